Context: an optimization exercise on an open-source flow, tuned for small area. The choices shown serve that exercise and are no tape-out recipe.
Where RTL was checked, it was by simulation tests only, not by an equivalence proof against the original.
Runs are listed by start time; runs that overlapped did not see each other's results, and the first one shown may already differ from the original design.
Not every run is shown, and edits may drop behaviour that the tests do not exercise.
No functional check of the RTL was part of runs 2, 16, 17 and 25.
Power is estimated from default activity; no workload was simulated.

==> design.v <==
module unum_adder(
	input clk,
	input[31:0] unum1,
	input[31:0] unum2,
	output[31:0] unum_o
);
reg[1:0] isZero_1;    
reg[1:0] isInf_1;	  
reg[31:0] temp1,temp2;   
reg[4:0] unum1_shift,unum2_shift;  
wire[4:0] n1,n2; 
wire[30:0] unum1_2s,unum2_2s;
assign unum1_2s=~unum1[30:0]+31'b1;
assign unum2_2s=~unum2[30:0]+31'b1;
always@(posedge clk)begin   
	if(unum1[30:0]==31'b0)begin isZero_1[1]<=unum1[31]; isInf_1[1]<=unum1[31]; end
	else begin isZero_1[1]<=1'b1; isInf_1[1]<=1'b0;end 
	if(unum2[30:0]==31'b0)begin isZero_1[0]<=unum2[31]; isInf_1[0]<=unum2[31]; end
	else begin isZero_1[0]<=1'b1; isInf_1[0]<=1'b0; end
	if(unum1[31])begin temp1<=unum1_2s; end   
	else begin temp1<=unum1[31:0]; end
	if(unum2[31])begin temp2<=unum2_2s; end
	else begin temp2<=unum2[31:0]; end
	unum1_shift<=n1;
	unum2_shift<=n2;
	temp1[31]<=unum1[31];
	temp2[31]<=unum2[31];
end
LZC lzc1(.x1(unum1[31]?unum1_2s:unum1[31:0]),.n(n1));
LZC lzc2(.x1(unum2[31]?unum2_2s:unum2[31:0]),.n(n2));
reg isInf_2;   
reg[8:0] expo_num1, expo_num2;  
reg[31:0] temp1_2,temp2_2;   
reg[1:0] isZero_2;    
reg compare_abs_2;              
always@(posedge clk)begin         
	temp1_2[30:0]<=temp1[30:0]<<unum1_shift;
	temp2_2[30:0]<=temp2[30:0]<<unum2_shift;
	temp1_2[31]<=temp1[31];
	temp2_2[31]<=temp2[31];
	if(temp1[30]) begin  expo_num1[7:3]<=unum1_shift; end
	else begin  expo_num1[7:3]<=~unum1_shift; end
	expo_num1[8]<=~temp1[30];
	if(temp2[30]) begin expo_num2[7:3]<=unum2_shift; end
	else begin expo_num2[7:3]<=~unum2_shift; end
	expo_num2[8]<=~temp2[30];
	isInf_2<=isInf_1[1]|isInf_1[0];
	compare_abs_2<=(temp1[30:0]>temp2[30:0]);
	isZero_2<=isZero_1;
end
reg[55:27] frac_num1_3,frac_num2_3;  
reg[8:0] expo_numo_3;
reg compare_abs_3;
reg[8:0] diff_expo; 
reg isInf_3;
always@(posedge clk)begin          
	frac_num1_3[55]<=temp1_2[31];
	frac_num2_3[55]<=temp2_2[31];
	frac_num1_3[53]<=isZero_2[1];
	frac_num2_3[53]<=isZero_2[0];
	frac_num1_3[52:27]<=temp1_2[25:0];
	frac_num2_3[52:27]<=temp2_2[25:0];
	compare_abs_3<=compare_abs_2;
	if(compare_abs_2)begin expo_numo_3<={expo_num1[8:3],temp1_2[28:26]}; diff_expo<={expo_num1[8:3],temp1_2[28:26]}-{expo_num2[8:3],temp2_2[28:26]}; end
	else begin expo_numo_3<={expo_num2[8:3],temp2_2[28:26]};	diff_expo<={expo_num2[8:3],temp2_2[28:26]}-{expo_num1[8:3],temp1_2[28:26]};end
	compare_abs_3<=compare_abs_2;
	isInf_3<=isInf_2;
end
reg[55:0] frac_num1_4,frac_num2_4;
reg[8:0] expo_numo_4;
reg isInf_4;
reg compare_abs_4;
always@(posedge clk)begin			 
	if(compare_abs_3)begin
		frac_num2_4[53:0]<={frac_num2_3[53:27],27'b0}>>diff_expo;
		frac_num1_4[53:0]<={frac_num1_3[53:27],27'b0};
	end
	else begin
		frac_num1_4[53:0]<={frac_num1_3[53:27],27'b0}>>diff_expo;
		frac_num2_4[53:0]<={frac_num2_3[53:27],27'b0};
	end
	expo_numo_4<=expo_numo_3;
	isInf_4<=isInf_3;
	frac_num2_4[55:54]<={frac_num2_3[55],1'b0};
	frac_num1_4[55:54]<={frac_num1_3[55],1'b0};
	compare_abs_4<=compare_abs_3;
end
reg[55:0] frac_numo_5;   
reg[8:0] expo_numo_5;
reg isInf_5;
wire[54:0] frac_add;
reg[4:0] frac_shift_5;
wire[4:0] frac_shift;
always@(posedge clk)begin   
	if(frac_num1_4[55]==frac_num2_4[55]) begin frac_numo_5[55]<=frac_num1_4[55]; frac_numo_5[54:25]<=frac_num1_4[53:25]+frac_num2_4[53:25]; end
	else if(compare_abs_4) begin frac_numo_5[55]<=frac_num1_4[55]; frac_numo_5[54:25]<=frac_num1_4[53:25]-frac_num2_4[53:25]; end
	else begin frac_numo_5[55]<=frac_num2_4[55]; frac_numo_5[54:25]<=frac_num2_4[53:25]-frac_num1_4[53:25]; end
	isInf_5<=isInf_4;
	expo_numo_5<=expo_numo_4;
	frac_shift_5<=frac_shift;
end
LZA_fraction lza_fraction1(.num1({frac_num1_4[55],(frac_num1_4[55]?~frac_num1_4[54:25]:frac_num1_4[54:25])}),.num2({frac_num2_4[55],(frac_num2_4[55]?~frac_num2_4[54:25]:frac_num2_4[54:25])}),.n(frac_shift));
reg[55:0] frac_numo_6;
reg[8:0] expo_numo_6;
reg isZero_6;
reg isInf_6;
wire[29:0] shift_result;
assign shift_result=frac_numo_5[54:25]<<frac_shift_5;
always@(posedge clk)begin     
	if(shift_result[29])begin frac_numo_6[53:25]<=shift_result[29:1]; end
	else begin frac_numo_6[53:25]<=shift_result[28:0];  end 
	expo_numo_6<=expo_numo_5+9'd1-{4'b0,frac_shift_5}-{4'b0,~shift_result[29]};
	isZero_6<=(frac_shift_5!=5'd30);
	isInf_6<=isInf_5;
	frac_numo_6[55]<=frac_numo_5[55];	
end
reg[31:0] runum_o_7;
wire signed[31:0] shift;
assign shift={~expo_numo_6[8]&isZero_6,expo_numo_6[8]&isZero_6,expo_numo_6[2:0]&{isZero_6,isZero_6,isZero_6},frac_numo_6[52:26]};
reg round;   
reg isInf_7;
always@(posedge clk)begin 
		{runum_o_7[30:0],round}<=shift>>>(expo_numo_6[8]?(~expo_numo_6[7:3]):expo_numo_6[7:3]);
		runum_o_7[31]<=frac_numo_6[55]&isZero_6;
		isInf_7<=isInf_6;	
end
reg[31:0] runum_o_8;
always@(posedge clk)begin 
	if(isInf_7) begin runum_o_8[31:0]<=32'h8000_0000; end
	else if(runum_o_7[31])begin runum_o_8[30:0]<=~runum_o_7[30:0]+32'd1+{31'd0,round}; runum_o_8[31]<=runum_o_7[31]; end
	else begin runum_o_8[30:0]<=runum_o_7[30:0]+{31'd0,round};	runum_o_8[31]<=runum_o_7[31];end
end
assign unum_o=runum_o_8;
endmodule
module LZC(
			input[30:0] x1,
			output[4:0] n
			);
wire[7:0] a;
wire[15:0] z;
reg[31:0] x;
reg [1:0] n1;
wire[2:0] y;
assign n[1:0]=n1[1:0];
assign n[4:2]=y;
always@(*)begin
	if(x1[30]) begin x[31:2]=~x1[29:0]; end			 
	else begin x[31:2]=x1[29:0]; end
	x[1:0]=2'b10;
	case(y)
	3'b000: n1[1:0]=z[1:0];
	3'b001: n1[1:0]=z[3:2];
	3'b010: n1[1:0]=z[5:4];
	3'b011: n1[1:0]=z[7:6];
	3'b100: n1[1:0]=z[9:8];
	3'b101: n1[1:0]=z[11:10];
	3'b110: n1[1:0]=z[13:12];
	3'b111: n1[1:0]=z[15:14];
	endcase
end
BNE BNE1(.a(a), .y(y));			
NLC NLC7(.x(x[3:0]),		.a(a[7]), 	.z(z[15:14]) );
NLC NLC6(.x(x[7:4]),		.a(a[6]), 	.z(z[13:12]) );
NLC NLC5(.x(x[11:8]),	.a(a[5]),	.z(z[11:10]) );
NLC NLC4(.x(x[15:12]),	.a(a[4]), 	.z(z[9:8])  );
NLC NLC3(.x(x[19:16]),	.a(a[3]), 	.z(z[7:6])  );
NLC NLC2(.x(x[23:20]),	.a(a[2]), 	.z(z[5:4])  );
NLC NLC1(.x(x[27:24]),	.a(a[1]), 	.z(z[3:2])  );
NLC NLC0(.x(x[31:28]),	.a(a[0]), 	.z(z[1:0])  );
endmodule
module LZA_fraction(
			input[30:0] num1,
			input[30:0] num2,
			output[4:0] n
			);
wire[7:0] a;
wire[15:0] z;
wire[31:0] x;
reg [1:0] n1;
wire[2:0] y;
wire [30:0] LOP_T, LOP_G, LOP_Z; 
wire[30:0] LOP;
assign n[1:0]=n1[1:0];
assign n[4:2]=y;
assign LOP_T[30:0] = num1[30:0] ^ num2[30:0]; 
assign LOP_G[30:0] = num1[30:0] & num2[30:0]; 
assign LOP_Z[30:0] = ~(num1[30:0] | num2[30:0]);
assign LOP[30:0] = {(LOP_T[30:2] & LOP_G[29:1] & ~LOP_Z[28:0] ) |
					(~LOP_T[30:2] & LOP_Z[29:1] & ~LOP_Z[28:0] ) |
					(LOP_T[30:2] & LOP_Z[29:1] & ~LOP_G[28:0] ) |
					(~LOP_T[30:2] & LOP_G[29:1] & ~LOP_G[28:0] ), ~LOP_T[0], 1'b1};
assign x={LOP,1'b0};
always@(*)begin
	case(y)
	3'b000: n1[1:0]=z[1:0];
	3'b001: n1[1:0]=z[3:2];
	3'b010: n1[1:0]=z[5:4];
	3'b011: n1[1:0]=z[7:6];
	3'b100: n1[1:0]=z[9:8];
	3'b101: n1[1:0]=z[11:10];
	3'b110: n1[1:0]=z[13:12];
	3'b111: n1[1:0]=z[15:14];
	endcase
end
BNE BNE1(.a(a), .y(y));			
NLC NLC7(.x(x[3:0]),		.a(a[7]), 	.z(z[15:14]) );
NLC NLC6(.x(x[7:4]),		.a(a[6]), 	.z(z[13:12]) );
NLC NLC5(.x(x[11:8]),	.a(a[5]),	.z(z[11:10]) );
NLC NLC4(.x(x[15:12]),	.a(a[4]), 	.z(z[9:8])  );
NLC NLC3(.x(x[19:16]),	.a(a[3]), 	.z(z[7:6])  );
NLC NLC2(.x(x[23:20]),	.a(a[2]), 	.z(z[5:4])  );
NLC NLC1(.x(x[27:24]),	.a(a[1]), 	.z(z[3:2])  );
NLC NLC0(.x(x[31:28]),	.a(a[0]), 	.z(z[1:0])  );
endmodule
module LZC_fraction(
			input[31:0] x,
			output[4:0] n
			);
wire[7:0] a;
wire[15:0] z;
reg [1:0] n1;
wire[2:0] y;
assign n[1:0]=n1[1:0];
assign n[4:2]=y;
always@(*)begin
	case(y)
	3'b000: n1[1:0]=z[1:0];
	3'b001: n1[1:0]=z[3:2];
	3'b010: n1[1:0]=z[5:4];
	3'b011: n1[1:0]=z[7:6];
	3'b100: n1[1:0]=z[9:8];
	3'b101: n1[1:0]=z[11:10];
	3'b110: n1[1:0]=z[13:12];
	3'b111: n1[1:0]=z[15:14];
	endcase
end
BNE BNE1(.a(a), .y(y));			
NLC NLC7(.x(x[3:0]),		.a(a[7]), 	.z(z[15:14]) );
NLC NLC6(.x(x[7:4]),		.a(a[6]), 	.z(z[13:12]) );
NLC NLC5(.x(x[11:8]),	.a(a[5]),	.z(z[11:10]) );
NLC NLC4(.x(x[15:12]),	.a(a[4]), 	.z(z[9:8])  );
NLC NLC3(.x(x[19:16]),	.a(a[3]), 	.z(z[7:6])  );
NLC NLC2(.x(x[23:20]),	.a(a[2]), 	.z(z[5:4])  );
NLC NLC1(.x(x[27:24]),	.a(a[1]), 	.z(z[3:2])  );
NLC NLC0(.x(x[31:28]),	.a(a[0]), 	.z(z[1:0])  );
endmodule
module BNE(
			input[7:0] a,
			output[2:0] y 
			);
assign y[2]=a[0]&a[1]&a[2]&a[3];
assign y[1]=a[0]&a[1]&(~a[2]|~a[3]|(a[4]&a[5]));
assign y[0]=a[0]&(~a[1]|(a[2]&~a[3]))|(a[0]&a[2]&a[4]&(~a[5]|a[6]));
endmodule
module NLC(
			input[3:0] x,
			output a,
			output[1:0] z
			);
assign z[1]=~(x[3]|x[2]);
assign z[0]=~(((~x[2])&x[1])|x[3]);
assign a=~(x[0]|x[1]|x[2]|x[3]);
endmodule 
==> run.sh <==
#!/bin/bash
# synth_recipe.tcl (not shown) runs the flow's synth.tcl, then flattens the netlist and writes it again
# the make line also repeats each setting of config.mk as NAME=value (left out here)
make -C /OpenROAD-flow-scripts/flow DESIGN_CONFIG=/design/flow/config.mk WORK_HOME=/design/flow/orfs CLKGATE_MAP_FILE= SYNTH_SCRIPT=/design/flow/synth_recipe.tcl finish
==> config.mk <==
export PLATFORM = sky130hd
export DESIGN_NAME = unum_adder
export DESIGN_NICKNAME = unum_adder
export VERILOG_FILES = /design/flow/design.v
export SDC_FILE = /design/flow/constraint.sdc
export NUM_CORES = 4
export LEC_CHECK = 0
export CAP_MARGIN = 20
export CORE_MARGIN = 2
export CORE_UTILIZATION = 40
export SLEW_MARGIN = 20
==> constraint.sdc <==
create_clock -name core_clock -period 4.5 [get_ports {clk}]
set_input_delay 0.9000 -clock core_clock [delete_from_list [all_inputs] [get_ports {clk}]]
set_output_delay 0.9000 -clock core_clock [all_outputs]
set_load 0.01 [all_outputs]
==> results of run 1 <==
through the flow:
step / TNS (ns) / setup slack (ns) / power [mW] / std cells / cell area [um^2]
3_3_place_gp: -1.01 / -0.358 / 22.8 / 5043 / 34800
3_5_place_dp: -1.32 / -0.414 / 22.9 / 5043 / 34800
5_1_grt: 0 / 0.0171 / 29.3 / 5131 / 36500
2_1_floorplan: 0 / 0.0900 / 18.5 / 3959 / 32000
4_1_cts: 0 / 0.208 / 27.1 / 5131 / 36400
6_report: 0 / 0.251 / 27.1 / 5132 / 36500
routing by layer:
metal / part of all wire / vias to the layer above
li1: - / 14200
met5: 0 / -
met2: 0.48 / 763
met3: 0.040 / 184
met4: 0.040 / 0
met1: 0.44 / 13200
synthesized netlist by cell type, types with 53 or more instances:
cell type,number,share of area
sky130_fd_sc_hd__dfxtp_1,452,0.28
sky130_fd_sc_hd__a21oi_1,294,0.046
sky130_fd_sc_hd__nand3_1,102,0.016
sky130_fd_sc_hd__nor3_1,78,0.012
sky130_fd_sc_hd__xnor2_1,110,0.030
sky130_fd_sc_hd__inv_1,317,0.037
sky130_fd_sc_hd__clkbuf_1,191,0.022
sky130_fd_sc_hd__ha_1,211,0.083
sky130_fd_sc_hd__xor2_1,97,0.027
sky130_fd_sc_hd__o21ai_0,272,0.043
sky130_fd_sc_hd__nand2_1,349,0.041
sky130_fd_sc_hd__buf_1,53,0.0062
sky130_fd_sc_hd__a211oi_1,55,0.013
sky130_fd_sc_hd__o22ai_1,69,0.013
sky130_fd_sc_hd__mux4_2,70,0.049
sky130_fd_sc_hd__mux2i_1,243,0.076
sky130_fd_sc_hd__nor2_1,308,0.036
power breakdown:
group / switching, mW / total [mW] / internal [mW]
Sequential: 1.73 / 7.25 / 5.52
Clock: 1.69 / 4.06 / 2.36
Combinational: 9.06 / 15.8 / 6.72
path summary, 6_finish.rpt:
check	start	endpoint	cells past startpoint
max	unum2[14]	unum2_shift[1]	12
min	expo_numo_4[3]	expo_numo_5[3]	0
max reg2reg	frac_shift_5[0]	expo_numo_6[7]	16
min reg2reg	expo_numo_4[3]	expo_numo_5[3]	0
state kept, by name, indices dropped and copies added (netlist names), 30 cells and up:
register	flops
temp2_2	30
temp1_2	30
temp1	32
runum_o_7	32
frac_num2_4	30
runum_o_8	32
frac_num1_4	30
temp2	32
frac_numo_5	31
cell families (layout without fill, tap and decap cells):
| family | Yosys count | count (layout) | share of synthesized area |
|---|---|---|---|
| AOI/OAI and AO/OA | 1028 | 1028 | 0.201 |
| xor gates and xnor gates | 209 | 209 | 0.0577 |
| adders and majority gates | 218 | 218 | 0.0869 |
| buffers and inverters | 579 | 701 | 0.0683 |
| DFF | 452 | 452 | 0.283 |
| muxes | 350 | 350 | 0.138 |
| other | 0 | 1 | 0 |
| and+or+nand+nor | 1123 | 1123 | 0.165 |
layout make-up:
class | count | area, um^2
Fill cell | 7948 | 42700
Multi-Input combinational cell | 2928 | 20800
Sequential cell | 452 | 9070
Timing Repair Buffer | 288 | 2420
Clock buffer | 59 | 1330
Tap cell | 1050 | 1310
Inverter | 325 | 1220
Clock inverter | 29 | 312
Antenna cell | 1 | 2.50
what timing repair did:
action / 4_1_cts / 5_1_grt
hold buffers: 0 / 0
endpoints found under the setup margin: 0 / 4
resized for setup: 0 / 3
==> PnR_summary.wiki, run 1 <==
{| class="wikitable"
! Metric !! Value
|-
| Outcome || finished clean
|-
| Final clock skew || 0.0227 ns
|-
| Setup-failing EPs final || 0
|-
| Top cell family by delay on the critical path || simple AND/OR/NAND/NOR gates
|-
| Crit-path slowest cell || sky130_fd_sc_hd__or4_1
|-
| Grt ovf || 0
|-
| I/O Buffers || 96
|-
| Busiest metal layer after global routing || met2
|-
| Wire length of the first global-routing pass || 142 mm
|-
| Met2 Use GR || 0.365
|-
| Mean routed wirelength per cell || 17.3 um
|-
| Net count of the finished layout || 4326
|-
| Time the final worst path needs with I/O delays and setup || 4.25 ns
|-
| Bufs on Longest Clock Path || 3
|-
| Slowest cell delay on critical path || 0.55 ns
|-
| Path type of the worst setup path || input port to register
|-
| Static power due to leakage || 15.5 nW
|-
| Sequential share of the synthesized area || 0.283
|-
| Nature of the critical path startpoint || input port
|-
| Placed wire-length estimate || 70.3 mm
|-
| Critical Path, Cell by Cell || clkdlybuf4s50_1 -> or4_1 -> or3_1 -> o41ai_4 -> xor2_2 -> inv_2 -> or4_4 -> o22a_1 -> or2_2 -> a2111oi_0 -> a31oi_1 -> a21oi_1
|-
| Final period utilization || 0.944
|-
| Core Footprint || 0.0791 mm^2
|-
| Commonest register cell after synthesis || sky130_fd_sc_hd__dfxtp_1
|-
| Area added between synthesis and finish || 14.0%
|-
| Setup repair after global routing missed its margin || no
|-
| Most used cells in the layout excluding fill and tap cells || sky130_fd_sc_hd__dfxtp_1 (439), sky130_fd_sc_hd__nand2_1 (349), sky130_fd_sc_hd__inv_1 (317)
|-
| Number of vias per cell || 5.52
|-
| Actual slew at the worst max-slew pin || 1.00 ns
|-
| Count of buffer and inverter cells on the critical path || 2
|-
| Sinks on Clock Net || 452
|-
| Routability-driven placement congestion ratio || 0.936
|-
| Total number of H-tree levels || 2
|-
| Share of final-layout standard cells stronger than drive strength 1 || 0.110
|-
| Util after Layout || 0.461
|-
| Largest fanout on the critical path || 9
|-
| Fraction of met3 tracks used by global routing || 0.0187
|-
| Number of top-level pins || 97
|-
| Fmax || 235 MHz
|-
| Most common cell after layout, fill and taps aside || sky130_fd_sc_hd__dfxtp_1
|-
| Postcts setup bufs || 0
|-
| Initial antenna violation count || 0
|-
| Remaining antenna violation count after routing || 0
|-
| Register-to-register path setup slack || 0.37 ns
|-
| Worst-case vdd ir drop || 0.433 mV
|-
| Iter 0 DRT Violations || 1847
|-
| Vias || 28400
|-
| Die height || 287 um
|-
| Critical Path End Type || register
|-
| Clock transition at path regs || 0.06 ns
|-
| Number of hold violations in the final report || 0
|-
| Horizontal die dimension || 287 um
|-
| Worst path required time || 5.02 ns
|-
| Worst min path class || register to register
|-
| TritonRoute pass-1 iters || 5
|-
| Worst hold slack across all endpoints || 0.311 ns
|-
| Number of warnings printed during yosys synthesis || 5
|-
| Number of enable-type register cells in the synthesized netlist || 0
|-
| TritonCTS Buffers || 48
|-
| Overall global routing resource usage || 0.211
|-
| Net count after synthesis || 4242
|-
| Power density relative to cell area || 743 mW/mm^2
|-
| Synthesized area per cell || 8.08 um^2
|-
| Number of global-route vias before repair || 26900
|-
| Die ar. || 0.0822 mm^2
|-
| DRT Wirelength || 88.9 mm
|-
| Total standard cell area after synthesis || 0.0320 mm^2
|-
| Source-to-sink clock delay at the later pin of the worst-skew pair || 0.59 ns
|-
| Share of async-settable or async-resettable flops after synthesis || 0
|-
| Number of storage elements in the synthesis netlist || 452
|-
| Number of pins with negative max-slew slack in the final report || 0
|-
| Residual DRC count || 0
|-
| Number of maximum-capacitance constraint violations || 0
|-
| Post-Synthesis Cells || 3959
|-
| Count of cell types in the netlist || 87
|-
| Slew HR || 0.332
|-
| Largest net degree at the start of global routing || 59
|-
| Met1 capacity usage during global routing || 0.272
|-
| TritonCTS clock tree || done
|-
| Root Buffer Master || sky130_fd_sc_hd__clkbuf_16
|-
| Initial core utilization || 0.404
|-
| Endpoint arrival time on the critical path || 4.77 ns
|-
| Number of placement rows || 103
|}
==> run 2, diff against run 1 <==
==> design.v (replaced) <==
module unum_adder(
	input clk,
	input[31:0] unum1,
	input[31:0] unum2,
	output[31:0] unum_o
);
wire [30:0] m1, m2;
neg31 ng1(.x(unum1[30:0]), .s(unum1[31]), .m(m1));
neg31 ng2(.x(unum2[30:0]), .s(unum2[31]), .m(m2));
wire cmp;
gt31 gt(.a(m1), .b(m2), .gt(cmp));
reg sL_1, sS_1;
reg [30:0] mL_1, mS_1;
always @(posedge clk) begin
	sL_1 <= cmp ? unum1[31] : unum2[31];
	sS_1 <= cmp ? unum2[31] : unum1[31];
	mL_1 <= cmp ? m1 : m2;
	mS_1 <= cmp ? m2 : m1;
end
wire rL = mL_1[30], rS = mS_1[30];
wire [4:0] nL, nS;
lzc32 lzL(.v({mL_1[29:0] ^ {30{rL}}, 2'b10}), .n(nL));
lzc32 lzS(.v({mS_1[29:0] ^ {30{rS}}, 2'b10}), .n(nS));
wire [28:0] tL, tS;
shl29 shL(.d(mL_1[28:0]), .n(nL), .q(tL));
shl29 shS(.d(mS_1[28:0]), .n(nS), .q(tS));
wire [8:0] scL = {~rL, rL ? nL : ~nL, tL[28:26]};
wire [8:0] scS = {~rS, rS ? nS : ~nS, tS[28:26]};
wire zL = ~rL & (nL == 5'd30);   
wire zS = ~rS & (nS == 5'd30);
wire [8:0] diff = scL - scS;
reg sL_2, sS_2, inf_2;
reg [8:0] sc_2;
reg [4:0] d_2;
reg [25:0] fL_2;
reg [26:0] fS_2;
always @(posedge clk) begin
	sL_2 <= sL_1;
	sS_2 <= sS_1;
	inf_2 <= (sL_1 & zL) | (sS_1 & zS);
	sc_2 <= zL ? 9'd232 : scL;
	d_2 <= (diff[8:5] != 4'd0) ? 5'd31 : diff[4:0];
	fL_2 <= tL[25:0];
	fS_2 <= {~zS | sS_1, tS[25:0]};
end
wire [28:0] A = {1'b1, fL_2, 2'b00};
wire [28:0] B;
shr29 shB(.d({fS_2, 2'b00}), .n(d_2), .q(B));
wire sub = sL_2 ^ sS_2;
wire [29:0] sum;
addsub29 as(.a(A), .b(B), .sub(sub), .y(sum));
reg sg_3, inf_3;
reg [8:0] sc_3;
reg [29:0] sum_3;
always @(posedge clk) begin
	sg_3 <= sL_2;
	inf_3 <= inf_2;
	sc_3 <= sc_2;
	sum_3 <= sum;
end
wire [4:0] lz;
lzc32 lzN(.v({sum_3, 2'b01}), .n(lz));      
wire nz = ~&lz;
wire [28:0] sh;
shl29 shN(.d(sum_3[28:0]), .n(lz), .q(sh));    
wire [8:0] e6 = sc_3 + 9'd1 - {4'd0, lz};
wire [31:0] shv = {~e6[8] & nz, e6[8] & nz, e6[2:0] & {3{nz}}, sh[28:2]};
wire [4:0] amt = e6[8] ? ~e6[7:3] : e6[7:3];
wire [31:0] pk;
sra32 shP(.d(shv), .n(amt), .q(pk));
reg sg_4, rnd_4;
reg [30:0] r_4;
always @(posedge clk) begin
	sg_4 <= (sg_3 & nz) | inf_3;
	r_4 <= inf_3 ? 31'd0 : pk[31:1];
	rnd_4 <= ~inf_3 & pk[0];
end
wire [30:0] o;
rnd31 rn(.r(r_4), .sg(sg_4), .rnd(rnd_4), .y(o));
reg [31:0] o_5, o_6, o_7, o_8;
always @(posedge clk) begin
	o_5 <= {sg_4, o};
	o_6 <= o_5;
	o_7 <= o_6;
	o_8 <= o_7;
end
assign unum_o = o_8;
endmodule
module neg31(input [30:0] x, input s, output [30:0] m);
wire [7:0] go;   
wire [7:0] gp;   
genvar i;
generate for (i = 0; i < 8; i = i + 1) begin: g
	if (i < 7) assign go[i] = |x[4*i+3:4*i];
	else assign go[i] = |x[30:28];
	if (i == 0) assign gp[i] = 1'b0;
	else assign gp[i] = gp[i-1] | go[i-1];
end endgenerate
wire [30:0] p;
generate for (i = 0; i < 31; i = i + 1) begin: b
	if (i % 4 == 0) assign p[i] = gp[i/4];
	else assign p[i] = p[i-1] | x[i-1];
end endgenerate
assign m = x ^ (p & {31{s}});
endmodule
module gt31(input [30:0] a, input [30:0] b, output gt);
wire [7:0] g, e;
genvar i;
generate for (i = 0; i < 8; i = i + 1) begin: grp
	wire [3:0] aa = (i < 7) ? a[4*i+3:4*i] : {1'b0, a[30:28]};
	wire [3:0] bb = (i < 7) ? b[4*i+3:4*i] : {1'b0, b[30:28]};
	assign g[i] = aa > bb;
	assign e[i] = aa == bb;
end endgenerate
wire [8:0] c;
assign c[0] = 1'b0;
generate for (i = 0; i < 8; i = i + 1) begin: rip
	assign c[i+1] = g[i] | (e[i] & c[i]);
end endgenerate
assign gt = c[8];
endmodule
module lzc32(input [31:0] v, output [4:0] n);
wire [15:0] z1, c1;
genvar i;
generate for (i = 0; i < 16; i = i + 1) begin: l1
	assign z1[i] = ~(v[2*i+1] | v[2*i]);
	assign c1[i] = ~v[2*i+1];
end endgenerate
wire [7:0] z2; wire [15:0] c2;
generate for (i = 0; i < 8; i = i + 1) begin: l2
	assign z2[i] = z1[2*i+1] & z1[2*i];
	assign c2[2*i+1:2*i] = z1[2*i+1] ? {1'b1, c1[2*i]} : {1'b0, c1[2*i+1]};
end endgenerate
wire [3:0] z3; wire [11:0] c3;
generate for (i = 0; i < 4; i = i + 1) begin: l3
	assign z3[i] = z2[2*i+1] & z2[2*i];
	assign c3[3*i+2:3*i] = z2[2*i+1] ? {1'b1, c2[4*i+1:4*i]} : {1'b0, c2[4*i+3:4*i+2]};
end endgenerate
wire [1:0] z4; wire [7:0] c4;
generate for (i = 0; i < 2; i = i + 1) begin: l4
	assign z4[i] = z3[2*i+1] & z3[2*i];
	assign c4[4*i+3:4*i] = z3[2*i+1] ? {1'b1, c3[6*i+2:6*i]} : {1'b0, c3[6*i+5:6*i+3]};
end endgenerate
assign n = z4[1] ? {1'b1, c4[3:0]} : {1'b0, c4[7:4]};
endmodule
module shl29(input [28:0] d, input [4:0] n, output [28:0] q);
wire [28:0] l1 = n[0] ? {d[27:0], 1'b0} : d;
wire [28:0] l2 = n[1] ? {l1[26:0], 2'b0} : l1;
wire [28:0] l3 = n[2] ? {l2[24:0], 4'b0} : l2;
wire [28:0] l4 = n[3] ? {l3[20:0], 8'b0} : l3;
assign q = n[4] ? {l4[12:0], 16'b0} : l4;
endmodule
module shr29(input [28:0] d, input [4:0] n, output [28:0] q);
wire [28:0] l1 = n[4] ? {16'b0, d[28:16]} : d;
wire [28:0] l2 = n[3] ? {8'b0, l1[28:8]} : l1;
wire [28:0] l3 = n[2] ? {4'b0, l2[28:4]} : l2;
wire [28:0] l4 = n[1] ? {2'b0, l3[28:2]} : l3;
assign q = n[0] ? {1'b0, l4[28:1]} : l4;
endmodule
module sra32(input [31:0] d, input [4:0] n, output [31:0] q);
wire s = d[31];
wire [31:0] l1 = n[4] ? {{16{s}}, d[31:16]} : d;
wire [31:0] l2 = n[3] ? {{8{s}}, l1[31:8]} : l1;
wire [31:0] l3 = n[2] ? {{4{s}}, l2[31:4]} : l2;
wire [31:0] l4 = n[1] ? {{2{s}}, l3[31:2]} : l3;
assign q = n[0] ? {s, l4[31:1]} : l4;
endmodule
module addsub29(input [28:0] a, input [28:0] b, input sub, output [29:0] y);
wire [28:0] bb = b ^ {29{sub}};
wire [28:0] g0 = a & bb;
wire [28:0] p0 = a ^ bb;
wire [29:0] G, P;    
wire [28:0] gi = {g0[28:1], g0[0] | (p0[0] & sub)};
wire [28:0] pi = p0;
wire [28:0] G1, P1;
genvar i;
generate for (i = 0; i < 29; i = i + 1) begin: s1
	if (i % 2 == 1) begin
		assign G1[i] = gi[i] | (pi[i] & gi[i-1]);
		assign P1[i] = pi[i] & pi[i-1];
	end else begin
		assign G1[i] = gi[i];
		assign P1[i] = pi[i];
	end
end endgenerate
wire [28:0] G2, P2;
generate for (i = 0; i < 29; i = i + 1) begin: s2
	if (i % 4 == 3) begin
		assign G2[i] = G1[i] | (P1[i] & G1[i-2]);
		assign P2[i] = P1[i] & P1[i-2];
	end else begin
		assign G2[i] = G1[i];
		assign P2[i] = P1[i];
	end
end endgenerate
wire [28:0] G3, P3;
generate for (i = 0; i < 29; i = i + 1) begin: s3
	if (i % 8 == 7) begin
		assign G3[i] = G2[i] | (P2[i] & G2[i-4]);
		assign P3[i] = P2[i] & P2[i-4];
	end else begin
		assign G3[i] = G2[i];
		assign P3[i] = P2[i];
	end
end endgenerate
wire [28:0] G4, P4;
generate for (i = 0; i < 29; i = i + 1) begin: s4
	if (i % 16 == 15) begin
		assign G4[i] = G3[i] | (P3[i] & G3[i-8]);
		assign P4[i] = P3[i] & P3[i-8];
	end else begin
		assign G4[i] = G3[i];
		assign P4[i] = P3[i];
	end
end endgenerate
wire [28:0] C;
assign C[15] = G4[15];
assign C[7] = G4[7];
assign C[23] = G4[23] | (P4[23] & C[15]);
assign C[3] = G4[3];
assign C[11] = G4[11] | (P4[11] & C[7]);
assign C[19] = G4[19] | (P4[19] & C[15]);
assign C[27] = G4[27] | (P4[27] & C[23]);
generate for (i = 0; i < 29; i = i + 1) begin: dn
	if (i % 4 == 1 && i > 1) assign C[i] = G4[i] | (P4[i] & C[i-2]);
	else if (i == 1) assign C[i] = G4[1];
	else if (i % 2 == 0 && i > 0) assign C[i] = gi[i] | (pi[i] & C[i-1]);
	else if (i == 0) assign C[i] = gi[0];
end endgenerate
assign y[0] = p0[0] ^ sub;
assign y[28:1] = p0[28:1] ^ C[27:0];
assign y[29] = C[28] ^ sub;
endmodule
module rnd31(input [30:0] r, input sg, input rnd, output [30:0] y);
wire [30:0] v = r ^ {31{sg}};
wire a0 = sg ^ rnd;
wire c1 = (v[0] & a0) | (sg & rnd);
wire [29:0] w = v[30:1];
wire [5:0] ga;   
wire [5:0] gc;   
genvar i;
generate for (i = 0; i < 6; i = i + 1) begin: g
	assign ga[i] = &w[5*i+4:5*i];
	if (i == 0) assign gc[i] = c1;
	else assign gc[i] = gc[i-1] & ga[i-1];
end endgenerate
wire [29:0] c;
generate for (i = 0; i < 30; i = i + 1) begin: b
	if (i % 5 == 0) assign c[i] = gc[i/5];
	else assign c[i] = c[i-1] & w[i-1];
end endgenerate
assign y = {w ^ c, v[0] ^ a0};
endmodule
--- a/config.mk
+++ b/config.mk
@@ -5,6 +5,7 @@
 export SDC_FILE = /design/flow/constraint.sdc
 export NUM_CORES = 4
 export LEC_CHECK = 0
+export ABC_AREA = 1
 export CAP_MARGIN = 20
 export CORE_MARGIN = 2
 export CORE_UTILIZATION = 40
==> PnR_summary.wiki, run 2 <==
{| class="wikitable"
! Metric !! Value
|-
| Outcome || failed layout checks
|-
| Violated layout checks || negative setup slack
|-
| Number of global-route vias before repair || 21900
|-
| Endpoint arrival time on the critical path || 5.14 ns
|-
| Sinks on Clock Net || 336
|-
| Grt ovf || 0
|-
| Synth cell count leaders || sky130_fd_sc_hd__nand2_1 (879), sky130_fd_sc_hd__nand3_1 (591), sky130_fd_sc_hd__dfxtp_1 (336)
|-
| Reg2reg start || mS_1[30]
|-
| TritonCTS Buffers || 38
|-
| Most used cells in the layout excluding fill and tap cells || sky130_fd_sc_hd__nand2_1 (740), sky130_fd_sc_hd__nand3_1 (535), sky130_fd_sc_hd__buf_4 (490)
|-
| Number of top-level pins || 97
|-
| Number of warnings printed during yosys synthesis || 1
|-
| Final period utilization || 1.05
|-
| Bufs on Longest Clock Path || 3
|-
| Mean routed wirelength per cell || 17.0 um
|-
| Cell taking the most area after synthesis || sky130_fd_sc_hd__dfxtp_1
|-
| Number of storage elements in the synthesis netlist || 336
|-
| Net count after synthesis || 3374
|-
| Number of vias per cell || 5.24
|-
| Number of enable-type register cells in the synthesized netlist || 0
|-
| Root Buffer Master || sky130_fd_sc_hd__clkbuf_16
|-
| Share of final-layout standard cells stronger than drive strength 1 || 0.290
|-
| Setup-failing EPs final || 6
|-
| Leading cell types by total area after synthesis || sky130_fd_sc_hd__dfxtp_1 (31%), sky130_fd_sc_hd__nand2_1 (15%), sky130_fd_sc_hd__nand3_1 (14%), sky130_fd_sc_hd__xor2_1 (6.1%), sky130_fd_sc_hd__ha_1 (5.9%)
|-
| Largest net degree at the start of global routing || 37
|-
| Critical Path End Type || register
|-
| Net count of the finished layout || 3924
|-
| Smallest setup slack after layout || -0.204 ns
|-
| Number of placement rows || 85
|-
| FF/Latch Area || 0.00674 mm^2
|-
| Nature of the critical path startpoint || register
|-
| Origin of the worst setup path || mS_1[30]
|-
| Die height || 238 um
|-
| Source-to-sink clock delay at the later pin of the worst-skew pair || 0.57 ns
|-
| Clock transition at path regs || 0.06 ns
|-
| Initial antenna violation count || 2
|-
| Fmax || 213 MHz
|-
| Crit-path slowest cell || sky130_fd_sc_hd__dfxtp_4
|-
| Top cell family by delay on the critical path || compound AO/OA/AOI/OAI gates
|-
| Number of hold violations in the final report || 0
|-
| Wire length of the first global-routing pass || 115 mm
|-
| Slowest cell delay on critical path || 0.37 ns
|-
| I/O Buffers || 96
|-
| Worst min path class || register to register
|-
| Final setup TNS || -1.08 ns
|-
| Largest fanout on the critical path || 8
|-
| Most used cell, CP || sky130_fd_sc_hd__buf_4
|-
| Worst path required time || 4.94 ns
|-
| Vias || 23400
|-
| Number of pins with negative max-slew slack in the final report || 0
|-
| Core Footprint || 0.0539 mm^2
|-
| Fill count || 4873
|-
| Post-Synthesis Cells || 3191
|-
| Time the final worst path needs with I/O delays and setup || 4.70 ns
|-
| Total number of H-tree levels || 2
|-
| Share of async-settable or async-resettable flops after synthesis || 0
|-
| Synthesized area per cell || 6.85 um^2
|-
| Sequential share of the synthesized area || 0.308
|-
| Count of hold-fix buffers inserted at cts || 0
|-
| Most repeated cell in the gate-level netlist after synthesis || sky130_fd_sc_hd__nand2_1
|-
| Initial core utilization || 0.405
|-
| Most common cell after layout, fill and taps aside || sky130_fd_sc_hd__nand2_1
|-
| Count of cell types in the netlist || 70
|-
| Overall global routing resource usage || 0.250
|-
| Setup repair after global routing missed its margin || yes
|-
| Slew HR || 0.499
|-
| Routability-driven placement congestion ratio || 0.948
|-
| Residual DRC count || 0
|-
| Count of buffer and inverter cells on the critical path || 9
|-
| Area added between synthesis and finish || 42.0%
|-
| Min-delay src || o_6[16]
|-
| Iter 0 DRT Violations || 1826
|-
| Number of maximum-capacitance constraint violations || 0
|-
| Register-to-register path setup slack || -0.20 ns
|-
| Actual slew at the worst max-slew pin || 0.746 ns
|-
| DRT Wirelength || 76.0 mm
|-
| Die ar. || 0.0565 mm^2
|-
| Remaining antenna violation count after routing || 0
|-
| TritonRoute pass-1 iters || 5
|-
| Placed wire-length estimate || 54.6 mm
|-
| Commonest register cell after synthesis || sky130_fd_sc_hd__dfxtp_1
|-
| TritonCTS clock tree || done
|-
| Final clock skew || 0.0314 ns
|-
| Total standard cell area after synthesis || 0.0218 mm^2
|-
| Top-area cell type share of the netlist area || 0.308
|-
| Path type of the worst setup path || register to register
|-
| Horizontal die dimension || 238 um
|-
| Multi-input gate area || 0.0150 mm^2
|}
-- run 2: final timing paths --
path	cells past startpoint	endpoint
min	0	o_7[16]
max reg2reg	31	d_2[3]
max	31	d_2[3]
min reg2reg	0	o_7[16]
-- run 2: worst register-to-register path, delay by kind of cell, from the launching register on --
kind,cells,cell delay (ns)
AOI/OAI and AO/OA,9,1.47
buffers and inverters,9,1.16
and+or+nand+nor,11,1.07
adders and majority gates,2,0.53
DFF,1,0.37
-- run 2: layout make-up --
cell class                      count  area share
Inverter                          264      0.0335
Antenna cell                        1   0.0000806
Clock buffer                       47      0.0337
Tap cell                          696      0.0281
Timing Repair Buffer              667       0.197
Multi-Input combinational cell   2434       0.482
Clock inverter                     22     0.00907
Sequential cell                   336       0.217
-- run 2: per-stage QoR --
| step | instance area [um^2] | util | std cells | setup slack (ns) | hold WS (ns) |
|---|---|---|---|---|---|
| 2_1_floorplan | 21900 | - | 3191 | 0.127 | 0.310 |
| 3_3_place_gp | 26000 | 0.483 | 4228 | -0.637 | 0.310 |
| 3_5_place_dp | 26000 | 0.483 | 4228 | -0.855 | 0.312 |
| 4_1_cts | 29000 | 0.537 | 4395 | -0.278 | 0.309 |
| 5_1_grt | 31000 | 0.576 | 4466 | -0.450 | 0.328 |
| 6_report | 31000 | 0.576 | 4467 | -0.204 | 0.314 |
-- run 2: what timing repair did --
item | CTS | global route
pin swaps | 95 | 143
resized for setup | 184 | 417
buffers inserted | 88 | 53
setup endpoints to repair | 69 | 116
cloned | 10 | 21
-- run 2: cell families (layout without fill, tap and decap cells) --
logic type	after synthesis	in the layout	share of synthesized area
mux	11	11	0.00510
other cells	0	1	0
buf+inv	421	1000	0.0839
fa+ha+maj	118	118	0.0727
compound gates	406	406	0.107
flops	336	336	0.308
xor+xnor	193	193	0.0784
simple gates	1706	1706	0.345
-- run 2: layer usage --
metal / routed length, um / vias to the layer above / track usage
met5: 0 / - / 0
met4: 2900 / 0 / 0.0719
met3: 3670 / 161 / 0.0304
met2: 34900 / 685 / 0.413
met1: 34500 / 10900 / 0.341
li1: - / 11600 / -
Power of run 2 is left out: the tool's default activity adds up to more than one toggle a clock period on the data nets, which glitch-free logic cannot reach.
==> run 3, diff against run 2 <==
--- a/design.v
+++ b/design.v
@@ -9,99 +9,120 @@
 neg31 ng2(.x(unum2[30:0]), .s(unum2[31]), .m(m2));
 wire cmp;
 gt31 gt(.a(m1), .b(m2), .gt(cmp));
-reg sL_1, sS_1;
-reg [30:0] mL_1, mS_1;
-always @(posedge clk) begin
-	sL_1 <= cmp ? unum1[31] : unum2[31];
-	sS_1 <= cmp ? unum2[31] : unum1[31];
-	mL_1 <= cmp ? m1 : m2;
-	mS_1 <= cmp ? m2 : m1;
-end
-wire rL = mL_1[30], rS = mS_1[30];
-wire [4:0] nL, nS;
-lzc32 lzL(.v({mL_1[29:0] ^ {30{rL}}, 2'b10}), .n(nL));
-lzc32 lzS(.v({mS_1[29:0] ^ {30{rS}}, 2'b10}), .n(nS));
-wire [28:0] tL, tS;
-shl29 shL(.d(mL_1[28:0]), .n(nL), .q(tL));
-shl29 shS(.d(mS_1[28:0]), .n(nS), .q(tS));
-wire [8:0] scL = {~rL, rL ? nL : ~nL, tL[28:26]};
-wire [8:0] scS = {~rS, rS ? nS : ~nS, tS[28:26]};
-wire zL = ~rL & (nL == 5'd30);   
-wire zS = ~rS & (nS == 5'd30);
-wire [8:0] diff = scL - scS;
+reg s1_1, s2_1, cmp_1;
+reg [30:0] m1_1, m2_1;
+always @(posedge clk) begin
+	s1_1 <= unum1[31];
+	s2_1 <= unum2[31];
+	m1_1 <= m1;
+	m2_1 <= m2;
+	cmp_1 <= cmp;
+end
+wire r1 = m1_1[30], r2 = m2_1[30];
+wire [4:0] n1, n2;
+lzc32 lz1(.v({m1_1[29:0] ^ {30{r1}}, 2'b10}), .n(n1));
+lzc32 lz2(.v({m2_1[29:0] ^ {30{r2}}, 2'b10}), .n(n2));
+wire [28:0] t1, t2;
+shl29 sh1(.d(m1_1[28:0]), .n(n1), .q(t1));
+shl29 sh2(.d(m2_1[28:0]), .n(n2), .q(t2));
+wire z1 = ~r1 & (n1 == 5'd30);   
+wire z2 = ~r2 & (n2 == 5'd30);
+wire [8:0] sc1 = {~r1, r1 ? n1 : ~n1, t1[28:26]};
+wire [8:0] sc2 = {~r2, r2 ? n2 : ~n2, t2[28:26]};
+wire sL = cmp_1 ? s1_1 : s2_1;
+wire sS = cmp_1 ? s2_1 : s1_1;
+wire zL = cmp_1 ? z1 : z2;
+wire zS = cmp_1 ? z2 : z1;
 reg sL_2, sS_2, inf_2;
-reg [8:0] sc_2;
-reg [4:0] d_2;
+reg [8:0] scL_2, scS_2;
 reg [25:0] fL_2;
 reg [26:0] fS_2;
 always @(posedge clk) begin
-	sL_2 <= sL_1;
-	sS_2 <= sS_1;
-	inf_2 <= (sL_1 & zL) | (sS_1 & zS);
-	sc_2 <= zL ? 9'd232 : scL;
-	d_2 <= (diff[8:5] != 4'd0) ? 5'd31 : diff[4:0];
-	fL_2 <= tL[25:0];
-	fS_2 <= {~zS | sS_1, tS[25:0]};
-end
-wire [28:0] A = {1'b1, fL_2, 2'b00};
+	sL_2 <= sL;
+	sS_2 <= sS;
+	inf_2 <= (s1_1 & z1) | (s2_1 & z2);
+	scL_2 <= zL ? 9'd232 : (cmp_1 ? sc1 : sc2);
+	scS_2 <= cmp_1 ? sc2 : sc1;
+	fL_2 <= cmp_1 ? t1[25:0] : t2[25:0];
+	fS_2 <= {~zS | sS, cmp_1 ? t2[25:0] : t1[25:0]};
+end
+wire [8:0] diff = scL_2 - scS_2;
+wire [4:0] d = (diff[8:5] != 4'd0) ? 5'd31 : diff[4:0];
 wire [28:0] B;
-shr29 shB(.d({fS_2, 2'b00}), .n(d_2), .q(B));
-wire sub = sL_2 ^ sS_2;
+shr29 shB(.d({fS_2, 2'b00}), .n(d), .q(B));
+reg sg_3, sub_3, inf_3;
+reg [8:0] sc_3;
+reg [25:0] fL_3;
+reg [28:0] B_3;
+always @(posedge clk) begin
+	sg_3 <= sL_2;
+	sub_3 <= sL_2 ^ sS_2;
+	inf_3 <= inf_2;
+	sc_3 <= scL_2;
+	fL_3 <= fL_2;
+	B_3 <= B;
+end
 wire [29:0] sum;
-addsub29 as(.a(A), .b(B), .sub(sub), .y(sum));
-reg sg_3, inf_3;
-reg [8:0] sc_3;
-reg [29:0] sum_3;
-always @(posedge clk) begin
-	sg_3 <= sL_2;
-	inf_3 <= inf_2;
-	sc_3 <= sc_2;
-	sum_3 <= sum;
+addsub29 as(.a({1'b1, fL_3, 2'b00}), .b(B_3), .sub(sub_3), .y(sum));
+reg sg_4, inf_4;
+reg [8:0] sc_4;
+reg [29:0] sum_4;
+always @(posedge clk) begin
+	sg_4 <= sg_3;
+	inf_4 <= inf_3;
+	sc_4 <= sc_3;
+	sum_4 <= sum;
 end
 wire [4:0] lz;
-lzc32 lzN(.v({sum_3, 2'b01}), .n(lz));      
+lzc32 lzN(.v({sum_4, 2'b01}), .n(lz));      
 wire nz = ~&lz;
 wire [28:0] sh;
-shl29 shN(.d(sum_3[28:0]), .n(lz), .q(sh));    
-wire [8:0] e6 = sc_3 + 9'd1 - {4'd0, lz};
-wire [31:0] shv = {~e6[8] & nz, e6[8] & nz, e6[2:0] & {3{nz}}, sh[28:2]};
-wire [4:0] amt = e6[8] ? ~e6[7:3] : e6[7:3];
+shl29 shN(.d(sum_4[28:0]), .n(lz), .q(sh));    
+reg sg_5, inf_5, nz_5;
+reg [8:0] e_5;
+reg [26:0] f_5;
+always @(posedge clk) begin
+	sg_5 <= sg_4;
+	inf_5 <= inf_4;
+	nz_5 <= nz;
+	e_5 <= sc_4 + 9'd1 - {4'd0, lz};
+	f_5 <= sh[28:2];
+end
+wire [31:0] shv = {~e_5[8] & nz_5, e_5[8] & nz_5, e_5[2:0] & {3{nz_5}}, f_5};
+wire [4:0] amt = e_5[8] ? ~e_5[7:3] : e_5[7:3];
 wire [31:0] pk;
 sra32 shP(.d(shv), .n(amt), .q(pk));
-reg sg_4, rnd_4;
-reg [30:0] r_4;
-always @(posedge clk) begin
-	sg_4 <= (sg_3 & nz) | inf_3;
-	r_4 <= inf_3 ? 31'd0 : pk[31:1];
-	rnd_4 <= ~inf_3 & pk[0];
-end
+wire sg = (sg_5 & nz_5) | inf_5;
 wire [30:0] o;
-rnd31 rn(.r(r_4), .sg(sg_4), .rnd(rnd_4), .y(o));
-reg [31:0] o_5, o_6, o_7, o_8;
-always @(posedge clk) begin
-	o_5 <= {sg_4, o};
-	o_6 <= o_5;
+rnd31 rn(.r(inf_5 ? 31'd0 : pk[31:1]), .sg(sg), .rnd(~inf_5 & pk[0]), .y(o));
+reg [31:0] o_6, o_7, o_8;
+always @(posedge clk) begin
+	o_6 <= {sg, o};
 	o_7 <= o_6;
 	o_8 <= o_7;
 end
 assign unum_o = o_8;
 endmodule
 module neg31(input [30:0] x, input s, output [30:0] m);
-wire [7:0] go;   
-wire [7:0] gp;   
-genvar i;
-generate for (i = 0; i < 8; i = i + 1) begin: g
-	if (i < 7) assign go[i] = |x[4*i+3:4*i];
-	else assign go[i] = |x[30:28];
-	if (i == 0) assign gp[i] = 1'b0;
-	else assign gp[i] = gp[i-1] | go[i-1];
-end endgenerate
-wire [30:0] p;
-generate for (i = 0; i < 31; i = i + 1) begin: b
-	if (i % 4 == 0) assign p[i] = gp[i/4];
-	else assign p[i] = p[i-1] | x[i-1];
-end endgenerate
-assign m = x ^ (p & {31{s}});
+wire [31:0] o0 = {x, 1'b0};
+wire [31:0] o1, o2, o3, o4, o5;
+genvar i;
+generate for (i = 0; i < 32; i = i + 1) begin: pf
+	assign o1[i] = (i % 2 >= 1) ? (o0[i] | o0[i - i % 2 + 0]) : o0[i];
+end endgenerate
+generate for (i = 0; i < 32; i = i + 1) begin: pf2
+	assign o2[i] = (i % 4 >= 2) ? (o1[i] | o1[i - i % 4 + 1]) : o1[i];
+end endgenerate
+generate for (i = 0; i < 32; i = i + 1) begin: pf3
+	assign o3[i] = (i % 8 >= 4) ? (o2[i] | o2[i - i % 8 + 3]) : o2[i];
+end endgenerate
+generate for (i = 0; i < 32; i = i + 1) begin: pf4
+	assign o4[i] = (i % 16 >= 8) ? (o3[i] | o3[i - i % 16 + 7]) : o3[i];
+end endgenerate
+generate for (i = 0; i < 32; i = i + 1) begin: pf5
+	assign o5[i] = (i >= 16) ? (o4[i] | o4[15]) : o4[i];
+end endgenerate
+assign m = x ^ (o5[30:0] & {31{s}});
 endmodule
 module gt31(input [30:0] a, input [30:0] b, output gt);
 wire [7:0] g, e;
@@ -112,12 +133,17 @@
 	assign g[i] = aa > bb;
 	assign e[i] = aa == bb;
 end endgenerate
-wire [8:0] c;
-assign c[0] = 1'b0;
-generate for (i = 0; i < 8; i = i + 1) begin: rip
-	assign c[i+1] = g[i] | (e[i] & c[i]);
-end endgenerate
-assign gt = c[8];
+wire [3:0] g2, e2;
+generate for (i = 0; i < 4; i = i + 1) begin: t1
+	assign g2[i] = g[2*i+1] | (e[2*i+1] & g[2*i]);
+	assign e2[i] = e[2*i+1] & e[2*i];
+end endgenerate
+wire [1:0] g3, e3;
+generate for (i = 0; i < 2; i = i + 1) begin: t2
+	assign g3[i] = g2[2*i+1] | (e2[2*i+1] & g2[2*i]);
+	assign e3[i] = e2[2*i+1] & e2[2*i];
+end endgenerate
+assign gt = g3[1] | (e3[1] & g3[0]);
 endmodule
 module lzc32(input [31:0] v, output [4:0] n);
 wire [15:0] z1, c1;
==> PnR_summary.wiki, run 3 <==
{| class="wikitable"
! Metric !! Value
|-
| Fmax || 259 MHz
|-
| Routability-driven placement congestion ratio || 0.914
|-
| DRT Wirelength || 68.0 mm
|-
| Setup-failing EPs final || 0
|-
| Count of hold-fix buffers inserted at cts || 0
|-
| Synthesized-area fraction occupied by xor and xnor cells || 0.0583
|-
| Remaining antenna violation count after routing || 0
|-
| Critical Path End Type || register
|-
| Net count of the finished layout || 3724
|-
| Share of final-layout standard cells stronger than drive strength 1 || 0.0616
|-
| Min-delay src || fL_2[24]
|-
| Final clock skew || 0.0272 ns
|-
| Bufs on Longest Clock Path || 3
|-
| TritonCTS clock tree || done
|-
| Post-synthesis share of cell area spent on and, or, nand and nor gates || 0.381
|-
| Multiplexer share of the synthesized area || 0.00169
|-
| Synth cell count leaders || sky130_fd_sc_hd__nand2_1 (953), sky130_fd_sc_hd__nand3_1 (791), sky130_fd_sc_hd__dfxtp_1 (382)
|-
| Initial core utilization || 0.404
|-
| Vias || 22500
|-
| Slew HR || 0.393
|-
| Final period utilization || 0.859
|-
| Post-synthesis compound-gate area fraction || 0.0761
|-
| Iter 0 DRT Violations || 1807
|-
| Postcts setup bufs || 0
|-
| Sinks on Clock Net || 382
|-
| Number of global-route vias before repair || 20800
|-
| Combinational family with the most area after synthesis || simple AND/OR/NAND/NOR gates
|-
| Number of maximum-capacitance constraint violations || 0
|-
| Largest net degree at the start of global routing || 77
|-
| Worst path required time || 5.01 ns
|-
| Most common cell after layout, fill and taps aside || sky130_fd_sc_hd__nand2_1
|-
| Number of placement rows || 89
|-
| Most used cells in the layout excluding fill and tap cells || sky130_fd_sc_hd__nand2_1 (953), sky130_fd_sc_hd__nand3_1 (791), sky130_fd_sc_hd__dfxtp_1 (379)
|-
| Pre-CTS setup slack || 0.0580 ns
|-
| Count of cell types in the netlist || 54
|-
| Grt ovf || 0
|-
| Total standard cell area after synthesis || 0.0237 mm^2
|-
| Actual slew at the worst max-slew pin || 0.910 ns
|-
| Biggest regs || o_6 x32, o_7 x32, o_8 x32
|-
| Leading cell types by total area after synthesis || sky130_fd_sc_hd__dfxtp_1 (32%), sky130_fd_sc_hd__nand3_1 (17%), sky130_fd_sc_hd__nand2_1 (15%), sky130_fd_sc_hd__ha_1 (5.4%), sky130_fd_sc_hd__inv_1 (5.0%)
|-
| Area added between synthesis and finish || 12.0%
|-
| Cell count of the worst reg-to-reg path || 16
|-
| Endpoint arrival time on the critical path || 4.38 ns
|-
| Wire length of the first global-routing pass || 109 mm
|-
| Number of storage elements in the synthesis netlist || 382
|-
| Core Footprint || 0.0588 mm^2
|-
| Number of warnings printed during yosys synthesis || 1
|-
| Horizontal die dimension || 248 um
|-
| Cell taking the most area after synthesis || sky130_fd_sc_hd__dfxtp_1
|-
| Initial antenna violation count || 0
|-
| Source-to-sink clock delay at the later pin of the worst-skew pair || 0.58 ns
|-
| Nature of the critical path startpoint || input port
|-
| Number of top-level pins || 97
|-
| Share of async-settable or async-resettable flops after synthesis || 0
|-
| Residual DRC count || 0
|-
| Instance count along the most critical hold path || 0
|-
| Worst min path class || register to register
|-
| Fill count || 6161
|-
| Setup repair after global routing missed its margin || no
|-
| Final setup TNS || 0 ns
|-
| Smallest setup slack after layout || 0.633 ns
|-
| Mean routed wirelength per cell || 15.6 um
|-
| Sequential share of the synthesized area || 0.322
|-
| Number of hold violations in the final report || 0
|-
| Die ar. || 0.0613 mm^2
|-
| Multi-input gate area || 0.0139 mm^2
|-
| Synthesized area per cell || 6.76 um^2
|-
| Largest fanout on the critical path || 4
|-
| TritonRoute pass-1 iters || 7
|-
| Root Buffer Master || sky130_fd_sc_hd__clkbuf_16
|-
| Clock transition at path regs || 0.06 ns
|-
| FF/Latch Area || 0.00765 mm^2
|-
| Outcome || finished clean
|-
| Overall global routing resource usage || 0.222
|-
| Top-area cell type share of the netlist area || 0.322
|-
| Time the final worst path needs with I/O delays and setup || 3.87 ns
|-
| Number of enable-type register cells in the synthesized netlist || 0
|-
| Quantity of gates resized following cts || 0
|-
| TritonCTS Buffers || 41
|-
| Origin of the worst setup path || unum2[1]
|-
| Path type of the worst setup path || input port to register
|-
| Most repeated cell in the gate-level netlist after synthesis || sky130_fd_sc_hd__nand2_1
|-
| Antenna diodes || 0
|-
| Number of vias per cell || 5.18
|-
| Post-Synthesis Cells || 3510
|-
| I/O Buffers || 96
|-
| Number of pins with negative max-slew slack in the final report || 0
|-
| Reg2reg start || scL_2[0]
|-
| Commonest register cell after synthesis || sky130_fd_sc_hd__dfxtp_1
|-
| Adder-Cell Fraction of Synth Area || 0.0670
|-
| Placed wire-length estimate || 53.1 mm
|-
| Net count after synthesis || 3693
|-
| Total number of H-tree levels || 2
|-
| Die height || 248 um
|}
## run 3: final timing paths
kind / endpoint / slack, ns
worst max-delay path: cmp_1 / 0.63
worst min-delay path: fL_3[24] / 0.32
worst max register to register: B_3[14] / 0.70
worst min register to register: fL_3[24] / 0.32
## run 3: metrics by stage
step	std cells	cell area, um^2	utilization	hold slack (ns)
final	4347	26600	0.452	0.318
after global routing	4347	26600	0.452	0.311
after CTS	4347	26600	0.452	0.308
after detailed placement	4271	25200	0.429	0.312
after global placement	4271	25200	0.429	0.311
after floorplan	3510	23700	-	0.310
## run 3: kinds of logic after synthesis
| family | after synthesis |
|---|---|
| simple gates | 2012 |
| buf+inv | 512 |
| flops | 382 |
| compound gates | 324 |
| xor+xnor | 158 |
| fa+ha+maj | 118 |
| mux | 4 |
## run 3: worst max-delay path, stage by stage
cell and delay [ns]:
sky130_fd_sc_hd__clkdlybuf4s50_1 0.46, sky130_fd_sc_hd__nor3_2 0.23, sky130_fd_sc_hd__nand2_1 0.11, sky130_fd_sc_hd__nor2_1 0.14, sky130_fd_sc_hd__nand2_1 0.09, sky130_fd_sc_hd__or2_1 0.24, sky130_fd_sc_hd__nor2_1 0.09, sky130_fd_sc_hd__nand2_1 0.08
sky130_fd_sc_hd__nor2_2 0.16, sky130_fd_sc_hd__nand4_1 0.13, sky130_fd_sc_hd__nor2_1 0.11, sky130_fd_sc_hd__inv_1 0.05, sky130_fd_sc_hd__o21ai_0 0.25, sky130_fd_sc_hd__xor2_1 0.12, sky130_fd_sc_hd__ha_1 0.30, sky130_fd_sc_hd__nand3_1 0.08
sky130_fd_sc_hd__inv_1 0.06, sky130_fd_sc_hd__nand2_1 0.06, sky130_fd_sc_hd__inv_1 0.07, sky130_fd_sc_hd__nand4_1 0.10, sky130_fd_sc_hd__o31ai_1 0.36, sky130_fd_sc_hd__nand3b_1 0.12, sky130_fd_sc_hd__nand2_1 0.07
## run 3: routing by layer
metal | global-route usage | vias to the layer above | wire, um
li1 | - | 11700 | -
met1 | 0.288 | 10200 | 30400
met2 | 0.384 | 523 | 32800
met3 | 0.0229 | 113 | 2610
met4 | 0.0775 | 0 | 2120
met5 | 0 | - | 0
## run 3: area by class of cell
type                    count  share of cell area
flip-flops and latches    382               0.288
clock inverters            23             0.00809
multi-input cells        2616               0.523
clock buffers              53              0.0425
well taps                 773              0.0364
repair buffers            163              0.0551
inverters                 337              0.0477
Power of run 3 is not shown: the default activity estimate is doubtful for this run.
==> run 4, diff against run 3 <==
==> flow/run.sh (new file) <==
#!/bin/bash
# Own layout flow: the standard synthesis, then the combinational logic between the
# standard synthesis's registers is mapped again with an area-oriented ABC script
# (the registers, their names and cells are kept), then the standard layout steps.
# Ports are buffered with the smallest buffer.
set -euo pipefail
W=$(pwd)
R=$W/orfs/results/$FLOW_PLATFORM/unum_adder/base
LIB=$FLOW_HOME/platforms/$FLOW_PLATFORM/lib/sky130_fd_sc_hd__tt_025C_1v80.lib
YOSYS=$(dirname $(command -v yosys 2>/dev/null || echo /OpenROAD-flow-scripts/tools/install/yosys/bin/yosys))/yosys
[ -x "$YOSYS" ] || YOSYS=/OpenROAD-flow-scripts/tools/install/yosys/bin/yosys

bash standard.sh synth > $W/log_synth.txt 2>&1

python3 $W/flow/genmodels.py $LIB > $W/cell_models.v 2> $W/log_genmodels.txt
cp $R/1_2_yosys.v $W/standard_synth.v
ABC_SCRIPT=${ABC_SCRIPT:-"strash;dch;amap -m"}
echo "$ABC_SCRIPT" | tr ';' '\n' > $W/remap.abc
DU=""
for c in $(grep -o "sky130_fd_sc_hd__probe\S*\|sky130_fd_sc_hd__lpflow\S*" $FLOW_HOME/platforms/$FLOW_PLATFORM/config.mk | sort -u); do DU="$DU -dont_use $c"; done
cat > $W/remap.ys <<EOT
read_verilog $W/cell_models.v
read_verilog $W/standard_synth.v
hierarchy -top $FLOW_TOP
flatten
opt_clean -purge
simplemap
opt -fast
abc -liberty $LIB $DU -script $W/remap.abc
opt_clean -purge
setundef -zero
splitnets
opt_clean -purge
hilomap -singleton -hicell sky130_fd_sc_hd__conb_1 HI -locell sky130_fd_sc_hd__conb_1 LO
opt_clean -purge
tee -o $W/remap_stat.txt stat -liberty $LIB
write_verilog -noattr -noexpr -nohex -nodec $R/1_2_yosys.v
EOT
$YOSYS -q -l $W/log_remap.txt -s $W/remap.ys > /dev/null 2>&1
rm -f $R/1_synth.odb
export BUFFER_PORTS_ARGS="-buffer_cell sky130_fd_sc_hd__buf_1"
bash standard.sh finish > $W/log_finish.txt 2>&1
==> flow/genmodels.py (new file) <==
# Generate Verilog models of the sky130hd combinational cells (from liberty functions)
# and blackbox stubs of the sequential ones.
import re, sys
lib = open(sys.argv[1]).read()
out = []
# split into cell blocks
idx = [m.start() for m in re.finditer(r'\n\s*cell\s*\(', lib)]
idx.append(len(lib))
def conv(f):
    f = f.strip().strip('"')
    # liberty: ! prefix not, ' postfix not, & * and, | + or, ^ xor, space = and
    f = re.sub(r"(\w+)'", r"(!\1)", f)
    f = re.sub(r"\(([^()]*)\)'", r"(!(\1))", f)
    f = f.replace('*', '&').replace('+', '|')
    # implicit AND (space between operands)
    f = re.sub(r'(?<=[\w)])\s+(?=[\w(!])', ' & ', f)
    f = f.replace('!', '~')
    return f
for a, b in zip(idx, idx[1:]):
    blk = lib[a:b]
    name = re.search(r'cell\s*\(\s*"?(\w+)"?\s*\)', blk).group(1)
    pins = re.findall(r'\n\s*pin\s*\(\s*"?(\w+)"?\s*\)\s*\{(.*?)\n\s{8}\}', blk, re.S)
    if not pins:
        pins = re.findall(r'pin\s*\(\s*"?(\w+)"?\s*\)\s*\{((?:[^{}]|\{[^{}]*\})*)\}', blk, re.S)
    seq = re.search(r'\b(ff|latch|statetable)\s*\(', blk) is not None
    ins, outs = [], []
    for pn, body in pins:
        d = re.search(r'direction\s*:\s*"?(\w+)"?', body)
        if not d: continue
        if d.group(1) == 'input': ins.append(pn)
        elif d.group(1) == 'output':
            fn = re.search(r'\bfunction\s*:\s*"([^"]*)"', body)
            outs.append((pn, fn.group(1) if fn else None))
    if not outs and not ins: continue
    ins = list(dict.fromkeys(ins)); outs = [o for o in dict((o[0], o) for o in outs).values() if o[0] not in ins]
    ports = ins + [o for o, _ in outs]
    if seq or any(f is None for _, f in outs):
        out.append('(* blackbox *)\nmodule %s(%s);\n%s\nendmodule\n' % (name, ', '.join(ports),
            '\n'.join(['input %s;' % i for i in ins] + ['output %s;' % o for o, _ in outs])))
    else:
        body = ['input %s;' % i for i in ins] + ['output %s;' % o for o, _ in outs]
        body += ['assign %s = %s;' % (o, conv(f)) for o, f in outs]
        out.append('module %s(%s);\n%s\nendmodule\n' % (name, ', '.join(ports), '\n'.join(body)))
print('\n'.join(out))
==> standard.sh (new file) <==
#!/bin/bash
# synth_recipe.tcl (not shown) runs the flow's synth.tcl, then flattens the netlist and writes it again
# the make line also repeats each setting of config.mk as NAME=value (left out here)
make -C /OpenROAD-flow-scripts/flow DESIGN_CONFIG=/design/flow/config.mk WORK_HOME=/design/flow/orfs CLKGATE_MAP_FILE= SYNTH_SCRIPT=/design/flow/synth_recipe.tcl "${@:-finish}"
removed: run.sh
==> PnR_summary.wiki, run 4 <==
{| class="wikitable"
! Metric !! Value
|-
| Worst min path class || register to register
|-
| Remaining antenna violation count after routing || 0
|-
| Number of maximum-capacitance constraint violations || 0
|-
| Outcome || failed layout checks
|-
| Setup repair after global routing missed its margin || yes
|-
| Worst path required time || 4.98 ns
|-
| Grt ovf || 0
|-
| Number of vias per cell || 5.70
|-
| Crit-path slowest cell || sky130_fd_sc_hd__dfxtp_2
|-
| Residual DRC count || 0
|-
| Sinks on Clock Net || 382
|-
| Most used cells in the layout excluding fill and tap cells || sky130_fd_sc_hd__nor2_1 (425), sky130_fd_sc_hd__o22ai_1 (388), sky130_fd_sc_hd__dfxtp_1 (376)
|-
| I/O Buffers || 96
|-
| Worst-case vdd ir drop || 0.503 mV
|-
| Mean routed wirelength per cell || 18.1 um
|-
| Number of warnings printed during yosys synthesis || 1
|-
| TritonCTS Buffers || 41
|-
| Initial antenna violation count || 1
|-
| Power density relative to cell area || 893 mW/mm^2
|-
| Slew HR || 0.373
|-
| Die height || 220 um
|-
| Iter 0 DRT Violations || 1748
|-
| PnR Total Power || 22.3 mW
|-
| Static power due to leakage || 9.53 nW
|-
| Root Buffer Master || sky130_fd_sc_hd__clkbuf_16
|-
| Core Footprint || 0.0464 mm^2
|-
| Cell count of the worst reg-to-reg path || 39
|-
| Endpoint arrival time on the critical path || 5.85 ns
|-
| Routability-driven placement congestion ratio || 0.937
|-
| Reg2reg start || e_5[8]
|-
| Synthesized area per cell || 7.47 um^2
|-
| DRT Wirelength || 65.7 mm
|-
| Slowest cell delay on critical path || 0.33 ns
|-
| TritonRoute pass-1 iters || 6
|-
| Count of hold-fix buffers inserted at cts || 0
|-
| Placed wire-length estimate || 51.1 mm
|-
| Share of final-layout standard cells stronger than drive strength 1 || 0.203
|-
| R2r endpoint || o_6[30]
|-
| Reported net switching power || 9.90 mW
|-
| Area added between synthesis and finish || 33.9%
|-
| Antenna diodes || 0
|-
| Worst hold slack across all endpoints || 0.317 ns
|-
| TritonCTS clock tree || done
|-
| Number of global-route vias before repair || 18800
|-
| Actual slew at the worst max-slew pin || 0.930 ns
|-
| Violated layout checks || negative setup slack
|-
| Combinational share of power || 0.601
|-
| Path type of the worst setup path || register to register
|-
| Die ar. || 0.0484 mm^2
|-
| Number of top-level pins || 97
|-
| Smallest setup slack after layout || -0.879 ns
|-
| Sequential share of power || 0.243
|-
| Largest net degree at the start of global routing || 63
|-
| Net count of the finished layout || 3070
|-
| Clock transition at path regs || 0.06 ns
|-
| Most common cell after layout, fill and taps aside || sky130_fd_sc_hd__nor2_1
|-
| Number of pins with negative max-slew slack in the final report || 0
|-
| Nature of the critical path startpoint || register
|-
| Net count after synthesis || 2565
|-
| Number of hold violations in the final report || 0
|-
| Min-delay src || sg_3
|-
| Most used cell, CP || sky130_fd_sc_hd__nor2_4
|-
| Largest fanout on the critical path || 6
|-
| Final clock skew || 0.0175 ns
|-
| Time the final worst path needs with I/O delays and setup || 5.38 ns
|-
| Switching power share of the total || 0.444
|-
| Biggest regs || o_6 x32, o_7 x32, o_8 x32
|-
| Number of placement rows || 79
|-
| Internal portion of total power || 12.4 mW
|-
| Final period utilization || 1.20
|-
| Fmax || 186 MHz
|-
| Portion of total power attributed to the clock network || 0.156
|-
| Total standard cell area after synthesis || 0.0187 mm^2
|-
| Initial core utilization || 0.403
|-
| Instance count along the most critical hold path || 0
|-
| End point of the most critical hold path || sg_4
|-
| Setup-failing EPs final || 9
|-
| Post-Synthesis Cells || 2500
|-
| Horizontal die dimension || 220 um
|-
| Register-to-register path setup slack || -0.88 ns
|-
| Bufs on Longest Clock Path || 3
|-
| Source-to-sink clock delay at the later pin of the worst-skew pair || 0.56 ns
|-
| Total number of H-tree levels || 2
|-
| Overall global routing resource usage || 0.265
|-
| Vias || 20800
|-
| Critical Path End Type || register
|-
| Wire length of the first global-routing pass || 101 mm
|}
==> run 4: cell count changes in the layout (fill, tap and decap cells not counted), sizes merged, moves of 60 or more <==
cell,before,now
nand3,802,17
nand2,966,182
o22ai,1,409
buf,67,461
inv,338,12
nor2,133,456
clkinv,18,248
a21oi,69,223
ha,103,0
xor2,98,0
clkdlybuf4s50,96,0
nand4,66,2
xnor2,60,0
==> run 4: power by group through the flow <==
stage,Clock (mW),Sequential (mW),Combinational (mW)
after global placement,0,5.47,12.1
final,3.48,5.43,13.4
after global routing,3.70,5.57,14.6
after floorplan,0,5.32,7.24
after CTS,3.56,5.42,12.5
after detailed placement,0,5.48,12.1
==> run 4: layout make-up <==
cell class | count | area (um^2)
fillers | 4357 | 21400
repair buffers | 462 | 3160
well taps | 607 | 759
multi-input cells | 1870 | 11100
flip-flops and latches | 382 | 7660
repair inverters | 1 | 8.76
inverters | 247 | 985
clock inverters | 19 | 273
clock buffers | 51 | 1110
==> run 4: worst max path at each step <==
| stage | startpoint | end | cells after the start |
|---|---|---|---|
| 2_1_floorplan | e_5[8] | o_6[30] | 35 |
| 6_report | e_5[8] | o_6[30] | 39 |
| 4_1_cts | e_5[8] | o_6[30] | 35 |
| 3_3_place_gp | e_5[8] | o_6[30] | 40 |
| 3_5_place_dp | e_5[8] | o_6[30] | 40 |
| 5_1_grt | e_5[8] | o_6[30] | 38 |
==> run 4: routing by layer <==
layer,wire (um),global-route usage
met1,29800,0.354
met2,30300,0.440
met3,3450,0.0338
met4,2180,0.0893
met5,0,0
==> run 4: repair_timing <==
action | CTS | global route
pin swaps | 13 | 62
resized for setup | 31 | 149
endpoints found under the setup margin | 17 | 90
cloned | 1 | 0
buffers inserted | 24 | 18
==> run 4: through the flow <==
step / TNS [ns] / utilization / area [um^2] / setup slack, ns / instances
after floorplan: -8.23 / - / 19000 / -1.32 / 2500
after global placement: -7.94 / 0.488 / 22600 / -1.17 / 3531
after detailed placement: -8.89 / 0.488 / 22600 / -1.23 / 3531
after CTS: -6.82 / 0.525 / 24300 / -0.946 / 3626
after global routing: -9.19 / 0.539 / 25000 / -1.19 / 3639
final: -6.10 / 0.539 / 25000 / -0.879 / 3639
==> run 4: worst max-delay path: cells and delay by family, from the launching register on <==
family,cells,cell delay (ns)
AO/OA/AOI/OAI,7,1.23
AND/OR/NAND/NOR,24,3.08
buffers and inverters,8,0.72
flip-flops,1,0.33
==> run 5, diff against run 4 <==
--- a/flow/run.sh
+++ b/flow/run.sh
@@ -14,7 +14,7 @@
 
 python3 $W/flow/genmodels.py $LIB > $W/cell_models.v 2> $W/log_genmodels.txt
 cp $R/1_2_yosys.v $W/standard_synth.v
-ABC_SCRIPT=${ABC_SCRIPT:-"strash;dch;amap -m"}
+ABC_SCRIPT=${ABC_SCRIPT:-"strash;dch;map -D 2000;topo;stime -c;buffer -c;upsize -c;dnsize -c"}
 echo "$ABC_SCRIPT" | tr ';' '\n' > $W/remap.abc
 DU=""
 for c in $(grep -o "sky130_fd_sc_hd__probe\S*\|sky130_fd_sc_hd__lpflow\S*" $FLOW_HOME/platforms/$FLOW_PLATFORM/config.mk | sort -u); do DU="$DU -dont_use $c"; done
==> PnR_summary.wiki, run 5 <==
{| class="wikitable"
! Metric !! Value
|-
| Number of global-route vias before repair || 19200
|-
| Largest net degree at the start of global routing || 65
|-
| Die height || 238 um
|-
| Routability-driven placement congestion ratio || 0.982
|-
| Area added between synthesis and finish || 12.7%
|-
| Worst min path class || register to register
|-
| Horizontal die dimension || 238 um
|-
| Mean routed wirelength per cell || 15.7 um
|-
| Number of hold violations in the final report || 0
|-
| Outcome || finished clean
|-
| Endpoint arrival time on the critical path || 4.67 ns
|-
| Time the final worst path needs with I/O delays and setup || 4.16 ns
|-
| Residual DRC count || 0
|-
| TritonCTS Buffers || 43
|-
| Most common cell after layout, fill and taps aside || sky130_fd_sc_hd__nand2_1
|-
| Share of final-layout standard cells stronger than drive strength 1 || 0.0741
|-
| Slew HR || 0.359
|-
| Post-Synthesis Cells || 3225
|-
| Path type of the worst setup path || register to register
|-
| Number of pins with negative max-slew slack in the final report || 0
|-
| Core Footprint || 0.0540 mm^2
|-
| Number of vias per cell || 5.21
|-
| Number of warnings printed during yosys synthesis || 1
|-
| Largest fanout on the critical path || 17
|-
| Number of maximum-capacitance constraint violations || 0
|-
| Critical Path End Type || register
|-
| Fmax || 240 MHz
|-
| Setup-failing EPs final || 0
|-
| Number of placement rows || 85
|-
| Total standard cell area after synthesis || 0.0219 mm^2
|-
| Overall global routing resource usage || 0.222
|-
| Instance count along the most critical hold path || 0
|-
| Min-delay src || fL_2[14]
|-
| TritonCTS clock tree || done
|-
| Wire length of the first global-routing pass || 101 mm
|-
| Synthesized area per cell || 6.80 um^2
|-
| Remaining antenna violation count after routing || 0
|-
| Bufs on Longest Clock Path || 3
|-
| Initial core utilization || 0.406
|-
| Die ar. || 0.0568 mm^2
|-
| Actual slew at the worst max-slew pin || 0.961 ns
|-
| Net count of the finished layout || 3381
|-
| Antenna diodes || 0
|-
| Source-to-sink clock delay at the later pin of the worst-skew pair || 0.58 ns
|-
| Worst path required time || 5.01 ns
|-
| Final setup TNS || 0 ns
|-
| Number of top-level pins || 97
|-
| Cell count of the worst reg-to-reg path || 18
|-
| Net count after synthesis || 3290
|-
| DRT Wirelength || 63.4 mm
|-
| Clock transition at path regs || 0.06 ns
|-
| Reg2reg start || m1_1[30]
|-
| Origin of the worst setup path || m1_1[30]
|-
| Post-route insts no fill || 4044
|-
| Biggest regs || o_6 x32, o_7 x32, o_8 x32
|-
| Worst hold slack across all endpoints || 0.324 ns
|-
| Final clock skew || 0.0211 ns
|-
| Count of placed standard cells including taps || 3967
|-
| Util after Layout || 0.458
|-
| I/O Buffers || 96
|-
| TritonRoute pass-1 iters || 6
|-
| Setup repair after global routing missed its margin || no
|-
| Root Buffer Master || sky130_fd_sc_hd__clkbuf_16
|-
| Most used cells in the layout excluding fill and tap cells || sky130_fd_sc_hd__nand2_1 (775), sky130_fd_sc_hd__dfxtp_1 (379), sky130_fd_sc_hd__o21ai_0 (324)
|-
| Vias || 21100
|-
| Nature of the critical path startpoint || register
|-
| Sinks on Clock Net || 382
|-
| Initial antenna violation count || 1
|-
| Placed wire-length estimate || 50.4 mm
|-
| Grt ovf || 0
|-
| Total number of H-tree levels || 2
|-
| Final period utilization || 0.925
|-
| Iter 0 DRT Violations || 1723
|}
## run 5: final cells by class
type	count	area (um^2)
Fill cell	5624	29300
Multi-Input combinational cell	2411	12600
Clock buffer	52	1140
Clock inverter	25	404
Tap cell	696	871
Inverter	310	1180
Sequential cell	382	7650
Timing Repair Buffer	168	921
## run 5: timing repair
| action | CTS | global route |
|---|---|---|
| gates resized for setup | 0 | 4 |
| setup endpoints to repair | 0 | 25 |
| setup buffers | 0 | 0 |
| hold buffers | 0 | 0 |
## run 5: worst paths after layout
check        slack (ns)  endpoint
max                0.34   fL_2[7]
min                0.32  fL_3[14]
max reg2reg        0.34   fL_2[7]
min reg2reg        0.32  fL_3[14]
## run 5: worst max-delay path, stage by stage, from the launching register on
cell,delay (ns)
sky130_fd_sc_hd__dfxtp_1,0.67
sky130_fd_sc_hd__buf_4,0.33
sky130_fd_sc_hd__nand2_1,0.09
sky130_fd_sc_hd__nand2_1,0.06
sky130_fd_sc_hd__o21ai_0,0.10
sky130_fd_sc_hd__nor2_1,0.14
sky130_fd_sc_hd__inv_1,0.09
sky130_fd_sc_hd__nor2_1,0.17
sky130_fd_sc_hd__nand3_1,0.10
sky130_fd_sc_hd__and3_1,0.20
sky130_fd_sc_hd__nor2_2,0.44
sky130_fd_sc_hd__mux2i_1,0.22
sky130_fd_sc_hd__nand2_1,0.09
sky130_fd_sc_hd__o21ai_0,0.19
sky130_fd_sc_hd__nand2_1,0.10
sky130_fd_sc_hd__o21ai_0,0.19
sky130_fd_sc_hd__or2_2,0.37
sky130_fd_sc_hd__o21ai_0,0.36
sky130_fd_sc_hd__buf_4,0.19
## run 5: routing by layer
| layer | up-vias | wire [um] | track usage |
|---|---|---|---|
| met1 | 9465 | 27900 | 0.278 |
| li1 | 10900 | - | - |
| met2 | 554 | 30700 | 0.391 |
| met5 | - | 0 | 0 |
| met3 | 118 | 3060 | 0.0289 |
| met4 | 0 | 1830 | 0.0737 |
## run 5: through the flow
stage               instance area, um^2  worst slack, ns
floorplan                         21900            0.865
global route                      24700          0.00244
detailed placement                23200            0.342
CTS                               24700            0.326
finish                            24700            0.338
global placement                  23200            0.353
Power of run 5 is not shown: the default activity estimate is doubtful for this run.
==> run 6, diff against run 5 <==
--- a/config.mk
+++ b/config.mk
@@ -8,5 +8,7 @@
 export ABC_AREA = 1
 export CAP_MARGIN = 20
 export CORE_MARGIN = 2
-export CORE_UTILIZATION = 40
+export CORE_UTILIZATION = 60
+export CTS_BUF_LIST = sky130_fd_sc_hd__clkbuf_4 sky130_fd_sc_hd__clkbuf_8
+export CTS_CLUSTER_SIZE = 30
 export SLEW_MARGIN = 20
==> PnR_summary.wiki, run 6 <==
{| class="wikitable"
! Metric !! Value
|-
| Outcome || finished clean
|-
| Bufs on Longest Clock Path || 3
|-
| Final period utilization || 0.903
|-
| Number of vias per cell || 5.76
|-
| Worst path required time || 5.01 ns
|-
| Biggest regs || o_6 x32, o_7 x32, o_8 x32
|-
| Iter 0 DRT Violations || 1795
|-
| Root Buffer Master || sky130_fd_sc_hd__clkbuf_8
|-
| Actual slew at the worst max-slew pin || 0.950 ns
|-
| Final setup TNS || 0 ns
|-
| Die height || 195 um
|-
| Largest fanout on the critical path || 21
|-
| Nature of the critical path startpoint || register
|-
| Endpoint arrival time on the critical path || 4.58 ns
|-
| Vias || 22100
|-
| Final clock skew || 0.0405 ns
|-
| Critical Path End Type || register
|-
| Post-route insts no fill || 3842
|-
| Total standard cell area after synthesis || 0.0219 mm^2
|-
| Worst min path class || register to register
|-
| Routability-driven placement congestion ratio || 1.06
|-
| Mean routed wirelength per cell || 17.4 um
|-
| Count of hold-fix buffers inserted at cts || 0
|-
| Synthesized area per cell || 6.80 um^2
|-
| Core Footprint || 0.0363 mm^2
|-
| Number of global-route vias before repair || 20900
|-
| Uppermost signal routing layer after detailed routing || met4
|-
| Total number of H-tree levels || 2
|-
| Net count after synthesis || 3290
|-
| Initial core utilization || 0.604
|-
| Grt ovf || 0
|-
| Horizontal die dimension || 195 um
|-
| Path type of the worst setup path || register to register
|-
| Postcts setup bufs || 0
|-
| Number of maximum-capacitance constraint violations || 0
|-
| Overall global routing resource usage || 0.348
|-
| Largest net degree at the start of global routing || 66
|-
| Wire length of the first global-routing pass || 105 mm
|-
| Count of placed standard cells including taps || 3742
|-
| TritonCTS clock tree || done
|-
| Wl on met1 || 24.9 mm
|-
| Net count of the finished layout || 3398
|-
| Number of placement rows || 70
|-
| Clock transition at path regs || 0.06 ns
|-
| Placed wire-length estimate || 53.0 mm
|-
| Source-to-sink clock delay at the later pin of the worst-skew pair || 0.69 ns
|-
| Slew HR || 0.366
|-
| TritonCTS Buffers || 57
|-
| Area added between synthesis and finish || 10.3%
|-
| Number of pins with negative max-slew slack in the final report || 0
|-
| TritonRoute pass-1 iters || 7
|-
| Time the final worst path needs with I/O delays and setup || 4.06 ns
|-
| Count of buffer and inverter cells on the critical path || 1
|-
| Post-Synthesis Cells || 3225
|-
| Initial antenna violation count || 3
|-
| Setup-failing EPs final || 0
|-
| Crit-path slowest cell || sky130_fd_sc_hd__dfxtp_1
|-
| Number of hold violations in the final report || 0
|-
| Most common cell after layout, fill and taps aside || sky130_fd_sc_hd__nand2_1
|-
| Critical Path, Cell by Cell || nand2_1 -> o21ai_0 -> nand2_1 -> nor2_1 -> o311ai_0 -> nand2_1 -> a21oi_1 -> nor2_2 -> buf_4 -> nand2_1 -> o21ai_0 -> nand2_1 -> o21ai_0 -> a21oi_1 -> o21ai_0 -> o21ai_0 -> nand2_1 -> o21ai_0
|-
| Share of final-layout standard cells stronger than drive strength 1 || 0.0824
|-
| Slowest cell delay on critical path || 0.70 ns
|-
| Die ar. || 0.0381 mm^2
|-
| Remaining antenna violation count after routing || 0
|-
| Number of top-level pins || 97
|-
| Setup repair after global routing missed its margin || no
|-
| Sinks on Clock Net || 382
|-
| Top cell family by delay on the critical path || compound AO/OA/AOI/OAI gates
|-
| Worst hold slack across all endpoints || 0.295 ns
|-
| Residual DRC count || 0
|-
| I/O Buffers || 96
|-
| Most used cells in the layout excluding fill and tap cells || sky130_fd_sc_hd__nand2_1 (775), sky130_fd_sc_hd__dfxtp_1 (379), sky130_fd_sc_hd__o21ai_0 (324)
|-
| Routed met2 length || 32.4 mm
|-
| Number of warnings printed during yosys synthesis || 1
|-
| Fmax || 246 MHz
|-
| DRT Wirelength || 66.8 mm
|-
| Routed wl met3 || 3.89 mm
|}
run 6: cell types whose count changed in the layout (fill, tap and decap cells not counted), moves of 2 or more:
cell                         delta
sky130_fd_sc_hd__buf_4          +3
sky130_fd_sc_hd__bufinv_16      -4
sky130_fd_sc_hd__clkbuf_1       -6
sky130_fd_sc_hd__clkbuf_16     -43
sky130_fd_sc_hd__clkbuf_4      +15
sky130_fd_sc_hd__clkbuf_8      +65
sky130_fd_sc_hd__clkinv_4       -2
sky130_fd_sc_hd__clkinvlp_4     +2
sky130_fd_sc_hd__inv_6          -5
sky130_fd_sc_hd__inv_8          -2
run 6: path summary, 6_finish.rpt:
check	cells after the start	startpoint	slack [ns]	to
worst max-delay path	18	m2_1[30]	0.44	fS_2[23]
worst min-delay path	0	fL_2[6]	0.30	fL_3[6]
worst max register to register	18	m2_1[30]	0.44	fS_2[23]
worst min register to register	0	fL_2[6]	0.30	fL_3[6]
run 6: area by class of cell:
cell class	instances	area (um^2)
well taps	468	586
fillers	3277	12100
inverters	310	1180
clock buffers	83	1050
clock inverters	16	233
repair buffers	171	936
diodes	1	2.50
flip-flops and latches	382	7650
multi-input cells	2411	12600
run 6: per-layer routing:
| layer | GRT usage | up-vias |
|---|---|---|
| met1 | 0.367 | 9966 |
| met3 | 0.0463 | 272 |
| met2 | 0.626 | 933 |
| li1 | - | 11000 |
| met4 | 0.273 | 0 |
| met5 | 0 | - |
run 6: what timing repair did:
item,CTS,global route
resized for setup,0,3
endpoints found under the hold margin,0,0
setup endpoints to repair,0,20
run 6: metrics by stage:
step,setup WS (ns),instance area (um^2),util
2_1_floorplan,0.865,21900,-
3_3_place_gp,0.373,22900,0.630
3_5_place_dp,0.262,22900,0.630
4_1_cts,0.221,24200,0.666
5_1_grt,0.00123,24200,0.666
6_report,0.436,24200,0.666
Power of run 6 is not shown: the default activity estimate is doubtful for this run.
==> run 7, diff against run 6 <==
--- a/design.v
+++ b/design.v
@@ -9,42 +9,35 @@
 neg31 ng2(.x(unum2[30:0]), .s(unum2[31]), .m(m2));
 wire cmp;
 gt31 gt(.a(m1), .b(m2), .gt(cmp));
-reg s1_1, s2_1, cmp_1;
-reg [30:0] m1_1, m2_1;
-always @(posedge clk) begin
-	s1_1 <= unum1[31];
-	s2_1 <= unum2[31];
-	m1_1 <= m1;
-	m2_1 <= m2;
-	cmp_1 <= cmp;
-end
-wire r1 = m1_1[30], r2 = m2_1[30];
-wire [4:0] n1, n2;
-lzc32 lz1(.v({m1_1[29:0] ^ {30{r1}}, 2'b10}), .n(n1));
-lzc32 lz2(.v({m2_1[29:0] ^ {30{r2}}, 2'b10}), .n(n2));
-wire [28:0] t1, t2;
-shl29 sh1(.d(m1_1[28:0]), .n(n1), .q(t1));
-shl29 sh2(.d(m2_1[28:0]), .n(n2), .q(t2));
-wire z1 = ~r1 & (n1 == 5'd30);   
-wire z2 = ~r2 & (n2 == 5'd30);
-wire [8:0] sc1 = {~r1, r1 ? n1 : ~n1, t1[28:26]};
-wire [8:0] sc2 = {~r2, r2 ? n2 : ~n2, t2[28:26]};
-wire sL = cmp_1 ? s1_1 : s2_1;
-wire sS = cmp_1 ? s2_1 : s1_1;
-wire zL = cmp_1 ? z1 : z2;
-wire zS = cmp_1 ? z2 : z1;
+reg sL_1, sS_1;
+reg [30:0] mL_1, mS_1;
+always @(posedge clk) begin
+	sL_1 <= cmp ? unum1[31] : unum2[31];
+	sS_1 <= cmp ? unum2[31] : unum1[31];
+	mL_1 <= cmp ? m1 : m2;
+	mS_1 <= cmp ? m2 : m1;
+end
+wire rL = mL_1[30], rS = mS_1[30];
+wire [4:0] nL, nS;
+lzc32 lzL(.v({mL_1[29:0] ^ {30{rL}}, 2'b10}), .n(nL));
+lzc32 lzS(.v({mS_1[29:0] ^ {30{rS}}, 2'b10}), .n(nS));
+wire [28:0] tL, tS;
+shl29 shL(.d(mL_1[28:0]), .n(nL), .q(tL));
+shl29 shS(.d(mS_1[28:0]), .n(nS), .q(tS));
+wire zL = ~rL & (nL == 5'd30);   
+wire zS = ~rS & (nS == 5'd30);
 reg sL_2, sS_2, inf_2;
 reg [8:0] scL_2, scS_2;
 reg [25:0] fL_2;
 reg [26:0] fS_2;
 always @(posedge clk) begin
-	sL_2 <= sL;
-	sS_2 <= sS;
-	inf_2 <= (s1_1 & z1) | (s2_1 & z2);
-	scL_2 <= zL ? 9'd232 : (cmp_1 ? sc1 : sc2);
-	scS_2 <= cmp_1 ? sc2 : sc1;
-	fL_2 <= cmp_1 ? t1[25:0] : t2[25:0];
-	fS_2 <= {~zS | sS, cmp_1 ? t2[25:0] : t1[25:0]};
+	sL_2 <= sL_1;
+	sS_2 <= sS_1;
+	inf_2 <= (sL_1 & zL) | (sS_1 & zS);
+	scL_2 <= zL ? 9'd232 : {~rL, rL ? nL : ~nL, tL[28:26]};
+	scS_2 <= {~rS, rS ? nS : ~nS, tS[28:26]};
+	fL_2 <= tL[25:0];
+	fS_2 <= {~zS | sS_1, tS[25:0]};
 end
 wire [8:0] diff = scL_2 - scS_2;
 wire [4:0] d = (diff[8:5] != 4'd0) ? 5'd31 : diff[4:0];
--- a/config.mk
+++ b/config.mk
@@ -8,7 +8,5 @@
 export ABC_AREA = 1
 export CAP_MARGIN = 20
 export CORE_MARGIN = 2
-export CORE_UTILIZATION = 60
-export CTS_BUF_LIST = sky130_fd_sc_hd__clkbuf_4 sky130_fd_sc_hd__clkbuf_8
-export CTS_CLUSTER_SIZE = 30
+export CORE_UTILIZATION = 40
 export SLEW_MARGIN = 20
==> PnR_summary.wiki, run 7 <==
{| class="wikitable"
! Metric !! Value
|-
| Count of hold-fix buffers inserted at cts || 0
|-
| Worst min path class || register to register
|-
| Largest fanout on the critical path || 29
|-
| Met2 Use GR || 0.364
|-
| Final setup TNS || 0 ns
|-
| Die ar. || 0.0563 mm^2
|-
| Actual slew at the worst max-slew pin || 0.885 ns
|-
| Most used cells in the layout excluding fill and tap cells || sky130_fd_sc_hd__nand2_1 (868), sky130_fd_sc_hd__o21ai_0 (389), sky130_fd_sc_hd__dfxtp_1 (379)
|-
| Remaining antenna violation count after routing || 0
|-
| Outcome || finished clean
|-
| Register-to-register path setup slack || 0.60 ns
|-
| Critical Path End Type || register
|-
| Number of vias per cell || 5.06
|-
| Fraction of met3 tracks used by global routing || 0.0210
|-
| Net count of the finished layout || 3438
|-
| Final period utilization || 0.868
|-
| Number of top-level pins || 97
|-
| TritonCTS clock tree || done
|-
| Total number of H-tree levels || 2
|-
| Final clock skew || 0.0413 ns
|-
| Util after Layout || 0.455
|-
| Time the final worst path needs with I/O delays and setup || 3.90 ns
|-
| Post-Synthesis Cells || 3295
|-
| Placed wire-length estimate || 46.3 mm
|-
| Net count after synthesis || 3360
|-
| Source-to-sink clock delay at the later pin of the worst-skew pair || 0.61 ns
|-
| Most common cell after layout, fill and taps aside || sky130_fd_sc_hd__nand2_1
|-
| Residual DRC count || 0
|-
| Initial antenna violation count || 0
|-
| Die height || 237 um
|-
| Busiest metal layer after global routing || met2
|-
| Worst path required time || 4.97 ns
|-
| Setup-failing EPs final || 0
|-
| Smallest setup slack after layout || 0.596 ns
|-
| Path type of the worst setup path || register to register
|-
| Number of placement rows || 85
|-
| I/O Buffers || 96
|-
| Total standard cell area after synthesis || 0.0218 mm^2
|-
| Number of pins with negative max-slew slack in the final report || 0
|-
| Core Footprint || 0.0538 mm^2
|-
| Count of placed standard cells including taps || 4025
|-
| Grt ovf || 0
|-
| TritonRoute pass-1 iters || 5
|-
| Share of final-layout standard cells stronger than drive strength 1 || 0.0663
|-
| Vias || 20700
|-
| Area added between synthesis and finish || 12.5%
|-
| Mean routed wirelength per cell || 14.3 um
|-
| Initial core utilization || 0.405
|-
| Bufs on Longest Clock Path || 3
|-
| Horizontal die dimension || 237 um
|-
| Pre-CTS setup slack || 0.262 ns
|-
| Met1 capacity usage during global routing || 0.255
|-
| Largest net degree at the start of global routing || 76
|-
| Synthesized area per cell || 6.61 um^2
|-
| TritonCTS Buffers || 42
|-
| Overall global routing resource usage || 0.206
|-
| Routability-driven placement congestion ratio || 0.919
|-
| Number of hold violations in the final report || 0
|-
| Biggest regs || o_6 x32, o_7 x32, o_8 x32
|-
| Number of maximum-capacitance constraint violations || 0
|-
| Number of global-route vias before repair || 18900
|-
| Fmax || 256 MHz
|-
| Slew HR || 0.408
|-
| Sinks on Clock Net || 381
|-
| Clock transition at path regs || 0.06 ns
|-
| Setup repair after global routing missed its margin || no
|-
| DRT Wirelength || 58.8 mm
|-
| Iter 0 DRT Violations || 1436
|-
| Nature of the critical path startpoint || register
|-
| Wire length of the first global-routing pass || 95.4 mm
|-
| Root Buffer Master || sky130_fd_sc_hd__clkbuf_16
|-
| Post-route insts no fill || 4104
|-
| Endpoint arrival time on the critical path || 4.37 ns
|-
| Number of warnings printed during yosys synthesis || 1
|}
run 7: cell types whose count changed in the layout (fill, tap and decap cells not counted), moves of 12 or more:
cell / change
sky130_fd_sc_hd__nand2_1: +93
sky130_fd_sc_hd__o21ai_0: +65
sky130_fd_sc_hd__clkbuf_8: -61
sky130_fd_sc_hd__o21ai_1: -56
sky130_fd_sc_hd__clkbuf_16: +42
sky130_fd_sc_hd__nor2_1: +42
sky130_fd_sc_hd__o211ai_1: -38
sky130_fd_sc_hd__nand4_1: +34
sky130_fd_sc_hd__o22ai_1: -21
sky130_fd_sc_hd__clkbuf_4: -15
sky130_fd_sc_hd__a21oi_1: -13
sky130_fd_sc_hd__nand3_1: -13
sky130_fd_sc_hd__nor3_1: +12
run 7: layout make-up:
type | instances | area [um^2]
timing repair buffer | 165 | 891
tap | 696 | 871
sequential | 381 | 7630
multi-input combinational | 2476 | 12400
fill | 5684 | 29300
antenna | 1 | 2.50
inverter | 307 | 1160
clock inverter | 28 | 348
clock buffer | 50 | 1150
run 7: layer usage:
layer	part of all wire	up-vias
li1	-	11000
met1	0.45	9187
met2	0.48	448
met3	0.035	112
met4	0.038	0
met5	0	-
run 7: critical path: stages, from the launching register on:
cell and delay, ns:
sky130_fd_sc_hd__dfxtp_1 0.54, sky130_fd_sc_hd__buf_4 0.29, sky130_fd_sc_hd__nand2_1 0.09, sky130_fd_sc_hd__nand2_1 0.06, sky130_fd_sc_hd__o21ai_0 0.09, sky130_fd_sc_hd__inv_1 0.10
sky130_fd_sc_hd__o211ai_1 0.09, sky130_fd_sc_hd__nor2_1 0.21, sky130_fd_sc_hd__inv_1 0.10, sky130_fd_sc_hd__nor2_1 0.13, sky130_fd_sc_hd__inv_1 0.24, sky130_fd_sc_hd__nor2_1 0.22
sky130_fd_sc_hd__nor2_2 0.07, sky130_fd_sc_hd__buf_4 0.23, sky130_fd_sc_hd__o21ai_0 0.27, sky130_fd_sc_hd__nand2_1 0.07, sky130_fd_sc_hd__o21ai_0 0.11, sky130_fd_sc_hd__buf_4 0.16
sky130_fd_sc_hd__nor2_1 0.03, sky130_fd_sc_hd__a31oi_1 0.29, sky130_fd_sc_hd__buf_4 0.17, sky130_fd_sc_hd__nor3_1 0.03, sky130_fd_sc_hd__buf_4 0.17
run 7: what timing repair did:
| item | CTS | global route |
|---|---|---|
| resized for setup | 0 | 2 |
| setup buffers | 0 | 0 |
| setup endpoints to repair | 0 | 2 |
run 7: path summary, 6_finish.rpt:
| check | start | end | cells after the start |
|---|---|---|---|
| hold reg to reg | fL_2[5] | fL_3[5] | 0 |
| setup reg to reg | mL_1[30] | fL_2[4] | 22 |
| setup / recovery | mL_1[30] | fL_2[4] | 22 |
| hold / removal | fL_2[5] | fL_3[5] | 0 |
run 7: stage by stage:
step	instance area [um^2]	hold slack (ns)
finish	24500	0.310
global route	24500	0.327
CTS	24500	0.312
detailed placement	23000	0.312
global placement	23000	0.310
floorplan	21800	0.310
Power of run 7 is not shown: the default activity estimate is doubtful for this run.
==> run 8, diff against run 7 <==
--- a/config.mk
+++ b/config.mk
@@ -8,5 +8,7 @@
 export ABC_AREA = 1
 export CAP_MARGIN = 20
 export CORE_MARGIN = 2
-export CORE_UTILIZATION = 40
+export CORE_UTILIZATION = 60
+export CTS_BUF_LIST = sky130_fd_sc_hd__clkbuf_4 sky130_fd_sc_hd__clkbuf_8
+export CTS_CLUSTER_SIZE = 30
 export SLEW_MARGIN = 20
==> PnR_summary.wiki, run 8 <==
{| class="wikitable"
! Metric !! Value
|-
| Outcome || finished clean
|-
| Largest fanout on the critical path || 24
|-
| Post-Synthesis Cells || 3295
|-
| Most used cell, CP || sky130_fd_sc_hd__nand2_1
|-
| Time the final worst path needs with I/O delays and setup || 4.09 ns
|-
| Setup-failing EPs final || 0
|-
| Grt ovf || 0
|-
| I/O Buffers || 96
|-
| Net count after synthesis || 3360
|-
| Number of pins with negative max-slew slack in the final report || 0
|-
| Initial core utilization || 0.611
|-
| Worst path required time || 5.06 ns
|-
| Fill count || 3225
|-
| DRT Wirelength || 59.5 mm
|-
| Cell count of the worst reg-to-reg path || 18
|-
| Top cell family by delay on the critical path || simple AND/OR/NAND/NOR gates
|-
| Min-delay src || fL_2[20]
|-
| Multi-input gate area || 0.0125 mm^2
|-
| Final clock skew || 0.0349 ns
|-
| Source-to-sink clock delay at the later pin of the worst-skew pair || 0.68 ns
|-
| R2r endpoint || o_6[29]
|-
| Synthesized area per cell || 6.61 um^2
|-
| Nature of the critical path startpoint || register
|-
| Number of global-route vias before repair || 19700
|-
| Reg2reg start || e_5[8]
|-
| Final setup TNS || 0 ns
|-
| Biggest regs || o_6 x32, o_7 x32, o_8 x32
|-
| Crit-path slowest cell || sky130_fd_sc_hd__xnor2_4
|-
| Remaining antenna violation count after routing || 0
|-
| Path type of the worst setup path || register to register
|-
| Uppermost signal routing layer after detailed routing || met4
|-
| Core Footprint || 0.0357 mm^2
|-
| Number of placement rows || 69
|-
| Antenna diodes || 0
|-
| Total standard cell area after synthesis || 0.0218 mm^2
|-
| Routability-driven placement congestion ratio || 0.969
|-
| Initial antenna violation count || 0
|-
| Critical Path, Cell by Cell || buf_4 -> xnor2_4 -> nor2_2 -> a21oi_1 -> o21ai_0 -> o21ai_0 -> o21ai_0 -> nand2_1 -> nand3_1 -> nand2_1 -> o21ai_0 -> nand3b_1 -> nor3_1 -> nand4_4 -> nor4_4 -> nand2_1 -> nand2_1 -> nand2_1
|-
| Number of maximum-capacitance constraint violations || 0
|-
| Routed met2 length || 29.6 mm
|-
| Number of top-level pins || 97
|-
| Total number of H-tree levels || 2
|-
| TritonCTS clock tree || done
|-
| Critical Path End Type || register
|-
| Clock transition at path regs || 0.06 ns
|-
| Placed wire-length estimate || 45.8 mm
|-
| Die ar. || 0.0378 mm^2
|-
| Number of warnings printed during yosys synthesis || 1
|-
| Actual slew at the worst max-slew pin || 0.787 ns
|-
| Bufs on Longest Clock Path || 3
|-
| Final period utilization || 0.908
|-
| TritonRoute pass-1 iters || 6
|-
| Vias || 21700
|-
| Worst hold slack across all endpoints || 0.296 ns
|-
| Worst min path class || register to register
|-
| Number of vias per cell || 5.58
|-
| Net count of the finished layout || 3441
|-
| Slowest cell delay on critical path || 0.50 ns
|-
| TritonCTS Buffers || 58
|-
| Most common cell after layout, fill and taps aside || sky130_fd_sc_hd__nand2_1
|-
| Sinks on Clock Net || 381
|-
| Overall global routing resource usage || 0.306
|-
| Count of buffer and inverter cells on the critical path || 1
|-
| Share of final-layout standard cells stronger than drive strength 1 || 0.0702
|-
| Die height || 194 um
|-
| Routed wl met3 || 3.18 mm
|-
| Setup repair after global routing missed its margin || no
|-
| Instance count along the most critical hold path || 0
|-
| Mean routed wirelength per cell || 15.3 um
|-
| Wl on met1 || 25.4 mm
|-
| Most used cells in the layout excluding fill and tap cells || sky130_fd_sc_hd__nand2_1 (868), sky130_fd_sc_hd__o21ai_0 (389), sky130_fd_sc_hd__dfxtp_1 (380)
|-
| Endpoint arrival time on the critical path || 4.65 ns
|-
| Register-to-register path setup slack || 0.41 ns
|-
| End point of the most critical hold path || fL_3[20]
|-
| Largest net degree at the start of global routing || 100
|-
| Fmax || 245 MHz
|-
| Wire length of the first global-routing pass || 95.7 mm
|-
| Root Buffer Master || sky130_fd_sc_hd__clkbuf_8
|-
| Number of hold violations in the final report || 0
|-
| FF/Latch Area || 0.00763 mm^2
|-
| Iter 0 DRT Violations || 1661
|-
| Slew HR || 0.475
|-
| Horizontal die dimension || 194 um
|-
| Count of hold-fix buffers inserted at cts || 0
|-
| Residual DRC count || 0
|-
| Area added between synthesis and finish || 10.3%
|}
-- run 8: layout make-up --
cell class / count / share of cell area
Multi-Input combinational cell: 2476 / 0.519
Sequential cell: 381 / 0.318
Inverter: 307 / 0.0482
Clock buffer: 81 / 0.0444
Timing Repair Buffer: 152 / 0.0336
Tap cell: 461 / 0.0240
Clock inverter: 24 / 0.0128
-- run 8: worst max-delay path by stage --
stage	start	end	depth (start not counted)
after floorplan	sub_3	sum_4[29]	14
after global placement	unum2[0]	mS_1[15]	22
after detailed placement	unum1[0]	mS_1[15]	18
after CTS	e_5[8]	o_6[29]	22
after global routing	e_5[8]	o_6[29]	18
final	e_5[8]	o_6[29]	18
-- run 8: per-layer routing --
layer  track usage  vias to the layer above
li1              -                    11000
met1         0.379                     9897
met2         0.545                      632
met3        0.0467                      119
met4        0.0980                        0
met5             0                        -
-- run 8: what timing repair did --
item / CTS / global route
setup endpoints to repair: 0 / 9
setup buffers: 0 / 0
gates resized for setup: 0 / 3
-- run 8: stage by stage --
step	util	instance area, um^2	instances	worst slack [ns]
2_1_floorplan	-	21800	3295	0.713
3_3_place_gp	0.634	22600	3777	0.364
3_5_place_dp	0.634	22600	3777	0.185
4_1_cts	0.673	24000	3882	0.347
5_1_grt	0.673	24000	3882	0.00926
6_report	0.673	24000	3882	0.414
Power of run 8 is not shown: the default activity estimate is doubtful for this run.
==> run 9, diff against run 8 <==
--- a/design.v
+++ b/design.v
@@ -85,13 +85,18 @@
 wire [4:0] amt = e_5[8] ? ~e_5[7:3] : e_5[7:3];
 wire [31:0] pk;
 sra32 shP(.d(shv), .n(amt), .q(pk));
-wire sg = (sg_5 & nz_5) | inf_5;
+reg sg_6, rnd_6;
+reg [30:0] r_6;
+always @(posedge clk) begin
+	sg_6 <= (sg_5 & nz_5) | inf_5;
+	r_6 <= inf_5 ? 31'd0 : pk[31:1];
+	rnd_6 <= ~inf_5 & pk[0];
+end
 wire [30:0] o;
-rnd31 rn(.r(inf_5 ? 31'd0 : pk[31:1]), .sg(sg), .rnd(~inf_5 & pk[0]), .y(o));
-reg [31:0] o_6, o_7, o_8;
-always @(posedge clk) begin
-	o_6 <= {sg, o};
-	o_7 <= o_6;
+rnd31 rn(.r(r_6), .sg(sg_6), .rnd(rnd_6), .y(o));
+reg [31:0] o_7, o_8;
+always @(posedge clk) begin
+	o_7 <= {sg_6, o};
 	o_8 <= o_7;
 end
 assign unum_o = o_8;
--- a/flow/run.sh
+++ b/flow/run.sh
@@ -1,7 +1,8 @@
 #!/bin/bash
 # Own layout flow: the standard synthesis, then the combinational logic between the
-# standard synthesis's registers is mapped again with an area-oriented ABC script
-# (the registers, their names and cells are kept), then the standard layout steps.
+# standard synthesis's registers is mapped again with ABC (the registers, their names
+# and cells are kept): the logic feeding the registers named in AREA_FLOPS with an
+# area-only mapper, the rest with a delay-bounded one. Then the standard layout steps.
 # Ports are buffered with the smallest buffer.
 set -euo pipefail
 W=$(pwd)
@@ -14,8 +15,14 @@
 
 python3 $W/flow/genmodels.py $LIB > $W/cell_models.v 2> $W/log_genmodels.txt
 cp $R/1_2_yosys.v $W/standard_synth.v
-ABC_SCRIPT=${ABC_SCRIPT:-"strash;dch;map -D 2000;topo;stime -c;buffer -c;upsize -c;dnsize -c"}
+FIX="topo;stime -c;buffer -c;upsize -c;dnsize -c"
+ABC_SCRIPT=${ABC_SCRIPT:-"strash;dch;map -D 2000;$FIX"}
+ABC_AREA_SCRIPT=${ABC_AREA_SCRIPT:-"strash;dch;amap -m;$FIX"}
+AREA_FLOPS=${AREA_FLOPS:-"sum_4* sg_4* inf_4* sc_4* e_5* f_5* nz_5* sg_5* inf_5* r_6* sg_6* rnd_6* o_7*"}
 echo "$ABC_SCRIPT" | tr ';' '\n' > $W/remap.abc
+echo "$ABC_AREA_SCRIPT" | tr ';' '\n' > $W/remap_area.abc
+SEL=""
+for p in $AREA_FLOPS; do if [ -z "$SEL" ]; then SEL="c:$p"; else SEL="$SEL c:$p %u"; fi; done
 DU=""
 for c in $(grep -o "sky130_fd_sc_hd__probe\S*\|sky130_fd_sc_hd__lpflow\S*" $FLOW_HOME/platforms/$FLOW_PLATFORM/config.mk | sort -u); do DU="$DU -dont_use $c"; done
 cat > $W/remap.ys <<EOT
@@ -26,7 +33,10 @@
 opt_clean -purge
 simplemap
 opt -fast
-abc -liberty $LIB $DU -script $W/remap.abc
+select -set late $SEL %ci*:-sky130_fd_sc_hd__dfxtp_1[Q,CLK] t:\$_* %i
+abc -liberty $LIB $DU -script $W/remap_area.abc @late
+select -clear
+abc -liberty $LIB $DU -script $W/remap.abc t:\$_*
 opt_clean -purge
 setundef -zero
 splitnets
==> PnR_summary.wiki, run 9 <==
{| class="wikitable"
! Metric !! Value
|-
| Area added between synthesis and finish || 10.8%
|-
| Dpl cell area || 0.0218 mm^2
|-
| Total standard cell area after synthesis || 0.0209 mm^2
|-
| Die ar. || 0.0363 mm^2
|-
| Fill count || 3123
|-
| Min-delay src || o_7[25]
|-
| Root Buffer Master || sky130_fd_sc_hd__clkbuf_8
|-
| Vias || 20700
|-
| Worst hold slack across all endpoints || 0.279 ns
|-
| Placed wire-length estimate || 44.3 mm
|-
| Most used cells in the layout excluding fill and tap cells || sky130_fd_sc_hd__nand2_1 (564), sky130_fd_sc_hd__dfxtp_1 (382), sky130_fd_sc_hd__nor2_1 (366)
|-
| TritonCTS clock tree || done
|-
| Largest net degree at the start of global routing || 45
|-
| Initial antenna violation count || 0
|-
| Post-Synthesis Cells || 3008
|-
| Net count of the finished layout || 3163
|-
| TritonCTS Buffers || 60
|-
| Critical Path End Type || register
|-
| Slew HR || 0.327
|-
| Grt ovf || 0
|-
| Wire length of the first global-routing pass || 92.7 mm
|-
| Number of top-level pins || 97
|-
| Most used cell, CP || sky130_fd_sc_hd__nand2_1
|-
| Number of hold violations in the final report || 0
|-
| Core Footprint || 0.0345 mm^2
|-
| Setup repair after global routing missed its margin || no
|-
| Sinks on Clock Net || 382
|-
| Remaining antenna violation count after routing || 0
|-
| I/O Buffers || 96
|-
| Bufs on Longest Clock Path || 3
|-
| Nature of the critical path startpoint || input port
|-
| Clock transition at path regs || 0.06 ns
|-
| Final clock skew || 0.0576 ns
|-
| Reg2reg start || scL_2[0]
|-
| Final period utilization || 0.897
|-
| Post-Layout Inst Area || 0.0231 mm^2
|-
| Final setup TNS || 0 ns
|-
| Net count after synthesis || 3073
|-
| Antenna diodes || 0
|-
| Util after Layout || 0.672
|-
| Horizontal die dimension || 191 um
|-
| Share of final-layout standard cells stronger than drive strength 1 || 0.0830
|-
| Largest fanout on the critical path || 20
|-
| Number of warnings printed during yosys synthesis || 1
|-
| Number of global-route vias before repair || 19000
|-
| Source-to-sink clock delay at the later pin of the worst-skew pair || 0.66 ns
|-
| Die height || 191 um
|-
| Number of placement rows || 68
|-
| Time the final worst path needs with I/O delays and setup || 4.04 ns
|-
| Postcts setup bufs || 0
|-
| Setup-failing EPs final || 0
|-
| Iter 0 DRT Violations || 1495
|-
| Overall global routing resource usage || 0.314
|-
| Slowest cell delay on critical path || 0.54 ns
|-
| Actual slew at the worst max-slew pin || 1.01 ns
|-
| DRT Wirelength || 57.4 mm
|-
| Routability-driven placement congestion ratio || 0.975
|-
| Total number of H-tree levels || 2
|-
| Initial core utilization || 0.607
|-
| Number of pins with negative max-slew slack in the final report || 0
|-
| Residual DRC count || 0
|-
| Multi-input gate area || 0.0118 mm^2
|-
| Critical Path, Cell by Cell || buf_1 -> nor3_4 -> nand4_1 -> nor2_2 -> nand3_2 -> nor4_4 -> nand3_2 -> nor2_2 -> nand4_1 -> o21ai_2 -> o21ai_1 -> inv_1 -> nand2_1 -> nand2_1 -> nor2_1 -> o311ai_0 -> o21ai_2 -> nand2_1 -> buf_12 -> o21ai_0
|-
| TritonRoute pass-1 iters || 6
|-
| Mean routed wirelength per cell || 15.9 um
|-
| Origin of the worst setup path || unum2[2]
|-
| Worst path required time || 4.99 ns
|-
| Crit-path slowest cell || sky130_fd_sc_hd__o311ai_0
|-
| Number of vias per cell || 5.76
|-
| Outcome || finished clean
|-
| Synthesized area per cell || 6.95 um^2
|-
| Number of maximum-capacitance constraint violations || 0
|-
| FF/Latch Area || 0.00765 mm^2
|-
| Fmax || 248 MHz
|-
| Worst min path class || register to register
|-
| Most common cell after layout, fill and taps aside || sky130_fd_sc_hd__nand2_1
|-
| Path type of the worst setup path || input port to register
|-
| Endpoint arrival time on the critical path || 4.52 ns
|-
| Biggest regs || o_7 x32, o_8 x32
|}
==> run 9: metal layers <==
| layer | GRT usage | vias up | wire [um] |
|---|---|---|---|
| li1 | - | 10600 | - |
| met1 | 0.397 | 9277 | 24700 |
| met2 | 0.531 | 728 | 26900 |
| met3 | 0.0366 | 159 | 3280 |
| met4 | 0.152 | 0 | 2560 |
| met5 | 0 | - | 0 |
==> run 9: layout make-up <==
type / count / share of cell area
multi-input cells: 2241 / 0.508
well taps: 455 / 0.0246
flip-flops and latches: 382 / 0.330
clock inverters: 20 / 0.0111
clock buffers: 87 / 0.0477
inverters: 256 / 0.0421
repair buffers: 157 / 0.0364
==> run 9: per-stage QoR <==
stage / cells / setup slack, ns
finish: 3598 / 0.461
CTS: 3598 / 0.444
floorplan: 3008 / 0.747
global route: 3598 / 0.00746
detailed placement: 3491 / -0.114
global placement: 3491 / 0.0786
==> run 9: worst max-delay path: cells and delay by family <==
family          cells  cell delay (ns)
compound gates      5             1.21
simple gates       12             2.02
buf+inv             3             0.38
==> run 9: worst paths after layout <==
kind | to | slack (ns) | cells after the start
min | o_8[25] | 0.28 | 0
max | mL_1[1] | 0.46 | 20
min reg2reg | o_8[25] | 0.28 | 0
max reg2reg | B_3[25] | 0.48 | 18
==> run 9: timing repair <==
action                     in CTS  in global routing
resized for setup               0                  2
setup endpoints to repair       0                  4
hold buffers                    0                  0
Power of run 9 is not shown: the default activity estimate is doubtful for this run.
==> run 10, diff against run 9 <==
--- a/flow/run.sh
+++ b/flow/run.sh
@@ -16,7 +16,7 @@
 python3 $W/flow/genmodels.py $LIB > $W/cell_models.v 2> $W/log_genmodels.txt
 cp $R/1_2_yosys.v $W/standard_synth.v
 FIX="topo;stime -c;buffer -c;upsize -c;dnsize -c"
-ABC_SCRIPT=${ABC_SCRIPT:-"strash;dch;map -D 2000;$FIX"}
+ABC_SCRIPT=${ABC_SCRIPT:-"strash;dch;map -D 2300;$FIX"}
 ABC_AREA_SCRIPT=${ABC_AREA_SCRIPT:-"strash;dch;amap -m;$FIX"}
 AREA_FLOPS=${AREA_FLOPS:-"sum_4* sg_4* inf_4* sc_4* e_5* f_5* nz_5* sg_5* inf_5* r_6* sg_6* rnd_6* o_7*"}
 echo "$ABC_SCRIPT" | tr ';' '\n' > $W/remap.abc
==> PnR_summary.wiki, run 10 <==
{| class="wikitable"
! Metric !! Value
|-
| Most used cell, CP || sky130_fd_sc_hd__o21ai_0
|-
| Top cell family by delay on the critical path || simple AND/OR/NAND/NOR gates
|-
| TritonCTS Buffers || 59
|-
| Worst hold slack across all endpoints || 0.311 ns
|-
| Wire length of the first global-routing pass || 90.8 mm
|-
| R2r endpoint || scL_2[1]
|-
| Path type of the worst setup path || register to register
|-
| Routability-driven placement congestion ratio || 0.955
|-
| Initial core utilization || 0.605
|-
| Antenna diodes || 0
|-
| Vias || 20300
|-
| Met2 Use GR || 0.543
|-
| Clock transition at path regs || 0.07 ns
|-
| TritonCTS clock tree || done
|-
| Iter 0 DRT Violations || 1684
|-
| Count of buffer and inverter cells on the critical path || 3
|-
| Die ar. || 0.0361 mm^2
|-
| Final period utilization || 0.907
|-
| Root Buffer Master || sky130_fd_sc_hd__clkbuf_8
|-
| Initial antenna violation count || 0
|-
| Cell count of the worst reg-to-reg path || 13
|-
| Core Footprint || 0.0343 mm^2
|-
| Final clock skew || 0.0261 ns
|-
| Met1 capacity usage during global routing || 0.384
|-
| Nature of the critical path startpoint || register
|-
| Number of maximum-capacitance constraint violations || 0
|-
| Overall global routing resource usage || 0.310
|-
| Number of warnings printed during yosys synthesis || 1
|-
| Bufs on Longest Clock Path || 3
|-
| Number of placement rows || 68
|-
| TritonRoute pass-1 iters || 6
|-
| Dpl cell area || 0.0216 mm^2
|-
| Net count after synthesis || 3020
|-
| Worst min path class || register to register
|-
| Source-to-sink clock delay at the later pin of the worst-skew pair || 0.66 ns
|-
| Origin of the worst setup path || mL_1[30]
|-
| Sinks on Clock Net || 382
|-
| Busiest metal layer after global routing || met2
|-
| Area added between synthesis and finish || 10.7%
|-
| Outcome || finished clean
|-
| Fraction of met3 tracks used by global routing || 0.0443
|-
| Register-to-register path setup slack || 0.42 ns
|-
| End point of the most critical hold path || fL_3[15]
|-
| Reg2reg start || mL_1[30]
|-
| Placed wire-length estimate || 44.5 mm
|-
| Critical Path, Cell by Cell || inv_1 -> o21ai_0 -> o21ai_0 -> nor2_1 -> inv_1 -> nor2_1 -> a2111oi_0 -> nor2_2 -> buf_4 -> mux2i_1 -> mux2i_1 -> o21ai_0 -> o21ai_0
|-
| Number of vias per cell || 5.73
|-
| Number of pins with negative max-slew slack in the final report || 0
|-
| Worst path required time || 5.01 ns
|-
| Total number of H-tree levels || 2
|-
| Number of hold violations in the final report || 0
|-
| Largest fanout on the critical path || 20
|-
| Residual DRC count || 0
|-
| Total standard cell area after synthesis || 0.0207 mm^2
|-
| Smallest setup slack after layout || 0.419 ns
|-
| Share of final-layout standard cells stronger than drive strength 1 || 0.0865
|-
| Number of top-level pins || 97
|-
| Post-Synthesis Cells || 2955
|-
| Time the final worst path needs with I/O delays and setup || 4.08 ns
|-
| Crit-path slowest cell || sky130_fd_sc_hd__nor2_2
|-
| Endpoint arrival time on the critical path || 4.60 ns
|-
| Most common cell after layout, fill and taps aside || sky130_fd_sc_hd__nand2_1
|-
| Synthesized area per cell || 7.02 um^2
|-
| Critical Path End Type || register
|-
| Instance count along the most critical hold path || 0
|-
| Post-Layout Inst Area || 0.0230 mm^2
|-
| Most used cells in the layout excluding fill and tap cells || sky130_fd_sc_hd__nand2_1 (492), sky130_fd_sc_hd__nor2_1 (399), sky130_fd_sc_hd__dfxtp_1 (381)
|-
| Largest net degree at the start of global routing || 69
|-
| Mean routed wirelength per cell || 16.2 um
|-
| I/O Buffers || 96
|-
| Setup repair after global routing missed its margin || no
|-
| Horizontal die dimension || 190 um
|-
| Pre-CTS setup slack || -0.00784 ns
|-
| Number of global-route vias before repair || 18700
|-
| Slew HR || 0.340
|-
| Net count of the finished layout || 3108
|-
| Biggest regs || o_7 x32, o_8 x32
|-
| Setup-failing EPs final || 0
|-
| Actual slew at the worst max-slew pin || 0.990 ns
|-
| Slowest cell delay on critical path || 0.64 ns
|-
| Remaining antenna violation count after routing || 0
|-
| Grt ovf || 0
|-
| DRT Wirelength || 57.2 mm
|-
| Fmax || 245 MHz
|-
| Min-delay src || fL_2[15]
|-
| Die height || 190 um
|-
| Final setup TNS || 0 ns
|}
run 10: what timing repair did:
item                                    CTS  global route
setup buffers                             0             0
hold buffers                              0             0
endpoints found under the setup margin    0            22
resized for setup                         0             1
run 10: final cells by class:
type                            instances  area [um^2]
Clock buffer                           91         1150
Clock inverter                         14          196
Fill cell                            2981        11300
Inverter                              298         1130
Multi-Input combinational cell       2149        11500
Sequential cell                       382         7650
Tap cell                              455          569
Timing Repair Buffer                  153          813
run 10: worst max-delay path by stage:
| stage | endpoint | cells after the start |
|---|---|---|
| 4_1_cts | scL_2[1] | 13 |
| 2_1_floorplan | mL_1[5] | 22 |
| 3_3_place_gp | mL_1[21] | 21 |
| 3_5_place_dp | mS_1[16] | 21 |
| 6_report | scL_2[1] | 13 |
| 5_1_grt | scL_2[1] | 16 |
run 10: worst reg2reg max path: cells and delay by family (launching register included):
family	cells	cell delay [ns]
flops	1	0.55
mux	2	0.52
simple gates	3	1.10
buf+inv	3	0.73
compound gates	5	1.05
run 10: metal layers:
layer  vias to the layer above  share of wire
met1                      9114           0.43
li1                      10300              -
met2                       687           0.48
met3                       140          0.056
met5                         -              0
met4                         0          0.034
run 10: stage by stage:
stage                     cells  utilization
after global routing       3542        0.670
after CTS                  3542        0.670
after global placement     3437        0.631
final                      3542        0.670
after detailed placement   3437        0.631
after floorplan            2955            -
Power of run 10 is not shown: the default activity estimate is doubtful for this run.
==> run 11, diff against run 10 <==
--- a/flow/run.sh
+++ b/flow/run.sh
@@ -16,7 +16,7 @@
 python3 $W/flow/genmodels.py $LIB > $W/cell_models.v 2> $W/log_genmodels.txt
 cp $R/1_2_yosys.v $W/standard_synth.v
 FIX="topo;stime -c;buffer -c;upsize -c;dnsize -c"
-ABC_SCRIPT=${ABC_SCRIPT:-"strash;dch;map -D 2300;$FIX"}
+ABC_SCRIPT=${ABC_SCRIPT:-"strash;dch;map -D 2000;$FIX"}
 ABC_AREA_SCRIPT=${ABC_AREA_SCRIPT:-"strash;dch;amap -m;$FIX"}
 AREA_FLOPS=${AREA_FLOPS:-"sum_4* sg_4* inf_4* sc_4* e_5* f_5* nz_5* sg_5* inf_5* r_6* sg_6* rnd_6* o_7*"}
 echo "$ABC_SCRIPT" | tr ';' '\n' > $W/remap.abc
--- a/config.mk
+++ b/config.mk
@@ -9,6 +9,7 @@
 export CAP_MARGIN = 20
 export CORE_MARGIN = 2
 export CORE_UTILIZATION = 60
-export CTS_BUF_LIST = sky130_fd_sc_hd__clkbuf_4 sky130_fd_sc_hd__clkbuf_8
+export CTS_BUF_LIST = sky130_fd_sc_hd__clkbuf_8 sky130_fd_sc_hd__clkbuf_16
+export CTS_CLUSTER_DIAMETER = 100
 export CTS_CLUSTER_SIZE = 30
 export SLEW_MARGIN = 20
==> PnR_summary.wiki, run 11 <==
{| class="wikitable"
! Metric !! Value
|-
| Slew HR || 0.317
|-
| Area added between synthesis and finish || 6.96%
|-
| Count of hold-fix buffers inserted at cts || 0
|-
| Iter 0 DRT Violations || 1599
|-
| Routed wl met3 || 3.00 mm
|-
| Synthesized area per cell || 6.95 um^2
|-
| Share of final-layout standard cells stronger than drive strength 1 || 0.0585
|-
| Routed met2 length || 26.8 mm
|-
| Number of hold violations in the final report || 0
|-
| Initial antenna violation count || 1
|-
| Postcts setup bufs || 0
|-
| Endpoint arrival time on the critical path || 4.53 ns
|-
| Sinks on Clock Net || 382
|-
| Outcome || finished clean
|-
| Worst path required time || 4.91 ns
|-
| Worst hold slack across all endpoints || 0.323 ns
|-
| Mean routed wirelength per cell || 16.1 um
|-
| Most common cell after layout, fill and taps aside || sky130_fd_sc_hd__nand2_1
|-
| Critical Path, Cell by Cell || buf_1 -> nor3_4 -> nand4_1 -> nor2_2 -> nand3_2 -> nor4_4 -> nand3_2 -> nor2_2 -> nand4_1 -> o21ai_2 -> xor2_2 -> xor2_1 -> nand4_1 -> nor3_2 -> nand4_2 -> nand2_1 -> buf_12 -> o21ai_0
|-
| Root Buffer Master || sky130_fd_sc_hd__clkbuf_16
|-
| Time the final worst path needs with I/O delays and setup || 4.12 ns
|-
| Grt ovf || 0
|-
| Quantity of gates resized following cts || 0
|-
| Wire length of the first global-routing pass || 91.1 mm
|-
| Post-route insts no fill || 3515
|-
| Wl on met1 || 24.7 mm
|-
| Horizontal die dimension || 191 um
|-
| Number of global-route vias before repair || 18400
|-
| Post-Layout Inst Area || 0.0224 mm^2
|-
| Most used cell, CP || sky130_fd_sc_hd__nand4_1
|-
| TritonCTS clock tree || done
|-
| Total number of H-tree levels || 1
|-
| Fmax || 243 MHz
|-
| Worst min path class || register to register
|-
| Dpl cell area || 0.0218 mm^2
|-
| Number of maximum-capacitance constraint violations || 0
|-
| Count of placed standard cells including taps || 3491
|-
| Number of pins with negative max-slew slack in the final report || 0
|-
| TritonRoute pass-1 iters || 6
|-
| Largest net degree at the start of global routing || 45
|-
| Number of top-level pins || 97
|-
| Nature of the critical path startpoint || input port
|-
| Final clock skew || 0.0256 ns
|-
| Bufs on Longest Clock Path || 3
|-
| Die height || 191 um
|-
| Source-to-sink clock delay at the later pin of the worst-skew pair || 0.54 ns
|-
| Routability-driven placement congestion ratio || 0.975
|-
| Pre-CTS setup slack || -0.114 ns
|-
| Path type of the worst setup path || input port to register
|-
| DRT Wirelength || 56.6 mm
|-
| TritonCTS Buffers || 18
|-
| Core Footprint || 0.0345 mm^2
|-
| Residual DRC count || 0
|-
| I/O Buffers || 96
|-
| Clock transition at path regs || 0.11 ns
|-
| Crit-path slowest cell || sky130_fd_sc_hd__nand2_1
|-
| Actual slew at the worst max-slew pin || 1.02 ns
|-
| Biggest regs || o_7 x32, o_8 x32
|-
| Final period utilization || 0.916
|-
| Slowest cell delay on critical path || 0.34 ns
|-
| Remaining antenna violation count after routing || 0
|-
| Uppermost signal routing layer after detailed routing || met4
|-
| Overall global routing resource usage || 0.306
|-
| Vias || 20300
|-
| Number of placement rows || 68
|-
| Die ar. || 0.0363 mm^2
|-
| Critical Path End Type || register
|-
| Initial core utilization || 0.607
|-
| Largest fanout on the critical path || 20
|-
| Total standard cell area after synthesis || 0.0209 mm^2
|-
| Antenna diodes || 0
|-
| Post-Synthesis Cells || 3008
|-
| Setup repair after global routing missed its margin || no
|-
| Number of vias per cell || 5.79
|-
| Smallest setup slack after layout || 0.377 ns
|-
| Number of warnings printed during yosys synthesis || 1
|-
| Setup-failing EPs final || 0
|-
| Most used cells in the layout excluding fill and tap cells || sky130_fd_sc_hd__nand2_1 (564), sky130_fd_sc_hd__dfxtp_1 (382), sky130_fd_sc_hd__nor2_1 (366)
|-
| Placed wire-length estimate || 44.3 mm
|-
| Net count of the finished layout || 3121
|-
| Net count after synthesis || 3073
|}
## run 11: cell type report
type                    instances  area (um^2)
repair buffers                157          843
well taps                     455          569
clock buffers                  19          475
fillers                      3212        12100
clock inverters                 5         81.3
inverters                     256          975
flip-flops and latches        382         7650
multi-input cells            2241        11800
## run 11: path summary, 6_finish.rpt
| check | endpoint | slack [ns] | cells after the start | startpoint |
|---|---|---|---|---|
| setup / recovery | mS_1[7] | 0.38 | 18 | unum2[2] |
| hold / removal | o_8[25] | 0.32 | 0 | o_7[25] |
| setup reg to reg | B_3[11] | 0.49 | 19 | scL_2[0] |
| hold reg to reg | o_8[25] | 0.32 | 0 | o_7[25] |
## run 11: critical path: cells and delay by family
kind	cells	cell delay (ns)
AO/OA/AOI/OAI	2	0.35
XOR/XNOR	2	0.48
buffers and inverters	2	0.32
AND/OR/NAND/NOR	12	2.47
## run 11: metal layers
layer,up-vias,GRT usage
met2,618,0.526
met4,0,0.117
met5,-,0
met1,9164,0.398
met3,126,0.0271
li1,10400,-
## run 11: per-stage QoR
stage | setup TNS [ns] | utilization
3_5_place_dp | -4.61 | 0.632
3_3_place_gp | 0 | 0.632
6_report | 0 | 0.649
4_1_cts | 0 | 0.648
2_1_floorplan | 0 | -
5_1_grt | 0 | 0.649
Power of run 11 is not shown: the default activity estimate is doubtful for this run.
==> run 12, diff against run 11 <==
--- a/flow/run.sh
+++ b/flow/run.sh
@@ -16,7 +16,7 @@
 python3 $W/flow/genmodels.py $LIB > $W/cell_models.v 2> $W/log_genmodels.txt
 cp $R/1_2_yosys.v $W/standard_synth.v
 FIX="topo;stime -c;buffer -c;upsize -c;dnsize -c"
-ABC_SCRIPT=${ABC_SCRIPT:-"strash;dch;map -D 2000;$FIX"}
+ABC_SCRIPT=${ABC_SCRIPT:-"strash;dch;map -D 2300;$FIX"}
 ABC_AREA_SCRIPT=${ABC_AREA_SCRIPT:-"strash;dch;amap -m;$FIX"}
 AREA_FLOPS=${AREA_FLOPS:-"sum_4* sg_4* inf_4* sc_4* e_5* f_5* nz_5* sg_5* inf_5* r_6* sg_6* rnd_6* o_7*"}
 echo "$ABC_SCRIPT" | tr ';' '\n' > $W/remap.abc
--- a/config.mk
+++ b/config.mk
@@ -8,7 +8,7 @@
 export ABC_AREA = 1
 export CAP_MARGIN = 20
 export CORE_MARGIN = 2
-export CORE_UTILIZATION = 60
+export CORE_UTILIZATION = 75
 export CTS_BUF_LIST = sky130_fd_sc_hd__clkbuf_8 sky130_fd_sc_hd__clkbuf_16
 export CTS_CLUSTER_DIAMETER = 100
 export CTS_CLUSTER_SIZE = 30
==> PnR_summary.wiki, run 12 <==
{| class="wikitable"
! Metric !! Value
|-
| End point of the most critical hold path || o_8[2]
|-
| Largest net degree at the start of global routing || 51
|-
| DRT Wirelength || 56.1 mm
|-
| Number of hold violations in the final report || 0
|-
| Setup repair after global routing missed its margin || no
|-
| Min-delay src || o_7[2]
|-
| Bufs on Longest Clock Path || 3
|-
| Die height || 170 um
|-
| Overall global routing resource usage || 0.376
|-
| Setup-failing EPs final || 0
|-
| Grt ovf || 0
|-
| Root Buffer Master || sky130_fd_sc_hd__clkbuf_16
|-
| Routability-driven placement congestion ratio || 1.01
|-
| Final setup TNS || 0 ns
|-
| Nature of the critical path startpoint || input port
|-
| Critical Path End Type || register
|-
| Outcome || finished clean
|-
| Remaining antenna violation count after routing || 0
|-
| Die ar. || 0.0290 mm^2
|-
| Endpoint arrival time on the critical path || 4.59 ns
|-
| Synthesized area per cell || 7.02 um^2
|-
| TritonRoute pass-1 iters || 7
|-
| Initial antenna violation count || 0
|-
| Number of maximum-capacitance constraint violations || 0
|-
| Area added between synthesis and finish || 5.95%
|-
| Number of pins with negative max-slew slack in the final report || 0
|-
| Path type of the worst setup path || input port to register
|-
| Source-to-sink clock delay at the later pin of the worst-skew pair || 0.53 ns
|-
| Final clock skew || 0.0258 ns
|-
| Reg2reg start || mL_1[30]
|-
| Largest fanout on the critical path || 33
|-
| Number of top-level pins || 97
|-
| Initial core utilization || 0.768
|-
| Time the final worst path needs with I/O delays and setup || 4.20 ns
|-
| Biggest regs || o_7 x32, o_8 x32
|-
| Vias || 21000
|-
| Instance count along the most critical hold path || 0
|-
| Total number of H-tree levels || 1
|-
| Slew HR || 0.317
|-
| Net count of the finished layout || 3066
|-
| Mean routed wirelength per cell || 16.8 um
|-
| Number of warnings printed during yosys synthesis || 1
|-
| Fill count || 1896
|-
| Count of hold-fix buffers inserted at cts || 0
|-
| Register-to-register path setup slack || 0.46 ns
|-
| Number of vias per cell || 6.29
|-
| Core Footprint || 0.0270 mm^2
|-
| Most used cells in the layout excluding fill and tap cells || sky130_fd_sc_hd__nand2_1 (492), sky130_fd_sc_hd__nor2_1 (399), sky130_fd_sc_hd__dfxtp_1 (381)
|-
| Actual slew at the worst max-slew pin || 1.02 ns
|-
| Net count after synthesis || 3020
|-
| Horizontal die dimension || 170 um
|-
| Worst path required time || 4.89 ns
|-
| Worst hold slack across all endpoints || 0.335 ns
|-
| Total standard cell area after synthesis || 0.0207 mm^2
|-
| Fmax || 238 MHz
|-
| Post-Synthesis Cells || 2955
|-
| R2r endpoint || fL_2[23]
|-
| Most common cell after layout, fill and taps aside || sky130_fd_sc_hd__nand2_1
|-
| Residual DRC count || 0
|-
| Cell count of the worst reg-to-reg path || 19
|-
| Placed wire-length estimate || 43.1 mm
|-
| TritonCTS Buffers || 17
|-
| Final period utilization || 0.934
|-
| Sinks on Clock Net || 382
|-
| Wire length of the first global-routing pass || 90.1 mm
|-
| I/O Buffers || 96
|-
| Iter 0 DRT Violations || 2409
|-
| Number of placement rows || 60
|-
| Antenna diodes || 0
|-
| Worst min path class || register to register
|-
| TritonCTS clock tree || done
|-
| Share of final-layout standard cells stronger than drive strength 1 || 0.0609
|-
| Number of global-route vias before repair || 19000
|-
| Clock transition at path regs || 0.11 ns
|}
run 12: cell type report:
type | instances | area, um^2 | share of cell area
inverters | 298 | 1140 | 0.0517
flip-flops and latches | 382 | 7650 | 0.348
well taps | 341 | 427 | 0.0194
clock buffers | 17 | 425 | 0.0194
repair buffers | 153 | 838 | 0.0381
clock inverters | 5 | 52.6 | 0.00239
multi-input cells | 2149 | 11500 | 0.521
run 12: layer usage:
metal | global-route usage | share of wire
met4 | 0.184 | 0.054
met2 | 0.648 | 0.48
met5 | 0 | 0
met3 | 0.0474 | 0.078
met1 | 0.467 | 0.39
run 12: how the worst max path moves through the flow:
stage	start	end	depth (start not counted)
after floorplan	unum1[0]	mL_1[5]	22
after global placement	unum1[0]	mL_1[28]	21
after detailed placement	unum1[0]	mL_1[22]	22
after CTS	unum1[0]	mL_1[25]	22
after global routing	scL_2[0]	B_3[19]	22
final	unum1[0]	mL_1[22]	22
run 12: critical path, cell delays in order:
cell                       delay, ns
sky130_fd_sc_hd__buf_1          0.11
sky130_fd_sc_hd__nor3_4         0.21
sky130_fd_sc_hd__nand4_1        0.16
sky130_fd_sc_hd__nor2_2         0.19
sky130_fd_sc_hd__nand2_1        0.12
sky130_fd_sc_hd__nor4_2         0.30
sky130_fd_sc_hd__nand2_1        0.20
sky130_fd_sc_hd__o31ai_4        0.25
sky130_fd_sc_hd__o21a_2         0.20
sky130_fd_sc_hd__o21ai_2        0.08
sky130_fd_sc_hd__a21oi_4        0.16
sky130_fd_sc_hd__o21ai_1        0.11
sky130_fd_sc_hd__xor2_1         0.24
sky130_fd_sc_hd__or2_1          0.17
sky130_fd_sc_hd__nand2_1        0.07
sky130_fd_sc_hd__a211oi_2       0.17
sky130_fd_sc_hd__nand4_1        0.15
sky130_fd_sc_hd__o211ai_2       0.13
sky130_fd_sc_hd__nand3_4        0.26
sky130_fd_sc_hd__buf_12         0.25
sky130_fd_sc_hd__nand2_1        0.06
sky130_fd_sc_hd__o21ai_0        0.09
run 12: per-stage QoR:
| stage | instance area, um^2 | instances | utilization | setup WS, ns |
|---|---|---|---|---|
| floorplan | 20700 | 2955 | - | 0.555 |
| global placement | 21500 | 3320 | 0.795 | 0.0727 |
| detailed placement | 21500 | 3320 | 0.795 | -0.151 |
| CTS | 22000 | 3342 | 0.812 | 0.376 |
| global route | 22000 | 3345 | 0.813 | 0.0103 |
| finish | 22000 | 3345 | 0.813 | 0.298 |
run 12: timing repair:
| action | in CTS | in global routing |
|---|---|---|
| resized for setup | 0 | 3 |
| buffers inserted | 0 | 3 |
| endpoints found under the setup margin | 0 | 10 |
Power of run 12 is not shown: the default activity estimate is doubtful for this run.
==> run 13, diff against run 12 <==
--- a/flow/run.sh
+++ b/flow/run.sh
@@ -15,7 +15,7 @@
 
 python3 $W/flow/genmodels.py $LIB > $W/cell_models.v 2> $W/log_genmodels.txt
 cp $R/1_2_yosys.v $W/standard_synth.v
-FIX="topo;stime -c;buffer -c;upsize -c;dnsize -c"
+FIX="topo;stime -c;buffer -c"
 ABC_SCRIPT=${ABC_SCRIPT:-"strash;dch;map -D 2300;$FIX"}
 ABC_AREA_SCRIPT=${ABC_AREA_SCRIPT:-"strash;dch;amap -m;$FIX"}
 AREA_FLOPS=${AREA_FLOPS:-"sum_4* sg_4* inf_4* sc_4* e_5* f_5* nz_5* sg_5* inf_5* r_6* sg_6* rnd_6* o_7*"}
--- a/config.mk
+++ b/config.mk
@@ -8,7 +8,7 @@
 export ABC_AREA = 1
 export CAP_MARGIN = 20
 export CORE_MARGIN = 2
-export CORE_UTILIZATION = 75
+export CORE_UTILIZATION = 60
 export CTS_BUF_LIST = sky130_fd_sc_hd__clkbuf_8 sky130_fd_sc_hd__clkbuf_16
 export CTS_CLUSTER_DIAMETER = 100
 export CTS_CLUSTER_SIZE = 30
==> PnR_summary.wiki, run 13 <==
{| class="wikitable"
! Metric !! Value
|-
| Outcome || finished clean
|-
| Number of warnings printed during yosys synthesis || 1
|-
| Number of maximum-capacitance constraint violations || 0
|-
| Initial antenna violation count || 0
|-
| Number of vias per cell || 5.71
|-
| Horizontal die dimension || 194 um
|-
| Antenna diodes || 0
|-
| Post-Synthesis Cells || 2955
|-
| Overall global routing resource usage || 0.286
|-
| Total standard cell area after synthesis || 0.0217 mm^2
|-
| Total number of H-tree levels || 1
|-
| Smallest setup slack after layout || 0.368 ns
|-
| Slowest cell delay on critical path || 0.54 ns
|-
| Instance count along the most critical hold path || 0
|-
| Net count after synthesis || 3020
|-
| Sinks on Clock Net || 382
|-
| Synthesized area per cell || 7.34 um^2
|-
| Bufs on Longest Clock Path || 3
|-
| Source-to-sink clock delay at the later pin of the worst-skew pair || 0.53 ns
|-
| Area added between synthesis and finish || 2.36%
|-
| Number of hold violations in the final report || 0
|-
| Final clock skew || 0.0162 ns
|-
| Crit-path slowest cell || sky130_fd_sc_hd__dfxtp_1
|-
| Most used cells in the layout excluding fill and tap cells || sky130_fd_sc_hd__nand2_1 (491), sky130_fd_sc_hd__nor2_1 (410), sky130_fd_sc_hd__dfxtp_1 (381), sky130_fd_sc_hd__o21ai_0 (381), sky130_fd_sc_hd__inv_1 (287)
|-
| Most used cell, CP || sky130_fd_sc_hd__o21ai_0
|-
| Number of pins with negative max-slew slack in the final report || 0
|-
| Fmax || 242 MHz
|-
| Residual DRC count || 0
|-
| Share of final-layout standard cells stronger than drive strength 1 || 0.0834
|-
| Grt ovf || 0
|-
| Most common cell after layout, fill and taps aside || sky130_fd_sc_hd__nand2_1
|-
| Largest net degree at the start of global routing || 65
|-
| Count of placed standard cells including taps || 3482
|-
| Reg2reg start || mL_1[30]
|-
| Root Buffer Master || sky130_fd_sc_hd__clkbuf_16
|-
| Mean routed wirelength per cell || 16.0 um
|-
| Nature of the critical path startpoint || register
|-
| TritonCTS Buffers || 17
|-
| Routability-driven placement congestion ratio || 0.929
|-
| Critical Path End Type || register
|-
| R2r endpoint || fL_2[25]
|-
| Register-to-register path setup slack || 0.37 ns
|-
| DRT Wirelength || 56.0 mm
|-
| TritonCTS clock tree || done
|-
| Number of placement rows || 69
|-
| Number of global-route vias before repair || 18300
|-
| Origin of the worst setup path || mL_1[30]
|-
| Biggest regs || o_7 x32, o_8 x32
|-
| Actual slew at the worst max-slew pin || 0.833 ns
|-
| Placed wire-length estimate || 44.4 mm
|-
| Number of top-level pins || 97
|-
| Pre-CTS setup slack || -0.268 ns
|-
| Final period utilization || 0.918
|-
| Capture point of the critical path || fL_2[25]
|-
| Wire length of the first global-routing pass || 90.2 mm
|-
| Post-route insts no fill || 3507
|-
| TritonRoute pass-1 iters || 6
|-
| Iter 0 DRT Violations || 1481
|-
| Net count of the finished layout || 3108
|-
| Endpoint arrival time on the critical path || 4.53 ns
|-
| Clock transition at path regs || 0.11 ns
|-
| Die height || 194 um
|-
| Die ar. || 0.0377 mm^2
|-
| Path type of the worst setup path || register to register
|-
| Worst hold slack across all endpoints || 0.325 ns
|-
| Initial core utilization || 0.610
|-
| Vias || 20000
|-
| Worst path required time || 4.89 ns
|-
| Critical Path, Cell by Cell || buf_4 -> nand2_1 -> nand2_1 -> o21ai_0 -> nor2_1 -> inv_1 -> nor2_1 -> inv_1 -> o311ai_1 -> nand3_1 -> buf_4 -> o21ai_0 -> or2_2 -> o21ai_0 -> o21ai_0 -> nor2_1 -> a31oi_1 -> o22ai_1
|-
| Largest fanout on the critical path || 49
|-
| Min-delay src || sg_3
|-
| Worst min path class || register to register
|-
| Time the final worst path needs with I/O delays and setup || 4.13 ns
|-
| Cell count of the worst reg-to-reg path || 18
|-
| I/O Buffers || 96
|-
| Setup-failing EPs final || 0
|-
| Remaining antenna violation count after routing || 0
|-
| Slew HR || 0.444
|-
| Core Footprint || 0.0356 mm^2
|}
-- run 13: per-layer routing --
metal / global-route usage / vias to the layer above / share of wire / wire (um)
li1: - / 10300 / - / -
met1: 0.364 / 9033 / 0.44 / 24500
met2: 0.510 / 568 / 0.48 / 27200
met3: 0.0217 / 127 / 0.043 / 2400
met4: 0.0979 / 0 / 0.035 / 1980
met5: 0 / - / 0 / 0
-- run 13: per-stage QoR --
step | utilization | instance area (um^2) | TNS [ns]
after floorplan | - | 21700 | 0
after global placement | 0.609 | 21700 | -4.78
after detailed placement | 0.609 | 21700 | -13.90
after CTS | 0.622 | 22100 | 0
after global routing | 0.624 | 22200 | -0.00435
final | 0.624 | 22200 | 0
-- run 13: final cells by class --
type | count | area, um^2
Clock inverter | 5 | 51.3
Sequential cell | 382 | 7650
Inverter | 298 | 1140
Timing Repair Buffer | 195 | 1120
Multi-Input combinational cell | 2149 | 11200
Clock buffer | 17 | 425
Fill cell | 3278 | 13400
Tap cell | 461 | 577
-- run 13: worst min path at each step --
stage               endpoint  slack [ns]
floorplan            fL_3[0]        0.31
global placement       inf_4        0.31
detailed placement     inf_5        0.31
CTS                     sg_4        0.33
global route            sg_4        0.34
finish                  sg_4        0.33
-- run 13: worst max-delay path: cells and delay by family, from the launching register on --
family                 cells  cell delay, ns
AO/OA/AOI/OAI              7            1.53
buffers and inverters      4            0.84
flip-flops                 1            0.54
AND/OR/NAND/NOR            7            1.07
-- run 13: what timing repair did --
action	CTS	global route
setup endpoints to repair	0	80
buffers inserted	0	3
gates resized for setup	0	15
hold buffers	0	0
Power of run 13 is not shown: the default activity estimate is doubtful for this run.
==> run 14, diff against run 13 <==
--- a/flow/run.sh
+++ b/flow/run.sh
@@ -15,7 +15,7 @@
 
 python3 $W/flow/genmodels.py $LIB > $W/cell_models.v 2> $W/log_genmodels.txt
 cp $R/1_2_yosys.v $W/standard_synth.v
-FIX="topo;stime -c;buffer -c"
+FIX="topo;stime -c;buffer -c;upsize -c;dnsize -c"
 ABC_SCRIPT=${ABC_SCRIPT:-"strash;dch;map -D 2300;$FIX"}
 ABC_AREA_SCRIPT=${ABC_AREA_SCRIPT:-"strash;dch;amap -m;$FIX"}
 AREA_FLOPS=${AREA_FLOPS:-"sum_4* sg_4* inf_4* sc_4* e_5* f_5* nz_5* sg_5* inf_5* r_6* sg_6* rnd_6* o_7*"}
--- a/config.mk
+++ b/config.mk
@@ -6,10 +6,10 @@
 export NUM_CORES = 4
 export LEC_CHECK = 0
 export ABC_AREA = 1
-export CAP_MARGIN = 20
+export CAP_MARGIN = 0
 export CORE_MARGIN = 2
 export CORE_UTILIZATION = 60
 export CTS_BUF_LIST = sky130_fd_sc_hd__clkbuf_8 sky130_fd_sc_hd__clkbuf_16
 export CTS_CLUSTER_DIAMETER = 100
 export CTS_CLUSTER_SIZE = 30
-export SLEW_MARGIN = 20
+export SLEW_MARGIN = 0
==> PnR_summary.wiki, run 14 <==
{| class="wikitable"
! Metric !! Value
|-
| Initial core utilization || 0.605
|-
| Reg2reg start || sub_3
|-
| Root Buffer Master || sky130_fd_sc_hd__clkbuf_16
|-
| Nature of the critical path startpoint || input port
|-
| Number of maximum-capacitance constraint violations || 0
|-
| Total standard cell area after synthesis || 0.0207 mm^2
|-
| Bufs on Longest Clock Path || 3
|-
| Post-Synthesis Cells || 2955
|-
| Critical Path End Type || register
|-
| Number of pins with negative max-slew slack in the final report || 0
|-
| Number of global-route vias before repair || 18200
|-
| Biggest regs || o_7 x32, o_8 x32
|-
| Largest net degree at the start of global routing || 69
|-
| Iter 0 DRT Violations || 1726
|-
| Residual DRC count || 0
|-
| Antenna diodes || 0
|-
| Share of final-layout standard cells stronger than drive strength 1 || 0.0612
|-
| Most common cell after layout, fill and taps aside || sky130_fd_sc_hd__nand2_1
|-
| Actual slew at the worst max-slew pin || 0.963 ns
|-
| Sinks on Clock Net || 382
|-
| Setup repair after global routing missed its margin || no
|-
| Worst min path class || register to register
|-
| Core Footprint || 0.0343 mm^2
|-
| Number of warnings printed during yosys synthesis || 1
|-
| Horizontal die dimension || 190 um
|-
| Worst hold slack across all endpoints || 0.325 ns
|-
| Clock transition at path regs || 0.11 ns
|-
| Area added between synthesis and finish || 6.59%
|-
| Overall global routing resource usage || 0.303
|-
| Largest fanout on the critical path || 68
|-
| Path type of the worst setup path || input port to register
|-
| Count of hold-fix buffers inserted at cts || 0
|-
| Count of placed standard cells including taps || 3437
|-
| Outcome || finished clean
|-
| Total number of H-tree levels || 1
|-
| Mean routed wirelength per cell || 16.3 um
|-
| Cell count of the worst reg-to-reg path || 19
|-
| TritonCTS Buffers || 17
|-
| TritonRoute pass-1 iters || 9
|-
| Fmax || 247 MHz
|-
| Min-delay src || sg_3
|-
| Remaining antenna violation count after routing || 0
|-
| Grt ovf || 0
|-
| Number of placement rows || 68
|-
| Setup-failing EPs final || 0
|-
| Wire length of the first global-routing pass || 89.6 mm
|-
| Initial antenna violation count || 0
|-
| Die height || 190 um
|-
| Most used cells in the layout excluding fill and tap cells || sky130_fd_sc_hd__nand2_1 (492), sky130_fd_sc_hd__nor2_1 (399), sky130_fd_sc_hd__dfxtp_1 (381)
|-
| Final clock skew || 0.0277 ns
|-
| Net count after synthesis || 3020
|-
| Die ar. || 0.0361 mm^2
|-
| Time the final worst path needs with I/O delays and setup || 4.05 ns
|-
| I/O Buffers || 96
|-
| DRT Wirelength || 56.6 mm
|-
| Synthesized area per cell || 7.02 um^2
|-
| Source-to-sink clock delay at the later pin of the worst-skew pair || 0.53 ns
|-
| Origin of the worst setup path || unum2[2]
|-
| Net count of the finished layout || 3066
|-
| Endpoint arrival time on the critical path || 4.46 ns
|-
| Post-route insts no fill || 3460
|-
| Number of hold violations in the final report || 0
|-
| Slew HR || 0.358
|-
| R2r endpoint || sum_4[27]
|-
| Register-to-register path setup slack || 0.47 ns
|-
| Final period utilization || 0.900
|-
| Routability-driven placement congestion ratio || 0.955
|-
| Number of vias per cell || 5.81
|-
| Worst path required time || 4.90 ns
|-
| Placed wire-length estimate || 44.5 mm
|-
| Vias || 20100
|-
| TritonCTS clock tree || done
|-
| Number of top-level pins || 97
|-
| Capture point of the critical path || mS_1[16]
|}
run 14: final cells by class:
type                            count  area (um^2)
Fill cell                        3073        12200
Multi-Input combinational cell   2149        11500
Sequential cell                   382         7650
Inverter                          298         1130
Timing Repair Buffer              153          817
Tap cell                          455          569
Clock buffer                       18          439
Clock inverter                      5         45.0
run 14: per-stage QoR:
step,instance area [um^2],setup TNS (ns),utilization,worst slack (ns)
after global routing,22100,0,0.645,0.0240
after CTS,22100,0,0.645,0.190
final,22100,0,0.645,0.448
after detailed placement,21600,-0.0216,0.631,-0.00784
after floorplan,20700,0,-,0.555
after global placement,21600,0,0.631,0.120
run 14: what timing repair did:
action	4_1_cts	5_1_grt
gates resized for setup	0	3
setup endpoints to repair	0	23
setup buffers	0	0
run 14: worst min-delay path by stage:
| stage | endpoint | slack, ns | cells after the start |
|---|---|---|---|
| floorplan | fL_3[0] | 0.31 | 0 |
| detailed placement | sc_4[6] | 0.31 | 0 |
| global route | sg_4 | 0.32 | 0 |
| global placement | fL_3[25] | 0.31 | 0 |
| CTS | sg_4 | 0.32 | 0 |
| finish | sg_4 | 0.32 | 0 |
run 14: per-layer routing:
layer / global-route usage / wire (um) / vias to the layer above
li1: - / - / 10200
met1: 0.384 / 23800 / 9083
met2: 0.541 / 27700 / 696
met3: 0.0277 / 3260 / 126
met4: 0.0993 / 1840 / 0
met5: 0 / 0 / -
run 14: worst max-delay path, cell delays in order:
cell and delay, ns:
sky130_fd_sc_hd__buf_1 0.12, sky130_fd_sc_hd__nor3_4 0.24, sky130_fd_sc_hd__nand2_1 0.14, sky130_fd_sc_hd__nor2_4 0.15
sky130_fd_sc_hd__nand4_2 0.14, sky130_fd_sc_hd__nor3_4 0.18, sky130_fd_sc_hd__nand3_2 0.21, sky130_fd_sc_hd__nor2_2 0.21
sky130_fd_sc_hd__inv_2 0.06, sky130_fd_sc_hd__o21ai_2 0.20, sky130_fd_sc_hd__o21ai_1 0.12, sky130_fd_sc_hd__xnor2_1 0.24
sky130_fd_sc_hd__nor2_1 0.06, sky130_fd_sc_hd__nor2_1 0.12, sky130_fd_sc_hd__nand3_1 0.09, sky130_fd_sc_hd__a211o_1 0.25
sky130_fd_sc_hd__and2b_1 0.27, sky130_fd_sc_hd__nand4_4 0.18, sky130_fd_sc_hd__nand3_4 0.15, sky130_fd_sc_hd__buf_12 0.26
sky130_fd_sc_hd__o21ai_0 0.12
Power of run 14 is not shown: the default activity estimate is doubtful for this run.
==> run 15, diff against run 14 <==
--- a/flow/run.sh
+++ b/flow/run.sh
@@ -18,7 +18,7 @@
 FIX="topo;stime -c;buffer -c;upsize -c;dnsize -c"
 ABC_SCRIPT=${ABC_SCRIPT:-"strash;dch;map -D 2300;$FIX"}
 ABC_AREA_SCRIPT=${ABC_AREA_SCRIPT:-"strash;dch;amap -m;$FIX"}
-AREA_FLOPS=${AREA_FLOPS:-"sum_4* sg_4* inf_4* sc_4* e_5* f_5* nz_5* sg_5* inf_5* r_6* sg_6* rnd_6* o_7*"}
+AREA_FLOPS=${AREA_FLOPS:-"sum_4* sg_4* inf_4* sc_4* e_5* f_5* nz_5* sg_5* inf_5* r_6* sg_6* rnd_6* o_7* fL_2* fS_2* scL_2* scS_2* sL_2* sS_2* inf_2* B_3* sg_3* sub_3* inf_3* sc_3* fL_3*"}
 echo "$ABC_SCRIPT" | tr ';' '\n' > $W/remap.abc
 echo "$ABC_AREA_SCRIPT" | tr ';' '\n' > $W/remap_area.abc
 SEL=""
==> PnR_summary.wiki, run 15 <==
{| class="wikitable"
! Metric !! Value
|-
| Area added between synthesis and finish || 6.75%
|-
| TritonCTS Buffers || 17
|-
| Net count of the finished layout || 2842
|-
| Multi-input gate area || 0.0110 mm^2
|-
| Share of final-layout standard cells stronger than drive strength 1 || 0.0651
|-
| Post-Synthesis Cells || 2736
|-
| Overall global routing resource usage || 0.306
|-
| Clock transition at path regs || 0.11 ns
|-
| Initial core utilization || 0.604
|-
| Uppermost signal routing layer after detailed routing || met5
|-
| Nature of the critical path startpoint || register
|-
| Worst hold slack across all endpoints || 0.331 ns
|-
| Slowest cell delay on critical path || 0.44 ns
|-
| Actual slew at the worst max-slew pin || 0.958 ns
|-
| Core Footprint || 0.0333 mm^2
|-
| Number of warnings printed during yosys synthesis || 1
|-
| Wire length of the first global-routing pass || 89.3 mm
|-
| Largest fanout on the critical path || 27
|-
| Mean routed wirelength per cell || 17.2 um
|-
| Endpoint arrival time on the critical path || 4.63 ns
|-
| Final period utilization || 0.940
|-
| Setup-failing EPs final || 0
|-
| Crit-path slowest cell || sky130_fd_sc_hd__clkinvlp_4
|-
| Bufs on Longest Clock Path || 3
|-
| Total number of H-tree levels || 1
|-
| Total standard cell area after synthesis || 0.0201 mm^2
|-
| Net count after synthesis || 2801
|-
| Die height || 187 um
|-
| Final clock skew || 0.0144 ns
|-
| Count of hold-fix buffers inserted at cts || 0
|-
| Root Buffer Master || sky130_fd_sc_hd__clkbuf_16
|-
| Remaining antenna violation count after routing || 0
|-
| Cell count of the worst reg-to-reg path || 18
|-
| Critical Path, Cell by Cell || inv_1 -> buf_4 -> nor2b_1 -> o22ai_1 -> nor2_1 -> inv_1 -> nor3_1 -> nor2_1 -> inv_2 -> nor3_1 -> nor4_4 -> clkinvlp_4 -> buf_4 -> nor2_1 -> nand2_1 -> o22ai_1 -> o22ai_1 -> o211ai_1
|-
| FF/Latch Area || 0.00765 mm^2
|-
| Antenna diodes || 0
|-
| TritonCTS clock tree || done
|-
| Vias || 19500
|-
| Largest net degree at the start of global routing || 64
|-
| Residual DRC count || 0
|-
| Sinks on Clock Net || 382
|-
| TritonRoute pass-1 iters || 6
|-
| Number of global-route vias before repair || 17800
|-
| Number of maximum-capacitance constraint violations || 0
|-
| Slew HR || 0.362
|-
| Fill count || 3044
|-
| Iter 0 DRT Violations || 1638
|-
| Routed wl met3 || 2.60 mm
|-
| Biggest regs || o_7 x32, o_8 x32
|-
| Placed wire-length estimate || 43.4 mm
|-
| I/O Buffers || 96
|-
| Fmax || 236 MHz
|-
| Path type of the worst setup path || register to register
|-
| Grt ovf || 0
|-
| Worst path required time || 4.90 ns
|-
| Instance count along the most critical hold path || 0
|-
| Outcome || finished clean
|-
| Number of pins with negative max-slew slack in the final report || 0
|-
| Number of vias per cell || 6.05
|-
| Most used cells in the layout excluding fill and tap cells || sky130_fd_sc_hd__nor2_1 (417), sky130_fd_sc_hd__dfxtp_1 (380), sky130_fd_sc_hd__o22ai_1 (333)
|-
| Synthesized area per cell || 7.35 um^2
|-
| Critical Path End Type || register
|-
| Initial antenna violation count || 1
|-
| Most common cell after layout, fill and taps aside || sky130_fd_sc_hd__nor2_1
|-
| Source-to-sink clock delay at the later pin of the worst-skew pair || 0.53 ns
|-
| Number of hold violations in the final report || 0
|-
| Wl on met1 || 24.2 mm
|-
| Time the final worst path needs with I/O delays and setup || 4.23 ns
|-
| Routability-driven placement congestion ratio || 0.984
|-
| Die ar. || 0.0350 mm^2
|-
| Routed met2 length || 26.5 mm
|-
| Number of placement rows || 67
|-
| DRT Wirelength || 55.5 mm
|-
| Horizontal die dimension || 187 um
|-
| Number of top-level pins || 97
|-
| Worst min path class || register to register
|}
## run 15: path summary, 6_finish.rpt
path            start  endpoint  slack [ns]
min           o_7[24]   o_8[24]        0.33
min reg2reg   o_7[24]   o_8[24]        0.33
max          mL_1[30]  scL_2[2]        0.27
max reg2reg  mL_1[30]  scL_2[2]        0.27
## run 15: worst max-delay path, delay by kind of cell (launching register included)
kind                   cells  cell delay, ns
and+or+nand+nor            8            1.53
buffers and inverters      6            1.27
AOI/OAI and AO/OA          4            0.89
DFF                        1            0.41
## run 15: through the flow
stage	setup WS [ns]	util	setup TNS, ns	instances	instance area [um^2]
after global routing	-0.0140	0.645	-0.0231	3228	21500
after detailed placement	-0.195	0.629	-6.93	3204	20900
after global placement	0.0212	0.629	0	3204	20900
after floorplan	0.428	-	0	2736	20100
final	0.271	0.645	0	3228	21500
after CTS	0.226	0.643	0	3226	21400
## run 15: cell type report
class	count	area share
well taps	448	0.0261
clock buffers	18	0.0205
inverters	230	0.0407
multi-input cells	1989	0.514
repair buffers	157	0.0407
flip-flops and latches	382	0.356
clock inverters	4	0.00210
## run 15: repair_timing
item,CTS,global route
buffers inserted,0,1
resized for setup,0,5
setup endpoints to repair,0,46
## run 15: metal layers
layer | vias to the layer above | global-route usage
met4 | 2 | 0.113
li1 | 9862 | -
met2 | 608 | 0.535
met5 | - | 0
met1 | 8929 | 0.393
met3 | 131 | 0.0287
Power of run 15 is not shown: the default activity estimate is doubtful for this run.
==> run 16, diff against run 15 <==
--- a/design.v
+++ b/design.v
@@ -175,19 +175,19 @@
 assign q = n[4] ? {l4[12:0], 16'b0} : l4;
 endmodule
 module shr29(input [28:0] d, input [4:0] n, output [28:0] q);
-wire [28:0] l1 = n[4] ? {16'b0, d[28:16]} : d;
-wire [28:0] l2 = n[3] ? {8'b0, l1[28:8]} : l1;
+wire [28:0] l1 = n[0] ? {1'b0, d[28:1]} : d;
+wire [28:0] l2 = n[1] ? {2'b0, l1[28:2]} : l1;
 wire [28:0] l3 = n[2] ? {4'b0, l2[28:4]} : l2;
-wire [28:0] l4 = n[1] ? {2'b0, l3[28:2]} : l3;
-assign q = n[0] ? {1'b0, l4[28:1]} : l4;
+wire [28:0] l4 = n[3] ? {8'b0, l3[28:8]} : l3;
+assign q = n[4] ? {16'b0, l4[28:16]} : l4;
 endmodule
 module sra32(input [31:0] d, input [4:0] n, output [31:0] q);
 wire s = d[31];
-wire [31:0] l1 = n[4] ? {{16{s}}, d[31:16]} : d;
-wire [31:0] l2 = n[3] ? {{8{s}}, l1[31:8]} : l1;
+wire [31:0] l1 = n[0] ? {s, d[31:1]} : d;
+wire [31:0] l2 = n[1] ? {{2{s}}, l1[31:2]} : l1;
 wire [31:0] l3 = n[2] ? {{4{s}}, l2[31:4]} : l2;
-wire [31:0] l4 = n[1] ? {{2{s}}, l3[31:2]} : l3;
-assign q = n[0] ? {s, l4[31:1]} : l4;
+wire [31:0] l4 = n[3] ? {{8{s}}, l3[31:8]} : l3;
+assign q = n[4] ? {{16{s}}, l4[31:16]} : l4;
 endmodule
 module addsub29(input [28:0] a, input [28:0] b, input sub, output [29:0] y);
 wire [28:0] bb = b ^ {29{sub}};
==> PnR_summary.wiki, run 16 <==
{| class="wikitable"
! Metric !! Value
|-
| Die ar. || 0.0346 mm^2
|-
| Post-route insts no fill || 3228
|-
| Total number of H-tree levels || 1
|-
| Util after Layout || 0.658
|-
| Number of global-route vias before repair || 17500
|-
| Horizontal die dimension || 186 um
|-
| Slew HR || 0.492
|-
| Area added between synthesis and finish || 7.94%
|-
| Overall global routing resource usage || 0.312
|-
| Die height || 186 um
|-
| Met2 Use GR || 0.531
|-
| Worst min path class || register to register
|-
| Placed wire-length estimate || 43.2 mm
|-
| Most used cells in the layout excluding fill and tap cells || sky130_fd_sc_hd__nor2_1 (413), sky130_fd_sc_hd__dfxtp_1 (380), sky130_fd_sc_hd__o22ai_1 (357)
|-
| Fraction of met3 tracks used by global routing || 0.0297
|-
| TritonCTS clock tree || done
|-
| Number of warnings printed during yosys synthesis || 1
|-
| Most used cell, CP || sky130_fd_sc_hd__nor2_4
|-
| Number of maximum-capacitance constraint violations || 0
|-
| Clock transition at path regs || 0.11 ns
|-
| Largest net degree at the start of global routing || 55
|-
| Grt ovf || 0
|-
| Core Footprint || 0.0326 mm^2
|-
| Vias || 19600
|-
| Final setup TNS || 0 ns
|-
| Number of vias per cell || 6.06
|-
| Path type of the worst setup path || register to register
|-
| Synthesized area per cell || 7.32 um^2
|-
| Number of placement rows || 66
|-
| Source-to-sink clock delay at the later pin of the worst-skew pair || 0.52 ns
|-
| Net count after synthesis || 2782
|-
| Setup-failing EPs final || 0
|-
| Share of final-layout standard cells stronger than drive strength 1 || 0.0897
|-
| Number of top-level pins || 97
|-
| Final period utilization || 0.981
|-
| TritonRoute pass-1 iters || 6
|-
| Fmax || 227 MHz
|-
| Fill count || 2897
|-
| Biggest regs || o_7 x32, o_8 x32
|-
| Outcome || finished clean
|-
| Met1 capacity usage during global routing || 0.401
|-
| Remaining antenna violation count after routing || 0
|-
| Mean routed wirelength per cell || 17.3 um
|-
| Nature of the critical path startpoint || register
|-
| Iter 0 DRT Violations || 1698
|-
| Dpl cell area || 0.0208 mm^2
|-
| Initial antenna violation count || 0
|-
| Net count of the finished layout || 2849
|-
| Residual DRC count || 0
|-
| Number of hold violations in the final report || 0
|-
| Root Buffer Master || sky130_fd_sc_hd__clkbuf_16
|-
| Wire length of the first global-routing pass || 87.3 mm
|-
| Number of pins with negative max-slew slack in the final report || 0
|-
| Crit-path slowest cell || sky130_fd_sc_hd__dfxtp_4
|-
| Antenna diodes || 0
|-
| Actual slew at the worst max-slew pin || 0.761 ns
|-
| Setup repair after global routing missed its margin || yes
|-
| Critical Path End Type || register
|-
| Sinks on Clock Net || 382
|-
| Initial core utilization || 0.610
|-
| DRT Wirelength || 55.8 mm
|-
| Time the final worst path needs with I/O delays and setup || 4.41 ns
|-
| Count of placed standard cells including taps || 3185
|-
| Routability-driven placement congestion ratio || 0.975
|-
| Post-Layout Inst Area || 0.0215 mm^2
|-
| Slowest cell delay on critical path || 0.50 ns
|-
| I/O Buffers || 96
|-
| Worst path required time || 4.95 ns
|-
| Total standard cell area after synthesis || 0.0199 mm^2
|-
| Most common cell after layout, fill and taps aside || sky130_fd_sc_hd__nor2_1
|-
| Post-Synthesis Cells || 2717
|-
| Final clock skew || 0.0206 ns
|-
| Busiest metal layer after global routing || met2
|-
| Bufs on Longest Clock Path || 3
|-
| Endpoint arrival time on the critical path || 4.86 ns
|-
| Largest fanout on the critical path || 6
|-
| TritonCTS Buffers || 17
|}
==> run 16: repair_timing <==
action,4_1_cts,5_1_grt
endpoints found under the hold margin,0,0
hold buffers,0,0
resized for setup,1,7
pin swaps,0,3
endpoints found under the setup margin,1,8
setup buffers,0,22
==> run 16: layout make-up <==
cell class	instances	area, um^2	share of cell area
clock buffers	17	425	0.0198
flip-flops and latches	382	7650	0.356
well taps	442	553	0.0258
clock inverters	4	51.3	0.00239
inverters	255	996	0.0464
multi-input cells	1948	10800	0.502
repair buffers	180	1020	0.0477
==> run 16: worst max-delay path, delay by kind of cell, from the launching register on <==
| family | cells | cell delay (ns) |
|---|---|---|
| buf+inv | 13 | 0.76 |
| compound gates | 1 | 0.19 |
| simple gates | 28 | 2.89 |
| flops | 1 | 0.50 |
==> run 16: per-layer routing <==
metal,part of all wire,wire length [um]
met1,0.43,24000
met2,0.47,26200
met3,0.053,2970
met4,0.046,2560
met5,0,0
==> run 16: final timing paths <==
path | start | to | slack, ns | cells after the start
setup / recovery | sg_6 | o_7[28] | 0.09 | 42
hold / removal | o_7[22] | o_8[22] | 0.32 | 0
setup reg to reg | sg_6 | o_7[28] | 0.09 | 42
hold reg to reg | o_7[22] | o_8[22] | 0.32 | 0
==> run 16: per-stage QoR <==
| stage | setup WS, ns | hold WS [ns] |
|---|---|---|
| floorplan | 0.129 | 0.310 |
| global placement | 0.0410 | 0.310 |
| detailed placement | -0.144 | 0.312 |
| CTS | 0.0722 | 0.330 |
| global route | -0.285 | 0.339 |
| finish | 0.0862 | 0.324 |
Power of run 16 is not shown: the default activity estimate is doubtful for this run.
==> run 17, diff against run 16 <==
--- a/flow/run.sh
+++ b/flow/run.sh
@@ -16,7 +16,7 @@
 python3 $W/flow/genmodels.py $LIB > $W/cell_models.v 2> $W/log_genmodels.txt
 cp $R/1_2_yosys.v $W/standard_synth.v
 FIX="topo;stime -c;buffer -c;upsize -c;dnsize -c"
-ABC_SCRIPT=${ABC_SCRIPT:-"strash;dch;map -D 2300;$FIX"}
+ABC_SCRIPT=${ABC_SCRIPT:-"strash;dch;map -D 2500;$FIX"}
 ABC_AREA_SCRIPT=${ABC_AREA_SCRIPT:-"strash;dch;amap -m;$FIX"}
 AREA_FLOPS=${AREA_FLOPS:-"sum_4* sg_4* inf_4* sc_4* e_5* f_5* nz_5* sg_5* inf_5* r_6* sg_6* rnd_6* o_7* fL_2* fS_2* scL_2* scS_2* sL_2* sS_2* inf_2* B_3* sg_3* sub_3* inf_3* sc_3* fL_3*"}
 echo "$ABC_SCRIPT" | tr ';' '\n' > $W/remap.abc
==> PnR_summary.wiki, run 17 <==
{| class="wikitable"
! Metric !! Value
|-
| Dpl cell area || 0.0210 mm^2
|-
| Die height || 186 um
|-
| Mean routed wirelength per cell || 17.3 um
|-
| Source-to-sink clock delay at the later pin of the worst-skew pair || 0.55 ns
|-
| Most used cells in the layout excluding fill and tap cells || sky130_fd_sc_hd__nor2_1 (424), sky130_fd_sc_hd__dfxtp_1 (379), sky130_fd_sc_hd__o22ai_1 (357)
|-
| Number of placement rows || 66
|-
| Initial antenna violation count || 1
|-
| Worst min path class || register to register
|-
| Largest fanout on the critical path || 4
|-
| Placed wire-length estimate || 43.2 mm
|-
| Final clock skew || 0.0476 ns
|-
| Overall global routing resource usage || 0.310
|-
| Smallest setup slack after layout || -0.0482 ns
|-
| Iter 0 DRT Violations || 1789
|-
| Count of buffer and inverter cells on the critical path || 14
|-
| Setup-failing EPs final || 2
|-
| Number of pins with negative max-slew slack in the final report || 0
|-
| Biggest regs || o_7 x32, o_8 x32
|-
| Fill count || 2805
|-
| Endpoint arrival time on the critical path || 5.04 ns
|-
| Number of warnings printed during yosys synthesis || 1
|-
| Post-Layout Inst Area || 0.0218 mm^2
|-
| Actual slew at the worst max-slew pin || 0.764 ns
|-
| Post-Synthesis Cells || 2712
|-
| Number of global-route vias before repair || 17600
|-
| Slew HR || 0.490
|-
| Final period utilization || 1.01
|-
| TritonCTS Buffers || 17
|-
| Register-to-register path setup slack || -0.05 ns
|-
| Core Footprint || 0.0326 mm^2
|-
| Wire length of the first global-routing pass || 86.9 mm
|-
| Initial core utilization || 0.611
|-
| Bufs on Longest Clock Path || 3
|-
| Root Buffer Master || sky130_fd_sc_hd__clkbuf_16
|-
| TritonRoute pass-1 iters || 6
|-
| Die ar. || 0.0347 mm^2
|-
| Net count of the finished layout || 2868
|-
| Total standard cell area after synthesis || 0.0199 mm^2
|-
| FF/Latch Area || 0.00765 mm^2
|-
| Reg2reg start || sg_6
|-
| Grt ovf || 0
|-
| Number of top-level pins || 97
|-
| Most used cell, CP || sky130_fd_sc_hd__nor2_4
|-
| Share of final-layout standard cells stronger than drive strength 1 || 0.102
|-
| Vias || 19800
|-
| Instance count along the most critical hold path || 0
|-
| I/O Buffers || 96
|-
| Origin of the worst setup path || sg_6
|-
| Time the final worst path needs with I/O delays and setup || 4.55 ns
|-
| Cell count of the worst reg-to-reg path || 43
|-
| Net count after synthesis || 2777
|-
| Total number of H-tree levels || 1
|-
| Horizontal die dimension || 186 um
|-
| Sinks on Clock Net || 382
|-
| DRT Wirelength || 56.4 mm
|-
| Min-delay src || o_7[7]
|-
| Routability-driven placement congestion ratio || 0.969
|-
| TritonCTS clock tree || done
|-
| Area added between synthesis and finish || 9.20%
|-
| Worst path required time || 4.99 ns
|-
| Clock transition at path regs || 0.12 ns
|-
| Path type of the worst setup path || register to register
|-
| Setup repair after global routing missed its margin || yes
|-
| Number of vias per cell || 6.11
|-
| Largest net degree at the start of global routing || 39
|-
| Top cell family by delay on the critical path || simple AND/OR/NAND/NOR gates
|-
| Outcome || failed layout checks
|-
| Synthesized area per cell || 7.35 um^2
|-
| Fmax || 220 MHz
|-
| Multi-input gate area || 0.0108 mm^2
|-
| End point of the most critical hold path || o_8[7]
|-
| Number of maximum-capacitance constraint violations || 0
|-
| Residual DRC count || 0
|-
| Most common cell after layout, fill and taps aside || sky130_fd_sc_hd__nor2_1
|-
| Crit-path slowest cell || sky130_fd_sc_hd__dfxtp_4
|-
| Violated layout checks || negative setup slack
|-
| R2r endpoint || o_7[28]
|-
| Critical Path End Type || register
|-
| Number of hold violations in the final report || 0
|-
| Remaining antenna violation count after routing || 0
|-
| Slowest cell delay on critical path || 0.39 ns
|-
| Nature of the critical path startpoint || register
|}
[run 17: worst max-delay path by stage]
stage | end | cells past startpoint
after floorplan | o_7[27] | 41
after detailed placement | o_7[28] | 42
after global routing | o_7[28] | 43
after global placement | mL_1[11] | 24
final | o_7[28] | 43
after CTS | o_7[28] | 42
[run 17: area by class of cell]
| cell class | count | area share |
|---|---|---|
| multi-input combinational | 1946 | 0.498 |
| sequential | 382 | 0.352 |
| timing repair buffer | 205 | 0.0582 |
| inverter | 251 | 0.0451 |
| tap | 442 | 0.0254 |
| clock buffer | 17 | 0.0195 |
| clock inverter | 6 | 0.00253 |
| antenna | 1 | 0.000115 |
[run 17: layer usage]
layer | global-route usage | wire length [um] | up-vias
met3 | 0.0263 | 3110 | 152
met4 | 0.140 | 2810 | 0
met5 | 0 | 0 | -
li1 | - | - | 9840
met2 | 0.532 | 26600 | 747
met1 | 0.398 | 23900 | 9108
[run 17: metrics by stage]
stage	worst slack (ns)	utilization	TNS, ns	cells	hold WS (ns)
floorplan	0.129	-	0	2712	0.310
global placement	0.185	0.643	0	3194	0.310
detailed placement	0.0246	0.643	0	3194	0.312
CTS	0.0128	0.657	0	3217	0.322
global route	-0.407	0.667	-0.927	3249	0.337
finish	-0.0482	0.667	-0.0517	3250	0.322
[run 17: timing repair]
action | CTS | global route
gates resized for setup | 1 | 17
endpoints found under the hold margin | 0 | 0
pin swaps | 0 | 2
hold buffers | 0 | 0
gates cloned | 0 | 1
endpoints found under the setup margin | 2 | 8
buffers inserted | 0 | 31
Power of run 17 is not shown: the default activity estimate is doubtful for this run.
==> run 18, diff against run 17 <==
--- a/design.v
+++ b/design.v
@@ -175,19 +175,19 @@
 assign q = n[4] ? {l4[12:0], 16'b0} : l4;
 endmodule
 module shr29(input [28:0] d, input [4:0] n, output [28:0] q);
-wire [28:0] l1 = n[0] ? {1'b0, d[28:1]} : d;
-wire [28:0] l2 = n[1] ? {2'b0, l1[28:2]} : l1;
+wire [28:0] l1 = n[4] ? {16'b0, d[28:16]} : d;
+wire [28:0] l2 = n[3] ? {8'b0, l1[28:8]} : l1;
 wire [28:0] l3 = n[2] ? {4'b0, l2[28:4]} : l2;
-wire [28:0] l4 = n[3] ? {8'b0, l3[28:8]} : l3;
-assign q = n[4] ? {16'b0, l4[28:16]} : l4;
+wire [28:0] l4 = n[1] ? {2'b0, l3[28:2]} : l3;
+assign q = n[0] ? {1'b0, l4[28:1]} : l4;
 endmodule
 module sra32(input [31:0] d, input [4:0] n, output [31:0] q);
 wire s = d[31];
-wire [31:0] l1 = n[0] ? {s, d[31:1]} : d;
-wire [31:0] l2 = n[1] ? {{2{s}}, l1[31:2]} : l1;
+wire [31:0] l1 = n[4] ? {{16{s}}, d[31:16]} : d;
+wire [31:0] l2 = n[3] ? {{8{s}}, l1[31:8]} : l1;
 wire [31:0] l3 = n[2] ? {{4{s}}, l2[31:4]} : l2;
-wire [31:0] l4 = n[3] ? {{8{s}}, l3[31:8]} : l3;
-assign q = n[4] ? {{16{s}}, l4[31:16]} : l4;
+wire [31:0] l4 = n[1] ? {{2{s}}, l3[31:2]} : l3;
+assign q = n[0] ? {s, l4[31:1]} : l4;
 endmodule
 module addsub29(input [28:0] a, input [28:0] b, input sub, output [29:0] y);
 wire [28:0] bb = b ^ {29{sub}};
--- a/flow/run.sh
+++ b/flow/run.sh
@@ -16,8 +16,8 @@
 python3 $W/flow/genmodels.py $LIB > $W/cell_models.v 2> $W/log_genmodels.txt
 cp $R/1_2_yosys.v $W/standard_synth.v
 FIX="topo;stime -c;buffer -c;upsize -c;dnsize -c"
-ABC_SCRIPT=${ABC_SCRIPT:-"strash;dch;map -D 2500;$FIX"}
-ABC_AREA_SCRIPT=${ABC_AREA_SCRIPT:-"strash;dch;amap -m;$FIX"}
+ABC_SCRIPT=${ABC_SCRIPT:-"strash;dch;map -D 2300;$FIX"}
+ABC_AREA_SCRIPT=${ABC_AREA_SCRIPT:-"strash;dch;amap -m"}
 AREA_FLOPS=${AREA_FLOPS:-"sum_4* sg_4* inf_4* sc_4* e_5* f_5* nz_5* sg_5* inf_5* r_6* sg_6* rnd_6* o_7* fL_2* fS_2* scL_2* scS_2* sL_2* sS_2* inf_2* B_3* sg_3* sub_3* inf_3* sc_3* fL_3*"}
 echo "$ABC_SCRIPT" | tr ';' '\n' > $W/remap.abc
 echo "$ABC_AREA_SCRIPT" | tr ';' '\n' > $W/remap_area.abc
==> PnR_summary.wiki, run 18 <==
{| class="wikitable"
! Metric !! Value
|-
| Instance count along the most critical hold path || 0
|-
| Synthesized area per cell || 7.43 um^2
|-
| Area added between synthesis and finish || 10.2%
|-
| Busiest metal layer after global routing || met2
|-
| Setup-failing EPs final || 0
|-
| Die ar. || 0.0339 mm^2
|-
| Iter 0 DRT Violations || 1755
|-
| Initial core utilization || 0.613
|-
| Number of top-level pins || 97
|-
| Number of placement rows || 65
|-
| DRT Wirelength || 54.4 mm
|-
| Sinks on Clock Net || 382
|-
| Number of global-route vias before repair || 17700
|-
| Number of vias per cell || 6.15
|-
| Largest net degree at the start of global routing || 47
|-
| Worst path required time || 4.91 ns
|-
| Clock transition at path regs || 0.11 ns
|-
| End point of the most critical hold path || fL_3[13]
|-
| Horizontal die dimension || 184 um
|-
| Initial antenna violation count || 0
|-
| Dpl cell area || 0.0208 mm^2
|-
| Residual DRC count || 0
|-
| Biggest regs || o_7 x32, o_8 x32
|-
| I/O Buffers || 96
|-
| Reg2reg start || mS_1[30]
|-
| Min-delay src || fL_2[13]
|-
| Count of hold-fix buffers inserted at cts || 0
|-
| Root Buffer Master || sky130_fd_sc_hd__clkbuf_16
|-
| Endpoint arrival time on the critical path || 4.54 ns
|-
| Die height || 184 um
|-
| Util after Layout || 0.676
|-
| Vias || 19600
|-
| Number of pins with negative max-slew slack in the final report || 0
|-
| TritonCTS clock tree || done
|-
| Core Footprint || 0.0317 mm^2
|-
| Placed wire-length estimate || 42.5 mm
|-
| Actual slew at the worst max-slew pin || 1.11 ns
|-
| Share of final-layout standard cells stronger than drive strength 1 || 0.0577
|-
| Register-to-register path setup slack || 0.37 ns
|-
| TritonRoute pass-1 iters || 6
|-
| Final period utilization || 0.917
|-
| Fmax || 242 MHz
|-
| Number of maximum-capacitance constraint violations || 0
|-
| Nature of the critical path startpoint || register
|-
| Slew HR || 0.255
|-
| Count of placed standard cells including taps || 3162
|-
| Bufs on Longest Clock Path || 3
|-
| Grt ovf || 0
|-
| Final clock skew || 0.00910 ns
|-
| Most used cells in the layout excluding fill and tap cells || sky130_fd_sc_hd__nor2_1 (419), sky130_fd_sc_hd__dfxtp_1 (379), sky130_fd_sc_hd__o22ai_1 (336)
|-
| Source-to-sink clock delay at the later pin of the worst-skew pair || 0.53 ns
|-
| Path type of the worst setup path || register to register
|-
| Outcome || finished clean
|-
| Fill count || 2758
|-
| Setup repair after global routing missed its margin || no
|-
| Post-route insts no fill || 3190
|-
| Most common cell after layout, fill and taps aside || sky130_fd_sc_hd__nor2_1
|-
| Fraction of met3 tracks used by global routing || 0.0244
|-
| Met1 capacity usage during global routing || 0.404
|-
| Remaining antenna violation count after routing || 0
|-
| Final setup TNS || 0 ns
|-
| Largest fanout on the critical path || 29
|-
| Cell count of the worst reg-to-reg path || 15
|-
| Net count of the finished layout || 2849
|-
| Total standard cell area after synthesis || 0.0194 mm^2
|-
| Critical Path End Type || register
|-
| Met2 Use GR || 0.555
|-
| Net count after synthesis || 2682
|-
| Total number of H-tree levels || 1
|-
| Antenna diodes || 0
|-
| Mean routed wirelength per cell || 17.0 um
|-
| Overall global routing resource usage || 0.315
|-
| Post-Layout Inst Area || 0.0214 mm^2
|-
| R2r endpoint || scS_2[1]
|-
| Routability-driven placement congestion ratio || 1.03
|-
| Time the final worst path needs with I/O delays and setup || 4.13 ns
|-
| Worst min path class || register to register
|-
| TritonCTS Buffers || 17
|-
| Wire length of the first global-routing pass || 87.7 mm
|-
| Number of warnings printed during yosys synthesis || 1
|-
| Number of hold violations in the final report || 0
|-
| Post-Synthesis Cells || 2617
|}
run 18: worst max path at each step:
stage / start / end / slack [ns] / cells after the start
global route: sg_6 / o_7[26] / 0.0001 / 23
global placement: unum1[9] / mL_1[20] / 0.11 / 21
CTS: sg_6 / o_7[26] / 0.12 / 23
finish: mS_1[30] / scS_2[1] / 0.37 / 15
detailed placement: unum2[1] / mL_1[5] / -0.09 / 21
floorplan: mL_1[30] / fL_2[20] / 0.02 / 17
run 18: stage by stage:
stage          worst slack, ns  hold slack, ns
2_1_floorplan           0.0244           0.310
3_3_place_gp             0.111           0.310
3_5_place_dp           -0.0855           0.312
4_1_cts                  0.119           0.334
5_1_grt               0.000122           0.341
6_report                 0.373           0.333
run 18: layer usage:
metal  routed length [um]  vias to the layer above
met4                 2050                        0
met2                26300                      685
met5                    0                        -
li1                     -                     9876
met1                23200                     8921
met3                 2800                      132
run 18: area by class of cell:
type	count	area, um^2	area share
multi-input cells	1989	11000	0.512
flip-flops and latches	382	7650	0.357
repair buffers	164	918	0.0429
inverters	230	903	0.0422
well taps	402	503	0.0235
clock buffers	17	425	0.0199
clock inverters	6	60.1	0.00280
run 18: critical path: stages, from the launching register on:
cell	delay, ns
sky130_fd_sc_hd__dfxtp_4	0.48
sky130_fd_sc_hd__clkinv_2	0.20
sky130_fd_sc_hd__nor2b_1	0.20
sky130_fd_sc_hd__o22ai_1	0.11
sky130_fd_sc_hd__or2_0	0.34
sky130_fd_sc_hd__or3_1	0.53
sky130_fd_sc_hd__a311oi_1	0.32
sky130_fd_sc_hd__nor3_2	0.10
sky130_fd_sc_hd__nor4_4	0.36
sky130_fd_sc_hd__clkinv_4	0.24
sky130_fd_sc_hd__o22ai_1	0.27
sky130_fd_sc_hd__nor2_1	0.07
sky130_fd_sc_hd__a21oi_1	0.19
sky130_fd_sc_hd__o21ai_0	0.16
sky130_fd_sc_hd__o22ai_1	0.28
sky130_fd_sc_hd__o22ai_1	0.13
run 18: timing repair:
item	4_1_cts	5_1_grt
setup endpoints to repair	0	42
buffers inserted	0	5
resized for setup	0	15
Power of run 18 is not shown: the default activity estimate is doubtful for this run.
==> run 19, diff against run 18 <==
--- a/flow/run.sh
+++ b/flow/run.sh
@@ -17,7 +17,7 @@
 cp $R/1_2_yosys.v $W/standard_synth.v
 FIX="topo;stime -c;buffer -c;upsize -c;dnsize -c"
 ABC_SCRIPT=${ABC_SCRIPT:-"strash;dch;map -D 2300;$FIX"}
-ABC_AREA_SCRIPT=${ABC_AREA_SCRIPT:-"strash;dch;amap -m"}
+ABC_AREA_SCRIPT=${ABC_AREA_SCRIPT:-"strash;dch;amap -m;topo;stime -c;buffer -c"}
 AREA_FLOPS=${AREA_FLOPS:-"sum_4* sg_4* inf_4* sc_4* e_5* f_5* nz_5* sg_5* inf_5* r_6* sg_6* rnd_6* o_7* fL_2* fS_2* scL_2* scS_2* sL_2* sS_2* inf_2* B_3* sg_3* sub_3* inf_3* sc_3* fL_3*"}
 echo "$ABC_SCRIPT" | tr ';' '\n' > $W/remap.abc
 echo "$ABC_AREA_SCRIPT" | tr ';' '\n' > $W/remap_area.abc
==> PnR_summary.wiki, run 19 <==
{| class="wikitable"
! Metric !! Value
|-
| Total number of H-tree levels || 1
|-
| Number of top-level pins || 97
|-
| Die ar. || 0.0371 mm^2
|-
| Number of global-route vias before repair || 17400
|-
| Fill count || 3295
|-
| Vias || 19500
|-
| Worst min path class || register to register
|-
| Sinks on Clock Net || 382
|-
| Actual slew at the worst max-slew pin || 1.21 ns
|-
| Wire length of the first global-routing pass || 87.3 mm
|-
| Horizontal die dimension || 192 um
|-
| Largest net degree at the start of global routing || 41
|-
| Residual DRC count || 0
|-
| Net count after synthesis || 2801
|-
| Number of maximum-capacitance constraint violations || 0
|-
| I/O Buffers || 96
|-
| Most used cells in the layout excluding fill and tap cells || sky130_fd_sc_hd__nor2_1 (421), sky130_fd_sc_hd__dfxtp_1 (379), sky130_fd_sc_hd__o22ai_1 (336)
|-
| Initial core utilization || 0.604
|-
| Total standard cell area after synthesis || 0.0213 mm^2
|-
| Post-Synthesis Cells || 2736
|-
| Setup-failing EPs final || 0
|-
| Number of vias per cell || 5.96
|-
| Placed wire-length estimate || 43.5 mm
|-
| Nature of the critical path startpoint || register
|-
| Overall global routing resource usage || 0.290
|-
| Worst path required time || 4.92 ns
|-
| Clock transition at path regs || 0.11 ns
|-
| Root Buffer Master || sky130_fd_sc_hd__clkbuf_16
|-
| Iter 0 DRT Violations || 1503
|-
| Number of pins with negative max-slew slack in the final report || 0
|-
| Final setup TNS || 0 ns
|-
| Grt ovf || 0
|-
| Outcome || finished clean
|-
| Time the final worst path needs with I/O delays and setup || 4.16 ns
|-
| Count of hold-fix buffers inserted at cts || 0
|-
| Area added between synthesis and finish || 1.93%
|-
| Most common cell after layout, fill and taps aside || sky130_fd_sc_hd__nor2_1
|-
| Setup repair after global routing missed its margin || no
|-
| Initial antenna violation count || 0
|-
| Number of warnings printed during yosys synthesis || 1
|-
| Worst hold slack across all endpoints || 0.335 ns
|-
| TritonCTS Buffers || 17
|-
| Number of placement rows || 69
|-
| Mean routed wirelength per cell || 17.0 um
|-
| Remaining antenna violation count after routing || 0
|-
| Bufs on Longest Clock Path || 3
|-
| Final period utilization || 0.925
|-
| Number of hold violations in the final report || 0
|-
| Fmax || 240 MHz
|-
| Synthesized area per cell || 7.79 um^2
|-
| Path type of the worst setup path || register to register
|-
| Source-to-sink clock delay at the later pin of the worst-skew pair || 0.53 ns
|-
| TritonCTS clock tree || done
|-
| Endpoint arrival time on the critical path || 4.58 ns
|-
| Share of final-layout standard cells stronger than drive strength 1 || 0.110
|-
| Net count of the finished layout || 2866
|-
| Core Footprint || 0.0353 mm^2
|-
| Die height || 192 um
|-
| Slew HR || 0.193
|-
| Util after Layout || 0.615
|-
| Largest fanout on the critical path || 14
|-
| Critical Path End Type || register
|-
| Biggest regs || o_7 x32, o_8 x32
|-
| Final clock skew || 0.0139 ns
|-
| TritonRoute pass-1 iters || 5
|-
| DRT Wirelength || 55.5 mm
|-
| Routability-driven placement congestion ratio || 0.963
|}
-- run 19: changes by cell type in the layout (fill, tap and decap cells not counted), sizes merged --
| cell | change |
|---|---|
| and2b | +20 |
| buf | +16 |
| bufinv | +1 |
| clkbuf | -1 |
| clkinv | -138 |
| clkinvlp | +1 |
| diode | +1 |
| inv | +137 |
| nand2b | -2 |
| nor2b | -20 |
| or2b | +2 |
-- run 19: routing by layer --
layer	GRT usage	vias up	share of wire
li1	-	9903	-
met1	0.373	8829	0.44
met2	0.500	609	0.47
met3	0.0280	120	0.048
met4	0.118	0	0.043
met5	0	-	0
-- run 19: cell type report --
class                   instances  area (um^2)  share of cell area
diodes                          1         2.50            0.000115
clock buffers                  17          425              0.0196
clock inverters                 5         56.3             0.00259
inverters                     230          892              0.0411
multi-input cells            1989        11100               0.511
flip-flops and latches        382         7650               0.352
well taps                     461          577              0.0265
repair buffers                179         1020              0.0468
repair inverters                2         15.0            0.000691
-- run 19: stage by stage --
step           instance area [um^2]  setup WS [ns]  std cells
2_1_floorplan                 21300         0.0673       2736
3_3_place_gp                  21200         0.0434       3237
6_report                      21700          0.335       3266
3_5_place_dp                  21200         -0.114       3237
5_1_grt                       21700         0.0176       3265
4_1_cts                       21600          0.236       3259
-- run 19: worst paths after layout --
| path | from | end | slack (ns) | cells after the start |
|---|---|---|---|---|
| worst max register to register | mS_1[30] | fS_2[25] | 0.34 | 16 |
| worst min-delay path | sc_3[1] | sc_4[1] | 0.34 | 0 |
| worst max-delay path | mS_1[30] | fS_2[25] | 0.34 | 16 |
| worst min register to register | sc_3[1] | sc_4[1] | 0.34 | 0 |
-- run 19: timing repair --
item / CTS / global route
buffers inserted: 0 / 4
gates resized for setup: 0 / 14
setup endpoints to repair: 0 / 29
-- run 19: worst max-delay path, stage by stage (launching register included) --
cell and delay, ns:
sky130_fd_sc_hd__dfxtp_2 0.39, sky130_fd_sc_hd__clkinv_1 0.14, sky130_fd_sc_hd__buf_4 0.20, sky130_fd_sc_hd__and2b_2 0.22, sky130_fd_sc_hd__o22ai_1 0.07, sky130_fd_sc_hd__or2_2 0.37, sky130_fd_sc_hd__or3_2 0.57, sky130_fd_sc_hd__a311oi_1 0.24
sky130_fd_sc_hd__nor3_1 0.14, sky130_fd_sc_hd__nor4_4 0.27, sky130_fd_sc_hd__buf_4 0.19, sky130_fd_sc_hd__clkinvlp_4 0.26, sky130_fd_sc_hd__o22ai_1 0.28, sky130_fd_sc_hd__o22ai_1 0.15, sky130_fd_sc_hd__a22o_2 0.29, sky130_fd_sc_hd__a31oi_1 0.17
sky130_fd_sc_hd__o21ai_0 0.10
Power of run 19 is not shown: the default activity estimate is doubtful for this run.
==> run 20, diff against run 19 <==
--- a/flow/run.sh
+++ b/flow/run.sh
@@ -17,7 +17,7 @@
 cp $R/1_2_yosys.v $W/standard_synth.v
 FIX="topo;stime -c;buffer -c;upsize -c;dnsize -c"
 ABC_SCRIPT=${ABC_SCRIPT:-"strash;dch;map -D 2300;$FIX"}
-ABC_AREA_SCRIPT=${ABC_AREA_SCRIPT:-"strash;dch;amap -m;topo;stime -c;buffer -c"}
+ABC_AREA_SCRIPT=${ABC_AREA_SCRIPT:-"strash;dch;amap -m;$FIX"}
 AREA_FLOPS=${AREA_FLOPS:-"sum_4* sg_4* inf_4* sc_4* e_5* f_5* nz_5* sg_5* inf_5* r_6* sg_6* rnd_6* o_7* fL_2* fS_2* scL_2* scS_2* sL_2* sS_2* inf_2* B_3* sg_3* sub_3* inf_3* sc_3* fL_3*"}
 echo "$ABC_SCRIPT" | tr ';' '\n' > $W/remap.abc
 echo "$ABC_AREA_SCRIPT" | tr ';' '\n' > $W/remap_area.abc
--- a/config.mk
+++ b/config.mk
@@ -12,4 +12,5 @@
 export CTS_BUF_LIST = sky130_fd_sc_hd__clkbuf_8 sky130_fd_sc_hd__clkbuf_16
 export CTS_CLUSTER_DIAMETER = 100
 export CTS_CLUSTER_SIZE = 30
+export GPL_TIMING_DRIVEN = 0
 export SLEW_MARGIN = 0
==> PnR_summary.wiki, run 20 <==
{| class="wikitable"
! Metric !! Value
|-
| Actual slew at the worst max-slew pin || 0.954 ns
|-
| Slew HR || 0.364
|-
| Clock transition at path regs || 0.11 ns
|-
| Mean routed wirelength per cell || 18.5 um
|-
| Remaining antenna violation count after routing || 0
|-
| Initial core utilization || 0.604
|-
| Number of maximum-capacitance constraint violations || 0
|-
| Util after Layout || 0.658
|-
| DRT Wirelength || 61.4 mm
|-
| Largest fanout on the critical path || 22
|-
| TritonCTS Buffers || 18
|-
| Horizontal die dimension || 187 um
|-
| Count of buffer and inverter cells on the critical path || 4
|-
| Slowest cell delay on critical path || 0.67 ns
|-
| Core Footprint || 0.0333 mm^2
|-
| Grt ovf || 0
|-
| Net count of the finished layout || 2928
|-
| Register-to-register path setup slack || 0.25 ns
|-
| Wire length of the first global-routing pass || 97.2 mm
|-
| Crit-path slowest cell || sky130_fd_sc_hd__clkdlybuf4s15_1
|-
| Most used cell, CP || sky130_fd_sc_hd__nand2_1
|-
| Die height || 187 um
|-
| Multi-input gate area || 0.0111 mm^2
|-
| Nature of the critical path startpoint || input port
|-
| Critical Path, Cell by Cell || clkdlybuf4s15_1 -> inv_1 -> clkbuf_1 -> nor2_1 -> xor2_1 -> nand2_1 -> o211ai_1 -> nand2_1 -> nor4_1 -> a21oi_1 -> nand4_1 -> a32oi_1 -> nand3b_4 -> clkbuf_2 -> nand2_1 -> o21ai_0
|-
| Final period utilization || 0.965
|-
| Path type of the worst setup path || input port to register
|-
| Number of pins with negative max-slew slack in the final report || 0
|-
| Number of top-level pins || 97
|-
| Source-to-sink clock delay at the later pin of the worst-skew pair || 0.54 ns
|-
| Number of vias per cell || 6.31
|-
| Fill count || 2882
|-
| Most used cells in the layout excluding fill and tap cells || sky130_fd_sc_hd__nor2_1 (416), sky130_fd_sc_hd__dfxtp_1 (378), sky130_fd_sc_hd__o22ai_1 (334)
|-
| Count of hold-fix buffers inserted at cts || 0
|-
| Share of final-layout standard cells stronger than drive strength 1 || 0.0715
|-
| Iter 0 DRT Violations || 2131
|-
| Biggest regs || o_7 x32, o_8 x32
|-
| Top cell family by delay on the critical path || buffers and inverters
|-
| Sinks on Clock Net || 382
|-
| Area added between synthesis and finish || 8.93%
|-
| Worst min path class || register to register
|-
| Total standard cell area after synthesis || 0.0201 mm^2
|-
| Final clock skew || 0.0259 ns
|-
| Number of hold violations in the final report || 0
|-
| I/O Buffers || 96
|-
| Die ar. || 0.0350 mm^2
|-
| Antenna diodes || 0
|-
| FF/Latch Area || 0.00766 mm^2
|-
| Net count after synthesis || 2801
|-
| Smallest setup slack after layout || 0.156 ns
|-
| Setup repair after global routing missed its margin || yes
|-
| Initial antenna violation count || 0
|-
| Post-Layout Inst Area || 0.0219 mm^2
|-
| Number of placement rows || 67
|-
| Time the final worst path needs with I/O delays and setup || 4.34 ns
|-
| Most common cell after layout, fill and taps aside || sky130_fd_sc_hd__nor2_1
|-
| Routability-driven placement congestion ratio || 0.991
|-
| Total number of H-tree levels || 1
|-
| Post-Synthesis Cells || 2736
|-
| Pre-CTS setup slack || -0.696 ns
|-
| Largest net degree at the start of global routing || 41
|-
| Dpl cell area || 0.0210 mm^2
|-
| Fmax || 230 MHz
|-
| Vias || 20900
|-
| Number of global-route vias before repair || 19300
|-
| Residual DRC count || 0
|-
| Number of warnings printed during yosys synthesis || 1
|-
| Worst path required time || 4.91 ns
|-
| TritonCTS clock tree || done
|-
| Root Buffer Master || sky130_fd_sc_hd__clkbuf_16
|-
| Synthesized area per cell || 7.35 um^2
|-
| Critical Path End Type || register
|-
| Placed wire-length estimate || 47.9 mm
|-
| Setup-failing EPs final || 0
|-
| Final setup TNS || 0 ns
|-
| Overall global routing resource usage || 0.334
|-
| TritonRoute pass-1 iters || 6
|-
| Bufs on Longest Clock Path || 3
|-
| Endpoint arrival time on the critical path || 4.75 ns
|-
| Outcome || finished clean
|}
==> run 20: worst register-to-register path: stages (launching register included) <==
cell and delay, ns:
sky130_fd_sc_hd__dfxtp_4 0.56, sky130_fd_sc_hd__inv_6 0.11, sky130_fd_sc_hd__nor2b_1 0.19, sky130_fd_sc_hd__o22ai_1 0.12, sky130_fd_sc_hd__or2_4 0.30, sky130_fd_sc_hd__or3_1 0.37, sky130_fd_sc_hd__clkbuf_1 0.22, sky130_fd_sc_hd__a311oi_2 0.30
sky130_fd_sc_hd__nor3_2 0.11, sky130_fd_sc_hd__nor4_4 0.42, sky130_fd_sc_hd__buf_2 0.29, sky130_fd_sc_hd__o22ai_1 0.12, sky130_fd_sc_hd__o22ai_1 0.27, sky130_fd_sc_hd__nand2_1 0.15, sky130_fd_sc_hd__nand2_1 0.08, sky130_fd_sc_hd__o21ai_0 0.14
sky130_fd_sc_hd__o22ai_1 0.38
==> run 20: worst paths after layout <==
path,from,to,depth (start not counted)
worst min-delay path,o_7[24],o_8[24],0
worst max register to register,mS_1[30],scS_2[0],16
worst min register to register,o_7[24],o_8[24],0
worst max-delay path,unum2[31],mS_1[24],16
==> run 20: what timing repair did <==
item | CTS | global route
hold endpoints to repair | 0 | 0
setup endpoints to repair | 60 | 102
pin swaps | 1 | 9
buffers inserted | 1 | 10
resized for setup | 12 | 94
==> run 20: stage by stage <==
stage / hold WS (ns) / std cells
floorplan: 0.310 / 2736
global placement: 0.310 / 3280
detailed placement: 0.312 / 3280
CTS: 0.314 / 3306
global route: 0.333 / 3316
finish: 0.317 / 3316
==> run 20: final cells by class <==
class,instances,share of cell area
multi-input cells,1989,0.508
flip-flops and latches,382,0.350
inverters,230,0.0397
plain buffers,135,0.0304
well taps,448,0.0256
clock buffers,19,0.0217
repair buffers,107,0.0208
clock inverters,6,0.00360
==> run 20: routing by layer <==
layer	vias up	global-route usage	part of all wire
li1	10000	-	-
met1	9700	0.417	0.41
met2	1011	0.586	0.48
met3	188	0.0311	0.067
met4	0	0.152	0.045
met5	-	0	0
Power of run 20 is not shown: the default activity estimate is doubtful for this run.
==> run 21, diff against run 20 <==
--- a/flow/run.sh
+++ b/flow/run.sh
@@ -17,7 +17,7 @@
 cp $R/1_2_yosys.v $W/standard_synth.v
 FIX="topo;stime -c;buffer -c;upsize -c;dnsize -c"
 ABC_SCRIPT=${ABC_SCRIPT:-"strash;dch;map -D 2300;$FIX"}
-ABC_AREA_SCRIPT=${ABC_AREA_SCRIPT:-"strash;dch;amap -m;$FIX"}
+ABC_AREA_SCRIPT=${ABC_AREA_SCRIPT:-"strash;dch;amap -m"}
 AREA_FLOPS=${AREA_FLOPS:-"sum_4* sg_4* inf_4* sc_4* e_5* f_5* nz_5* sg_5* inf_5* r_6* sg_6* rnd_6* o_7* fL_2* fS_2* scL_2* scS_2* sL_2* sS_2* inf_2* B_3* sg_3* sub_3* inf_3* sc_3* fL_3*"}
 echo "$ABC_SCRIPT" | tr ';' '\n' > $W/remap.abc
 echo "$ABC_AREA_SCRIPT" | tr ';' '\n' > $W/remap_area.abc
==> PnR_summary.wiki, run 21 <==
{| class="wikitable"
! Metric !! Value
|-
| Outcome || finished clean
|-
| I/O Buffers || 96
|-
| Net count after synthesis || 2682
|-
| Overall global routing resource usage || 0.321
|-
| Biggest regs || o_7 x32, o_8 x32
|-
| Actual slew at the worst max-slew pin || 1.19 ns
|-
| Endpoint arrival time on the critical path || 4.72 ns
|-
| TritonCTS clock tree || done
|-
| Mean routed wirelength per cell || 17.9 um
|-
| Worst min path class || register to register
|-
| Horizontal die dimension || 184 um
|-
| Final clock skew || 0.0226 ns
|-
| Source-to-sink clock delay at the later pin of the worst-skew pair || 0.53 ns
|-
| Die height || 184 um
|-
| Initial antenna violation count || 0
|-
| Nature of the critical path startpoint || input port
|-
| Wire length of the first global-routing pass || 89.5 mm
|-
| Time the final worst path needs with I/O delays and setup || 4.38 ns
|-
| Number of vias per cell || 6.29
|-
| Antenna diodes || 0
|-
| Path type of the worst setup path || input port to register
|-
| Vias || 20100
|-
| Worst hold slack across all endpoints || 0.333 ns
|-
| Total standard cell area after synthesis || 0.0194 mm^2
|-
| Synthesized area per cell || 7.43 um^2
|-
| Remaining antenna violation count after routing || 0
|-
| Slowest cell delay on critical path || 0.31 ns
|-
| Bufs on Longest Clock Path || 3
|-
| Instance count along the most critical hold path || 0
|-
| Number of pins with negative max-slew slack in the final report || 0
|-
| Area added between synthesis and finish || 12.8%
|-
| TritonRoute pass-1 iters || 6
|-
| Root Buffer Master || sky130_fd_sc_hd__clkbuf_16
|-
| Final period utilization || 0.974
|-
| DRT Wirelength || 57.2 mm
|-
| Largest net degree at the start of global routing || 41
|-
| Critical Path End Type || register
|-
| Sinks on Clock Net || 382
|-
| Setup repair after global routing missed its margin || yes
|-
| Residual DRC count || 0
|-
| Number of top-level pins || 97
|-
| Fill count || 2676
|-
| Grt ovf || 0
|-
| Largest fanout on the critical path || 10
|-
| Number of warnings printed during yosys synthesis || 1
|-
| Number of maximum-capacitance constraint violations || 0
|-
| Number of placement rows || 65
|-
| Fmax || 228 MHz
|-
| Slew HR || 0.207
|-
| Share of final-layout standard cells stronger than drive strength 1 || 0.0790
|-
| Post-Synthesis Cells || 2617
|-
| Net count of the finished layout || 2860
|-
| Die ar. || 0.0339 mm^2
|-
| Count of placed standard cells including taps || 3121
|-
| Multi-input gate area || 0.0113 mm^2
|-
| Number of hold violations in the final report || 0
|-
| Most used cells in the layout excluding fill and tap cells || sky130_fd_sc_hd__nor2_1 (409), sky130_fd_sc_hd__dfxtp_1 (378), sky130_fd_sc_hd__o22ai_1 (335)
|-
| Cell count of the worst reg-to-reg path || 14
|-
| Most common cell after layout, fill and taps aside || sky130_fd_sc_hd__nor2_1
|-
| FF/Latch Area || 0.00766 mm^2
|-
| Util after Layout || 0.691
|-
| Worst path required time || 4.84 ns
|-
| Setup-failing EPs final || 0
|-
| Count of hold-fix buffers inserted at cts || 0
|-
| Routability-driven placement congestion ratio || 0.968
|-
| Clock transition at path regs || 0.11 ns
|-
| Post-route insts no fill || 3200
|-
| Most used cell, CP || sky130_fd_sc_hd__nand2_1
|-
| Crit-path slowest cell || sky130_fd_sc_hd__nor4_4
|-
| Core Footprint || 0.0317 mm^2
|-
| Number of global-route vias before repair || 17800
|-
| Total number of H-tree levels || 1
|-
| Placed wire-length estimate || 41.4 mm
|-
| Critical Path, Cell by Cell || buf_1 -> nor3_4 -> nand2_2 -> nor2_4 -> nand3_2 -> nor4_4 -> nand3_2 -> nand3b_4 -> o31ai_4 -> o21ai_1 -> xor2_2 -> xnor2_1 -> nand3_1 -> a211o_1 -> nand2_1 -> nand2_1 -> o32ai_4 -> buf_12 -> nand3_4 -> buf_8 -> buf_8 -> nand2_1 -> o21ai_0
|-
| Initial core utilization || 0.613
|-
| TritonCTS Buffers || 17
|-
| Iter 0 DRT Violations || 2083
|}
-- run 21: cell types whose count changed in the layout (fill, tap and decap cells not counted), sizes merged, moves of 2 or more --
cell and change:
nor4 +2, clkbuf -95, nor2 +2, inv -144, buf +19, clkinv +140
a2111oi +2
-- run 21: critical path: cells and delay by family --
| kind | cells | cell delay [ns] |
|---|---|---|
| buffers and inverters | 4 | 0.61 |
| XOR/XNOR | 2 | 0.37 |
| AND/OR/NAND/NOR | 12 | 1.81 |
| AO/OA/AOI/OAI | 5 | 1.01 |
-- run 21: final timing paths --
check,endpoint,slack [ns],from
hold / removal,fL_3[6],0.33,fL_2[6]
setup reg to reg,fL_2[11],0.19,mL_1[30]
setup / recovery,mS_1[20],0.12,unum2[2]
hold reg to reg,fL_3[6],0.33,fL_2[6]
-- run 21: what timing repair did --
action	4_1_cts	5_1_grt
cloned	7	2
gates resized for setup	55	70
setup buffers	9	39
endpoints found under the setup margin	193	170
pin swaps	11	14
-- run 21: area by class of cell --
| type | instances | area share |
|---|---|---|
| Buffer | 16 | 0.00668 |
| Clock buffer | 18 | 0.0200 |
| Clock inverter | 4 | 0.00257 |
| Inverter | 230 | 0.0431 |
| Multi-Input combinational cell | 1998 | 0.517 |
| Sequential cell | 382 | 0.349 |
| Tap cell | 402 | 0.0229 |
| Timing Repair Buffer | 150 | 0.0382 |
-- run 21: metrics by stage --
stage | TNS, ns | setup WS, ns | cell area (um^2)
5_1_grt | -0.436 | -0.0690 | 21900
3_3_place_gp | -133.37 | -1.38 | 20500
3_5_place_dp | -146.97 | -1.44 | 20500
4_1_cts | -0.186 | -0.0516 | 21300
2_1_floorplan | 0 | 0.0244 | 19600
6_report | 0 | 0.118 | 21900
-- run 21: layer usage --
layer,vias to the layer above,GRT usage,part of all wire
met5,-,0,0
met4,0,0.0925,0.030
met3,154,0.0313,0.067
met2,899,0.566,0.48
met1,9122,0.419,0.42
li1,9940,-,-
Power of run 21 is not shown: the default activity estimate is doubtful for this run.
==> run 22, diff against run 21 <==
--- a/design.v
+++ b/design.v
@@ -9,21 +9,28 @@
 neg31 ng2(.x(unum2[30:0]), .s(unum2[31]), .m(m2));
 wire cmp;
 gt31 gt(.a(m1), .b(m2), .gt(cmp));
-reg sL_1, sS_1;
-reg [30:0] mL_1, mS_1;
-always @(posedge clk) begin
-	sL_1 <= cmp ? unum1[31] : unum2[31];
-	sS_1 <= cmp ? unum2[31] : unum1[31];
-	mL_1 <= cmp ? m1 : m2;
-	mS_1 <= cmp ? m2 : m1;
-end
-wire rL = mL_1[30], rS = mS_1[30];
-wire [4:0] nL, nS;
-lzc32 lzL(.v({mL_1[29:0] ^ {30{rL}}, 2'b10}), .n(nL));
-lzc32 lzS(.v({mS_1[29:0] ^ {30{rS}}, 2'b10}), .n(nS));
+reg s1_1, s2_1, cmp_1;
+reg [30:0] m1_1, m2_1;
+always @(posedge clk) begin
+	s1_1 <= unum1[31];
+	s2_1 <= unum2[31];
+	m1_1 <= m1;
+	m2_1 <= m2;
+	cmp_1 <= cmp;
+end
+wire [4:0] n1, n2;
+lzc32 lz1(.v({m1_1[29:0] ^ {30{m1_1[30]}}, 2'b10}), .n(n1));
+lzc32 lz2(.v({m2_1[29:0] ^ {30{m2_1[30]}}, 2'b10}), .n(n2));
+wire sL = cmp_1 ? s1_1 : s2_1;
+wire sS = cmp_1 ? s2_1 : s1_1;
+wire [30:0] mL = cmp_1 ? m1_1 : m2_1;
+wire [30:0] mS = cmp_1 ? m2_1 : m1_1;
+wire [4:0] nL = cmp_1 ? n1 : n2;
+wire [4:0] nS = cmp_1 ? n2 : n1;
+wire rL = mL[30], rS = mS[30];
 wire [28:0] tL, tS;
-shl29 shL(.d(mL_1[28:0]), .n(nL), .q(tL));
-shl29 shS(.d(mS_1[28:0]), .n(nS), .q(tS));
+shl29 shL(.d(mL[28:0]), .n(nL), .q(tL));
+shl29 shS(.d(mS[28:0]), .n(nS), .q(tS));
 wire zL = ~rL & (nL == 5'd30);   
 wire zS = ~rS & (nS == 5'd30);
 reg sL_2, sS_2, inf_2;
@@ -31,13 +38,13 @@
 reg [25:0] fL_2;
 reg [26:0] fS_2;
 always @(posedge clk) begin
-	sL_2 <= sL_1;
-	sS_2 <= sS_1;
-	inf_2 <= (sL_1 & zL) | (sS_1 & zS);
+	sL_2 <= sL;
+	sS_2 <= sS;
+	inf_2 <= (sL & zL) | (sS & zS);
 	scL_2 <= zL ? 9'd232 : {~rL, rL ? nL : ~nL, tL[28:26]};
 	scS_2 <= {~rS, rS ? nS : ~nS, tS[28:26]};
 	fL_2 <= tL[25:0];
-	fS_2 <= {~zS | sS_1, tS[25:0]};
+	fS_2 <= {~zS | sS, tS[25:0]};
 end
 wire [8:0] diff = scL_2 - scS_2;
 wire [4:0] d = (diff[8:5] != 4'd0) ? 5'd31 : diff[4:0];
@@ -175,19 +182,19 @@
 assign q = n[4] ? {l4[12:0], 16'b0} : l4;
 endmodule
 module shr29(input [28:0] d, input [4:0] n, output [28:0] q);
-wire [28:0] l1 = n[4] ? {16'b0, d[28:16]} : d;
-wire [28:0] l2 = n[3] ? {8'b0, l1[28:8]} : l1;
+wire [28:0] l1 = n[0] ? {1'b0, d[28:1]} : d;
+wire [28:0] l2 = n[1] ? {2'b0, l1[28:2]} : l1;
 wire [28:0] l3 = n[2] ? {4'b0, l2[28:4]} : l2;
-wire [28:0] l4 = n[1] ? {2'b0, l3[28:2]} : l3;
-assign q = n[0] ? {1'b0, l4[28:1]} : l4;
+wire [28:0] l4 = n[3] ? {8'b0, l3[28:8]} : l3;
+assign q = n[4] ? {16'b0, l4[28:16]} : l4;
 endmodule
 module sra32(input [31:0] d, input [4:0] n, output [31:0] q);
 wire s = d[31];
-wire [31:0] l1 = n[4] ? {{16{s}}, d[31:16]} : d;
-wire [31:0] l2 = n[3] ? {{8{s}}, l1[31:8]} : l1;
+wire [31:0] l1 = n[0] ? {s, d[31:1]} : d;
+wire [31:0] l2 = n[1] ? {{2{s}}, l1[31:2]} : l1;
 wire [31:0] l3 = n[2] ? {{4{s}}, l2[31:4]} : l2;
-wire [31:0] l4 = n[1] ? {{2{s}}, l3[31:2]} : l3;
-assign q = n[0] ? {s, l4[31:1]} : l4;
+wire [31:0] l4 = n[3] ? {{8{s}}, l3[31:8]} : l3;
+assign q = n[4] ? {{16{s}}, l4[31:16]} : l4;
 endmodule
 module addsub29(input [28:0] a, input [28:0] b, input sub, output [29:0] y);
 wire [28:0] bb = b ^ {29{sub}};
--- a/flow/run.sh
+++ b/flow/run.sh
@@ -17,7 +17,7 @@
 cp $R/1_2_yosys.v $W/standard_synth.v
 FIX="topo;stime -c;buffer -c;upsize -c;dnsize -c"
 ABC_SCRIPT=${ABC_SCRIPT:-"strash;dch;map -D 2300;$FIX"}
-ABC_AREA_SCRIPT=${ABC_AREA_SCRIPT:-"strash;dch;amap -m"}
+ABC_AREA_SCRIPT=${ABC_AREA_SCRIPT:-"strash;dch;amap -m;$FIX"}
 AREA_FLOPS=${AREA_FLOPS:-"sum_4* sg_4* inf_4* sc_4* e_5* f_5* nz_5* sg_5* inf_5* r_6* sg_6* rnd_6* o_7* fL_2* fS_2* scL_2* scS_2* sL_2* sS_2* inf_2* B_3* sg_3* sub_3* inf_3* sc_3* fL_3*"}
 echo "$ABC_SCRIPT" | tr ';' '\n' > $W/remap.abc
 echo "$ABC_AREA_SCRIPT" | tr ';' '\n' > $W/remap_area.abc
--- a/config.mk
+++ b/config.mk
@@ -12,5 +12,4 @@
 export CTS_BUF_LIST = sky130_fd_sc_hd__clkbuf_8 sky130_fd_sc_hd__clkbuf_16
 export CTS_CLUSTER_DIAMETER = 100
 export CTS_CLUSTER_SIZE = 30
-export GPL_TIMING_DRIVEN = 0
 export SLEW_MARGIN = 0
==> PnR_summary.wiki, run 22 <==
{| class="wikitable"
! Metric !! Value
|-
| Overall global routing resource usage || 0.305
|-
| TritonCTS Buffers || 17
|-
| Die ar. || 0.0345 mm^2
|-
| Final setup TNS || 0 ns
|-
| Final clock skew || 0.0234 ns
|-
| Critical Path End Type || register
|-
| Root Buffer Master || sky130_fd_sc_hd__clkbuf_16
|-
| DRT Wirelength || 55.0 mm
|-
| Wire length of the first global-routing pass || 84.4 mm
|-
| I/O Buffers || 96
|-
| Mean routed wirelength per cell || 17.8 um
|-
| Vias || 19100
|-
| Setup-failing EPs final || 0
|-
| Nature of the critical path startpoint || register
|-
| Largest net degree at the start of global routing || 73
|-
| Die height || 186 um
|-
| Total number of H-tree levels || 1
|-
| Slew HR || 0.453
|-
| Core Footprint || 0.0325 mm^2
|-
| Time the final worst path needs with I/O delays and setup || 4.21 ns
|-
| Multi-input gate area || 0.0108 mm^2
|-
| Total standard cell area after synthesis || 0.0198 mm^2
|-
| Path type of the worst setup path || register to register
|-
| TritonRoute pass-1 iters || 8
|-
| TritonCTS clock tree || done
|-
| Fmax || 238 MHz
|-
| Dpl cell area || 0.0206 mm^2
|-
| Source-to-sink clock delay at the later pin of the worst-skew pair || 0.53 ns
|-
| Most used cells in the layout excluding fill and tap cells || sky130_fd_sc_hd__nor2_1 (399), sky130_fd_sc_hd__dfxtp_1 (380), sky130_fd_sc_hd__o22ai_1 (346)
|-
| Worst path required time || 4.92 ns
|-
| Routability-driven placement congestion ratio || 1.01
|-
| Fill count || 2901
|-
| Number of hold violations in the final report || 0
|-
| Initial antenna violation count || 0
|-
| Net count after synthesis || 2672
|-
| Remaining antenna violation count after routing || 0
|-
| Clock transition at path regs || 0.11 ns
|-
| Number of warnings printed during yosys synthesis || 1
|-
| Iter 0 DRT Violations || 1864
|-
| Largest fanout on the critical path || 16
|-
| Setup repair after global routing missed its margin || yes
|-
| Util after Layout || 0.649
|-
| Sinks on Clock Net || 383
|-
| Endpoint arrival time on the critical path || 4.63 ns
|-
| Biggest regs || o_7 x32, o_8 x32
|-
| FF/Latch Area || 0.00767 mm^2
|-
| Worst min path class || register to register
|-
| Post-Layout Inst Area || 0.0211 mm^2
|-
| Synthesized area per cell || 7.60 um^2
|-
| Horizontal die dimension || 186 um
|-
| Number of top-level pins || 97
|-
| Number of placement rows || 66
|-
| Placed wire-length estimate || 42.6 mm
|-
| Outcome || finished clean
|-
| Most common cell after layout, fill and taps aside || sky130_fd_sc_hd__nor2_1
|-
| Net count of the finished layout || 2715
|-
| Actual slew at the worst max-slew pin || 0.821 ns
|-
| Initial core utilization || 0.609
|-
| Number of global-route vias before repair || 16700
|-
| Post-Synthesis Cells || 2607
|-
| Grt ovf || 0
|-
| Number of vias per cell || 6.18
|-
| Antenna diodes || 0
|-
| Final period utilization || 0.936
|-
| Area added between synthesis and finish || 6.61%
|-
| Share of final-layout standard cells stronger than drive strength 1 || 0.0746
|-
| Number of maximum-capacitance constraint violations || 0
|-
| Bufs on Longest Clock Path || 3
|-
| Residual DRC count || 0
|-
| Number of pins with negative max-slew slack in the final report || 0
|}
## run 22: metrics by stage
step           worst slack [ns]  std cells  hold WS [ns]
3_5_place_dp              0.232       3068         0.312
6_report                  0.290       3095         0.328
5_1_grt                -0.00400       3095         0.338
3_3_place_gp              0.378       3068         0.310
2_1_floorplan             0.679       2607         0.310
4_1_cts                   0.422       3090         0.325
## run 22: metal layers
metal / routed length [um] / global-route usage / part of all wire / vias up
met5: 0 / 0 / 0 / -
met4: 1270 / 0.0872 / 0.023 / 0
met3: 3470 / 0.0366 / 0.063 / 104
met2: 26700 / 0.531 / 0.49 / 710
met1: 23500 / 0.396 / 0.43 / 8766
li1: - / - / - / 9534
## run 22: final cells by class
class | instances | share of cell area
Clock inverter | 4 | 0.00201
Tap cell | 442 | 0.0262
Timing Repair inverter | 1 | 0.000237
Multi-Input combinational cell | 1884 | 0.513
Timing Repair Buffer | 148 | 0.0359
Sequential cell | 383 | 0.363
Inverter | 215 | 0.0390
Clock buffer | 18 | 0.0208
## run 22: path summary, 6_finish.rpt
check / from / to / slack (ns) / cells past startpoint
worst max-delay path: m1_1[30] / fS_2[20] / 0.29 / 19
worst max register to register: m1_1[30] / fS_2[20] / 0.29 / 19
worst min-delay path: sg_4 / sg_5 / 0.33 / 0
worst min register to register: sg_4 / sg_5 / 0.33 / 0
## run 22: repair_timing
item | 4_1_cts | 5_1_grt
setup endpoints to repair | 0 | 17
setup buffers | 0 | 4
hold buffers | 0 | 0
resized for setup | 0 | 8
## run 22: critical path: stages (launching register included)
cell	delay, ns
sky130_fd_sc_hd__dfxtp_1	0.46
sky130_fd_sc_hd__inv_6	0.12
sky130_fd_sc_hd__nor2b_1	0.18
sky130_fd_sc_hd__o22ai_1	0.14
sky130_fd_sc_hd__or2_2	0.36
sky130_fd_sc_hd__nor2_2	0.18
sky130_fd_sc_hd__inv_1	0.10
sky130_fd_sc_hd__nor4_2	0.19
sky130_fd_sc_hd__inv_1	0.16
sky130_fd_sc_hd__a32oi_1	0.19
sky130_fd_sc_hd__o31ai_1	0.15
sky130_fd_sc_hd__o22ai_2	0.32
sky130_fd_sc_hd__clkinvlp_4	0.25
sky130_fd_sc_hd__buf_4	0.18
sky130_fd_sc_hd__nand2_1	0.04
sky130_fd_sc_hd__o21ai_0	0.14
sky130_fd_sc_hd__o22ai_1	0.28
sky130_fd_sc_hd__o22ai_1	0.17
sky130_fd_sc_hd__a222oi_1	0.41
sky130_fd_sc_hd__inv_1	0.07
Power of run 22 is not shown: the default activity estimate is doubtful for this run.
==> run 23, diff against run 22 <==
--- a/config.mk
+++ b/config.mk
@@ -9,7 +9,7 @@
 export CAP_MARGIN = 0
 export CORE_MARGIN = 2
 export CORE_UTILIZATION = 60
-export CTS_BUF_LIST = sky130_fd_sc_hd__clkbuf_8 sky130_fd_sc_hd__clkbuf_16
-export CTS_CLUSTER_DIAMETER = 100
-export CTS_CLUSTER_SIZE = 30
+export CTS_BUF_LIST = sky130_fd_sc_hd__clkbuf_8
+export CTS_CLUSTER_DIAMETER = 80
+export CTS_CLUSTER_SIZE = 20
 export SLEW_MARGIN = 0
==> PnR_summary.wiki, run 23 <==
{| class="wikitable"
! Metric !! Value
|-
| Actual slew at the worst max-slew pin || 0.813 ns
|-
| Area added between synthesis and finish || 6.51%
|-
| Fmax || 239 MHz
|-
| Grt ovf || 0
|-
| Cell count of the worst reg-to-reg path || 19
|-
| Net count after synthesis || 2672
|-
| Die height || 186 um
|-
| Number of pins with negative max-slew slack in the final report || 0
|-
| Total standard cell area after synthesis || 0.0198 mm^2
|-
| Share of final-layout standard cells stronger than drive strength 1 || 0.0780
|-
| Time the final worst path needs with I/O delays and setup || 4.18 ns
|-
| Largest net degree at the start of global routing || 73
|-
| Met2 Use GR || 0.534
|-
| Critical Path, Cell by Cell || inv_6 -> nor2b_1 -> o22ai_1 -> or2_2 -> nor2_2 -> inv_1 -> nor4_2 -> inv_1 -> a32oi_1 -> o31ai_1 -> o22ai_2 -> clkinvlp_4 -> buf_4 -> nand2_1 -> o21ai_0 -> o22ai_1 -> o22ai_1 -> a222oi_1 -> inv_1
|-
| Synthesized area per cell || 7.60 um^2
|-
| Bufs on Longest Clock Path || 3
|-
| Largest fanout on the critical path || 16
|-
| Endpoint arrival time on the critical path || 4.67 ns
|-
| Wire length of the first global-routing pass || 84.8 mm
|-
| Nature of the critical path startpoint || register
|-
| Top cell family by delay on the critical path || compound AO/OA/AOI/OAI gates
|-
| Multi-input gate area || 0.0108 mm^2
|-
| Number of maximum-capacitance constraint violations || 0
|-
| Remaining antenna violation count after routing || 0
|-
| Fill count || 2896
|-
| TritonCTS clock tree || done
|-
| Worst path required time || 4.99 ns
|-
| Placed wire-length estimate || 42.6 mm
|-
| Count of hold-fix buffers inserted at cts || 0
|-
| Slew HR || 0.458
|-
| Clock transition at path regs || 0.12 ns
|-
| Residual DRC count || 0
|-
| Total number of H-tree levels || 1
|-
| Fraction of met3 tracks used by global routing || 0.0346
|-
| Net count of the finished layout || 2724
|-
| Count of buffer and inverter cells on the critical path || 6
|-
| Reg2reg start || m1_1[30]
|-
| Path type of the worst setup path || register to register
|-
| Setup-failing EPs final || 0
|-
| Number of top-level pins || 97
|-
| Met1 capacity usage during global routing || 0.396
|-
| I/O Buffers || 96
|-
| Sinks on Clock Net || 383
|-
| Biggest regs || o_7 x32, o_8 x32
|-
| Routability-driven placement congestion ratio || 1.01
|-
| Setup repair after global routing missed its margin || no
|-
| Vias || 19100
|-
| Instance count along the most critical hold path || 0
|-
| Number of warnings printed during yosys synthesis || 1
|-
| Min-delay src || sg_4
|-
| Die ar. || 0.0345 mm^2
|-
| Core Footprint || 0.0325 mm^2
|-
| R2r endpoint || fS_2[20]
|-
| Most common cell after layout, fill and taps aside || sky130_fd_sc_hd__nor2_1
|-
| Dpl cell area || 0.0206 mm^2
|-
| TritonRoute pass-1 iters || 6
|-
| Busiest metal layer after global routing || met2
|-
| Root Buffer Master || sky130_fd_sc_hd__clkbuf_8
|-
| Number of placement rows || 66
|-
| Post-Layout Inst Area || 0.0211 mm^2
|-
| Worst min path class || register to register
|-
| Initial antenna violation count || 0
|-
| Initial core utilization || 0.609
|-
| Origin of the worst setup path || m1_1[30]
|-
| Antenna diodes || 0
|-
| Outcome || finished clean
|-
| End point of the most critical hold path || sg_5
|-
| Final clock skew || 0.0264 ns
|-
| Source-to-sink clock delay at the later pin of the worst-skew pair || 0.60 ns
|-
| FF/Latch Area || 0.00767 mm^2
|-
| Critical Path End Type || register
|-
| Iter 0 DRT Violations || 1872
|-
| Crit-path slowest cell || sky130_fd_sc_hd__dfxtp_1
|-
| Post-Synthesis Cells || 2607
|-
| Horizontal die dimension || 186 um
|-
| Number of hold violations in the final report || 0
|-
| DRT Wirelength || 55.0 mm
|-
| Final setup TNS || 0 ns
|-
| Mean routed wirelength per cell || 17.7 um
|-
| Overall global routing resource usage || 0.305
|-
| Final period utilization || 0.928
|-
| Number of vias per cell || 6.15
|-
| Slowest cell delay on critical path || 0.46 ns
|-
| Most used cells in the layout excluding fill and tap cells || sky130_fd_sc_hd__nor2_1 (399), sky130_fd_sc_hd__dfxtp_1 (380), sky130_fd_sc_hd__o22ai_1 (346)
|-
| TritonCTS Buffers || 25
|-
| Instance count on the critical path || 19
|-
| Register-to-register path setup slack || 0.32 ns
|-
| Number of global-route vias before repair || 16800
|}
run 23: per-layer routing:
| layer | share of wire | vias up |
|---|---|---|
| met4 | 0.025 | 0 |
| met1 | 0.43 | 8759 |
| li1 | - | 9561 |
| met2 | 0.49 | 677 |
| met5 | 0 | - |
| met3 | 0.060 | 118 |
run 23: worst max-delay path by stage:
| stage | endpoint | slack [ns] |
|---|---|---|
| after floorplan | o_7[26] | 0.68 |
| after global placement | cmp_1 | 0.38 |
| after detailed placement | cmp_1 | 0.23 |
| after CTS | sum_4[27] | 0.40 |
| after global routing | fS_2[23] | 0.05 |
| final | fS_2[20] | 0.32 |
run 23: area by class of cell:
| type | instances | share of cell area |
|---|---|---|
| Clock buffer | 25 | 0.0163 |
| Clock inverter | 8 | 0.00504 |
| Inverter | 215 | 0.0390 |
| Multi-Input combinational cell | 1884 | 0.513 |
| Sequential cell | 383 | 0.364 |
| Tap cell | 442 | 0.0262 |
| Timing Repair Buffer | 149 | 0.0363 |
| Timing Repair inverter | 1 | 0.000356 |
run 23: timing repair:
item                                    in CTS  in global routing
setup buffers                                0                  5
resized for setup                            0                  9
endpoints found under the setup margin       0                 19
run 23: metrics by stage:
stage	utilization	hold WS (ns)	std cells	setup WS [ns]
floorplan	-	0.310	2607	0.679
global placement	0.633	0.310	3068	0.378
detailed placement	0.633	0.312	3068	0.232
CTS	0.646	0.322	3101	0.400
global route	0.648	0.338	3107	0.0490
finish	0.648	0.325	3107	0.323
Power of run 23 is not shown: the default activity estimate is doubtful for this run.
==> run 24, diff against run 23 <==
==> config.mk (replaced) <==
export PLATFORM = sky130hd
export DESIGN_NAME = unum_adder
export DESIGN_NICKNAME = unum_adder
export VERILOG_FILES = /design/flow/design.v
export SDC_FILE = /design/flow/constraint.sdc
export NUM_CORES = 4
export LEC_CHECK = 0
export ABC_AREA = 0
export CAP_MARGIN = 0
export CORE_MARGIN = 2
export CORE_UTILIZATION = 60
export CTS_BUF_LIST = sky130_fd_sc_hd__clkbuf_8 sky130_fd_sc_hd__clkbuf_16
export CTS_CLUSTER_DIAMETER = 100
export CTS_CLUSTER_SIZE = 30
export SLEW_MARGIN = 0
==> PnR_summary.wiki, run 24 <==
{| class="wikitable"
! Metric !! Value
|-
| Most used cells in the layout excluding fill and tap cells || sky130_fd_sc_hd__nor2_1 (424), sky130_fd_sc_hd__dfxtp_1 (382), sky130_fd_sc_hd__o22ai_1 (340)
|-
| Fmax || 236 MHz
|-
| Final clock skew || 0.0292 ns
|-
| Path type of the worst setup path || register to register
|-
| Source-to-sink clock delay at the later pin of the worst-skew pair || 0.54 ns
|-
| Worst path required time || 4.95 ns
|-
| Reg2reg start || m1_1[30]
|-
| Share of final-layout standard cells stronger than drive strength 1 || 0.0940
|-
| Count of placed standard cells including taps || 3250
|-
| Number of warnings printed during yosys synthesis || 1
|-
| TritonRoute pass-1 iters || 11
|-
| Initial antenna violation count || 0
|-
| Net count of the finished layout || 2891
|-
| I/O Buffers || 96
|-
| Number of vias per cell || 6.47
|-
| Core Footprint || 0.0336 mm^2
|-
| Dpl cell area || 0.0218 mm^2
|-
| Vias || 21200
|-
| Cell count of the worst reg-to-reg path || 13
|-
| Number of maximum-capacitance constraint violations || 0
|-
| Number of pins with negative max-slew slack in the final report || 0
|-
| Number of placement rows || 67
|-
| Largest net degree at the start of global routing || 71
|-
| Time the final worst path needs with I/O delays and setup || 4.24 ns
|-
| Residual DRC count || 0
|-
| Fill count || 2881
|-
| Busiest metal layer after global routing || met2
|-
| Iter 0 DRT Violations || 2646
|-
| TritonCTS clock tree || done
|-
| Routability-driven placement congestion ratio || 1.09
|-
| Area added between synthesis and finish || 9.09%
|-
| Power density relative to cell area || 827 mW/mm^2
|-
| Worst min path class || register to register
|-
| Die height || 189 um
|-
| Final setup TNS || 0 ns
|-
| Total standard cell area after synthesis || 0.0205 mm^2
|-
| Antenna diodes || 0
|-
| Die ar. || 0.0357 mm^2
|-
| Endpoint arrival time on the critical path || 4.69 ns
|-
| Multi-input gate area || 0.0115 mm^2
|-
| Critical Path End Type || register
|-
| Number of top-level pins || 97
|-
| Placed wire-length estimate || 48.5 mm
|-
| Final period utilization || 0.942
|-
| Setup-failing EPs final || 0
|-
| Setup repair after global routing missed its margin || no
|-
| Min-delay src || fL_2[5]
|-
| TritonCTS Buffers || 18
|-
| Clock transition at path regs || 0.11 ns
|-
| Instance count along the most critical hold path || 0
|-
| Wire length of the first global-routing pass || 98.6 mm
|-
| Initial core utilization || 0.611
|-
| Largest fanout on the critical path || 11
|-
| Number of hold violations in the final report || 0
|-
| Post-route insts no fill || 3277
|-
| Sinks on Clock Net || 383
|-
| Met1 capacity usage during global routing || 0.440
|-
| Mean routed wirelength per cell || 19.1 um
|-
| Bufs on Longest Clock Path || 3
|-
| Worst-case vdd ir drop || 0.609 mV
|-
| End point of the most critical hold path || fL_3[5]
|-
| Net count after synthesis || 2780
|-
| R2r endpoint || fL_2[9]
|-
| Fraction of met3 tracks used by global routing || 0.0486
|-
| Count of hold-fix buffers inserted at cts || 0
|-
| Overall global routing resource usage || 0.336
|-
| Biggest regs || o_7 x32, o_8 x32
|-
| Most used cell, CP || sky130_fd_sc_hd__nor2_1
|-
| Most common cell after layout, fill and taps aside || sky130_fd_sc_hd__nor2_1
|-
| Slowest cell delay on critical path || 0.58 ns
|-
| Met2 Use GR || 0.565
|-
| Static power due to leakage || 8.91 nW
|-
| Crit-path slowest cell || sky130_fd_sc_hd__clkinvlp_2
|-
| Actual slew at the worst max-slew pin || 1.02 ns
|-
| FF/Latch Area || 0.00767 mm^2
|-
| Slew HR || 0.321
|-
| Remaining antenna violation count after routing || 0
|-
| Root Buffer Master || sky130_fd_sc_hd__clkbuf_16
|-
| Outcome || finished clean
|-
| Post-Layout Inst Area || 0.0224 mm^2
|-
| Post-Synthesis Cells || 2715
|-
| Horizontal die dimension || 189 um
|-
| DRT Wirelength || 62.6 mm
|-
| Nature of the critical path startpoint || register
|-
| Number of global-route vias before repair || 19200
|-
| Synthesized area per cell || 7.56 um^2
|-
| Total number of H-tree levels || 1
|-
| Register-to-register path setup slack || 0.26 ns
|-
| Critical Path, Cell by Cell || or3_1 -> o22a_1 -> nor2_1 -> inv_1 -> nor2_1 -> nand2_1 -> o31ai_1 -> nor2_1 -> nor2_1 -> clkinvlp_2 -> or2_2 -> o22ai_1 -> nor2b_1
|-
| Grt ovf || 0
|}
run 24: changes by cell type in the layout (fill, tap and decap cells not counted), sizes merged, moves of 10 or more:
| cell | previous run | this run |
|---|---|---|
| buf | 149 | 194 |
| nor4 | 3 | 13 |
| nand2 | 221 | 254 |
| a21oi | 220 | 178 |
| o221ai | 29 | 47 |
| o22a | 76 | 54 |
| nor2 | 418 | 439 |
| nor3 | 43 | 57 |
| inv | 210 | 255 |
run 24: layout make-up:
| class | instances | area share |
|---|---|---|
| Timing Repair Buffer | 194 | 0.0512 |
| Tap cell | 448 | 0.0250 |
| Inverter | 258 | 0.0439 |
| Clock buffer | 19 | 0.0212 |
| Clock inverter | 4 | 0.00447 |
| Sequential cell | 383 | 0.342 |
| Multi-Input combinational cell | 1970 | 0.512 |
| Timing Repair inverter | 1 | 0.000223 |
run 24: worst max path at each step:
stage | start | to | slack, ns | cells after the start
floorplan | sub_3 | sum_4[28] | 0.30 | 25
global placement | unum2[0] | cmp_1 | 0.23 | 21
detailed placement | unum2[0] | cmp_1 | 0.24 | 21
CTS | scL_2[0] | B_3[1] | 0.28 | 23
global route | scL_2[0] | B_3[1] | 0.01 | 25
finish | m1_1[30] | fL_2[9] | 0.26 | 13
run 24: repair_timing:
item	CTS	global route
resized for setup	0	7
setup endpoints to repair	0	6
setup buffers	0	3
run 24: metrics by stage:
stage	utilization	power [mW]	hold slack, ns	worst slack, ns
floorplan	-	13.2	0.310	0.296
global placement	0.647	16.1	0.310	0.235
detailed placement	0.647	16.2	0.312	0.245
CTS	0.664	18.2	0.312	0.284
global route	0.666	19.7	0.312	0.00995
finish	0.666	18.5	0.315	0.260
run 24: critical path: cells and delay by family (launching register included):
| family | cells | cell delay (ns) |
|---|---|---|
| AO/OA/AOI/OAI | 3 | 0.91 |
| buffers and inverters | 2 | 0.66 |
| flip-flops | 1 | 0.41 |
| AND/OR/NAND/NOR | 8 | 2.16 |
run 24: power breakdown:
| part | internal [mW] | leakage [nW] | switching, mW |
|---|---|---|---|
| clock network | 0.859 | 0.279 | 1.10 |
| registers | 4.85 | 3.22 | 0.979 |
| logic | 3.87 | 5.41 | 6.86 |
| total | 9.58 | 8.91 | 8.94 |
run 24: layer usage:
| layer | vias to the layer above | wire length (um) |
|---|---|---|
| met3 | 205 | 4940 |
| met1 | 9752 | 25900 |
| met4 | 0 | 2310 |
| li1 | 10100 | - |
| met5 | - | 0 |
| met2 | 1100 | 29400 |
==> run 25, diff against run 24 <==
--- a/design.v
+++ b/design.v
@@ -47,29 +47,27 @@
 	fS_2 <= {~zS | sS, tS[25:0]};
 end
 wire [8:0] diff = scL_2 - scS_2;
-wire [4:0] d = (diff[8:5] != 4'd0) ? 5'd31 : diff[4:0];
+wire [4:0] d = (inf_2 | (diff[8:5] != 4'd0)) ? 5'd31 : diff[4:0];
 wire [28:0] B;
 shr29 shB(.d({fS_2, 2'b00}), .n(d), .q(B));
-reg sg_3, sub_3, inf_3;
+reg sg_3, sub_3;
 reg [8:0] sc_3;
 reg [25:0] fL_3;
 reg [28:0] B_3;
 always @(posedge clk) begin
-	sg_3 <= sL_2;
+	sg_3 <= sL_2 | inf_2;
 	sub_3 <= sL_2 ^ sS_2;
-	inf_3 <= inf_2;
-	sc_3 <= scL_2;
+	sc_3 <= inf_2 ? 9'h100 : scL_2;
 	fL_3 <= fL_2;
 	B_3 <= B;
 end
 wire [29:0] sum;
 addsub29 as(.a({1'b1, fL_3, 2'b00}), .b(B_3), .sub(sub_3), .y(sum));
-reg sg_4, inf_4;
+reg sg_4;
 reg [8:0] sc_4;
 reg [29:0] sum_4;
 always @(posedge clk) begin
 	sg_4 <= sg_3;
-	inf_4 <= inf_3;
 	sc_4 <= sc_3;
 	sum_4 <= sum;
 end
@@ -78,12 +76,11 @@
 wire nz = ~&lz;
 wire [28:0] sh;
 shl29 shN(.d(sum_4[28:0]), .n(lz), .q(sh));    
-reg sg_5, inf_5, nz_5;
+reg sg_5, nz_5;
 reg [8:0] e_5;
 reg [26:0] f_5;
 always @(posedge clk) begin
 	sg_5 <= sg_4;
-	inf_5 <= inf_4;
 	nz_5 <= nz;
 	e_5 <= sc_4 + 9'd1 - {4'd0, lz};
 	f_5 <= sh[28:2];
@@ -95,9 +92,9 @@
 reg sg_6, rnd_6;
 reg [30:0] r_6;
 always @(posedge clk) begin
-	sg_6 <= (sg_5 & nz_5) | inf_5;
-	r_6 <= inf_5 ? 31'd0 : pk[31:1];
-	rnd_6 <= ~inf_5 & pk[0];
+	sg_6 <= sg_5 & nz_5;
+	r_6 <= pk[31:1];
+	rnd_6 <= pk[0];
 end
 wire [30:0] o;
 rnd31 rn(.r(r_6), .sg(sg_6), .rnd(rnd_6), .y(o));
--- a/config.mk
+++ b/config.mk
@@ -5,7 +5,7 @@
 export SDC_FILE = /design/flow/constraint.sdc
 export NUM_CORES = 4
 export LEC_CHECK = 0
-export ABC_AREA = 0
+export ABC_AREA = 1
 export CAP_MARGIN = 0
 export CORE_MARGIN = 2
 export CORE_UTILIZATION = 60
==> PnR_summary.wiki, run 25 <==
{| class="wikitable"
! Metric !! Value
|-
| Outcome || finished clean
|-
| Number of placement rows || 66
|-
| Count of hold-fix buffers inserted at cts || 0
|-
| TritonRoute pass-1 iters || 9
|-
| Largest net degree at the start of global routing || 66
|-
| Most used cells in the layout excluding fill and tap cells || sky130_fd_sc_hd__nor2_1 (420), sky130_fd_sc_hd__dfxtp_1 (379), sky130_fd_sc_hd__o22ai_1 (350)
|-
| Worst min path class || register to register
|-
| TritonCTS Buffers || 17
|-
| Vias || 19100
|-
| Number of pins with negative max-slew slack in the final report || 0
|-
| Horizontal die dimension || 186 um
|-
| Critical Path, Cell by Cell || inv_2 -> nor2b_1 -> o22ai_1 -> or2_1 -> nor3_1 -> inv_1 -> or2_0 -> a31oi_1 -> a2111oi_2 -> o22ai_2 -> buf_4 -> nor2_1 -> inv_1 -> nor2_1 -> a2111oi_0 -> a211oi_1
|-
| Fmax || 241 MHz
|-
| Critical Path End Type || register
|-
| Initial antenna violation count || 0
|-
| Instance count on the critical path || 16
|-
| DRT Wirelength || 53.9 mm
|-
| Fill count || 2889
|-
| Setup-failing EPs final || 0
|-
| Total number of H-tree levels || 1
|-
| Time the final worst path needs with I/O delays and setup || 4.14 ns
|-
| Sinks on Clock Net || 380
|-
| Actual slew at the worst max-slew pin || 0.832 ns
|-
| Core Footprint || 0.0325 mm^2
|-
| Worst hold slack across all endpoints || 0.335 ns
|-
| Quantity of gates resized following cts || 0
|-
| Slowest cell delay on critical path || 0.63 ns
|-
| Largest fanout on the critical path || 24
|-
| Fraction of met3 tracks used by global routing || 0.0311
|-
| Min-delay src || o_7[19]
|-
| Busiest metal layer after global routing || met2
|-
| Slew HR || 0.442
|-
| Crit-path slowest cell || sky130_fd_sc_hd__a2111oi_0
|-
| Bufs on Longest Clock Path || 3
|-
| Clock transition at path regs || 0.11 ns
|-
| I/O Buffers || 96
|-
| Wire length of the first global-routing pass || 85.6 mm
|-
| Total standard cell area after synthesis || 0.0198 mm^2
|-
| Final clock skew || 0.0134 ns
|-
| Met1 capacity usage during global routing || 0.405
|-
| Final setup TNS || 0 ns
|-
| Path type of the worst setup path || register to register
|-
| Number of global-route vias before repair || 17100
|-
| Origin of the worst setup path || m1_1[30]
|-
| Net count after synthesis || 2703
|-
| Root Buffer Master || sky130_fd_sc_hd__clkbuf_16
|-
| Source-to-sink clock delay at the later pin of the worst-skew pair || 0.51 ns
|-
| Share of final-layout standard cells stronger than drive strength 1 || 0.0689
|-
| Placed wire-length estimate || 42.2 mm
|-
| Most common cell after layout, fill and taps aside || sky130_fd_sc_hd__nor2_1
|-
| Met2 Use GR || 0.522
|-
| Residual DRC count || 0
|-
| Number of vias per cell || 6.10
|-
| Area added between synthesis and finish || 6.69%
|-
| Iter 0 DRT Violations || 1807
|-
| Count of buffer and inverter cells on the critical path || 4
|-
| Post-Synthesis Cells || 2638
|-
| Die ar. || 0.0345 mm^2
|-
| Worst path required time || 4.87 ns
|-
| Biggest regs || o_7 x32, o_8 x32
|-
| Synthesized area per cell || 7.52 um^2
|-
| Setup repair after global routing missed its margin || no
|-
| Net count of the finished layout || 2748
|-
| Register-to-register path setup slack || 0.36 ns
|-
| Routability-driven placement congestion ratio || 1.02
|-
| Overall global routing resource usage || 0.306
|-
| Reg2reg start || m1_1[30]
|-
| Mean routed wirelength per cell || 17.2 um
|-
| Number of top-level pins || 97
|-
| Number of hold violations in the final report || 0
|-
| Initial core utilization || 0.609
|-
| R2r endpoint || scL_2[0]
|-
| Antenna diodes || 0
|-
| Postcts setup bufs || 0
|-
| Top cell family by delay on the critical path || compound AO/OA/AOI/OAI gates
|-
| Die height || 186 um
|-
| Nature of the critical path startpoint || register
|-
| Endpoint arrival time on the critical path || 4.51 ns
|-
| Final period utilization || 0.921
|-
| Number of warnings printed during yosys synthesis || 1
|-
| Capture point of the critical path || scL_2[0]
|-
| Cell count of the worst reg-to-reg path || 16
|-
| Grt ovf || 0
|-
| TritonCTS clock tree || done
|-
| Remaining antenna violation count after routing || 0
|-
| Number of maximum-capacitance constraint violations || 0
|}
==> run 25: how the worst min path moves through the flow <==
stage,to,slack [ns],cells after the start
after floorplan,fL_3[0],0.31,0
final,o_8[19],0.33,0
after CTS,fL_3[24],0.34,0
after global routing,o_8[20],0.34,0
after global placement,fL_3[22],0.31,0
after detailed placement,fL_3[24],0.31,0
==> run 25: worst reg2reg max path, delay by kind of cell (launching register included) <==
family	cells	cell delay [ns]
AOI/OAI and AO/OA	6	1.60
and+or+nand+nor	6	1.36
buffers and inverters	4	0.67
DFF	1	0.36
==> run 25: metal layers <==
layer  vias up  routed length [um]
met4         0                1760
li1       9605                   -
met1      8714               23500
met2       653               25700
met3       129                2990
met5         -                   0
==> run 25: metrics by stage <==
stage	std cells	utilization	worst slack, ns	instance area [um^2]
after floorplan	2638	-	0.500	19800
after global placement	3106	0.634	0.437	20600
after detailed placement	3106	0.634	0.319	20600
after CTS	3129	0.650	0.427	21200
after global routing	3129	0.650	0.0156	21200
final	3129	0.650	0.356	21200
==> run 25: cell type report <==
class                   count  area (um^2)  share of cell area
inverters                 257          965              0.0456
well taps                 442          553              0.0261
clock buffers              18          439              0.0208
repair buffers            145          728              0.0344
multi-input cells        1882        10800               0.510
clock inverters             5         71.3             0.00337
flip-flops and latches    380         7610               0.360
Power of run 25 is not shown: the default activity estimate is doubtful for this run.

[static timing again, ports no longer ideal]
Ports are ideal in the flow. The routed layouts listed here were re-timed in OpenROAD.
Step 1: set_driving_cell puts a clkbuf_16 on clk and a buf_2 on each other input, an assumption about the parent block.
Step 2 adds t to the input delays and takes it off the output delays; t is the mean of the earliest and latest rising clock arrival at the registers after step 1. Input paths then give back, and output paths get back, about the clock's delay inside the block.
Slacks: ideal ports / drivers / drivers and shift; pairs: ideal ports / drivers.
| run | t, ns | slack for setup (ns) | worst slew at a driven data input, ns |
|---|---|---|---|
| run 1 | 0.647 | 0.251 / 0.295 / -0.352 | 0.06 |
| run 2 | 0.613 | -0.204 / -0.204 / -0.498 | 0.06 |
| run 3 | 0.627 | 0.633 / 0.674 / 0.047 | 0.04 |
| run 4 | 0.605 | -0.879 / -0.879 / -0.879 | 0.09 |
| run 5 | 0.623 | 0.338 / 0.338 / 0.338 | 0.04 |
| run 6 | 0.718 | 0.436 / 0.436 / 0.241 | 0.06 |
| run 7 | 0.640 | 0.596 / 0.596 / 0.250 | 0.03 |
| run 8 | 0.720 | 0.414 / 0.414 / 0.087 | 0.04 |
| run 9 | 0.683 | 0.461 / 0.482 / -0.189 | 0.03 |
| run 10 | 0.702 | 0.419 / 0.419 / -0.151 | 0.06 |
| run 11 | 0.583 | 0.377 / 0.417 / -0.167 | 0.03 |
| run 12 | 0.569 | 0.298 / 0.331 / -0.238 | 0.07 |
| run 13 | 0.577 | 0.368 / 0.368 / -0.032 | 0.04 |
| run 14 | 0.580 | 0.448 / 0.466 / -0.093 | 0.05 |
| run 15 | 0.576 | 0.271 / 0.271 / -0.234 | 0.04 |
| run 16 | 0.572 | 0.086 / 0.086 / -0.222 | 0.05 |
| run 17 | 0.582 | -0.048 / -0.048 / -0.048 | 0.04 |
| run 18 | 0.580 | 0.373 / 0.373 / -0.115 | 0.04 |
| run 19 | 0.584 | 0.335 / 0.335 / -0.110 | 0.04 |
| run 20 | 0.585 | 0.156 / 0.189 / -0.396 | 0.04 |
| run 21 | 0.578 | 0.118 / 0.154 / -0.424 | 0.04 |
| run 22 | 0.572 | 0.290 / 0.290 / 0.190 | 0.05 |
| run 23 | 0.640 | 0.323 / 0.323 / 0.194 | 0.05 |
| run 24 | 0.589 | 0.260 / 0.260 / 0.184 | 0.04 |
| run 25 | 0.565 | 0.356 / 0.356 / 0.264 | 0.04 |
Met with ideal ports but missed after step 2: setup timing in 13 of these runs. For run 9, which loses most, drivers alone change the setup slack by +0.021 ns; drivers and shift together by -0.650 ns.
